This design comes from an exercise in tuning for small area, a short achievable clock period and few clock cycles on the open sky130 flow, not from production work. The RTL was checked by simulation tests, not by an equivalence proof against the original design. Runs are listed by start time; runs that overlapped did not see each other's results, and the first one shown may already differ from the original design. Not every run is shown, and edits may drop behaviour that the tests do not exercise.

$ cat config.mk
export PLATFORM = sky130hd
export DESIGN_NAME = CHIP
export DESIGN_NICKNAME = CHIP
export VERILOG_FILES = /design/flow/design.v
export SDC_FILE = /design/flow/constraint.sdc
export NUM_CORES = 4
export LEC_CHECK = 0
export CAP_MARGIN = 20
export CORE_MARGIN = 2
export CORE_UTILIZATION = 40
export PLACE_DENSITY = 0.6
export SLEW_MARGIN = 20
$ cat constraint.sdc
create_clock -name core_clock -period 10.0 [get_ports {clk}]
set_input_delay 2.0000 -clock core_clock [delete_from_list [all_inputs] [get_ports {clk}]]
set_output_delay 2.0000 -clock core_clock [all_outputs]
set_load 0.01 [all_outputs]
$ cat design.v
module CHIP (	clk,
				rst_n,
				mem_read_D,
				mem_write_D,
				mem_addr_D,
				mem_wdata_D,
				mem_rdata_D,
				mem_ready_D,
				mem_read_I,
				mem_write_I,
				mem_addr_I,
				mem_wdata_I,
				mem_rdata_I,
				mem_ready_I,
				DCACHE_addr,
				DCACHE_wdata,
				DCACHE_wen
			);
input			clk, rst_n;
output			mem_read_D;
output			mem_write_D;
output	[31:4]	mem_addr_D;
output	[127:0]	mem_wdata_D;
input	[127:0]	mem_rdata_D;
input			mem_ready_D;
output			mem_read_I;
output			mem_write_I;
output	[31:4]	mem_addr_I;
output	[127:0]	mem_wdata_I;
input	[127:0]	mem_rdata_I;
input			mem_ready_I;
output	[29:0]	DCACHE_addr;
output	[31:0]	DCACHE_wdata;
output			DCACHE_wen;
wire [29:0] if_pc;
wire        if_hit;
wire [31:0] if_word;
wire        d_ren;
wire [31:0] d_rdata;
wire        d_stall;
	RISCV_Pipeline i_RISCV(
		.clk        (clk),
		.rst_n      (rst_n),
		.if_pc      (if_pc),
		.if_hit     (if_hit),
		.if_word    (if_word),
		.d_ren      (d_ren),
		.d_wen      (DCACHE_wen),
		.d_addr     (DCACHE_addr),
		.d_wdata    (DCACHE_wdata),
		.d_rdata    (d_rdata),
		.d_stall    (d_stall)
	);
	cache D_cache(
		.clk        (clk),
		.rst_n      (rst_n),
		.proc_read  (d_ren),
		.proc_write (DCACHE_wen),
		.proc_addr  (DCACHE_addr),
		.proc_wdata (DCACHE_wdata),
		.proc_rdata (d_rdata),
		.proc_stall (d_stall),
		.mem_read   (mem_read_D),
		.mem_write  (mem_write_D),
		.mem_addr   (mem_addr_D),
		.mem_wdata  (mem_wdata_D),
		.mem_rdata  (mem_rdata_D),
		.mem_ready  (mem_ready_D)
	);
	cache_read_only I_cache(
		.clk        (clk),
		.rst_n      (rst_n),
		.pc         (if_pc),
		.hit        (if_hit),
		.word       (if_word),
		.mem_read   (mem_read_I),
		.mem_addr   (mem_addr_I),
		.mem_rdata  (mem_rdata_I),
		.mem_ready  (mem_ready_I)
	);
	assign mem_write_I = 1'b0;
	assign mem_wdata_I = 128'd0;
endmodule
module RISCV_Pipeline(
    input              clk,
    input              rst_n,
    output     [29:0]  if_pc,
    input              if_hit,
    input      [31:0]  if_word,
    output             d_ren,
    output             d_wen,
    output     [29:0]  d_addr,
    output     [31:0]  d_wdata,
    input      [31:0]  d_rdata,
    input              d_stall
);
    localparam OP_LUI = 5'b01101;
    wire freeze = d_stall;
    reg  [29:0] pc;
    assign if_pc = pc;
    wire [31:0] if_inst = {if_word[7:0], if_word[15:8], if_word[23:16], if_word[31:24]};
    reg         d_v;
    reg  [31:0] d_inst;
    reg  [29:0] d_pc;
    reg         e_v;
    reg  [29:0] e_pc;
    reg  [31:0] e_a, e_b, e_imm;
    reg  [4:0]  e_rd;
    reg         e_we, e_ld, e_st, e_br, e_jal, e_jalr, e_alusrc, e_pt;
    reg  [2:0]  e_f3;
    reg         e_f7;        
    reg         e_rtype;
    reg         e_fam, e_faw, e_fbm, e_fbw;
    reg         m_we, m_ld, m_st;
    reg  [4:0]  m_rd;
    reg  [31:0] m_res;
    reg  [31:0] m_sd;
    reg         w_we;
    reg  [4:0]  w_rd;
    reg  [31:0] w_res;
    wire [4:0] op  = d_inst[6:2];
    wire [4:0] rs1 = d_inst[19:15];
    wire [4:0] rs2 = d_inst[24:20];
    wire [4:0] rd  = d_inst[11:7];
    wire is_r    = (op == 5'b01100);
    wire is_i    = (op == 5'b00100);
    wire is_ld   = (op == 5'b00000);
    wire is_st   = (op == 5'b01000);
    wire is_br   = (op == 5'b11000);
    wire is_jal  = (op == 5'b11011);
    wire is_jalr = (op == 5'b11001);
    wire we      = (is_r | is_i | is_ld | is_jal | is_jalr) && (rd != 5'd0);
    wire use1    = is_r | is_i | is_ld | is_st | is_br | is_jalr;
    wire use2    = is_r | is_st | is_br;
    reg [31:0] imm;
    always @(*) begin
        if (is_st)       imm = {{21{d_inst[31]}}, d_inst[30:25], d_inst[11:7]};
        else if (is_br)  imm = {{20{d_inst[31]}}, d_inst[7], d_inst[30:25], d_inst[11:8], 1'b0};
        else if (is_jal) imm = {{12{d_inst[31]}}, d_inst[19:12], d_inst[20], d_inst[30:21], 1'b0};
        else             imm = {{21{d_inst[31]}}, d_inst[30:20]};
    end
    wire [31:0] rf_a, rf_b;
    register_file rf(
        .clk(clk), .rst_n(rst_n),
        .we(w_we), .wa(w_rd), .wd(w_res),
        .ra(rs1), .rb(rs2), .da(rf_a), .db(rf_b)
    );
    wire [31:0] id_a = (w_we && w_rd == rs1) ? w_res : rf_a;
    wire [31:0] id_b = (w_we && w_rd == rs2) ? w_res : rf_b;
    wire ld_stall = d_v && e_v && e_ld && e_we &&
                    ((use1 && e_rd == rs1) || (use2 && e_rd == rs2));
    wire pred_t   = is_jal || (is_br && d_inst[31]);
    wire [29:0] id_tgt = d_pc + imm[31:2];
    wire [31:0] fa = e_fam ? m_res : e_faw ? w_res : e_a;
    wire [31:0] fb = e_fbm ? m_res : e_fbw ? w_res : e_b;
    wire [31:0] x  = fa;
    wire [31:0] y  = e_alusrc ? e_imm : fb;
    wire        sub  = e_rtype && e_f7;
    wire [32:0] sum  = {1'b0, x} + {1'b0, sub ? ~y : y} + {32'd0, sub};
    wire [31:0] diff = x - y;
    wire        lt   = (x[31] ^ y[31]) ? x[31] : diff[31];
    wire        shl  = (e_f3 == 3'b001);
    reg  [31:0] xr;
    integer k;
    always @(*) for (k = 0; k < 32; k = k + 1) xr[k] = x[31-k];
    wire [31:0] sin  = shl ? xr : x;
    wire        sfill = e_f7 & x[31] & !shl;
    wire [31:0] sr   = $signed({sfill, sin}) >>> y[4:0];
    reg  [31:0] srr;
    always @(*) for (k = 0; k < 32; k = k + 1) srr[k] = sr[31-k];
    wire [31:0] shv  = shl ? srr : sr;
    reg [31:0] alu;
    always @(*) begin
        case (e_f3)
            3'b000: alu = sum[31:0];
            3'b001: alu = shv;
            3'b010: alu = {31'd0, lt};
            3'b100: alu = x ^ y;
            3'b101: alu = shv;
            3'b110: alu = x | y;
            3'b111: alu = x & y;
            default: alu = sum[31:0];
        endcase
    end
    wire        use_alu = !(e_ld || e_st || e_jalr || e_jal);
    wire [29:0] e_pc4   = e_pc + 30'd1;
    wire [31:0] e_res   = (e_jal || e_jalr) ? {e_pc4, 2'b00} :
                          use_alu ? alu : sum[31:0];
    wire        eq      = (fa == fb);
    wire        taken   = eq ^ e_f3[0];
    wire [29:0] e_btgt  = e_pc + e_imm[31:2];
    wire        br_mis  = e_v && e_br && (taken != e_pt);
    wire        ex_redir = br_mis || (e_v && e_jalr);
    wire [29:0] ex_tgt  = e_jalr ? sum[31:2] : (taken ? e_btgt : e_pc4);
    assign d_ren   = m_ld;
    assign d_wen   = m_st;
    assign d_addr  = m_res[31:2];
    assign d_wdata = m_sd;
    wire [31:0] m_ldv = {d_rdata[7:0], d_rdata[15:8], d_rdata[23:16], d_rdata[31:24]};
    wire id_adv   = !ld_stall;                       
    wire id_redir = d_v && pred_t && id_adv;         
    always @(posedge clk or negedge rst_n) begin
        if (!rst_n) begin
            pc  <= 30'd0;
            d_v <= 1'b0;
            e_v <= 1'b0;
            e_we <= 1'b0; e_ld <= 1'b0; e_st <= 1'b0; e_br <= 1'b0;
            e_jal <= 1'b0; e_jalr <= 1'b0;
            m_we <= 1'b0; m_ld <= 1'b0; m_st <= 1'b0;
            w_we <= 1'b0;
        end else if (!freeze) begin
            if (ex_redir) begin
                pc  <= ex_tgt;
                d_v <= 1'b0;
            end else if (ld_stall) begin
            end else if (id_redir) begin
                pc  <= id_tgt;
                d_v <= 1'b0;
            end else begin
                d_v <= if_hit;
                if (if_hit) pc <= pc + 30'd1;
            end
            if (ex_redir || ld_stall || !d_v) begin
                e_v <= 1'b0;
                e_we <= 1'b0; e_ld <= 1'b0; e_st <= 1'b0; e_br <= 1'b0;
                e_jal <= 1'b0; e_jalr <= 1'b0;
            end else begin
                e_v <= 1'b1;
                e_we <= we; e_ld <= is_ld; e_st <= is_st; e_br <= is_br;
                e_jal <= is_jal; e_jalr <= is_jalr;
            end
            m_we <= e_we; m_ld <= e_ld; m_st <= e_st;
            w_we <= m_we;
        end
    end
    always @(posedge clk) begin
        if (!freeze) begin
            if (!ex_redir && !ld_stall && !id_redir && if_hit) begin
                d_inst <= if_inst;
                d_pc   <= pc;
            end
            if (!ld_stall) begin
                e_pc  <= d_pc;
                e_a   <= id_a;
                e_b   <= id_b;
                e_imm <= imm;
                e_rd  <= rd;
                e_pt  <= pred_t;
                e_f3  <= d_inst[14:12];
                e_f7  <= d_inst[30];
                e_rtype  <= is_r;
                e_alusrc <= !(is_r || is_br);
                e_fam <= e_we && e_v && e_rd == rs1;
                e_faw <= m_we && m_rd == rs1;
                e_fbm <= e_we && e_v && e_rd == rs2;
                e_fbw <= m_we && m_rd == rs2;
            end
            m_rd  <= e_rd;
            m_res <= e_res;
            m_sd  <= {fb[7:0], fb[15:8], fb[23:16], fb[31:24]};
            w_rd  <= m_rd;
            w_res <= m_ld ? m_ldv : m_res;
        end
    end
endmodule
module register_file(
    input         clk,
    input         rst_n,
    input         we,
    input  [4:0]  wa,
    input  [31:0] wd,
    input  [4:0]  ra,
    input  [4:0]  rb,
    output [31:0] da,
    output [31:0] db
);
    reg [31:0] r [1:31];
    reg [31:1] ok;
    wire [31:0] okx = {ok, 1'b0};
    assign da = okx[ra] ? r[ra] : 32'd0;
    assign db = okx[rb] ? r[rb] : 32'd0;
    always @(posedge clk or negedge rst_n) begin
        if (!rst_n) ok <= 31'd0;
        else if (we && wa != 5'd0) ok[wa] <= 1'b1;
    end
    always @(posedge clk) begin
        if (we && wa != 5'd0) r[wa] <= wd;
    end
endmodule
module cache #(
    parameter IW = 3             
)(
    input              clk,
    input              rst_n,
    input              proc_read,
    input              proc_write,
    input      [29:0]  proc_addr,
    input      [31:0]  proc_wdata,
    output     [31:0]  proc_rdata,
    output             proc_stall,
    output             mem_read,
    output             mem_write,
    output     [27:0]  mem_addr,
    output     [127:0] mem_wdata,
    input      [127:0] mem_rdata,
    input              mem_ready
);
    localparam N  = 1 << IW;
    localparam TW = 28 - IW;
    reg [127:0]  data  [0:N-1];
    reg [TW-1:0] tag   [0:N-1];
    reg [N-1:0]  valid, dirty;
    wire [27:0]   line = proc_addr[29:2];
    wire [1:0]    wsel = proc_addr[1:0];
    wire [IW-1:0] idx  = line[IW-1:0];
    wire          hit  = valid[idx] && (tag[idx] == line[27:IW]);
    wire [127:0]  ld   = data[idx];
    assign proc_rdata = ld[wsel*32 +: 32];
    wire          miss = (proc_read || proc_write) && !hit;
    assign proc_stall = miss;
    reg          rd_act, wr_act;
    reg  [27:0]  raddr;
    reg  [127:0] wbuf;
    reg  [27:0]  waddr;
    reg          wbuf_v;
    wire         idle   = !rd_act && !wr_act;
    wire         do_wr  = idle && wbuf_v;
    wire         do_rd  = idle && !wbuf_v && miss;
    assign mem_read  = rd_act || do_rd;
    assign mem_write = wr_act || do_wr;
    assign mem_addr  = wr_act ? waddr : raddr;
    assign mem_wdata = wbuf;
    wire [IW-1:0] fidx = raddr[IW-1:0];
    wire          fill = rd_act && mem_ready;
    always @(posedge clk or negedge rst_n) begin
        if (!rst_n) begin
            rd_act <= 1'b0;
            wr_act <= 1'b0;
            wbuf_v <= 1'b0;
            valid  <= {N{1'b0}};
            dirty  <= {N{1'b0}};
        end else begin
            if (do_rd) rd_act <= 1'b1;
            if (do_wr) wr_act <= 1'b1;
            if (wr_act && mem_ready) begin
                wr_act <= 1'b0;
                wbuf_v <= 1'b0;
            end
            if (fill) begin
                rd_act      <= 1'b0;
                valid[fidx] <= 1'b1;
                dirty[fidx] <= 1'b0;
                if (valid[fidx] && dirty[fidx]) wbuf_v <= 1'b1;
            end
            if (proc_write && hit) dirty[idx] <= 1'b1;
        end
    end
    always @(posedge clk) begin
        if (do_rd) raddr <= line;
        if (fill) begin
            data[fidx] <= mem_rdata;
            tag[fidx]  <= raddr[27:IW];
            wbuf       <= data[fidx];
            waddr      <= {tag[fidx], fidx};
        end
        if (proc_write && hit) data[idx][wsel*32 +: 32] <= proc_wdata;
    end
endmodule
module cache_read_only #(
    parameter IW = 3,            
    parameter PD = 2,            
    parameter PTB = 4            
)(
    input              clk,
    input              rst_n,
    input      [29:0]  pc,
    output             hit,
    output     [31:0]  word,
    output             mem_read,
    output     [27:0]  mem_addr,
    input      [127:0] mem_rdata,
    input              mem_ready
);
    localparam N  = 1 << IW;
    localparam TW = 28 - IW;
    integer i;
    reg [127:0]  data  [0:N-1];
    reg [TW-1:0] tag   [0:N-1];
    reg [N-1:0]  valid;
    wire [27:0]   line = pc[29:2];
    wire [IW-1:0] idx  = line[IW-1:0];
    assign hit  = valid[idx] && (tag[idx] == line[27:IW]);
    wire [127:0] ld = data[idx];
    assign word = ld[pc[1:0]*32 +: 32];
    wire [27:0] l1 = line + 28'd1;
    wire [27:0] l2 = line + 28'd2;
    wire [IW-1:0] i1 = l1[IW-1:0];
    wire [IW-1:0] i2 = l2[IW-1:0];
    wire p1 = valid[i1] && (tag[i1][PTB-1:0] == l1[IW+PTB-1:IW]);
    wire p2 = valid[i2] && (tag[i2][PTB-1:0] == l2[IW+PTB-1:IW]);
    reg          act;
    reg  [27:0]  maddr;
    wire         want = !act && (!hit || !p1 || (PD > 1 && !p2));
    wire [27:0]  nxt  = !hit ? line : !p1 ? l1 : l2;
    assign mem_read = act || want;
    assign mem_addr = maddr;
    always @(posedge clk or negedge rst_n) begin
        if (!rst_n) begin
            act   <= 1'b0;
            valid <= {N{1'b0}};
        end else begin
            if (act) begin
                if (mem_ready) begin
                    act <= 1'b0;
                    valid[maddr[IW-1:0]] <= 1'b1;
                end
            end else if (want) begin
                act <= 1'b1;
            end
        end
    end
    always @(posedge clk) begin
        if (!act && want)
            maddr <= nxt;
        if (act && mem_ready) begin
            data[maddr[IW-1:0]] <= mem_rdata;
            tag[maddr[IW-1:0]]  <= maddr[27:IW];
        end
    end
endmodule
$ cat run.sh
#!/bin/bash
# synth_recipe.tcl (not shown) runs the flow's synth.tcl, then flattens the netlist and writes it again
# the make line also repeats each setting of config.mk as NAME=value (left out here)
make -C /OpenROAD-flow-scripts/flow DESIGN_CONFIG=/design/flow/config.mk WORK_HOME=/design/flow/orfs CLKGATE_MAP_FILE= SYNTH_SCRIPT=/design/flow/synth_recipe.tcl finish
==> results.toml, run 1 <==
[timing]
max_slew_margin = 0.0753
setup_viol = 0
worst_pin_slew_ps = 1350
clock_skew_ps = 115
rsz0062_at_grt = "no"
max_freq_mhz = 116
post-route-period-util = 0.859
finalHoldViolations = 0
post-route-min-period_ps = 8590
maxSlewViolCount = 0
hold_ws_ps = 451

[placed_design]
dpl.hpwl_microns = 389000
dp_cells = 17880
place_congestion = 0.939
io_buffers = 501

[route]
drt_iter0_drc = 15376
totalWireLength_microns = 656000
drt-pass1-iter-count = 8
avgRoutedWirePerCell_microns = 35.0
via_per_inst = 6.36
drc_errors = 0
detail-route-antenna-nets = 0
num_vias = 119094

[critical_path]
critPathKind = "reg2out"
worstPathCellList = "buf_4 > mux4_2 > mux2i_1 > xnor2_1 > nor4_1 > nand3_1 > o22a_1 > inv_6 > or3_1 > nand2b_1 > clkdlybuf4s50_1"
critPathMaxStageDelay_ps = 940
ff2ff_path_depth = 11
cp-endpoint = "mem_read_D"
endpoint_kind = "output pin"
cp_slowest_cell = "clkdlybuf4s50_1"
critPathLaunchType = "flop"
r2r_end = "D_cache.data[1][95]"
critPathRequiredTime_ps = 8000
cp.depth = 11
critPathArrivalTime_ps = 6590
reg2reg_slack_ps = 3170
cp_max_fo = 52
cp_top_family = "buffers and inverters"
crit_buf_inv = 3

[final_layout]
nFillCells = 41455
finalNetCount = 12352
final_common_cell = "edfxtp_1"
drive_above_1_share = 0.300
final_cell_mix = "3,884 x edfxtp_1, 1,377 x mux4_2, 1,172 x mux2_2"
area_delta_synth_final_pct = 13.6
fin_cells = 18730

[synth]
syn_avg_cell_area_sq_um = 16.9
syn_area_sq_um = 195000
ys_ff_latch = 3998
synth_area_leaders = "edfxtp_1 60%, mux4_2 16%, mux2_2 6.8%, a22oi_1 2.4%, mux2i_1 1.9%"
ys.flop_type = "edfxtp_1"
synth_edf_count = 3884
synth_top_area_share = 0.597
ys_seq_area_frac = 0.611
syn_inst = 11559
ys_types = 95
ys_warn_count = 4
ys_async_sr_fraction = 0.0253
yosysTopAreaCell = "edfxtp_1"

[floorplan]
rows = 256
die_x_microns = 703
die-area_sq_um = 494000
ios = 639
core_area_sq_um = 486000
start_util = 0.402
die_h_microns = 703

[clocking]
cts_root_buf = "clkbuf_16"
cts_tree = "built"
path_clk_slew_ps = 60
h-tree-depth = 5
postCtsSetupBuffers = 0
clock_latency_ps = 1070
clk_path_buf_depth = 4
cts-resized-gates = 0
cts_made_buffers = 424
cts_hold_buf = 0
clock-sinks = 3998

[grt]
grt_pass1_vias = 120511
overflow = 0
grt_usage = 0.259
grt_pass1_wl_microns = 915000
antenna_found_initial = 124
grt_max_degree = 126

[hold_path]
hp-class = "reg2reg"

[run_status]
status = "complete, no violations"

[job]
max_cap_violations = 0
-- logic make-up after synthesis --
group | count (synthesis) | synth area share
flops | 3998 | 0.611
fa+ha+maj | 214 | 0.0139
xor+xnor | 316 | 0.0142
other cells | 1 | 0.0000192
simple gates | 1275 | 0.0320
buf+inv | 1247 | 0.0281
compound gates | 1583 | 0.0550
mux | 2925 | 0.246
-- worst min path at each step --
stage | depth (start not counted) | startpoint | end | slack (ps)
2_1_floorplan | 0 | i_RISCV.pc[10] | i_RISCV.d_pc[10] | 420
3_3_place_gp | 0 | i_RISCV.d_pc[0] | i_RISCV.e_pc[0] | 440
3_5_place_dp | 0 | i_RISCV.d_pc[17] | i_RISCV.e_pc[17] | 440
4_1_cts | 0 | i_RISCV.d_pc[17] | i_RISCV.e_pc[17] | 450
5_1_grt | 0 | i_RISCV.d_pc[17] | i_RISCV.e_pc[17] | 470
6_report | 0 | i_RISCV.d_pc[17] | i_RISCV.e_pc[17] | 450
-- cell type report --
class	count	area (sq um)	share of cell area
inverters	184	703	0.00317
diodes	41	103	0.000462
clock buffers	516	11100	0.0499
clock inverters	271	2960	0.0133
repair buffers	828	7910	0.0356
well taps	6450	8070	0.0364
multi-input cells	6442	71600	0.323
flip-flops and latches	3998	119000	0.538
-- per-stage QoR --
step | utilization | instance area, sq um | TNS, ps | worst slack, ps
floorplan | - | 196000 | -1430010 | -2880
global placement | 0.427 | 207000 | 0 | 2700
detailed placement | 0.427 | 207000 | 0 | 2710
CTS | 0.456 | 221000 | 0 | 1570
global route | 0.456 | 222000 | 0 | 1410
finish | 0.456 | 222000 | 0 | 1410
-- cell usage after synthesis, types with 11 or more instances --
cell type / count
o22ai_1: 24
mux2_2: 1172
a211oi_1: 33
nand4_1: 196
a31oi_1: 27
xor2_1: 112
or3_1: 22
a221oi_1: 18
dfrtp_1: 101
buf_4: 175
edfxtp_1: 3884
buf_1: 173
a21oi_1: 293
a211o_1: 13
a22oi_1: 635
nor4_1: 41
dfxtp_1: 13
mux2_1: 14
and3_1: 42
xnor2_1: 204
o21ai_0: 235
buf_2: 118
ha_1: 210
o211ai_1: 37
a311oi_1: 11
o21bai_1: 36
clkbuf_1: 596
nand2b_1: 39
nor2_1: 318
nor3_1: 78
mux4_2: 1377
nor2b_1: 15
a22o_1: 16
inv_1: 179
mux2i_1: 362
o21a_1: 23
nand3_1: 90
nand2_1: 351
a21o_1: 65
and2_1: 15
-- state kept, by name, indices dropped and copies added, names as in the netlist, 30 cells and up, named ones only --
| register | flops |
|---|---|
| D_cache.data | 1024 |
| i_RISCV.w_res | 32 |
| I_cache.data | 960 |
| i_RISCV.pc | 30 |
| i_RISCV.e_b | 32 |
| D_cache.wbuf | 128 |
| I_cache.tag | 200 |
| i_RISCV.rf.r | 992 |
| i_RISCV.m_res | 32 |
| D_cache.tag | 200 |
| i_RISCV.e_a | 32 |
| i_RISCV.m_sd | 32 |
| i_RISCV.rf.ok | 31 |
| i_RISCV.d_inst | 30 |
| i_RISCV.e_pc | 30 |
| i_RISCV.d_pc | 30 |
-- layer usage --
metal	vias up	part of all wire	GRT usage
li1	47934	-	-
met1	62240	0.37	0.327
met2	7120	0.47	0.412
met3	1696	0.11	0.0775
met4	104	0.053	0.115
met5	-	0.0014	0
Testbench counts, summed over its fixed seeds: cycles 17,494.
Power of run 1 is not shown: the default activity estimate is doubtful for this run.
==> run 2: changes to the inputs <==
--- a/design.v
+++ b/design.v
@@ -39,4 +39,7 @@
 wire [31:0] d_rdata;
 wire        d_stall;
+wire [3:0]  d_nset;
+wire        ld_kill, ld_pend, ld_done, ld_busy;
+wire [31:0] ld_ddata;
 	RISCV_Pipeline i_RISCV(
 		.clk        (clk),
@@ -48,7 +51,13 @@
 		.d_wen      (DCACHE_wen),
 		.d_addr     (DCACHE_addr),
+		.d_nset     (d_nset),
 		.d_wdata    (DCACHE_wdata),
 		.d_rdata    (d_rdata),
-		.d_stall    (d_stall)
+		.d_stall    (d_stall),
+		.ld_kill    (ld_kill),
+		.ld_pend    (ld_pend),
+		.ld_done    (ld_done),
+		.ld_ddata   (ld_ddata),
+		.ld_busy    (ld_busy)
 	);
 	cache D_cache(
@@ -58,7 +67,13 @@
 		.proc_write (DCACHE_wen),
 		.proc_addr  (DCACHE_addr),
+		.proc_nset  (d_nset),
 		.proc_wdata (DCACHE_wdata),
 		.proc_rdata (d_rdata),
 		.proc_stall (d_stall),
+		.ld_kill    (ld_kill),
+		.ld_pend    (ld_pend),
+		.ld_done    (ld_done),
+		.ld_ddata   (ld_ddata),
+		.ld_busy    (ld_busy),
 		.mem_read   (mem_read_D),
 		.mem_write  (mem_write_D),
@@ -91,10 +106,17 @@
     output             d_wen,
     output     [29:0]  d_addr,
+    output     [3:0]   d_nset,      
     output     [31:0]  d_wdata,
     input      [31:0]  d_rdata,
-    input              d_stall
+    input              d_stall,
+    input              ld_kill,     
+    input              ld_pend,     
+    input              ld_done,     
+    input      [31:0]  ld_ddata,
+    output             ld_busy      
 );
     localparam OP_LUI = 5'b01101;
     wire freeze = d_stall;
+    integer k;
     reg  [29:0] pc;
     assign if_pc = pc;
@@ -107,9 +129,11 @@
     reg  [31:0] e_a, e_b, e_imm;
     reg  [4:0]  e_rd;
-    reg         e_we, e_ld, e_st, e_br, e_jal, e_jalr, e_alusrc, e_pt;
+    reg         e_we, e_ld, e_st, e_br, e_jal, e_jalr, e_pt;
     reg  [2:0]  e_f3;
     reg         e_f7;        
-    reg         e_rtype;
-    reg         e_fam, e_faw, e_fbm, e_fbw;
+    reg  [3:0]  e_fam, e_fbm;    
+    reg  [3:0]  e_fym;           
+    reg  [31:0] e_y;
+    reg         e_sub;
     reg         m_we, m_ld, m_st;
     reg  [4:0]  m_rd;
@@ -141,26 +165,67 @@
     end
     wire [31:0] rf_a, rf_b;
+    wire        rf_we = w_we || pw_v;
+    wire [4:0]  rf_wa = w_we ? w_rd : pw_rd;
+    wire [31:0] rf_wd = w_we ? w_res : pw_d;
     register_file rf(
         .clk(clk), .rst_n(rst_n),
-        .we(w_we), .wa(w_rd), .wd(w_res),
+        .we(rf_we), .wa(rf_wa), .wd(rf_wd),
         .ra(rs1), .rb(rs2), .da(rf_a), .db(rf_b)
     );
-    wire [31:0] id_a = (w_we && w_rd == rs1) ? w_res : rf_a;
-    wire [31:0] id_b = (w_we && w_rd == rs2) ? w_res : rf_b;
-    wire ld_stall = d_v && e_v && e_ld && e_we &&
-                    ((use1 && e_rd == rs1) || (use2 && e_rd == rs2));
-    wire pred_t   = is_jal || (is_br && d_inst[31]);
+    wire [31:0] m_ldv = {d_rdata[7:0], d_rdata[15:8], d_rdata[23:16], d_rdata[31:24]};
+    wire [31:0] w_nxt = m_ld ? m_ldv : m_res;
+    wire        fm1  = m_we && !m_ld && m_rd == rs1;
+    wire        fm2  = m_we && !m_ld && m_rd == rs2;
+    wire [31:0] id_a = fm1 ? m_res : (w_we && w_rd == rs1) ? w_res : rf_a;
+    wire [31:0] id_b = fm2 ? m_res : (w_we && w_rd == rs2) ? w_res : rf_b;
+    wire sub_d = (is_r && d_inst[30] && d_inst[14:12] == 3'b000) ||
+                 ((is_r || is_i) && d_inst[14:12] == 3'b010);
+    reg         pw_v;
+    reg  [4:0]  pl_rd, pw_rd;
+    reg  [31:0] pw_d;
+    assign ld_busy = pw_v;
+    wire [4:0] sb_rd  = ld_kill ? m_rd : pl_rd;
+    wire       sb_act = (ld_pend || pw_v) && sb_rd != 5'd0;
+    wire sb_stall = sb_act && ((use1 && rs1 == sb_rd) || (use2 && rs2 == sb_rd) ||
+                               (we && rd == sb_rd));
+    wire ld_stall = d_v && ((e_v && e_ld && e_we &&
+                    ((use1 && e_rd == rs1) || (use2 && e_rd == rs2))) ||
+                    (m_ld && m_we && ((use1 && m_rd == rs1) || (use2 && m_rd == rs2))) ||
+                    sb_stall);
+    wire same     = (rs1 == rs2);
+    wire pred_t   = is_jal || (is_br && (same ? !d_inst[12] : (d_inst[31] || d_inst[12])));
     wire [29:0] id_tgt = d_pc + imm[31:2];
-    wire [31:0] fa = e_fam ? m_res : e_faw ? w_res : e_a;
-    wire [31:0] fb = e_fbm ? m_res : e_fbw ? w_res : e_b;
+    reg  [31:0] fa, fb;
+    always @(*) begin
+        for (k = 0; k < 4; k = k + 1) begin
+            fa[8*k +: 8] = e_fam[k] ? m_res[8*k +: 8] : e_a[8*k +: 8];
+            fb[8*k +: 8] = e_fbm[k] ? m_res[8*k +: 8] : e_b[8*k +: 8];
+        end
+    end
     wire [31:0] x  = fa;
-    wire [31:0] y  = e_alusrc ? e_imm : fb;
-    wire        sub  = e_rtype && e_f7;
-    wire [32:0] sum  = {1'b0, x} + {1'b0, sub ? ~y : y} + {32'd0, sub};
-    wire [31:0] diff = x - y;
-    wire        lt   = (x[31] ^ y[31]) ? x[31] : diff[31];
+    reg  [31:0] yy;
+    always @(*) begin
+        for (k = 0; k < 4; k = k + 1)
+            yy[8*k +: 8] = e_fym[k] ? (m_res[8*k +: 8] ^ {8{e_sub}}) : e_y[8*k +: 8];
+    end
+    wire [31:0] y  = yy;     
+    reg  [31:0] pg, pp, sum;
+    integer dd;
+    always @(*) begin
+        pg = x & yy;
+        pp = x ^ yy;
+        pg[0] = pg[0] | (pp[0] & e_sub);
+        for (dd = 1; dd < 32; dd = dd * 2)
+            for (k = 31; k >= dd; k = k - 1) begin
+                pg[k] = pg[k] | (pp[k] & pg[k-dd]);
+                pp[k] = pp[k] & pp[k-dd];
+            end
+        sum = (x ^ yy) ^ {pg[30:0], e_sub};
+    end
+    wire [7:0]  lsum = x[7:0] + e_imm[7:0];          
+    assign d_nset = lsum[7:4];
+    wire        lt   = (x[31] ^ yy[31] ^ e_sub) ? x[31] : sum[31];
     wire        shl  = (e_f3 == 3'b001);
     reg  [31:0] xr;
-    integer k;
     always @(*) for (k = 0; k < 32; k = k + 1) xr[k] = x[31-k];
     wire [31:0] sin  = shl ? xr : x;
@@ -173,5 +238,5 @@
     always @(*) begin
         case (e_f3)
-            3'b000: alu = sum[31:0];
+            3'b000: alu = sum;
             3'b001: alu = shv;
             3'b010: alu = {31'd0, lt};
@@ -180,5 +245,5 @@
             3'b110: alu = x | y;
             3'b111: alu = x & y;
-            default: alu = sum[31:0];
+            default: alu = sum;
         endcase
     end
@@ -186,5 +251,5 @@
     wire [29:0] e_pc4   = e_pc + 30'd1;
     wire [31:0] e_res   = (e_jal || e_jalr) ? {e_pc4, 2'b00} :
-                          use_alu ? alu : sum[31:0];
+                          use_alu ? alu : sum;
     wire        eq      = (fa == fb);
     wire        taken   = eq ^ e_f3[0];
@@ -197,5 +262,4 @@
     assign d_addr  = m_res[31:2];
     assign d_wdata = m_sd;
-    wire [31:0] m_ldv = {d_rdata[7:0], d_rdata[15:8], d_rdata[23:16], d_rdata[31:24]};
     wire id_adv   = !ld_stall;                       
     wire id_redir = d_v && pred_t && id_adv;         
@@ -231,34 +295,51 @@
             end
             m_we <= e_we; m_ld <= e_ld; m_st <= e_st;
-            w_we <= m_we;
+            w_we <= m_we && !ld_kill;
+        end
+    end
+    reg  pl_dead;
+    wire w_pl = w_we && w_rd == pl_rd;
+    always @(posedge clk or negedge rst_n) begin
+        if (!rst_n) begin
+            pw_v    <= 1'b0;
+            pl_dead <= 1'b0;
+        end else begin
+            if (ld_kill) pl_dead <= 1'b0;
+            else if (ld_pend && w_pl) pl_dead <= 1'b1;
+            if (ld_done) pw_v <= ld_kill || !(pl_dead || w_pl);
+            else if (!w_we || w_rd == pw_rd) pw_v <= 1'b0;
+        end
+    end
+    always @(posedge clk) begin
+        if (ld_kill && !freeze) pl_rd <= m_rd;
+        if (ld_done) begin
+            pw_rd <= sb_rd;
+            pw_d  <= {ld_ddata[7:0], ld_ddata[15:8], ld_ddata[23:16], ld_ddata[31:24]};
         end
     end
     always @(posedge clk) begin
         if (!freeze) begin
-            if (!ex_redir && !ld_stall && !id_redir && if_hit) begin
+            if (!ld_stall) begin
                 d_inst <= if_inst;
                 d_pc   <= pc;
             end
-            if (!ld_stall) begin
-                e_pc  <= d_pc;
-                e_a   <= id_a;
-                e_b   <= id_b;
-                e_imm <= imm;
-                e_rd  <= rd;
-                e_pt  <= pred_t;
-                e_f3  <= d_inst[14:12];
-                e_f7  <= d_inst[30];
-                e_rtype  <= is_r;
-                e_alusrc <= !(is_r || is_br);
-                e_fam <= e_we && e_v && e_rd == rs1;
-                e_faw <= m_we && m_rd == rs1;
-                e_fbm <= e_we && e_v && e_rd == rs2;
-                e_fbw <= m_we && m_rd == rs2;
-            end
+            e_pc  <= d_pc;
+            e_a   <= id_a;
+            e_b   <= id_b;
+            e_imm <= imm;
+            e_rd  <= rd;
+            e_pt  <= pred_t;
+            e_f3  <= d_inst[14:12];
+            e_f7  <= d_inst[30];
+            e_fam <= {4{e_we && e_rd == rs1}};
+            e_fbm <= {4{e_we && e_rd == rs2}};
+            e_fym <= {4{e_we && e_rd == rs2 && (is_r || is_br)}};
+            e_y   <= (is_r || is_br ? id_b : imm) ^ {32{sub_d}};
+            e_sub <= sub_d;
             m_rd  <= e_rd;
             m_res <= e_res;
             m_sd  <= {fb[7:0], fb[15:8], fb[23:16], fb[31:24]};
             w_rd  <= m_rd;
-            w_res <= m_ld ? m_ldv : m_res;
+            w_res <= w_nxt;
         end
     end
@@ -289,5 +370,5 @@
 endmodule
 module cache #(
-    parameter IW = 3             
+    parameter IW = 2             
 )(
     input              clk,
@@ -296,7 +377,13 @@
     input              proc_write,
     input      [29:0]  proc_addr,
+    input      [3:0]   proc_nset,    
     input      [31:0]  proc_wdata,
     output     [31:0]  proc_rdata,
     output             proc_stall,
+    output             ld_kill,
+    output             ld_pend,
+    output             ld_done,
+    output     [31:0]  ld_ddata,
+    input              ld_busy,
     output             mem_read,
     output             mem_write,
@@ -306,31 +393,84 @@
     input              mem_ready
 );
-    localparam N  = 1 << IW;
+    localparam S  = 1 << IW;
+    localparam N  = 2 * S;           
     localparam TW = 28 - IW;
-    reg [127:0]  data  [0:N-1];
+    integer i, j;
+    reg [31:0]   data  [0:N-1][0:3];
     reg [TW-1:0] tag   [0:N-1];
     reg [N-1:0]  valid, dirty;
+    reg [3:0]    wv    [0:N-1];
+    reg [S-1:0]  lru;                
     wire [27:0]   line = proc_addr[29:2];
     wire [1:0]    wsel = proc_addr[1:0];
-    wire [IW-1:0] idx  = line[IW-1:0];
-    wire          hit  = valid[idx] && (tag[idx] == line[27:IW]);
-    wire [127:0]  ld   = data[idx];
-    assign proc_rdata = ld[wsel*32 +: 32];
-    wire          miss = (proc_read || proc_write) && !hit;
-    assign proc_stall = miss;
+    wire [IW-1:0] set  = line[IW-1:0];
+    wire [IW:0]   l0   = {1'b0, set};
+    wire [IW:0]   l1   = {1'b1, set};
+    reg  [TW-1:0] mt0, mt1;
+    reg           mv0, mv1;
+    wire          h0   = mv0 && (mt0 == line[27:IW]);
+    wire          h1   = mv1 && (mt1 == line[27:IW]);
+    wire          tmatch = h0 || h1;
+    wire [IW:0]   hl   = {h1, set};                  
+    wire          vw   = lru[set];
+    wire [IW:0]   vl   = {vw, set};                  
+    wire [3:0]    wvi  = h1 ? wv[l1] : wv[l0];
+    wire          acc  = proc_read || proc_write;
+    wire [IW:0]   al   = tmatch ? hl : vl;           
     reg          rd_act, wr_act;
-    reg  [27:0]  raddr;
+    reg          pf_v, pf_iss;       
+    reg  [27:0]  pf_addr;
+    reg  [IW:0]  pf_l;
     reg  [127:0] wbuf;
     reg  [27:0]  waddr;
     reg          wbuf_v;
-    wire         idle   = !rd_act && !wr_act;
-    wire         do_wr  = idle && wbuf_v;
-    wire         do_rd  = idle && !wbuf_v && miss;
-    assign mem_read  = rd_act || do_rd;
-    assign mem_write = wr_act || do_wr;
-    assign mem_addr  = wr_act ? waddr : raddr;
+    reg          vc_v;               
+    reg  [IW:0]  vc_l;
+    reg           sp_v;
+    reg  [IW:0]   sp_l;
+    reg  [1:0]    sp_w;
+    reg  [31:0]   sp_d;
+    wire          sp_hit = sp_v && sp_l == hl && sp_w == wsel;
+    wire [31:0]   rd0 = data[l0][wsel];
+    wire [31:0]   rd1 = data[l1][wsel];
+    wire          fwd_fill = rd_act && mem_ready;
+    wire [31:0]   rdm = mem_rdata[32*wsel +: 32];
+    assign proc_rdata = !wvi[wsel] ? rdm : sp_hit ? sp_d : (h1 ? rd1 : rd0);
+    wire vict_dirty = valid[vl] && dirty[vl];
+    wire alloc      = acc && !tmatch && !pf_v && !(vict_dirty && wbuf_v) &&
+                      !(sp_v && sp_l == vl);
+    wire ld_ok      = tmatch && wvi[wsel];
+    wire alloc_ok   = !pf_v && !(vict_dirty && wbuf_v) && !(sp_v && sp_l == vl);
+    reg          dl_v, dl_cur;
+    reg  [1:0]   dl_w;
+    wire         defer = proc_read && !dl_v && !ld_busy &&
+                         (tmatch ? (!wvi[wsel] && !fwd_fill) : alloc);
+    assign ld_kill  = dl_cur;
+    assign ld_pend  = dl_v;
+    assign ld_done  = dl_v && rd_act && mem_ready;
+    assign ld_ddata = mem_rdata[32*dl_w +: 32];
+    wire          wv0s = wv[l0][wsel];
+    wire          wv1s = wv[l1][wsel];
+    wire          st_h0 = proc_read && !wv0s && !fwd_fill;
+    wire          st_h1 = proc_read && !wv1s && !fwd_fill;
+    wire          st_m  = proc_read || (proc_write && !alloc_ok);
+    assign proc_stall = !dl_cur && ((h0 && st_h0) || (h1 && st_h1) || (!h0 && !h1 && st_m));
+    wire [IW-1:0] sset = proc_stall ? set : proc_nset[IW-1:0];
+    wire [IW:0]   s0 = {1'b0, sset};
+    wire [IW:0]   s1 = {1'b1, sset};
+    wire st_do      = proc_write && (tmatch || alloc);
+    wire rdone   = rd_act && mem_ready;
+    wire wdone   = wr_act && mem_ready;
+    wire free    = !(rd_act || wr_act) || mem_ready;
+    wire [27:0] rd_line = pf_v ? pf_addr : line;
+    wire rd_want = (pf_v && !pf_iss) || alloc;
+    wire rd_ok   = !wbuf_v || wdone || (waddr != rd_line);
+    wire go_rd   = free && rd_want && rd_ok;
+    wire go_wr   = free && !go_rd && wbuf_v && !wdone;
+    assign mem_read  = rd_act;
+    assign mem_write = wr_act;
+    reg  [27:0] maddr;
+    assign mem_addr  = maddr;
     assign mem_wdata = wbuf;
-    wire [IW-1:0] fidx = raddr[IW-1:0];
-    wire          fill = rd_act && mem_ready;
     always @(posedge clk or negedge rst_n) begin
         if (!rst_n) begin
@@ -338,36 +478,83 @@
             wr_act <= 1'b0;
             wbuf_v <= 1'b0;
+            pf_v   <= 1'b0;
+            pf_iss <= 1'b0;
+            sp_v   <= 1'b0;
+            vc_v   <= 1'b0;
             valid  <= {N{1'b0}};
             dirty  <= {N{1'b0}};
+            lru    <= {S{1'b0}};
+            mv0    <= 1'b0;
+            mv1    <= 1'b0;
+            dl_v   <= 1'b0;
+            dl_cur <= 1'b0;
         end else begin
-            if (do_rd) rd_act <= 1'b1;
-            if (do_wr) wr_act <= 1'b1;
-            if (wr_act && mem_ready) begin
-                wr_act <= 1'b0;
-                wbuf_v <= 1'b0;
+            dl_cur <= defer;
+            if (defer) dl_v <= 1'b1;
+            else if (ld_done) dl_v <= 1'b0;
+            mv0 <= (alloc && vl == s0) || valid[s0];
+            mv1 <= (alloc && vl == s1) || valid[s1];
+            if (free) begin
+                rd_act <= go_rd;
+                wr_act <= go_wr;
             end
-            if (fill) begin
-                rd_act      <= 1'b0;
-                valid[fidx] <= 1'b1;
-                dirty[fidx] <= 1'b0;
-                if (valid[fidx] && dirty[fidx]) wbuf_v <= 1'b1;
+            if (go_rd) pf_iss <= 1'b1;
+            if (wdone) wbuf_v <= 1'b0;
+            if (rdone) begin
+                pf_v   <= 1'b0;
+                pf_iss <= 1'b0;
+            end
+            sp_v <= st_do;
+            vc_v <= alloc && vict_dirty;
+            if (acc && (tmatch || alloc)) lru[set] <= !al[IW];
+            if (alloc) begin
+                pf_v <= 1'b1;
+                valid[vl] <= 1'b1;
+                dirty[vl] <= proc_write;
+                if (vict_dirty) wbuf_v <= 1'b1;
+            end else if (st_do) begin
+                dirty[hl] <= 1'b1;
             end
-            if (proc_write && hit) dirty[idx] <= 1'b1;
         end
     end
     always @(posedge clk) begin
-        if (do_rd) raddr <= line;
-        if (fill) begin
-            data[fidx] <= mem_rdata;
-            tag[fidx]  <= raddr[27:IW];
-            wbuf       <= data[fidx];
-            waddr      <= {tag[fidx], fidx};
+        mt0 <= (alloc && vl == s0) ? line[27:IW] : tag[s0];
+        mt1 <= (alloc && vl == s1) ? line[27:IW] : tag[s1];
+        if (defer) dl_w <= wsel;
+        if (go_rd) maddr <= rd_line;
+        else if (go_wr) maddr <= waddr;
+        if (alloc) begin
+            pf_addr  <= line;
+            pf_l     <= vl;
+            tag[vl]  <= line[27:IW];
+            waddr    <= {tag[vl], set};
+            vc_l     <= vl;
+        end
+        if (vc_v)
+            wbuf <= {data[vc_l][3], data[vc_l][2], data[vc_l][1], data[vc_l][0]};
+        if (st_do) begin
+            sp_l <= al;
+            sp_w <= wsel;
+            sp_d <= proc_wdata;
+        end
+        for (i = 0; i < N; i = i + 1) begin
+            for (j = 0; j < 4; j = j + 1) begin
+                if (st_do && al == i && wsel == j)
+                    wv[i][j] <= 1'b1;
+                else if (alloc && vl == i)
+                    wv[i][j] <= 1'b0;
+                else if (rdone && pf_l == i)
+                    wv[i][j] <= 1'b1;
+                if (sp_v && sp_l == i && sp_w == j)
+                    data[i][j] <= sp_d;
+                else if (rdone && pf_l == i && !wv[i][j])
+                    data[i][j] <= mem_rdata[32*j +: 32];
+            end
         end
-        if (proc_write && hit) data[idx][wsel*32 +: 32] <= proc_wdata;
     end
 endmodule
 module cache_read_only #(
     parameter IW = 3,            
-    parameter PD = 2,            
+    parameter PD = 3,            
     parameter PTB = 4            
 )(
@@ -384,5 +571,4 @@
     localparam N  = 1 << IW;
     localparam TW = 28 - IW;
-    integer i;
     reg [127:0]  data  [0:N-1];
     reg [TW-1:0] tag   [0:N-1];
@@ -390,18 +576,33 @@
     wire [27:0]   line = pc[29:2];
     wire [IW-1:0] idx  = line[IW-1:0];
-    assign hit  = valid[idx] && (tag[idx] == line[27:IW]);
-    wire [127:0] ld = data[idx];
+    reg          act;
+    reg  [27:0]  maddr;
+    wire         done = act && mem_ready;
+    wire chit = valid[idx] && (tag[idx] == line[27:IW]);
+    wire byp  = done && maddr == line;
+    assign hit  = chit || byp;
+    wire [127:0] ld = byp ? mem_rdata : data[idx];
     assign word = ld[pc[1:0]*32 +: 32];
-    wire [27:0] l1 = line + 28'd1;
-    wire [27:0] l2 = line + 28'd2;
+    wire         free = !act || mem_ready;
+    reg  [27:0] pline;
+    reg         phit;
+    always @(posedge clk) begin
+        pline <= line;
+        phit  <= hit;
+    end
+    wire [27:0] l1 = pline + 28'd1;
+    wire [27:0] l2 = pline + 28'd2;
+    wire [27:0] l3 = pline + 28'd3;
     wire [IW-1:0] i1 = l1[IW-1:0];
     wire [IW-1:0] i2 = l2[IW-1:0];
-    wire p1 = valid[i1] && (tag[i1][PTB-1:0] == l1[IW+PTB-1:IW]);
-    wire p2 = valid[i2] && (tag[i2][PTB-1:0] == l2[IW+PTB-1:IW]);
-    reg          act;
-    reg  [27:0]  maddr;
-    wire         want = !act && (!hit || !p1 || (PD > 1 && !p2));
-    wire [27:0]  nxt  = !hit ? line : !p1 ? l1 : l2;
-    assign mem_read = act || want;
+    wire [IW-1:0] i3 = l3[IW-1:0];
+    wire [IW+PTB-1:0] mlow = maddr[IW+PTB-1:0];
+    wire p0 = phit || (done && maddr == pline);
+    wire p1 = (valid[i1] && tag[i1][PTB-1:0] == l1[IW+PTB-1:IW]) || (done && mlow == l1[IW+PTB-1:0]);
+    wire p2 = (PD < 2) || (valid[i2] && tag[i2][PTB-1:0] == l2[IW+PTB-1:IW]) || (done && mlow == l2[IW+PTB-1:0]);
+    wire p3 = (PD < 3) || (valid[i3] && tag[i3][PTB-1:0] == l3[IW+PTB-1:IW]) || (done && mlow == l3[IW+PTB-1:0]);
+    wire         want = !p0 || !p1 || !p2 || !p3;
+    wire [27:0]  nxt  = !p0 ? pline : !p1 ? l1 : !p2 ? l2 : l3;
+    assign mem_read = act;
     assign mem_addr = maddr;
     always @(posedge clk or negedge rst_n) begin
@@ -410,18 +611,12 @@
             valid <= {N{1'b0}};
         end else begin
-            if (act) begin
-                if (mem_ready) begin
-                    act <= 1'b0;
-                    valid[maddr[IW-1:0]] <= 1'b1;
-                end
-            end else if (want) begin
-                act <= 1'b1;
-            end
+            if (free) act <= want;
+            if (done) valid[maddr[IW-1:0]] <= 1'b1;
         end
     end
     always @(posedge clk) begin
-        if (!act && want)
+        if (free && want)
             maddr <= nxt;
-        if (act && mem_ready) begin
+        if (done) begin
             data[maddr[IW-1:0]] <= mem_rdata;
             tag[maddr[IW-1:0]]  <= maddr[27:IW];
--- a/config.mk
+++ b/config.mk
@@ -10,3 +10,4 @@
 export CORE_UTILIZATION = 40
 export PLACE_DENSITY = 0.6
+export SETUP_SLACK_MARGIN = 4
 export SLEW_MARGIN = 20
==> results.toml, run 2 <==
[critical_path]
critPathMaxStageDelay_ps = 920
ff2ff_path_depth = 14
cp_slowest_cell = "a21oi_1"
worstPathCellList = "buf_6 > inv_1 > ha_1 > buf_4 > or3_1 > a21oi_4 > buf_4 > a21oi_1 > and4_1 > nand4_1 > o221a_2 > mux2i_1 > a21oi_1 > mux2_2"
critPathKind = "reg2reg"
worstReg2RegStart = "i_RISCV.m_res[5]"
r2r_end = "i_RISCV.w_res[14]"
cp_max_fo = 33
critPathLaunchType = "flop"
endpoint_kind = "flop"
reg2reg_slack_ps = 3870
crit_buf_inv = 4
crit_start = "i_RISCV.m_res[5]"
cp_top_family = "compound AO/OA/AOI/OAI gates"
critPathArrivalTime_ps = 7010
critPathRequiredTime_ps = 10880

[route]
route.met2.wl_microns = 339000
drt_iter0_drc = 20137
maxUsedRoutingLayer = "met5"
num_vias = 138763
via_per_inst = 6.51
avgRoutedWirePerCell_microns = 36.8
wl_met1_microns = 287000
dr_wl_met3_microns = 98300
detail-route-antenna-nets = 0
totalWireLength_microns = 783000
drc_errors = 0
drt-pass1-iter-count = 14

[job]
max_cap_violations = 0

[clocking]
cts_made_buffers = 449
path_clk_slew_ps = 60
clock_latency_ps = 1060
cts_root_buf = "clkbuf_16"
cts_tree = "built"
h-tree-depth = 5
clock-sinks = 4218
clk_path_buf_depth = 4

[synth]
ys_ff_latch = 4218
syn_avg_cell_area_sq_um = 15.2
syn_inst = 13710
synth_top_area_share = 0.580
synth_common_cells = "4,030 x edfxtp_1, 1,211 x mux2_2, 1,073 x mux4_2"
ys.flop_type = "edfxtp_1"
yosysTopAreaCell = "edfxtp_1"
ys_seq_area_frac = 0.600
syn_area_sq_um = 209000
synth_area_leaders = "edfxtp_1 58%, mux4_2 12%, mux2_2 6.5%, mux2i_1 2.7%, a22oi_1 2.1%"
ys_async_sr_fraction = 0.0273
ys_warn_count = 6
synth_edf_count = 4030
post-synth-top-count-cell = "edfxtp_1"
ys_types = 95

[placed_design]
io_buffers = 501
place_congestion = 0.959
dpl.hpwl_microns = 472000
dp_slack_ps = 3520

[floorplan]
rows = 265
core_area_sq_um = 520000
die-area_sq_um = 528000
ios = 639
die_h_microns = 726
start_util = 0.401
die_x_microns = 726

[grt]
grt_max_degree = 133
grt_usage = 0.287
antenna_found_initial = 134
grt_pass1_wl_microns = 1080000
overflow = 0
grt_pass1_vias = 133670

[final_layout]
nFillCells = 45287
top_regs = "D_cache.data x1024, i_RISCV.rf.r x992, I_cache.data x960"
final_common_cell = "edfxtp_1"
final_cell_mix = "4,030 x edfxtp_1, 1,210 x mux2_2, 1,073 x mux4_2"
largest_register_ffs = 1024
drive_above_1_share = 0.253
area_delta_synth_final_pct = 13.5
finalNetCount = 14331
top_register = "D_cache.data"

[hold_path]
hold_end = "i_RISCV.e_pc[13]"
hold_depth = 0
hp-start = "i_RISCV.d_pc[13]"
hp-class = "reg2reg"

[timing]
worst_pin_slew_ps = 1340
max_freq_mhz = 163
post-route-period-util = 0.613
fin_setup_tns_ps = 0
post-route-min-period_ps = 6130
rsz0062_at_grt = "no"
finalHoldViolations = 0
hold_ws_ps = 463
maxSlewViolCount = 0
clock_skew_ps = 161
setup_viol = 0
layout_setup_ws_ps = 3870
max_slew_margin = 0.0982

[run_status]
status = "complete, no violations"
-- run 2: cell count changes in the layout (fill, tap and decap cells not counted), sizes merged, moves of 121 or more --
cell	previous run	this run
a21oi	293	533
a221oi	18	183
a22o	16	175
edfxtp	3884	4030
mux2i	362	577
mux4	1377	1073
nand2	351	472
nor2	320	716
xnor2	204	357
-- run 2: cells by family (layout without fill, tap and decap cells) --
family / Yosys count / count (layout) / share of synthesized area
AND/OR/NAND/NOR: 1989 / 1989 / 0.0447
flip-flops: 4218 / 4218 / 0.600
AO/OA/AOI/OAI: 2463 / 2463 / 0.0829
XOR/XNOR: 558 / 558 / 0.0234
adder cells (fa/ha/maj): 160 / 160 / 0.00973
other: 1 / 200 / 0.0000180
buffers and inverters: 1460 / 1915 / 0.0298
multiplexers: 2861 / 2861 / 0.209
-- run 2: final cells by class --
class	instances	area, sq um	share of cell area
multi-input combinational	8160	78900	0.333
antenna	71	178	0.000750
clock buffer	552	11700	0.0495
clock inverter	281	2850	0.0120
inverter	173	663	0.00280
tap	6942	8690	0.0367
timing repair buffer	909	8540	0.0360
sequential	4218	125000	0.529
-- run 2: worst max-delay path by stage --
stage	cells after the start	endpoint	slack (ps)
6_report	14	i_RISCV.w_res[14]	3870
4_1_cts	16	i_RISCV.d_inst[8]	3950
3_3_place_gp	12	i_RISCV.pc[29]	3550
5_1_grt	18	i_RISCV.pc[24]	4000
2_1_floorplan	4	I_cache.data[2][0]	3380
3_5_place_dp	12	i_RISCV.pc[29]	3520
-- run 2: metrics by stage --
step,cell area [sq um],util,std cells
3_3_place_gp,222000,0.427,20394
2_1_floorplan,209000,-,13838
6_report,237000,0.456,21306
3_5_place_dp,222000,0.427,20396
5_1_grt,237000,0.455,21252
4_1_cts,237000,0.455,21230
-- run 2: what timing repair did --
item / 4_1_cts / 5_1_grt
hold buffers: 0 / 0
gates cloned: 0 / 0
endpoints found under the setup margin: 124 / 111
hold endpoints to repair: 0 / 0
setup buffers: 1 / 0
gates resized for setup: 7 / 6
-- run 2: metal layers --
metal	track usage	up-vias
met5	0.00562	-
met4	0.171	118
met3	0.0929	2574
met2	0.426	9671
met1	0.369	71007
li1	-	55393
Testbench counts for the RTL of run 2, summed over its fixed seeds: cycles 14,694.
Power of run 2 is not shown: the default activity estimate is doubtful for this run.
==> run 3: changes to the inputs <==
--- a/design.v
+++ b/design.v
@@ -36,4 +36,5 @@
 wire        if_hit;
 wire [31:0] if_word;
+wire        if_ptk;
 wire        d_ren;
 wire [31:0] d_rdata;
@@ -48,4 +49,5 @@
 		.if_hit     (if_hit),
 		.if_word    (if_word),
+		.if_ptk     (if_ptk),
 		.d_ren      (d_ren),
 		.d_wen      (DCACHE_wen),
@@ -89,4 +91,5 @@
 		.hit        (if_hit),
 		.word       (if_word),
+		.ptk        (if_ptk),
 		.mem_read   (mem_read_I),
 		.mem_addr   (mem_addr_I),
@@ -103,4 +106,5 @@
     input              if_hit,
     input      [31:0]  if_word,
+    input              if_ptk,
     output             d_ren,
     output             d_wen,
@@ -122,10 +126,21 @@
     assign if_pc = pc;
     wire [31:0] if_inst = {if_word[7:0], if_word[15:8], if_word[23:16], if_word[31:24]};
+    wire        fj    = if_inst[3];                  
+    wire [8:0]  foff  = fj ? if_inst[30:22] : {if_inst[30:25], if_inst[11:9]};
+    wire        ffits = fj ? (&{if_inst[31], if_inst[19:12], if_inst[20], if_inst[30]} ||
+                              !(|{if_inst[31], if_inst[19:12], if_inst[20], if_inst[30]}))
+                           : (&{if_inst[31], if_inst[7], if_inst[30]} ||
+                              !(|{if_inst[31], if_inst[7], if_inst[30]}));
+    wire [9:0]  fsum  = {1'b0, pc[8:0]} + {1'b0, foff};
+    wire        f_pred = if_ptk && ffits && (fsum[9] == if_inst[31]);
+    wire [29:0] f_tgt = {pc[29:9], fsum[8:0]};
     reg         d_v;
+    reg         d_fp;        
     reg  [31:0] d_inst;
     reg  [29:0] d_pc;
     reg         e_v;
     reg  [29:0] e_pc;
-    reg  [31:0] e_a, e_b, e_imm;
+    reg  [31:0] e_a, e_b;
+    reg  [12:0] e_imm;           
     reg  [4:0]  e_rd;
     reg         e_we, e_ld, e_st, e_br, e_jal, e_jalr, e_pt;
@@ -254,5 +269,5 @@
     wire        eq      = (fa == fb);
     wire        taken   = eq ^ e_f3[0];
-    wire [29:0] e_btgt  = e_pc + e_imm[31:2];
+    wire [29:0] e_btgt  = e_pc + {{19{e_imm[12]}}, e_imm[12:2]};
     wire        br_mis  = e_v && e_br && (taken != e_pt);
     wire        ex_redir = br_mis || (e_v && e_jalr);
@@ -263,5 +278,5 @@
     assign d_wdata = m_sd;
     wire id_adv   = !ld_stall;                       
-    wire id_redir = d_v && pred_t && id_adv;         
+    wire id_redir = d_v && pred_t && !d_fp && id_adv;    
     always @(posedge clk or negedge rst_n) begin
         if (!rst_n) begin
@@ -272,5 +287,4 @@
             e_jal <= 1'b0; e_jalr <= 1'b0;
             m_we <= 1'b0; m_ld <= 1'b0; m_st <= 1'b0;
-            w_we <= 1'b0;
         end else if (!freeze) begin
             if (ex_redir) begin
@@ -283,5 +297,5 @@
             end else begin
                 d_v <= if_hit;
-                if (if_hit) pc <= pc + 30'd1;
+                if (if_hit) pc <= f_pred ? f_tgt : pc + 30'd1;
             end
             if (ex_redir || ld_stall || !d_v) begin
@@ -295,7 +309,14 @@
             end
             m_we <= e_we; m_ld <= e_ld; m_st <= e_st;
-            w_we <= m_we && !ld_kill;
         end
     end
+    always @(posedge clk or negedge rst_n) begin
+        if (!rst_n) w_we <= 1'b0;
+        else        w_we <= m_we && !ld_kill && !freeze;
+    end
+    always @(posedge clk) begin
+        w_rd  <= m_rd;
+        w_res <= w_nxt;
+    end
     reg  pl_dead;
     wire w_pl = w_we && w_rd == pl_rd;
@@ -323,9 +344,10 @@
                 d_inst <= if_inst;
                 d_pc   <= pc;
+                d_fp   <= f_pred;
             end
             e_pc  <= d_pc;
             e_a   <= id_a;
             e_b   <= id_b;
-            e_imm <= imm;
+            e_imm <= imm[12:0];
             e_rd  <= rd;
             e_pt  <= pred_t;
@@ -340,6 +362,4 @@
             m_res <= e_res;
             m_sd  <= {fb[7:0], fb[15:8], fb[23:16], fb[31:24]};
-            w_rd  <= m_rd;
-            w_res <= w_nxt;
         end
     end
@@ -397,5 +417,5 @@
     localparam TW = 28 - IW;
     integer i, j;
-    reg [31:0]   data  [0:N-1][0:3];
+    reg [31:0]   data  [0:4*N-1];    
     reg [TW-1:0] tag   [0:N-1];
     reg [N-1:0]  valid, dirty;
@@ -415,5 +435,4 @@
     wire          vw   = lru[set];
     wire [IW:0]   vl   = {vw, set};                  
-    wire [3:0]    wvi  = h1 ? wv[l1] : wv[l0];
     wire          acc  = proc_read || proc_write;
     wire [IW:0]   al   = tmatch ? hl : vl;           
@@ -427,36 +446,36 @@
     reg          vc_v;               
     reg  [IW:0]  vc_l;
+    reg  [3:0]    mwv0, mwv1;        
+    wire          wv0s = mwv0[wsel];
+    wire          wv1s = mwv1[wsel];
     reg           sp_v;
     reg  [IW:0]   sp_l;
     reg  [1:0]    sp_w;
     reg  [31:0]   sp_d;
-    wire          sp_hit = sp_v && sp_l == hl && sp_w == wsel;
-    wire [31:0]   rd0 = data[l0][wsel];
-    wire [31:0]   rd1 = data[l1][wsel];
+    wire          sp0 = sp_v && sp_l == l0 && sp_w == wsel;
+    wire          sp1 = sp_v && sp_l == l1 && sp_w == wsel;
+    wire [31:0]   rd0 = data[{l0, wsel}];
+    wire [31:0]   rd1 = data[{l1, wsel}];
     wire          fwd_fill = rd_act && mem_ready;
     wire [31:0]   rdm = mem_rdata[32*wsel +: 32];
-    assign proc_rdata = !wvi[wsel] ? rdm : sp_hit ? sp_d : (h1 ? rd1 : rd0);
+    wire [31:0]   rw0 = !wv0s ? rdm : sp0 ? sp_d : rd0;
+    wire [31:0]   rw1 = !wv1s ? rdm : sp1 ? sp_d : rd1;
+    assign proc_rdata = h1 ? rw1 : rw0;
     wire vict_dirty = valid[vl] && dirty[vl];
     wire alloc      = acc && !tmatch && !pf_v && !(vict_dirty && wbuf_v) &&
                       !(sp_v && sp_l == vl);
-    wire ld_ok      = tmatch && wvi[wsel];
     wire alloc_ok   = !pf_v && !(vict_dirty && wbuf_v) && !(sp_v && sp_l == vl);
     reg          dl_v, dl_cur;
     reg  [1:0]   dl_w;
     wire         defer = proc_read && !dl_v && !ld_busy &&
-                         (tmatch ? (!wvi[wsel] && !fwd_fill) : alloc);
+                         (tmatch ? (!(h1 ? wv1s : wv0s) && !fwd_fill) : alloc);
     assign ld_kill  = dl_cur;
     assign ld_pend  = dl_v;
     assign ld_done  = dl_v && rd_act && mem_ready;
     assign ld_ddata = mem_rdata[32*dl_w +: 32];
-    wire          wv0s = wv[l0][wsel];
-    wire          wv1s = wv[l1][wsel];
     wire          st_h0 = proc_read && !wv0s && !fwd_fill;
     wire          st_h1 = proc_read && !wv1s && !fwd_fill;
     wire          st_m  = proc_read || (proc_write && !alloc_ok);
     assign proc_stall = !dl_cur && ((h0 && st_h0) || (h1 && st_h1) || (!h0 && !h1 && st_m));
-    wire [IW-1:0] sset = proc_stall ? set : proc_nset[IW-1:0];
-    wire [IW:0]   s0 = {1'b0, sset};
-    wire [IW:0]   s1 = {1'b1, sset};
     wire st_do      = proc_write && (tmatch || alloc);
     wire rdone   = rd_act && mem_ready;
@@ -489,10 +508,12 @@
             dl_v   <= 1'b0;
             dl_cur <= 1'b0;
+            ta_v   <= 1'b0;
         end else begin
+            ta_v   <= alloc;
             dl_cur <= defer;
             if (defer) dl_v <= 1'b1;
             else if (ld_done) dl_v <= 1'b0;
-            mv0 <= (alloc && vl == s0) || valid[s0];
-            mv1 <= (alloc && vl == s1) || valid[s1];
+            mv0 <= proc_stall ? ((alloc && vl == l0) || valid[l0]) : ((alloc && vl == n0) || valid[n0]);
+            mv1 <= proc_stall ? ((alloc && vl == l1) || valid[l1]) : ((alloc && vl == n1) || valid[n1]);
             if (free) begin
                 rd_act <= go_rd;
@@ -518,7 +539,40 @@
         end
     end
+    reg [3:0] wv_n [0:N-1];
+    always @(*) begin
+        for (i = 0; i < N; i = i + 1)
+            for (j = 0; j < 4; j = j + 1) begin
+                if (st_do && al == i && wsel == j)
+                    wv_n[i][j] = 1'b1;
+                else if (alloc && vl == i)
+                    wv_n[i][j] = 1'b0;
+                else if (rdone && pf_l == i)
+                    wv_n[i][j] = 1'b1;
+                else
+                    wv_n[i][j] = wv[i][j];
+            end
+    end
+    reg           ta_v;
+    reg  [IW:0]   ta_l;
+    reg  [TW-1:0] ta_t;
+    wire [IW-1:0] nset = proc_nset[IW-1:0];
+    wire [IW:0]   n0 = {1'b0, nset};
+    wire [IW:0]   n1 = {1'b1, nset};
+    wire [TW-1:0] tvS0 = (ta_v && ta_l == l0) ? ta_t : tag[l0];
+    wire [TW-1:0] tvS1 = (ta_v && ta_l == l1) ? ta_t : tag[l1];
+    wire [TW-1:0] tvN0 = (ta_v && ta_l == n0) ? ta_t : tag[n0];
+    wire [TW-1:0] tvN1 = (ta_v && ta_l == n1) ? ta_t : tag[n1];
+    wire [TW-1:0] mtS0 = (alloc && vl == l0) ? line[27:IW] : tvS0;
+    wire [TW-1:0] mtS1 = (alloc && vl == l1) ? line[27:IW] : tvS1;
+    wire [TW-1:0] mtN0 = (alloc && vl == n0) ? line[27:IW] : tvN0;
+    wire [TW-1:0] mtN1 = (alloc && vl == n1) ? line[27:IW] : tvN1;
     always @(posedge clk) begin
-        mt0 <= (alloc && vl == s0) ? line[27:IW] : tag[s0];
-        mt1 <= (alloc && vl == s1) ? line[27:IW] : tag[s1];
+        mt0  <= proc_stall ? mtS0 : mtN0;
+        mt1  <= proc_stall ? mtS1 : mtN1;
+        mwv0 <= proc_stall ? wv_n[{1'b0, set}] : wv_n[{1'b0, nset}];
+        mwv1 <= proc_stall ? wv_n[{1'b1, set}] : wv_n[{1'b1, nset}];
+        ta_l <= vl;
+        ta_t <= line[27:IW];
+        if (ta_v) tag[ta_l] <= ta_t;
         if (defer) dl_w <= wsel;
         if (go_rd) maddr <= rd_line;
@@ -527,10 +581,9 @@
             pf_addr  <= line;
             pf_l     <= vl;
-            tag[vl]  <= line[27:IW];
             waddr    <= {tag[vl], set};
             vc_l     <= vl;
         end
         if (vc_v)
-            wbuf <= {data[vc_l][3], data[vc_l][2], data[vc_l][1], data[vc_l][0]};
+            wbuf <= {data[{vc_l, 2'd3}], data[{vc_l, 2'd2}], data[{vc_l, 2'd1}], data[{vc_l, 2'd0}]};
         if (st_do) begin
             sp_l <= al;
@@ -540,14 +593,9 @@
         for (i = 0; i < N; i = i + 1) begin
             for (j = 0; j < 4; j = j + 1) begin
-                if (st_do && al == i && wsel == j)
-                    wv[i][j] <= 1'b1;
-                else if (alloc && vl == i)
-                    wv[i][j] <= 1'b0;
-                else if (rdone && pf_l == i)
-                    wv[i][j] <= 1'b1;
+                wv[i][j] <= wv_n[i][j];
                 if (sp_v && sp_l == i && sp_w == j)
-                    data[i][j] <= sp_d;
+                    data[4*i+j] <= sp_d;
                 else if (rdone && pf_l == i && !wv[i][j])
-                    data[i][j] <= mem_rdata[32*j +: 32];
+                    data[4*i+j] <= mem_rdata[32*j +: 32];
             end
         end
@@ -557,5 +605,5 @@
     parameter IW = 3,            
     parameter PD = 3,            
-    parameter PTB = 4            
+    parameter LT = 4             
 )(
     input              clk,
@@ -564,4 +612,5 @@
     output             hit,
     output     [31:0]  word,
+    output             ptk,         
     output             mem_read,
     output     [27:0]  mem_addr,
@@ -570,8 +619,10 @@
 );
     localparam N  = 1 << IW;
-    localparam TW = 28 - IW;
+    localparam RB = 28 - IW - LT;
     reg [127:0]  data  [0:N-1];
-    reg [TW-1:0] tag   [0:N-1];
+    reg [LT-1:0] tag   [0:N-1];
+    reg [RB-1:0] region;
     reg [N-1:0]  valid;
+    reg [3:0]    pt    [0:N-1];   
     wire [27:0]   line = pc[29:2];
     wire [IW-1:0] idx  = line[IW-1:0];
@@ -579,9 +630,21 @@
     reg  [27:0]  maddr;
     wire         done = act && mem_ready;
-    wire chit = valid[idx] && (tag[idx] == line[27:IW]);
+    wire chit = valid[idx] && (tag[idx] == line[IW+LT-1:IW]) && (region == line[27:IW+LT]);
     wire byp  = done && maddr == line;
     assign hit  = chit || byp;
     wire [127:0] ld = byp ? mem_rdata : data[idx];
     assign word = ld[pc[1:0]*32 +: 32];
+    wire [3:0] ptl = pt[idx];
+    assign ptk  = chit && ptl[pc[1:0]];
+    function pred;
+        input [31:0] w;      
+        reg   [31:0] ins;
+        begin
+            ins  = {w[7:0], w[15:8], w[23:16], w[31:24]};
+            pred = (ins[6:2] == 5'b11011) ||
+                   ((ins[6:2] == 5'b11000) &&
+                    ((ins[19:15] == ins[24:20]) ? !ins[12] : (ins[31] || ins[12])));
+        end
+    endfunction
     wire         free = !act || mem_ready;
     reg  [27:0] pline;
@@ -597,9 +660,9 @@
     wire [IW-1:0] i2 = l2[IW-1:0];
     wire [IW-1:0] i3 = l3[IW-1:0];
-    wire [IW+PTB-1:0] mlow = maddr[IW+PTB-1:0];
+    wire [IW+LT-1:0] mlow = maddr[IW+LT-1:0];
     wire p0 = phit || (done && maddr == pline);
-    wire p1 = (valid[i1] && tag[i1][PTB-1:0] == l1[IW+PTB-1:IW]) || (done && mlow == l1[IW+PTB-1:0]);
-    wire p2 = (PD < 2) || (valid[i2] && tag[i2][PTB-1:0] == l2[IW+PTB-1:IW]) || (done && mlow == l2[IW+PTB-1:0]);
-    wire p3 = (PD < 3) || (valid[i3] && tag[i3][PTB-1:0] == l3[IW+PTB-1:IW]) || (done && mlow == l3[IW+PTB-1:0]);
+    wire p1 = (l1[27:IW+LT] != region) || (valid[i1] && tag[i1] == l1[IW+LT-1:IW]) || (done && mlow == l1[IW+LT-1:0]);
+    wire p2 = (PD < 2) || (l2[27:IW+LT] != region) || (valid[i2] && tag[i2] == l2[IW+LT-1:IW]) || (done && mlow == l2[IW+LT-1:0]);
+    wire p3 = (PD < 3) || (l3[27:IW+LT] != region) || (valid[i3] && tag[i3] == l3[IW+LT-1:IW]) || (done && mlow == l3[IW+LT-1:0]);
     wire         want = !p0 || !p1 || !p2 || !p3;
     wire [27:0]  nxt  = !p0 ? pline : !p1 ? l1 : !p2 ? l2 : l3;
@@ -612,5 +675,12 @@
         end else begin
             if (free) act <= want;
-            if (done) valid[maddr[IW-1:0]] <= 1'b1;
+            if (done) begin
+                if (maddr[27:IW+LT] == region) begin
+                    valid[maddr[IW-1:0]] <= 1'b1;
+                end else begin
+                    valid <= {N{1'b0}};
+                    valid[maddr[IW-1:0]] <= 1'b1;
+                end
+            end
         end
     end
@@ -620,5 +690,8 @@
         if (done) begin
             data[maddr[IW-1:0]] <= mem_rdata;
-            tag[maddr[IW-1:0]]  <= maddr[27:IW];
+            tag[maddr[IW-1:0]]  <= maddr[IW+LT-1:IW];
+            pt[maddr[IW-1:0]]   <= {pred(mem_rdata[127:96]), pred(mem_rdata[95:64]),
+                                    pred(mem_rdata[63:32]), pred(mem_rdata[31:0])};
+            region <= maddr[27:IW+LT];
         end
     end
==> results.toml, run 3 <==
[final_layout]
final_cell_mix = "3,871 x edfxtp_1, 1,223 x mux2_2, 1,170 x mux4_2"
multi_input_area_sq_um = 85800
finalNetCount = 15486
nFillCells = 46757
largest_register_ffs = 1024
top_regs = "D_cache.data x1024, i_RISCV.rf.r x992, I_cache.data x960"
regArea_sq_um = 123000
top_register = "D_cache.data"
drive_above_1_share = 0.246
final_common_cell = "edfxtp_1"
area_delta_synth_final_pct = 13.5

[placed_design]
io_buffers = 501
place_congestion = 0.952
dpl.hpwl_microns = 519000

[route]
avgRoutedWirePerCell_microns = 37.9
num_vias = 150697
detail-route-antenna-nets = 0
drt_iter0_drc = 24032
drc_errors = 0
via_per_inst = 6.69
totalWireLength_microns = 853000
drt-pass1-iter-count = 9

[clocking]
cts_made_buffers = 442
cts_root_buf = "clkbuf_16"
clock-sinks = 4186
clock_latency_ps = 1150
path_clk_slew_ps = 60
h-tree-depth = 5
clk_path_buf_depth = 4
cts_tree = "built"

[synth]
ys_types = 112
ys_seq_area_frac = 0.575
synth_top_area_share = 0.543
ys_warn_count = 7
synth_common_cells = "3,871 x edfxtp_1, 1,225 x mux2_2, 1,170 x mux4_2"
syn_area_sq_um = 214000
post-synth-top-count-cell = "edfxtp_1"
yosysTopAreaCell = "edfxtp_1"
ys.flop_type = "edfxtp_1"
syn_inst = 14891
ys_ff_latch = 4186
ys_async_sr_fraction = 0.0277
syn_avg_cell_area_sq_um = 14.4
synth_edf_count = 3871
synth_area_leaders = "edfxtp_1 54%, mux4_2 12%, mux2_2 6.4%, mux2i_1 2.7%, dfxtp_1 1.9%"

[critical_path]
endpoint_kind = "flop"
ff2ff_path_depth = 16
worstPathCellList = "buf_4 > buf_6 > mux2i_1 > inv_2 > xnor2_1 > o32ai_1 > or3_1 > nor4_4 > nand3_1 > o41ai_2 > o41a_2 > buf_4 > nor3_4 > buf_6 > nor2_4 > mux2_1"
critPathRequiredTime_ps = 10970
critPathMaxStageDelay_ps = 640
cp_slowest_cell = "o41a_2"
critPathLaunchType = "flop"
cp_max_fo = 42
critPathArrivalTime_ps = 6950
critPathKind = "reg2reg"

[hold_path]
hp-class = "reg2reg"
hold_depth = 0

[run_status]
status = "complete, no violations"

[grt]
grt_max_degree = 121
grt_usage = 0.304
antenna_found_initial = 135
grt_pass1_wl_microns = 1160000
grt_pass1_vias = 142338
overflow = 0

[job]
max_cap_violations = 0

[floorplan]
die_x_microns = 735
die-area_sq_um = 541000
ios = 639
start_util = 0.402
die_h_microns = 735
core_area_sq_um = 533000
rows = 268

[timing]
hold_ws_ps = 435
worst_pin_slew_ps = 1290
setup_viol = 0
clock_skew_ps = 191
rsz0062_at_grt = "yes"
max_slew_margin = 0.138
max_freq_mhz = 167
post-route-min-period_ps = 5980
fin_setup_tns_ps = 0
maxSlewViolCount = 0
post-route-period-util = 0.598
finalHoldViolations = 0
## run 3: cell types whose count changed after synthesis, moves of 33 or more
cell / previous run / this run
a21oi_1: 532 / 731
a22oi_1: 589 / 466
a31oi_1: 68 / 101
clkbuf_1: 797 / 899
dfxtp_1: 73 / 199
edfxtp_1: 4030 / 3871
inv_1: 166 / 276
mux4_2: 1073 / 1170
nand2_1: 472 / 639
nor2_1: 716 / 941
nor3_1: 92 / 133
o21ai_0: 256 / 357
o22ai_1: 57 / 167
xor2_1: 201 / 280
## run 3: area by class of cell
cell class | instances | area share
inverter | 293 | 0.00460
multi-input combinational | 9152 | 0.353
clock inverter | 238 | 0.00920
clock buffer | 573 | 0.0493
timing repair buffer | 982 | 0.0389
tap | 7020 | 0.0362
antenna | 95 | 0.000979
sequential | 4186 | 0.507
## run 3: final timing paths
path                            slack (ps)        startpoint              end
worst min register to register         440   i_RISCV.d_pc[3]  i_RISCV.e_pc[3]
worst min-delay path                   440   i_RISCV.d_pc[3]  i_RISCV.e_pc[3]
worst max-delay path                  4020  i_RISCV.e_fam[0]   i_RISCV.pc[11]
worst max register to register        4020  i_RISCV.e_fam[0]   i_RISCV.pc[11]
max in group asynchronous             7380             rst_n     D_cache.pf_v
min in group asynchronous              800             rst_n      I_cache.act
## run 3: repair_timing
item | 4_1_cts | 5_1_grt
endpoints found under the setup margin | 147 | 178
gates resized for setup | 33 | 45
hold buffers | 0 | 0
pin swaps | 8 | 8
cloned | 2 | 4
setup buffers | 22 | 18
## run 3: cells by family after synthesis
kind of cell,Yosys count,share of synthesized area
and+or+nand+nor,2477,0.0533
other,1,0.0000175
muxes,2978,0.215
adders and majority gates,169,0.0101
xor gates and xnor gates,638,0.0261
AOI/OAI and AO/OA,2759,0.0870
DFF,4186,0.575
buffers and inverters,1683,0.0331
## run 3: worst max-delay path, delay by kind of cell (launching register included)
family                    cells  cell delay (ps)
buffers and inverters         5             1510
muxes                         2              870
AOI/OAI and AO/OA             3             1230
and+or+nand+nor               5             1460
xor gates and xnor gates      1              400
DFF                           1              350
## run 3: routing by layer
layer | global-route usage | part of all wire
met5 | 0.00397 | 0.00073
met3 | 0.0953 | 0.13
met1 | 0.392 | 0.36
met4 | 0.191 | 0.075
met2 | 0.446 | 0.43
## run 3: metrics by stage
step	util	area (sq um)	setup WS [ps]	instances
3_5_place_dp	0.427	227000	1430	21573
2_1_floorplan	-	215000	2840	15019
4_1_cts	0.454	242000	4010	22408
6_report	0.456	243000	4020	22539
3_3_place_gp	0.426	227000	1370	21571
5_1_grt	0.455	243000	3940	22458
Testbench counts for the RTL of run 3, summed over its fixed seeds: cycles 13,844.
Power of run 3 is not shown: the default activity estimate is doubtful for this run.
==> run 4: changes to the inputs <==
--- a/design.v
+++ b/design.v
@@ -35,5 +35,5 @@
 wire [29:0] if_pc;
 wire        if_hit;
-wire [31:0] if_word;
+wire [31:0] if_word, if_cword;
 wire        if_ptk;
 wire        d_ren;
@@ -49,4 +49,5 @@
 		.if_hit     (if_hit),
 		.if_word    (if_word),
+		.if_cword   (if_cword),
 		.if_ptk     (if_ptk),
 		.d_ren      (d_ren),
@@ -91,4 +92,5 @@
 		.hit        (if_hit),
 		.word       (if_word),
+		.cword      (if_cword),
 		.ptk        (if_ptk),
 		.mem_read   (mem_read_I),
@@ -106,4 +108,5 @@
     input              if_hit,
     input      [31:0]  if_word,
+    input      [31:0]  if_cword,
     input              if_ptk,
     output             d_ren,
@@ -126,12 +129,8 @@
     assign if_pc = pc;
     wire [31:0] if_inst = {if_word[7:0], if_word[15:8], if_word[23:16], if_word[31:24]};
-    wire        fj    = if_inst[3];                  
-    wire [8:0]  foff  = fj ? if_inst[30:22] : {if_inst[30:25], if_inst[11:9]};
-    wire        ffits = fj ? (&{if_inst[31], if_inst[19:12], if_inst[20], if_inst[30]} ||
-                              !(|{if_inst[31], if_inst[19:12], if_inst[20], if_inst[30]}))
-                           : (&{if_inst[31], if_inst[7], if_inst[30]} ||
-                              !(|{if_inst[31], if_inst[7], if_inst[30]}));
-    wire [9:0]  fsum  = {1'b0, pc[8:0]} + {1'b0, foff};
-    wire        f_pred = if_ptk && ffits && (fsum[9] == if_inst[31]);
+    wire [31:0] fi    = {if_cword[7:0], if_cword[15:8], if_cword[23:16], if_cword[31:24]};
+    wire [8:0]  foff  = fi[3] ? fi[30:22] : {fi[30:25], fi[11:9]};
+    wire [8:0]  fsum  = pc[8:0] + foff;
+    wire        f_pred = if_ptk;
     wire [29:0] f_tgt = {pc[29:9], fsum[8:0]};
     reg         d_v;
@@ -151,4 +150,6 @@
     reg  [31:0] e_y;
     reg         e_sub;
+    reg         e_selsum;        
+    reg  [31:0] m_resx;          
     reg         m_we, m_ld, m_st;
     reg  [4:0]  m_rd;
@@ -190,18 +191,19 @@
     wire [31:0] m_ldv = {d_rdata[7:0], d_rdata[15:8], d_rdata[23:16], d_rdata[31:24]};
     wire [31:0] w_nxt = m_ld ? m_ldv : m_res;
+    reg         pw_v;        
+    reg  [4:0]  pl_rd, pw_rd;
+    reg  [31:0] pw_d;
     wire        fm1  = m_we && !m_ld && m_rd == rs1;
     wire        fm2  = m_we && !m_ld && m_rd == rs2;
-    wire [31:0] id_a = fm1 ? m_res : (w_we && w_rd == rs1) ? w_res : rf_a;
-    wire [31:0] id_b = fm2 ? m_res : (w_we && w_rd == rs2) ? w_res : rf_b;
+    wire [31:0] id_a = fm1 ? m_res : (w_we && w_rd == rs1) ? w_res :
+                       (pw_v && pw_rd == rs1) ? pw_d : rf_a;
+    wire [31:0] id_b = fm2 ? m_res : (w_we && w_rd == rs2) ? w_res :
+                       (pw_v && pw_rd == rs2) ? pw_d : rf_b;
     wire sub_d = (is_r && d_inst[30] && d_inst[14:12] == 3'b000) ||
                  ((is_r || is_i) && d_inst[14:12] == 3'b010);
-    reg         pw_v;
-    reg  [4:0]  pl_rd, pw_rd;
-    reg  [31:0] pw_d;
     assign ld_busy = pw_v;
     wire [4:0] sb_rd  = ld_kill ? m_rd : pl_rd;
-    wire       sb_act = (ld_pend || pw_v) && sb_rd != 5'd0;
-    wire sb_stall = sb_act && ((use1 && rs1 == sb_rd) || (use2 && rs2 == sb_rd) ||
-                               (we && rd == sb_rd));
+    wire       sb_act = ld_pend && sb_rd != 5'd0;
+    wire sb_stall = sb_act && ((use1 && rs1 == sb_rd) || (use2 && rs2 == sb_rd));
     wire ld_stall = d_v && ((e_v && e_ld && e_we &&
                     ((use1 && e_rd == rs1) || (use2 && e_rd == rs2))) ||
@@ -222,5 +224,5 @@
     always @(*) begin
         for (k = 0; k < 4; k = k + 1)
-            yy[8*k +: 8] = e_fym[k] ? (m_res[8*k +: 8] ^ {8{e_sub}}) : e_y[8*k +: 8];
+            yy[8*k +: 8] = e_fym[k] ? m_resx[8*k +: 8] : e_y[8*k +: 8];
     end
     wire [31:0] y  = yy;     
@@ -250,8 +252,7 @@
     always @(*) for (k = 0; k < 32; k = k + 1) srr[k] = sr[31-k];
     wire [31:0] shv  = shl ? srr : sr;
-    reg [31:0] alu;
+    reg [31:0] alu;      
     always @(*) begin
         case (e_f3)
-            3'b000: alu = sum;
             3'b001: alu = shv;
             3'b010: alu = {31'd0, lt};
@@ -259,12 +260,10 @@
             3'b101: alu = shv;
             3'b110: alu = x | y;
-            3'b111: alu = x & y;
-            default: alu = sum;
+            default: alu = x & y;
         endcase
     end
-    wire        use_alu = !(e_ld || e_st || e_jalr || e_jal);
     wire [29:0] e_pc4   = e_pc + 30'd1;
-    wire [31:0] e_res   = (e_jal || e_jalr) ? {e_pc4, 2'b00} :
-                          use_alu ? alu : sum;
+    wire [31:0] e_oth   = (e_jal || e_jalr) ? {e_pc4, 2'b00} : alu;
+    wire [31:0] e_res   = e_selsum ? sum : e_oth;
     wire        eq      = (fa == fb);
     wire        taken   = eq ^ e_f3[0];
@@ -328,5 +327,5 @@
             if (ld_kill) pl_dead <= 1'b0;
             else if (ld_pend && w_pl) pl_dead <= 1'b1;
-            if (ld_done) pw_v <= ld_kill || !(pl_dead || w_pl);
+            if (ld_done) pw_v <= (ld_kill || !(pl_dead || w_pl)) && sb_rd != 5'd0;
             else if (!w_we || w_rd == pw_rd) pw_v <= 1'b0;
         end
@@ -359,6 +358,8 @@
             e_y   <= (is_r || is_br ? id_b : imm) ^ {32{sub_d}};
             e_sub <= sub_d;
+            e_selsum <= is_ld || is_st || ((is_r || is_i) && d_inst[14:12] == 3'b000);
             m_rd  <= e_rd;
             m_res <= e_res;
+            m_resx <= e_res ^ {32{sub_d}};
             m_sd  <= {fb[7:0], fb[15:8], fb[23:16], fb[31:24]};
         end
@@ -425,4 +426,5 @@
     wire [1:0]    wsel = proc_addr[1:0];
     wire [IW-1:0] set  = line[IW-1:0];
+    wire [IW-1:0] nset = proc_nset[IW-1:0];
     wire [IW:0]   l0   = {1'b0, set};
     wire [IW:0]   l1   = {1'b1, set};
@@ -433,5 +435,6 @@
     wire          tmatch = h0 || h1;
     wire [IW:0]   hl   = {h1, set};                  
-    wire          vw   = lru[set];
+    reg           m_vw, m_vd;        
+    wire          vw   = m_vw;
     wire [IW:0]   vl   = {vw, set};                  
     wire          acc  = proc_read || proc_write;
@@ -462,7 +465,8 @@
     wire [31:0]   rw1 = !wv1s ? rdm : sp1 ? sp_d : rd1;
     assign proc_rdata = h1 ? rw1 : rw0;
-    wire vict_dirty = valid[vl] && dirty[vl];
+    wire sp_hold    = sp_v && rd_act && mem_ready && (sp_l != pf_l);
+    wire vict_dirty = m_vd;
     wire alloc      = acc && !tmatch && !pf_v && !(vict_dirty && wbuf_v) &&
-                      !(sp_v && sp_l == vl);
+                      !(sp_v && sp_l == vl) && !(proc_write && sp_hold);
     wire alloc_ok   = !pf_v && !(vict_dirty && wbuf_v) && !(sp_v && sp_l == vl);
     reg          dl_v, dl_cur;
@@ -477,6 +481,7 @@
     wire          st_h1 = proc_read && !wv1s && !fwd_fill;
     wire          st_m  = proc_read || (proc_write && !alloc_ok);
-    assign proc_stall = !dl_cur && ((h0 && st_h0) || (h1 && st_h1) || (!h0 && !h1 && st_m));
-    wire st_do      = proc_write && (tmatch || alloc);
+    assign proc_stall = (proc_write && sp_hold) ||
+                        (!dl_cur && ((h0 && st_h0) || (h1 && st_h1) || (!h0 && !h1 && st_m)));
+    wire st_do      = proc_write && (tmatch || alloc) && !sp_hold;
     wire rdone   = rd_act && mem_ready;
     wire wdone   = wr_act && mem_ready;
@@ -506,4 +511,6 @@
             mv0    <= 1'b0;
             mv1    <= 1'b0;
+            m_vw   <= 1'b0;
+            m_vd   <= 1'b0;
             dl_v   <= 1'b0;
             dl_cur <= 1'b0;
@@ -514,4 +521,6 @@
             if (defer) dl_v <= 1'b1;
             else if (ld_done) dl_v <= 1'b0;
+            m_vw <= proc_stall ? vwS : vwN;
+            m_vd <= proc_stall ? vdS : vdN;
             mv0 <= proc_stall ? ((alloc && vl == l0) || valid[l0]) : ((alloc && vl == n0) || valid[n0]);
             mv1 <= proc_stall ? ((alloc && vl == l1) || valid[l1]) : ((alloc && vl == n1) || valid[n1]);
@@ -526,5 +535,5 @@
                 pf_iss <= 1'b0;
             end
-            sp_v <= st_do;
+            sp_v <= st_do || sp_hold;
             vc_v <= alloc && vict_dirty;
             if (acc && (tmatch || alloc)) lru[set] <= !al[IW];
@@ -539,4 +548,24 @@
         end
     end
+    reg [S-1:0] lru_n;
+    reg [N-1:0] vd_n;
+    always @(*) begin
+        lru_n = lru;
+        if (acc && (tmatch || alloc)) lru_n[set] = !al[IW];
+        for (i = 0; i < N; i = i + 1) begin
+            if (alloc && vl == i)          vd_n[i] = proc_write;
+            else if (st_do && hl == i)     vd_n[i] = 1'b1;
+            else                           vd_n[i] = valid[i] && dirty[i];
+        end
+    end
+    wire vwS = lru_n[set];
+    wire vwN = lru_n[nset];
+    wire vdS = vd_n[{vwS, set}];
+    wire vdN = vd_n[{vwN, nset}];
+    reg [31:0] wbus [0:3];
+    always @(*) begin
+        for (j = 0; j < 4; j = j + 1)
+            wbus[j] = (sp_v && !sp_hold && sp_w == j) ? sp_d : mem_rdata[32*j +: 32];
+    end
     reg [3:0] wv_n [0:N-1];
     always @(*) begin
@@ -556,5 +585,4 @@
     reg  [IW:0]   ta_l;
     reg  [TW-1:0] ta_t;
-    wire [IW-1:0] nset = proc_nset[IW-1:0];
     wire [IW:0]   n0 = {1'b0, nset};
     wire [IW:0]   n1 = {1'b1, nset};
@@ -586,5 +614,5 @@
         if (vc_v)
             wbuf <= {data[{vc_l, 2'd3}], data[{vc_l, 2'd2}], data[{vc_l, 2'd1}], data[{vc_l, 2'd0}]};
-        if (st_do) begin
+        if (st_do && !sp_hold) begin
             sp_l <= al;
             sp_w <= wsel;
@@ -594,8 +622,7 @@
             for (j = 0; j < 4; j = j + 1) begin
                 wv[i][j] <= wv_n[i][j];
-                if (sp_v && sp_l == i && sp_w == j)
-                    data[4*i+j] <= sp_d;
-                else if (rdone && pf_l == i && !wv[i][j])
-                    data[4*i+j] <= mem_rdata[32*j +: 32];
+                if ((sp_v && !sp_hold && sp_l == i && sp_w == j) ||
+                    (rdone && pf_l == i && !wv[i][j]))
+                    data[4*i+j] <= wbus[j];
             end
         end
@@ -612,4 +639,5 @@
     output             hit,
     output     [31:0]  word,
+    output     [31:0]  cword,       
     output             ptk,         
     output             mem_read,
@@ -633,16 +661,32 @@
     wire byp  = done && maddr == line;
     assign hit  = chit || byp;
-    wire [127:0] ld = byp ? mem_rdata : data[idx];
-    assign word = ld[pc[1:0]*32 +: 32];
+    wire [127:0] ld = data[idx];
+    assign cword = ld[pc[1:0]*32 +: 32];
+    assign word  = byp ? mem_rdata[pc[1:0]*32 +: 32] : cword;
     wire [3:0] ptl = pt[idx];
     assign ptk  = chit && ptl[pc[1:0]];
     function pred;
         input [31:0] w;      
+        input [6:0]  la;     
+        input [1:0]  k;      
         reg   [31:0] ins;
+        reg   [8:0]  off;
+        reg          fits;
+        reg   [9:0]  s;
         begin
             ins  = {w[7:0], w[15:8], w[23:16], w[31:24]};
-            pred = (ins[6:2] == 5'b11011) ||
-                   ((ins[6:2] == 5'b11000) &&
-                    ((ins[19:15] == ins[24:20]) ? !ins[12] : (ins[31] || ins[12])));
+            if (ins[3]) begin
+                off  = ins[30:22];
+                fits = &{ins[31], ins[19:12], ins[20], ins[30]} ||
+                       !(|{ins[31], ins[19:12], ins[20], ins[30]});
+            end else begin
+                off  = {ins[30:25], ins[11:9]};
+                fits = &{ins[31], ins[7], ins[30]} || !(|{ins[31], ins[7], ins[30]});
+            end
+            s    = {1'b0, la, k} + {1'b0, off};
+            pred = ((ins[6:2] == 5'b11011) ||
+                    ((ins[6:2] == 5'b11000) &&
+                     ((ins[19:15] == ins[24:20]) ? !ins[12] : (ins[31] || ins[12])))) &&
+                   fits && (s[9] == ins[31]);
         end
     endfunction
@@ -691,6 +735,8 @@
             data[maddr[IW-1:0]] <= mem_rdata;
             tag[maddr[IW-1:0]]  <= maddr[IW+LT-1:IW];
-            pt[maddr[IW-1:0]]   <= {pred(mem_rdata[127:96]), pred(mem_rdata[95:64]),
-                                    pred(mem_rdata[63:32]), pred(mem_rdata[31:0])};
+            pt[maddr[IW-1:0]]   <= {pred(mem_rdata[127:96], maddr[6:0], 2'd3),
+                                    pred(mem_rdata[95:64],  maddr[6:0], 2'd2),
+                                    pred(mem_rdata[63:32],  maddr[6:0], 2'd1),
+                                    pred(mem_rdata[31:0],   maddr[6:0], 2'd0)};
             region <= maddr[27:IW+LT];
         end
--- a/config.mk
+++ b/config.mk
@@ -10,4 +10,4 @@
 export CORE_UTILIZATION = 40
 export PLACE_DENSITY = 0.6
-export SETUP_SLACK_MARGIN = 4
+export SETUP_SLACK_MARGIN = 5
 export SLEW_MARGIN = 20
==> results.toml, run 4 <==
[critical_path]
critPathLaunchType = "flop"
crit_start = "D_cache.pf_l[0]"
cp_max_fo = 37
worstPathCellList = "inv_4 > buf_4 > nand2_1 > buf_4 > nor2_4 > buf_4 > a22oi_1 > a31oi_1"
crit_buf_inv = 4
critPathRequiredTime_ps = 10700
worstReg2RegStart = "D_cache.pf_l[0]"
endpoint_kind = "flop"
critPathKind = "reg2reg"
ff2ff_path_depth = 8
cp_common_cell = "buf_4"
r2r_end = "D_cache.wbuf[3]"
critPathMaxStageDelay_ps = 970
reg2reg_slack_ps = 4810
cp_slowest_cell = "nand2_1"
cp_top_family = "buffers and inverters"
critPathArrivalTime_ps = 5890

[floorplan]
die_h_microns = 721
die-area_sq_um = 519000
rows = 263
die_x_microns = 721
core_area_sq_um = 512000
start_util = 0.401
ios = 639

[clocking]
clk_path_buf_depth = 4
clock_latency_ps = 1120
path_clk_slew_ps = 60
clock-sinks = 4221
cts_tree = "built"
cts_hold_buf = 0
h-tree-depth = 5
cts_made_buffers = 445
cts_root_buf = "clkbuf_16"

[final_layout]
top_register = "D_cache.data"
drive_above_1_share = 0.206
area_delta_synth_final_pct = 14.3
multi_input_area_sq_um = 77200
final_cell_mix = "3,904 x edfxtp_1, 1,243 x mux4_2, 731 x nor2_1"
largest_register_ffs = 1024
nFillCells = 44365
regArea_sq_um = 124000
top_regs = "D_cache.data x1024, i_RISCV.rf.r x992, I_cache.data x960"
final_common_cell = "edfxtp_1"
finalNetCount = 14499
postLayoutCellArea_sq_um = 235000

[placed_design]
io_buffers = 501
dpl.hpwl_microns = 468000
dp_slack_ps = 3280
place_area_sq_um = 219000
place_congestion = 0.942

[timing]
post-route-min-period_ps = 5190
hold_ws_ps = 468
max_slew_margin = 0.125
maxSlewViolCount = 0
finalHoldViolations = 0
layout_setup_ws_ps = 4810
fin_setup_tns_ps = 0
max_freq_mhz = 193
post-route-period-util = 0.519
clock_skew_ps = 144
setup_viol = 0
worst_pin_slew_ps = 1310
rsz0062_at_grt = "yes"

[hold_path]
hp-class = "reg2reg"
hp-start = "i_RISCV.d_pc[0]"
hold_depth = 0
hold_end = "i_RISCV.e_pc[0]"

[synth]
syn_area_sq_um = 205000
ys.flop_type = "edfxtp_1"
ys_ff_latch = 4221
ys_async_sr_fraction = 0.0280
synth_common_cells = "3,904 x edfxtp_1, 1,243 x mux4_2, 800 x nor2_1"
synth_edf_count = 3904
ys_types = 107
post-synth-top-count-cell = "edfxtp_1"
synth_area_leaders = "edfxtp_1 57%, mux4_2 14%, mux2i_1 2.7%, dfxtp_1 1.9%, mux2_2 1.8%"
ys_seq_area_frac = 0.604
syn_inst = 13680
syn_avg_cell_area_sq_um = 15.0
yosysTopAreaCell = "edfxtp_1"
synth_top_area_share = 0.571
ys_warn_count = 8

[route]
drt-pass1-iter-count = 7
avgRoutedWirePerCell_microns = 35.7
drc_errors = 0
drt_iter0_drc = 20521
totalWireLength_microns = 758000
via_per_inst = 6.52
num_vias = 138314
detail-route-antenna-nets = 0

[grt]
grt_usage = 0.282
grt_pass1_wl_microns = 1040000
grt_pass1_vias = 132837
overflow = 0
grt_max_degree = 130
antenna_found_initial = 90

[job]
max_cap_violations = 0

[run_status]
status = "complete, no violations"
[run 4: worst max path at each step]
stage                    endpoint  slack (ps)  depth (start not counted)
3_5_place_dp    D_cache.maddr[22]        3280                         14
4_1_cts         I_cache.maddr[18]        5000                         13
3_3_place_gp    D_cache.maddr[22]        3280                         14
6_report          D_cache.wbuf[3]        4810                          8
5_1_grt             i_RISCV.pc[8]        4980                         18
2_1_floorplan  I_cache.data[1][0]        4010                          5
[run 4: cell type report]
cell class | count | share of cell area
timing repair inverter | 1 | 0.0000320
multi-input combinational | 8216 | 0.329
sequential | 4221 | 0.529
timing repair buffer | 932 | 0.0386
clock buffer | 568 | 0.0503
antenna | 51 | 0.000543
tap | 6757 | 0.0360
inverter | 223 | 0.00380
clock inverter | 258 | 0.0127
[run 4: metrics by stage]
| stage | instances | utilization |
|---|---|---|
| global placement | 20300 | 0.427 |
| CTS | 21160 | 0.457 |
| finish | 21227 | 0.458 |
| floorplan | 13808 | - |
| detailed placement | 20302 | 0.427 |
| global route | 21194 | 0.458 |
[run 4: repair_timing]
| action | in CTS | in global routing |
|---|---|---|
| gates resized for setup | 60 | 58 |
| endpoints found under the setup margin | 520 | 337 |
| pin swaps | 7 | 7 |
| setup buffers | 26 | 10 |
| gates cloned | 6 | 5 |
[run 4: cell families (layout without fill, tap and decap cells)]
group | after synthesis | after routing | synth area share
buffers and inverters | 1371 | 1982 | 0.0293
AND/OR/NAND/NOR | 2307 | 2307 | 0.0516
AO/OA/AOI/OAI | 2797 | 2797 | 0.0928
multiplexers | 2126 | 2126 | 0.182
adder cells (fa/ha/maj) | 199 | 199 | 0.0123
flip-flops | 4221 | 4221 | 0.604
other | 1 | 180 | 0.0000183
XOR/XNOR | 658 | 658 | 0.0281
[run 4: metal layers]
metal  part of all wire  vias to the layer above  track usage
li1                   -                    55561            -
met3               0.11                     2263       0.0665
met1               0.37                    70888        0.364
met4              0.068                       32        0.163
met2               0.45                     9570        0.435
met5            0.00034                        -     0.000370
Testbench counts for the RTL of run 4, summed over its fixed seeds: cycles 13,634.
Power of run 4 is not shown: the default activity estimate is doubtful for this run.
==> run 5: changes to the inputs <==
--- a/design.v
+++ b/design.v
@@ -391,5 +391,5 @@
 endmodule
 module cache #(
-    parameter IW = 2             
+    parameter IW = 1             
 )(
     input              clk,
@@ -415,78 +415,103 @@
 );
     localparam S  = 1 << IW;
-    localparam N  = 2 * S;           
+    localparam W  = 4;               
+    localparam N  = W * S;           
     localparam TW = 28 - IW;
-    integer i, j;
+    integer i, j, w;
     reg [31:0]   data  [0:4*N-1];    
     reg [TW-1:0] tag   [0:N-1];
     reg [N-1:0]  valid, dirty;
     reg [3:0]    wv    [0:N-1];
-    reg [S-1:0]  lru;                
+    reg [2:0]    plru  [0:S-1];      
+    function [1:0] plru_victim;
+        input [2:0] b;
+        plru_victim = b[0] ? {1'b1, b[2]} : {1'b0, b[1]};
+    endfunction
+    function [2:0] plru_touch;
+        input [2:0] b;
+        input [1:0] wy;
+        begin
+            plru_touch = b;
+            plru_touch[0] = !wy[1];
+            if (wy[1]) plru_touch[2] = !wy[0];
+            else       plru_touch[1] = !wy[0];
+        end
+    endfunction
     wire [27:0]   line = proc_addr[29:2];
     wire [1:0]    wsel = proc_addr[1:0];
     wire [IW-1:0] set  = line[IW-1:0];
     wire [IW-1:0] nset = proc_nset[IW-1:0];
-    wire [IW:0]   l0   = {1'b0, set};
-    wire [IW:0]   l1   = {1'b1, set};
-    reg  [TW-1:0] mt0, mt1;
-    reg           mv0, mv1;
-    wire          h0   = mv0 && (mt0 == line[27:IW]);
-    wire          h1   = mv1 && (mt1 == line[27:IW]);
-    wire          tmatch = h0 || h1;
-    wire [IW:0]   hl   = {h1, set};                  
-    reg           m_vw, m_vd;        
-    wire          vw   = m_vw;
-    wire [IW:0]   vl   = {vw, set};                  
     wire          acc  = proc_read || proc_write;
-    wire [IW:0]   al   = tmatch ? hl : vl;           
+    reg  [TW-1:0] mt  [0:W-1];
+    reg  [W-1:0]  mv;
+    reg  [3:0]    mwv [0:W-1];
+    reg  [W-1:0]  h, wvs;
+    always @(*) begin
+        for (w = 0; w < W; w = w + 1) begin
+            h[w]   = mv[w] && (mt[w] == line[27:IW]);
+            wvs[w] = mwv[w][wsel];
+        end
+    end
+    wire          tmatch = |h;
+    wire [1:0]    hw   = {h[3] | h[2], h[3] | h[1]};
+    wire [IW+1:0] hl   = {hw, set};                  
+    reg  [1:0]    m_vw;                              
+    reg           m_vd;                              
+    wire [IW+1:0] vl   = {m_vw, set};                
+    wire [IW+1:0] al   = tmatch ? hl : vl;           
     reg          rd_act, wr_act;
     reg          pf_v, pf_iss;       
     reg  [27:0]  pf_addr;
-    reg  [IW:0]  pf_l;
+    reg  [IW+1:0] pf_l;
+    reg          pq_v;               
+    reg  [27:0]  pq_addr;
+    reg  [IW+1:0] pq_l;
     reg  [127:0] wbuf;
     reg  [27:0]  waddr;
     reg          wbuf_v;
     reg          vc_v;               
-    reg  [IW:0]  vc_l;
-    reg  [3:0]    mwv0, mwv1;        
-    wire          wv0s = mwv0[wsel];
-    wire          wv1s = mwv1[wsel];
+    reg  [IW+1:0] vc_l;
     reg           sp_v;
-    reg  [IW:0]   sp_l;
+    reg  [IW+1:0] sp_l;
     reg  [1:0]    sp_w;
     reg  [31:0]   sp_d;
-    wire          sp0 = sp_v && sp_l == l0 && sp_w == wsel;
-    wire          sp1 = sp_v && sp_l == l1 && sp_w == wsel;
-    wire [31:0]   rd0 = data[{l0, wsel}];
-    wire [31:0]   rd1 = data[{l1, wsel}];
-    wire          fwd_fill = rd_act && mem_ready;
+    wire          fwd_fill = rd_act && mem_ready && pf_l == hl;
     wire [31:0]   rdm = mem_rdata[32*wsel +: 32];
-    wire [31:0]   rw0 = !wv0s ? rdm : sp0 ? sp_d : rd0;
-    wire [31:0]   rw1 = !wv1s ? rdm : sp1 ? sp_d : rd1;
-    assign proc_rdata = h1 ? rw1 : rw0;
+    reg  [31:0]   rdata;
+    always @(*) begin
+        rdata = 32'd0;
+        for (w = 0; w < W; w = w + 1)
+            if (h[w])
+                rdata = rdata |
+                    (!wvs[w] ? rdm :
+                     (sp_v && sp_l == {w[1:0], set} && sp_w == wsel) ? sp_d :
+                     data[{w[1:0], set, wsel}]);
+    end
+    assign proc_rdata = rdata;
     wire sp_hold    = sp_v && rd_act && mem_ready && (sp_l != pf_l);
     wire vict_dirty = m_vd;
-    wire alloc      = acc && !tmatch && !pf_v && !(vict_dirty && wbuf_v) &&
-                      !(sp_v && sp_l == vl) && !(proc_write && sp_hold);
-    wire alloc_ok   = !pf_v && !(vict_dirty && wbuf_v) && !(sp_v && sp_l == vl);
+    wire alloc_ok   = !pq_v && !(vict_dirty && wbuf_v) && !(sp_v && sp_l == vl) &&
+                      !(pf_v && pf_l == vl);
+    wire alloc      = acc && !tmatch && alloc_ok && !(proc_write && sp_hold);
     reg          dl_v, dl_cur;
     reg  [1:0]   dl_w;
+    reg  [IW+1:0] dl_l;
     wire         defer = proc_read && !dl_v && !ld_busy &&
-                         (tmatch ? (!(h1 ? wv1s : wv0s) && !fwd_fill) : alloc);
+                         (tmatch ? (!(|(h & wvs)) && !fwd_fill) : alloc);
     assign ld_kill  = dl_cur;
     assign ld_pend  = dl_v;
-    assign ld_done  = dl_v && rd_act && mem_ready;
+    assign ld_done  = dl_v && rd_act && mem_ready && pf_l == dl_l;
     assign ld_ddata = mem_rdata[32*dl_w +: 32];
-    wire          st_h0 = proc_read && !wv0s && !fwd_fill;
-    wire          st_h1 = proc_read && !wv1s && !fwd_fill;
-    wire          st_m  = proc_read || (proc_write && !alloc_ok);
+    wire          st_h = proc_read && !fwd_fill;
+    wire          st_m = proc_read || (proc_write && !alloc_ok);
     assign proc_stall = (proc_write && sp_hold) ||
-                        (!dl_cur && ((h0 && st_h0) || (h1 && st_h1) || (!h0 && !h1 && st_m)));
+                        (!dl_cur && ((|(h & ~wvs) && st_h) || (!tmatch && st_m)));
     wire st_do      = proc_write && (tmatch || alloc) && !sp_hold;
     wire rdone   = rd_act && mem_ready;
     wire wdone   = wr_act && mem_ready;
     wire free    = !(rd_act || wr_act) || mem_ready;
-    wire [27:0] rd_line = pf_v ? pf_addr : line;
-    wire rd_want = (pf_v && !pf_iss) || alloc;
+    wire a_free  = !pf_v || rdone;
+    wire [27:0] rd_line = (pf_v && !pf_iss) ? pf_addr : pq_v ? pq_addr : line;
+    wire rd_want = (pf_v && !pf_iss) || (a_free && (pq_v || alloc));
     wire rd_ok   = !wbuf_v || wdone || (waddr != rd_line);
     wire go_rd   = free && rd_want && rd_ok;
@@ -497,4 +522,19 @@
     assign mem_addr  = maddr;
     assign mem_wdata = wbuf;
+    reg [2:0]   plru_n [0:S-1];
+    reg [N-1:0] vd_n;
+    always @(*) begin
+        for (i = 0; i < S; i = i + 1)
+            plru_n[i] = (acc && (tmatch || alloc) && set == i) ? plru_touch(plru[i], al[IW+1:IW]) : plru[i];
+        for (i = 0; i < N; i = i + 1) begin
+            if (alloc && vl == i)          vd_n[i] = proc_write;
+            else if (st_do && hl == i)     vd_n[i] = 1'b1;
+            else                           vd_n[i] = valid[i] && dirty[i];
+        end
+    end
+    wire [1:0] vwS = plru_victim(plru_n[set]);
+    wire [1:0] vwN = plru_victim(plru_n[nset]);
+    wire vdS = vd_n[{vwS, set}];
+    wire vdN = vd_n[{vwN, nset}];
     always @(posedge clk or negedge rst_n) begin
         if (!rst_n) begin
@@ -504,12 +544,12 @@
             pf_v   <= 1'b0;
             pf_iss <= 1'b0;
+            pq_v   <= 1'b0;
             sp_v   <= 1'b0;
             vc_v   <= 1'b0;
             valid  <= {N{1'b0}};
             dirty  <= {N{1'b0}};
-            lru    <= {S{1'b0}};
-            mv0    <= 1'b0;
-            mv1    <= 1'b0;
-            m_vw   <= 1'b0;
+            for (i = 0; i < S; i = i + 1) plru[i] <= 3'd0;
+            mv     <= {W{1'b0}};
+            m_vw   <= 2'd0;
             m_vd   <= 1'b0;
             dl_v   <= 1'b0;
@@ -523,21 +563,24 @@
             m_vw <= proc_stall ? vwS : vwN;
             m_vd <= proc_stall ? vdS : vdN;
-            mv0 <= proc_stall ? ((alloc && vl == l0) || valid[l0]) : ((alloc && vl == n0) || valid[n0]);
-            mv1 <= proc_stall ? ((alloc && vl == l1) || valid[l1]) : ((alloc && vl == n1) || valid[n1]);
+            for (w = 0; w < W; w = w + 1)
+                mv[w] <= proc_stall ? ((alloc && vl == {w[1:0], set}) || valid[{w[1:0], set}])
+                                    : ((alloc && vl == {w[1:0], nset}) || valid[{w[1:0], nset}]);
             if (free) begin
                 rd_act <= go_rd;
                 wr_act <= go_wr;
             end
-            if (go_rd) pf_iss <= 1'b1;
             if (wdone) wbuf_v <= 1'b0;
-            if (rdone) begin
-                pf_v   <= 1'b0;
-                pf_iss <= 1'b0;
+            if (a_free) begin
+                pf_v   <= pq_v || alloc;
+                pf_iss <= go_rd;
+                pq_v   <= pq_v && alloc;
+            end else begin
+                if (go_rd) pf_iss <= 1'b1;
+                if (alloc) pq_v <= 1'b1;
             end
             sp_v <= st_do || sp_hold;
             vc_v <= alloc && vict_dirty;
-            if (acc && (tmatch || alloc)) lru[set] <= !al[IW];
+            for (i = 0; i < S; i = i + 1) plru[i] <= plru_n[i];
             if (alloc) begin
-                pf_v <= 1'b1;
                 valid[vl] <= 1'b1;
                 dirty[vl] <= proc_write;
@@ -548,19 +591,4 @@
         end
     end
-    reg [S-1:0] lru_n;
-    reg [N-1:0] vd_n;
-    always @(*) begin
-        lru_n = lru;
-        if (acc && (tmatch || alloc)) lru_n[set] = !al[IW];
-        for (i = 0; i < N; i = i + 1) begin
-            if (alloc && vl == i)          vd_n[i] = proc_write;
-            else if (st_do && hl == i)     vd_n[i] = 1'b1;
-            else                           vd_n[i] = valid[i] && dirty[i];
-        end
-    end
-    wire vwS = lru_n[set];
-    wire vwN = lru_n[nset];
-    wire vdS = vd_n[{vwS, set}];
-    wire vdN = vd_n[{vwN, nset}];
     reg [31:0] wbus [0:3];
     always @(*) begin
@@ -583,30 +611,48 @@
     end
     reg           ta_v;
-    reg  [IW:0]   ta_l;
+    reg  [IW+1:0] ta_l;
     reg  [TW-1:0] ta_t;
-    wire [IW:0]   n0 = {1'b0, nset};
-    wire [IW:0]   n1 = {1'b1, nset};
-    wire [TW-1:0] tvS0 = (ta_v && ta_l == l0) ? ta_t : tag[l0];
-    wire [TW-1:0] tvS1 = (ta_v && ta_l == l1) ? ta_t : tag[l1];
-    wire [TW-1:0] tvN0 = (ta_v && ta_l == n0) ? ta_t : tag[n0];
-    wire [TW-1:0] tvN1 = (ta_v && ta_l == n1) ? ta_t : tag[n1];
-    wire [TW-1:0] mtS0 = (alloc && vl == l0) ? line[27:IW] : tvS0;
-    wire [TW-1:0] mtS1 = (alloc && vl == l1) ? line[27:IW] : tvS1;
-    wire [TW-1:0] mtN0 = (alloc && vl == n0) ? line[27:IW] : tvN0;
-    wire [TW-1:0] mtN1 = (alloc && vl == n1) ? line[27:IW] : tvN1;
+    reg  [TW-1:0] mt_n [0:W-1];
+    reg  [3:0]    mwv_n [0:W-1];
+    reg  [IW+1:0] ls, ln;
+    always @(*) begin
+        for (w = 0; w < W; w = w + 1) begin
+            ls = {w[1:0], set};
+            ln = {w[1:0], nset};
+            if (proc_stall)
+                mt_n[w] = (alloc && vl == ls) ? line[27:IW] : (ta_v && ta_l == ls) ? ta_t : tag[ls];
+            else
+                mt_n[w] = (alloc && vl == ln) ? line[27:IW] : (ta_v && ta_l == ln) ? ta_t : tag[ln];
+            mwv_n[w] = proc_stall ? wv_n[ls] : wv_n[ln];
+        end
+    end
     always @(posedge clk) begin
-        mt0  <= proc_stall ? mtS0 : mtN0;
-        mt1  <= proc_stall ? mtS1 : mtN1;
-        mwv0 <= proc_stall ? wv_n[{1'b0, set}] : wv_n[{1'b0, nset}];
-        mwv1 <= proc_stall ? wv_n[{1'b1, set}] : wv_n[{1'b1, nset}];
+        for (w = 0; w < W; w = w + 1) begin
+            mt[w]  <= mt_n[w];
+            mwv[w] <= mwv_n[w];
+        end
         ta_l <= vl;
         ta_t <= line[27:IW];
         if (ta_v) tag[ta_l] <= ta_t;
-        if (defer) dl_w <= wsel;
+        if (defer) begin
+            dl_w <= wsel;
+            dl_l <= al;
+        end
         if (go_rd) maddr <= rd_line;
         else if (go_wr) maddr <= waddr;
+        if (a_free) begin
+            if (pq_v) begin
+                pf_addr <= pq_addr;
+                pf_l    <= pq_l;
+            end else begin
+                pf_addr <= line;
+                pf_l    <= vl;
+            end
+        end
         if (alloc) begin
-            pf_addr  <= line;
-            pf_l     <= vl;
+            pq_addr  <= line;
+            pq_l     <= vl;
+        end
+        if (alloc && vict_dirty) begin
             waddr    <= {tag[vl], set};
             vc_l     <= vl;
--- a/config.mk
+++ b/config.mk
@@ -8,6 +8,6 @@
 export CAP_MARGIN = 20
 export CORE_MARGIN = 2
-export CORE_UTILIZATION = 40
-export PLACE_DENSITY = 0.6
+export CORE_UTILIZATION = 60
+export PLACE_DENSITY = 0.75
 export SETUP_SLACK_MARGIN = 5
 export SLEW_MARGIN = 20
==> results.toml, run 5 <==
[run_status]
status = "complete, no violations"

[critical_path]
critPathMaxStageDelay_ps = 1090
endpoint_kind = "flop"
worstPathCellList = "buf_4 > inv_4 > buf_4 > nor2_4 > buf_4 > a221oi_1 > o21ai_0"
critPathArrivalTime_ps = 6000
cp_max_fo = 40
cp_slowest_cell = "edfxtp_1"
critPathLaunchType = "flop"
critPathKind = "reg2reg"
critPathRequiredTime_ps = 10690
cp_common_cell = "buf_4"

[synth]
post-synth-top-count-cell = "edfxtp_1"
synth_common_cells = "3,950 x edfxtp_1, 1,243 x mux4_2, 1,228 x nand2_1"
syn_area_sq_um = 214000
synth_edf_count = 3950
ys_warn_count = 14
ys_ff_latch = 4337
syn_avg_cell_area_sq_um = 14.3
syn_inst = 14891
ys_types = 109
ys_async_sr_fraction = 0.0286
ys_seq_area_frac = 0.595
synth_top_area_share = 0.555
synth_area_leaders = "edfxtp_1 56%, mux4_2 13%, mux2i_1 3.3%, dfxtp_1 2.5%, nand2_1 2.2%"
ys.flop_type = "edfxtp_1"
yosysTopAreaCell = "edfxtp_1"

[grt]
grt_pass1_vias = 143220
antenna_found_initial = 100
grt_max_degree = 134
grt_pass1_wl_microns = 1070000
overflow = 0
grt_usage = 0.414

[timing]
fin_setup_tns_ps = 0
clock_skew_ps = 126
rsz0062_at_grt = "yes"
max_freq_mhz = 188
max_slew_margin = 0.0353
post-route-min-period_ps = 5310
maxSlewViolCount = 0
finalHoldViolations = 0
setup_viol = 0
worst_pin_slew_ps = 1430
post-route-period-util = 0.531

[final_layout]
fin_util = 0.677
largest_register_ffs = 1024
multi_input_area_sq_um = 82600
top_regs = "D_cache.data x1024, i_RISCV.rf.r x992, I_cache.data x960"
final_common_cell = "edfxtp_1"
top_register = "D_cache.data"
fin_cells = 20356
area_delta_synth_final_pct = 12.7
drive_above_1_share = 0.199
nFillCells = 23748
regArea_sq_um = 127000
finalNetCount = 15623
final_cell_mix = "3,950 x edfxtp_1, 1,242 x mux4_2, 1,206 x nand2_1"

[job]
max_cap_violations = 0

[floorplan]
start_util = 0.601
die_x_microns = 601
ios = 639
die_h_microns = 601
core_area_sq_um = 355000
die-area_sq_um = 361000
rows = 219

[placed_design]
place_congestion = 1.02
io_buffers = 501
dpl.hpwl_microns = 455000
dp_cells = 19388

[clocking]
cts_made_buffers = 438
cts_tree = "built"
clock_latency_ps = 1100
clock-sinks = 4337
cts_root_buf = "clkbuf_16"
path_clk_slew_ps = 60
h-tree-depth = 5
cts_hold_buf = 0
clk_path_buf_depth = 4

[route]
via_per_inst = 7.39
num_vias = 150357
avgRoutedWirePerCell_microns = 37.6
drc_errors = 0
drt_iter0_drc = 26659
drt-pass1-iter-count = 12
detail-route-antenna-nets = 0
totalWireLength_microns = 765000

[hold_path]
hp-class = "reg2reg"
[run 5: changes by cell type after synthesis, sizes merged, moves of 72 or more]
cell,before,now
a22oi,371,78
nor2,800,939
a22o,155,38
nand2,669,1230
a21oi,589,676
mux2i,557,710
clkbuf,684,756
o21ai,492,701
[run 5: path summary, 6_finish.rpt]
check / cells past startpoint / slack, ps / to / from
worst min register to register: 0 / 450 / i_RISCV.e_pc[9] / i_RISCV.d_pc[9]
worst max-delay path: 7 / 4690 / D_cache.wbuf[60] / D_cache.vc_l[0]
max in group asynchronous: 2 / 7910 / D_cache.vc_v / rst_n
worst max register to register: 7 / 4690 / D_cache.wbuf[60] / D_cache.vc_l[0]
min in group asynchronous: 1 / 800 / i_RISCV.pc[6] / rst_n
worst min-delay path: 0 / 450 / i_RISCV.e_pc[9] / i_RISCV.d_pc[9]
[run 5: worst max-delay path, delay by kind of cell, from the launching register on]
family | cells | cell delay, ps
flops | 1 | 1090
buf+inv | 4 | 1740
compound gates | 2 | 1340
simple gates | 1 | 570
[run 5: cells by family after synthesis]
group | after synthesis | share of synthesized area
buffers and inverters | 1446 | 0.0292
muxes | 2331 | 0.185
AOI/OAI and AO/OA | 2874 | 0.0884
xor gates and xnor gates | 714 | 0.0294
DFF | 4337 | 0.595
adders and majority gates | 199 | 0.0118
other | 1 | 0.0000176
and+or+nand+nor | 2989 | 0.0616
[run 5: per-layer routing]
| metal | global-route usage | vias to the layer above | share of wire |
|---|---|---|---|
| met1 | 0.521 | 73776 | 0.32 |
| li1 | - | 59205 | - |
| met3 | 0.162 | 3519 | 0.16 |
| met2 | 0.595 | 13759 | 0.43 |
| met5 | 0.0157 | - | 0.0015 |
| met4 | 0.279 | 98 | 0.087 |
[run 5: per-stage QoR]
step | cell area [sq um] | worst slack, ps | hold slack [ps]
CTS | 240000 | 5000 | 459
detailed placement | 224000 | 3200 | 443
global route | 240000 | 4960 | 461
global placement | 224000 | 3250 | 436
finish | 241000 | 4690 | 452
floorplan | 214000 | 3990 | 361
[run 5: timing repair]
item,4_1_cts,5_1_grt
setup endpoints to repair,612,280
gates cloned,14,6
setup buffers,34,30
pin swaps,7,6
resized for setup,88,83
[run 5: area by class of cell]
| type | count | area share |
|---|---|---|
| antenna | 60 | 0.000624 |
| sequential | 4337 | 0.528 |
| inverter | 197 | 0.00327 |
| clock inverter | 283 | 0.0128 |
| tap | 4751 | 0.0247 |
| timing repair buffer | 951 | 0.0390 |
| multi-input combinational | 9239 | 0.343 |
| clock buffer | 538 | 0.0483 |
Testbench counts for the RTL of run 5, summed over its fixed seeds: cycles 12,789.
Power of run 5 is not shown: the default activity estimate is doubtful for this run.
==> run 6: changes to the inputs <==
--- a/design.v
+++ b/design.v
@@ -35,5 +35,6 @@
 wire [29:0] if_pc;
 wire        if_hit;
-wire [31:0] if_word, if_cword;
+wire [31:0] if_word;
+wire [8:0]  if_coff;
 wire        if_ptk;
 wire        d_ren;
@@ -49,5 +50,5 @@
 		.if_hit     (if_hit),
 		.if_word    (if_word),
-		.if_cword   (if_cword),
+		.if_coff    (if_coff),
 		.if_ptk     (if_ptk),
 		.d_ren      (d_ren),
@@ -92,5 +93,5 @@
 		.hit        (if_hit),
 		.word       (if_word),
-		.cword      (if_cword),
+		.coff       (if_coff),
 		.ptk        (if_ptk),
 		.mem_read   (mem_read_I),
@@ -108,5 +109,5 @@
     input              if_hit,
     input      [31:0]  if_word,
-    input      [31:0]  if_cword,
+    input      [8:0]   if_coff,
     input              if_ptk,
     output             d_ren,
@@ -128,7 +129,6 @@
     reg  [29:0] pc;
     assign if_pc = pc;
-    wire [31:0] if_inst = {if_word[7:0], if_word[15:8], if_word[23:16], if_word[31:24]};
-    wire [31:0] fi    = {if_cword[7:0], if_cword[15:8], if_cword[23:16], if_cword[31:24]};
-    wire [8:0]  foff  = fi[3] ? fi[30:22] : {fi[30:25], fi[11:9]};
+    wire [31:0] if_inst = if_word;       
+    wire [8:0]  foff  = if_coff;
     wire [8:0]  fsum  = pc[8:0] + foff;
     wire        f_pred = if_ptk;
@@ -194,15 +194,19 @@
     reg  [4:0]  pl_rd, pw_rd;
     reg  [31:0] pw_d;
+    reg         pl_dead;
+    wire [31:0] ld_word = {ld_ddata[7:0], ld_ddata[15:8], ld_ddata[23:16], ld_ddata[31:24]};
+    wire        ldb1 = ld_done && !pl_dead && pl_rd == rs1 && rs1 != 5'd0;
+    wire        ldb2 = ld_done && !pl_dead && pl_rd == rs2 && rs2 != 5'd0;
     wire        fm1  = m_we && !m_ld && m_rd == rs1;
     wire        fm2  = m_we && !m_ld && m_rd == rs2;
     wire [31:0] id_a = fm1 ? m_res : (w_we && w_rd == rs1) ? w_res :
-                       (pw_v && pw_rd == rs1) ? pw_d : rf_a;
+                       (pw_v && pw_rd == rs1) ? pw_d : ldb1 ? ld_word : rf_a;
     wire [31:0] id_b = fm2 ? m_res : (w_we && w_rd == rs2) ? w_res :
-                       (pw_v && pw_rd == rs2) ? pw_d : rf_b;
+                       (pw_v && pw_rd == rs2) ? pw_d : ldb2 ? ld_word : rf_b;
     wire sub_d = (is_r && d_inst[30] && d_inst[14:12] == 3'b000) ||
                  ((is_r || is_i) && d_inst[14:12] == 3'b010);
     assign ld_busy = pw_v;
-    wire [4:0] sb_rd  = ld_kill ? m_rd : pl_rd;
-    wire       sb_act = ld_pend && sb_rd != 5'd0;
+    wire [4:0] sb_rd  = pl_rd;
+    wire       sb_act = ld_pend && !ld_done && sb_rd != 5'd0;
     wire sb_stall = sb_act && ((use1 && rs1 == sb_rd) || (use2 && rs2 == sb_rd));
     wire ld_stall = d_v && ((e_v && e_ld && e_we &&
@@ -318,5 +322,4 @@
         w_res <= w_nxt;
     end
-    reg  pl_dead;
     wire w_pl = w_we && w_rd == pl_rd;
     always @(posedge clk or negedge rst_n) begin
@@ -327,5 +330,5 @@
             if (ld_kill) pl_dead <= 1'b0;
             else if (ld_pend && w_pl) pl_dead <= 1'b1;
-            if (ld_done) pw_v <= (ld_kill || !(pl_dead || w_pl)) && sb_rd != 5'd0;
+            if (ld_done) pw_v <= !(pl_dead || w_pl) && sb_rd != 5'd0;
             else if (!w_we || w_rd == pw_rd) pw_v <= 1'b0;
         end
@@ -417,5 +420,7 @@
     localparam W  = 4;               
     localparam N  = W * S;           
-    localparam TW = 28 - IW;
+    localparam LT = 6;               
+    localparam TW = LT;
+    localparam RB = 28 - IW - LT;    
     integer i, j, w;
     reg [31:0]   data  [0:4*N-1];    
@@ -443,4 +448,7 @@
     wire [IW-1:0] nset = proc_nset[IW-1:0];
     wire          acc  = proc_read || proc_write;
+    reg  [RB-1:0] dreg;              
+    wire          inreg = line[27:IW+LT] == dreg;
+    wire [TW-1:0] ltag  = line[IW+LT-1:IW];
     reg  [TW-1:0] mt  [0:W-1];
     reg  [W-1:0]  mv;
@@ -449,5 +457,5 @@
     always @(*) begin
         for (w = 0; w < W; w = w + 1) begin
-            h[w]   = mv[w] && (mt[w] == line[27:IW]);
+            h[w]   = mv[w] && (mt[w] == ltag) && inreg;
             wvs[w] = mwv[w][wsel];
         end
@@ -462,8 +470,8 @@
     reg          rd_act, wr_act;
     reg          pf_v, pf_iss;       
-    reg  [27:0]  pf_addr;
+    reg  [IW+LT-1:0] pf_addr;      
     reg  [IW+1:0] pf_l;
     reg          pq_v;               
-    reg  [27:0]  pq_addr;
+    reg  [IW+LT-1:0] pq_addr;
     reg  [IW+1:0] pq_l;
     reg  [127:0] wbuf;
@@ -493,18 +501,31 @@
     wire alloc_ok   = !pq_v && !(vict_dirty && wbuf_v) && !(sp_v && sp_l == vl) &&
                       !(pf_v && pf_l == vl);
-    wire alloc      = acc && !tmatch && alloc_ok && !(proc_write && sp_hold);
-    reg          dl_v, dl_cur;
+    wire alloc      = acc && !tmatch && inreg && alloc_ok && !(proc_write && sp_hold);
+    wire          oreg  = acc && !inreg;
+    wire          quiet = !pf_v && !pq_v && !dl_v && !sp_v && !vc_v;
+    wire [N-1:0]  dl_lines = valid & dirty;
+    wire          any_d = |dl_lines;
+    reg  [IW+1:0] ev_l;
+    always @(*) begin
+        ev_l = {(IW+2){1'b0}};
+        for (i = N - 1; i >= 0; i = i - 1)
+            if (dl_lines[i]) ev_l = i;
+    end
+    wire          rmove = oreg && quiet && !any_d;
+    wire          evict = oreg && quiet && any_d && !wbuf_v;
+    reg          dl_v;
     reg  [1:0]   dl_w;
     reg  [IW+1:0] dl_l;
     wire         defer = proc_read && !dl_v && !ld_busy &&
                          (tmatch ? (!(|(h & wvs)) && !fwd_fill) : alloc);
-    assign ld_kill  = dl_cur;
+    assign ld_kill  = defer;
     assign ld_pend  = dl_v;
     assign ld_done  = dl_v && rd_act && mem_ready && pf_l == dl_l;
     assign ld_ddata = mem_rdata[32*dl_w +: 32];
-    wire          st_h = proc_read && !fwd_fill;
-    wire          st_m = proc_read || (proc_write && !alloc_ok);
+    wire          dl_ok = !dl_v && !ld_busy;
+    wire          st_h = proc_read && !fwd_fill && !dl_ok;
+    wire          st_m = proc_read ? !(alloc_ok && dl_ok) : (proc_write && !alloc_ok);
     assign proc_stall = (proc_write && sp_hold) ||
-                        (!dl_cur && ((|(h & ~wvs) && st_h) || (!tmatch && st_m)));
+                        (|(h & ~wvs) && st_h) || (!tmatch && (inreg ? st_m : acc));
     wire st_do      = proc_write && (tmatch || alloc) && !sp_hold;
     wire rdone   = rd_act && mem_ready;
@@ -512,5 +533,5 @@
     wire free    = !(rd_act || wr_act) || mem_ready;
     wire a_free  = !pf_v || rdone;
-    wire [27:0] rd_line = (pf_v && !pf_iss) ? pf_addr : pq_v ? pq_addr : line;
+    wire [27:0] rd_line = {dreg, (pf_v && !pf_iss) ? pf_addr : pq_v ? pq_addr : line[IW+LT-1:0]};
     wire rd_want = (pf_v && !pf_iss) || (a_free && (pq_v || alloc));
     wire rd_ok   = !wbuf_v || wdone || (waddr != rd_line);
@@ -522,4 +543,11 @@
     assign mem_addr  = maddr;
     assign mem_wdata = wbuf;
+    reg [N-1:0] valid_n;
+    always @(*) begin
+        valid_n = valid;
+        if (rmove) valid_n = {N{1'b0}};
+        if (evict) valid_n[ev_l] = 1'b0;
+        if (alloc) valid_n[vl] = 1'b1;
+    end
     reg [2:0]   plru_n [0:S-1];
     reg [N-1:0] vd_n;
@@ -528,11 +556,12 @@
             plru_n[i] = (acc && (tmatch || alloc) && set == i) ? plru_touch(plru[i], al[IW+1:IW]) : plru[i];
         for (i = 0; i < N; i = i + 1) begin
-            if (alloc && vl == i)          vd_n[i] = proc_write;
+            if (rmove || (evict && ev_l == i)) vd_n[i] = 1'b0;
+            else if (alloc && vl == i)     vd_n[i] = proc_write;
             else if (st_do && hl == i)     vd_n[i] = 1'b1;
             else                           vd_n[i] = valid[i] && dirty[i];
         end
     end
-    wire [1:0] vwS = plru_victim(plru_n[set]);
-    wire [1:0] vwN = plru_victim(plru_n[nset]);
+    wire [1:0] vwS = plru_victim(plru[set]);
+    wire [1:0] vwN = plru_victim(plru[nset]);
     wire vdS = vd_n[{vwS, set}];
     wire vdN = vd_n[{vwN, nset}];
@@ -554,9 +583,7 @@
             m_vd   <= 1'b0;
             dl_v   <= 1'b0;
-            dl_cur <= 1'b0;
             ta_v   <= 1'b0;
         end else begin
             ta_v   <= alloc;
-            dl_cur <= defer;
             if (defer) dl_v <= 1'b1;
             else if (ld_done) dl_v <= 1'b0;
@@ -564,6 +591,10 @@
             m_vd <= proc_stall ? vdS : vdN;
             for (w = 0; w < W; w = w + 1)
-                mv[w] <= proc_stall ? ((alloc && vl == {w[1:0], set}) || valid[{w[1:0], set}])
-                                    : ((alloc && vl == {w[1:0], nset}) || valid[{w[1:0], nset}]);
+                mv[w] <= proc_stall ? valid_n[{w[1:0], set}] : valid_n[{w[1:0], nset}];
+            valid <= valid_n;
+            if (evict) begin
+                dirty[ev_l] <= 1'b0;
+                wbuf_v      <= 1'b1;
+            end
             if (free) begin
                 rd_act <= go_rd;
@@ -580,8 +611,7 @@
             end
             sp_v <= st_do || sp_hold;
-            vc_v <= alloc && vict_dirty;
+            vc_v <= (alloc && vict_dirty) || evict;
             for (i = 0; i < S; i = i + 1) plru[i] <= plru_n[i];
             if (alloc) begin
-                valid[vl] <= 1'b1;
                 dirty[vl] <= proc_write;
                 if (vict_dirty) wbuf_v <= 1'b1;
@@ -621,7 +651,7 @@
             ln = {w[1:0], nset};
             if (proc_stall)
-                mt_n[w] = (alloc && vl == ls) ? line[27:IW] : (ta_v && ta_l == ls) ? ta_t : tag[ls];
+                mt_n[w] = (alloc && vl == ls) ? ltag : (ta_v && ta_l == ls) ? ta_t : tag[ls];
             else
-                mt_n[w] = (alloc && vl == ln) ? line[27:IW] : (ta_v && ta_l == ln) ? ta_t : tag[ln];
+                mt_n[w] = (alloc && vl == ln) ? ltag : (ta_v && ta_l == ln) ? ta_t : tag[ln];
             mwv_n[w] = proc_stall ? wv_n[ls] : wv_n[ln];
         end
@@ -633,5 +663,6 @@
         end
         ta_l <= vl;
-        ta_t <= line[27:IW];
+        ta_t <= ltag;
+        if (rmove) dreg <= line[27:IW+LT];
         if (ta_v) tag[ta_l] <= ta_t;
         if (defer) begin
@@ -646,15 +677,18 @@
                 pf_l    <= pq_l;
             end else begin
-                pf_addr <= line;
+                pf_addr <= line[IW+LT-1:0];
                 pf_l    <= vl;
             end
         end
         if (alloc) begin
-            pq_addr  <= line;
+            pq_addr  <= line[IW+LT-1:0];
             pq_l     <= vl;
         end
         if (alloc && vict_dirty) begin
-            waddr    <= {tag[vl], set};
+            waddr    <= {dreg, tag[vl], set};
             vc_l     <= vl;
+        end else if (evict) begin
+            waddr    <= {dreg, tag[ev_l], ev_l[IW-1:0]};
+            vc_l     <= ev_l;
         end
         if (vc_v)
@@ -685,5 +719,5 @@
     output             hit,
     output     [31:0]  word,
-    output     [31:0]  cword,       
+    output     [8:0]   coff,        
     output             ptk,         
     output             mem_read,
@@ -694,5 +728,5 @@
     localparam N  = 1 << IW;
     localparam RB = 28 - IW - LT;
-    reg [127:0]  data  [0:N-1];
+    reg [111:0]  data  [0:N-1];
     reg [LT-1:0] tag   [0:N-1];
     reg [RB-1:0] region;
@@ -707,7 +741,52 @@
     wire byp  = done && maddr == line;
     assign hit  = chit || byp;
-    wire [127:0] ld = data[idx];
-    assign cword = ld[pc[1:0]*32 +: 32];
-    assign word  = byp ? mem_rdata[pc[1:0]*32 +: 32] : cword;
+    wire [111:0] ld = data[idx];
+    wire [27:0] cw = ld[pc[1:0]*28 +: 28];
+    wire [31:0] cword = decomp(cw);
+    assign coff  = {cw[26:21], cw[7:5]};
+    wire [31:0] bw = mem_rdata[pc[1:0]*32 +: 32];
+    assign word  = byp ? {bw[7:0], bw[15:8], bw[23:16], bw[31:24]} : cword;
+    function [27:0] comp;
+        input [31:0] w;      
+        reg   [31:0] ins;
+        reg   [2:0]  c;
+        begin
+            ins = {w[7:0], w[15:8], w[23:16], w[31:24]};
+            case (ins[6:2])
+                5'b01100: c = 3'd1;      
+                5'b00100: c = 3'd2;      
+                5'b00000: c = 3'd3;      
+                5'b01000: c = 3'd4;      
+                5'b11000: c = 3'd5;      
+                5'b11011: c = 3'd6;      
+                5'b11001: c = 3'd7;      
+                default:  c = 3'd0;      
+            endcase
+            if (c == 3'd6)
+                comp = {ins[31:25], ins[11:9], ins[21:12], ins[24:22], ins[8:7], c};
+            else
+                comp = {ins[31:7], c};
+        end
+    endfunction
+    function [31:0] decomp;
+        input [27:0] c;
+        reg   [4:0]  op;
+        begin
+            case (c[2:0])
+                3'd1: op = 5'b01100;
+                3'd2: op = 5'b00100;
+                3'd3: op = 5'b00000;
+                3'd4: op = 5'b01000;
+                3'd5: op = 5'b11000;
+                3'd6: op = 5'b11011;
+                3'd7: op = 5'b11001;
+                default: op = 5'b11111;
+            endcase
+            if (c[2:0] == 3'd6)
+                decomp = {c[27:21], c[7:5], c[17:8], c[20:18], c[4:3], op, 2'b11};
+            else
+                decomp = {c[27:3], op, 2'b11};
+        end
+    endfunction
     wire [3:0] ptl = pt[idx];
     assign ptk  = chit && ptl[pc[1:0]];
@@ -744,7 +823,8 @@
         phit  <= hit;
     end
-    wire [27:0] l1 = pline + 28'd1;
-    wire [27:0] l2 = pline + 28'd2;
-    wire [27:0] l3 = pline + 28'd3;
+    wire          pout = pline[27:IW+LT] != region;
+    wire [IW+LT:0] l1 = {1'b0, pline[IW+LT-1:0]} + 1'd1;
+    wire [IW+LT:0] l2 = {1'b0, pline[IW+LT-1:0]} + 2'd2;
+    wire [IW+LT:0] l3 = {1'b0, pline[IW+LT-1:0]} + 2'd3;
     wire [IW-1:0] i1 = l1[IW-1:0];
     wire [IW-1:0] i2 = l2[IW-1:0];
@@ -752,9 +832,10 @@
     wire [IW+LT-1:0] mlow = maddr[IW+LT-1:0];
     wire p0 = phit || (done && maddr == pline);
-    wire p1 = (l1[27:IW+LT] != region) || (valid[i1] && tag[i1] == l1[IW+LT-1:IW]) || (done && mlow == l1[IW+LT-1:0]);
-    wire p2 = (PD < 2) || (l2[27:IW+LT] != region) || (valid[i2] && tag[i2] == l2[IW+LT-1:IW]) || (done && mlow == l2[IW+LT-1:0]);
-    wire p3 = (PD < 3) || (l3[27:IW+LT] != region) || (valid[i3] && tag[i3] == l3[IW+LT-1:IW]) || (done && mlow == l3[IW+LT-1:0]);
+    wire p1 = pout || l1[IW+LT] || (valid[i1] && tag[i1] == l1[IW+LT-1:IW]) || (done && mlow == l1[IW+LT-1:0]);
+    wire p2 = (PD < 2) || pout || l2[IW+LT] || (valid[i2] && tag[i2] == l2[IW+LT-1:IW]) || (done && mlow == l2[IW+LT-1:0]);
+    wire p3 = (PD < 3) || pout || l3[IW+LT] || (valid[i3] && tag[i3] == l3[IW+LT-1:IW]) || (done && mlow == l3[IW+LT-1:0]);
     wire         want = !p0 || !p1 || !p2 || !p3;
-    wire [27:0]  nxt  = !p0 ? pline : !p1 ? l1 : !p2 ? l2 : l3;
+    wire [IW+LT-1:0] nlow = !p1 ? l1[IW+LT-1:0] : !p2 ? l2[IW+LT-1:0] : l3[IW+LT-1:0];
+    wire [27:0]  nxt  = !p0 ? pline : {region, nlow};
     assign mem_read = act;
     assign mem_addr = maddr;
@@ -779,5 +860,6 @@
             maddr <= nxt;
         if (done) begin
-            data[maddr[IW-1:0]] <= mem_rdata;
+            data[maddr[IW-1:0]] <= {comp(mem_rdata[127:96]), comp(mem_rdata[95:64]),
+                                    comp(mem_rdata[63:32]), comp(mem_rdata[31:0])};
             tag[maddr[IW-1:0]]  <= maddr[IW+LT-1:IW];
             pt[maddr[IW-1:0]]   <= {pred(mem_rdata[127:96], maddr[6:0], 2'd3),
==> results.toml, run 6 <==
[timing]
layout_setup_ws_ps = 4600
fin_setup_tns_ps = 0
clock_skew_ps = 105
post-route-min-period_ps = 5400
max_freq_mhz = 185
worst_pin_slew_ps = 1320
finalHoldViolations = 0
setup_viol = 0
rsz0062_at_grt = "no"
max_slew_margin = 0.118
post-route-period-util = 0.540
maxSlewViolCount = 0

[job]
max_cap_violations = 0

[clocking]
clock_latency_ps = 1040
cts_made_buffers = 408
path_clk_slew_ps = 70
clk_path_buf_depth = 4
h-tree-depth = 5
cts_root_buf = "clkbuf_16"
cts_hold_buf = 0
clock-sinks = 3978
cts_tree = "built"

[synth]
ys_types = 97
yosysTopAreaCell = "edfxtp_1"
synth_common_cells = "3,697 x edfxtp_1, 1,147 x mux4_2, 938 x nor2_1"
synth_area_leaders = "edfxtp_1 57%, mux4_2 13%, mux2i_1 3.3%, mux2_2 2.7%, nor2_1 1.8%"
syn_inst = 13392
syn_area_sq_um = 196000
ys_warn_count = 14
ys_ff_latch = 3978
ys_async_sr_fraction = 0.0309
synth_edf_count = 3697
post-synth-top-count-cell = "edfxtp_1"
ys.flop_type = "edfxtp_1"
ys_seq_area_frac = 0.597
syn_avg_cell_area_sq_um = 14.7
synth_top_area_share = 0.565

[critical_path]
critPathArrivalTime_ps = 6200
cp_max_fo = 29
critPathRequiredTime_ps = 10800
worstPathCellList = "buf_6 > buf_16 > inv_2 > buf_4 > nor2_4 > buf_6 > a221oi_1 > o21ai_0 > o211ai_1 > a21oi_1 > a2111oi_1 > a21oi_1"
r2r_end = "i_RISCV.w_res[2]"
reg2reg_slack_ps = 4600
cp_top_family = "buffers and inverters"
worstReg2RegStart = "i_RISCV.m_res[2]"
critPathKind = "reg2reg"
ff2ff_path_depth = 12
cp_slowest_cell = "a21oi_1"
critPathLaunchType = "flop"
crit_buf_inv = 5
endpoint_kind = "flop"
critPathMaxStageDelay_ps = 790

[floorplan]
rows = 210
ios = 639
die-area_sq_um = 332000
core_area_sq_um = 327000
die_h_microns = 576
die_x_microns = 576
start_util = 0.601

[final_layout]
area_delta_synth_final_pct = 12.8
final_cell_mix = "3,697 x edfxtp_1, 1,147 x mux4_2, 873 x nor2_1"
finalNetCount = 14211
largest_register_ffs = 1024
top_regs = "D_cache.data x1024, i_RISCV.rf.r x992, I_cache.data x896"
final_common_cell = "edfxtp_1"
drive_above_1_share = 0.207
top_register = "D_cache.data"

[route]
totalWireLength_microns = 714000
drt_iter0_drc = 24393
avgRoutedWirePerCell_microns = 38.7
drc_errors = 0
detail-route-antenna-nets = 0
drt-pass1-iter-count = 14
num_vias = 137688
via_per_inst = 7.45

[grt]
antenna_found_initial = 78
overflow = 0
grt_max_degree = 126
grt_pass1_vias = 132744
grt_pass1_wl_microns = 995000
grt_usage = 0.424

[placed_design]
io_buffers = 501
place_congestion = 1.02
dpl.hpwl_microns = 436000
dp_slack_ps = 2450

[run_status]
status = "complete, no violations"

[hold_path]
hold_depth = 0
hp-start = "i_RISCV.d_pc[9]"
hold_end = "i_RISCV.e_pc[9]"
hp-class = "reg2reg"
## run 6: cell count changes after synthesis, sizes merged, moves of 71 or more
cell / previous run / this run
mux4: 1243 / 1147
o21ai: 701 / 465
xnor2: 424 / 303
edfxtp: 3950 / 3697
nand2: 1230 / 785
mux2: 378 / 477
o221ai: 105 / 34
clkbuf: 756 / 658
dfxtp: 263 / 158
## run 6: cell type report
class | count | area [sq um]
clock buffer | 508 | 10800
fill | 21798 | 105000
tap | 4346 | 5440
inverter | 183 | 738
multi-input combinational | 8269 | 75800
clock inverter | 244 | 2600
antenna | 48 | 120
timing repair inverter | 1 | 5.00
timing repair buffer | 905 | 8750
sequential | 3978 | 117000
## run 6: logic make-up after synthesis
family          count (synthesis)  share of synthesized area
simple gates                 2518                     0.0566
mux                          2270                      0.192
buf+inv                      1275                     0.0283
compound gates               2548                     0.0860
xor+xnor                      597                     0.0269
fa+ha+maj                     205                     0.0133
other cells                     1                  0.0000191
flops                        3978                      0.597
## run 6: stage by stage
step                area [sq um]  hold slack [ps]   util  instances
finish                    222000              446  0.678      18482
detailed placement        207000              443  0.633      17627
global route              221000              435  0.678      18446
floorplan                 197000              361      -      13520
global placement          207000              442  0.633      17624
CTS                       221000              450  0.677      18411
## run 6: worst max path at each step
stage	endpoint	cells after the start	from	slack [ps]
finish	i_RISCV.w_res[2]	12	i_RISCV.m_res[2]	4600
global placement	i_RISCV.e_y[14]	13	mem_ready_D	2460
global route	i_RISCV.m_resx[30]	17	i_RISCV.e_fym[0]	4920
detailed placement	i_RISCV.e_y[14]	13	mem_ready_D	2450
floorplan	I_cache.data[1][0]	5	mem_ready_I	4190
CTS	i_RISCV.w_res[7]	12	i_RISCV.m_res[4]	4960
## run 6: metal layers
| metal | global-route usage | wire, microns |
|---|---|---|
| met1 | 0.553 | 242000 |
| met2 | 0.617 | 308000 |
| met3 | 0.160 | 114000 |
| met4 | 0.232 | 50800 |
| met5 | 0.00502 | 551 |
## run 6: what timing repair did
action,in CTS,in global routing
gates resized for setup,67,51
buffers inserted,25,20
endpoints found under the setup margin,1088,514
pin swaps,7,12
cloned,7,3
Testbench counts for the RTL of run 6, summed over its fixed seeds: cycles 12,711.
Power of run 6 is not shown: the default activity estimate is doubtful for this run.
==> run 7: changes to the inputs <==
--- a/config.mk
+++ b/config.mk
@@ -8,6 +8,6 @@
 export CAP_MARGIN = 20
 export CORE_MARGIN = 2
-export CORE_UTILIZATION = 60
-export PLACE_DENSITY = 0.75
+export CORE_UTILIZATION = 40
+export PLACE_DENSITY = 0.6
 export SETUP_SLACK_MARGIN = 5
 export SLEW_MARGIN = 20
==> results.toml, run 7 <==
[final_layout]
finalNetCount = 14241
final_common_cell = "edfxtp_1"
top_register = "D_cache.data"
drive_above_1_share = 0.208
top_regs = "D_cache.data x1024, i_RISCV.rf.r x992, I_cache.data x896"
area_delta_synth_final_pct = 14.4
largest_register_ffs = 1024
final_cell_mix = "3,697 x edfxtp_1, 1,147 x mux4_2, 879 x nor2_1"

[floorplan]
die_h_microns = 705
core_area_sq_um = 489000
start_util = 0.401
die_x_microns = 705
die-area_sq_um = 497000
ios = 639
rows = 257

[critical_path]
cp_slowest_cell = "nand2_1"
critPathLaunchType = "flop"
critPathMaxStageDelay_ps = 800
crit_buf_inv = 5
critPathKind = "reg2reg"
cp_top_family = "buffers and inverters"
critPathRequiredTime_ps = 10910
critPathArrivalTime_ps = 6010
cp_max_fo = 21
worstPathCellList = "buf_4 > nand2_1 > buf_4 > nor2_4 > buf_4 > buf_4 > a22o_1 > a221oi_1 > o211ai_1 > o21ai_0 > nor2_1 > a21oi_1 > o22ai_1 > a2111oi_2 > buf_4 > a21oi_1"
endpoint_kind = "flop"
cp_common_cell = "buf_4"
reg2reg_slack_ps = 4900

[clocking]
h-tree-depth = 5
clock-sinks = 3978
cts_hold_buf = 0
cts_tree = "built"
cts_root_buf = "clkbuf_16"
clock_latency_ps = 1070
path_clk_slew_ps = 60
cts_made_buffers = 427
clk_path_buf_depth = 4

[hold_path]
hp-class = "reg2reg"

[synth]
syn_area_sq_um = 196000
synth_edf_count = 3697
post-synth-top-count-cell = "edfxtp_1"
synth_top_area_share = 0.565
synth_common_cells = "3,697 x edfxtp_1, 1,147 x mux4_2, 938 x nor2_1"
ys_async_sr_fraction = 0.0309
ys.flop_type = "edfxtp_1"
ys_seq_area_frac = 0.597
syn_inst = 13392
syn_avg_cell_area_sq_um = 14.7
ys_ff_latch = 3978
synth_area_leaders = "edfxtp_1 57%, mux4_2 13%, mux2i_1 3.3%, mux2_2 2.7%, nor2_1 1.8%"
yosysTopAreaCell = "edfxtp_1"
ys_warn_count = 14
ys_types = 97

[timing]
rsz0062_at_grt = "yes"
clock_skew_ps = 148
setup_viol = 0
finalHoldViolations = 0
hold_ws_ps = 457
worst_pin_slew_ps = 1320
fin_setup_tns_ps = 0
max_freq_mhz = 196
post-route-min-period_ps = 5100
max_slew_margin = 0.118
maxSlewViolCount = 0
post-route-period-util = 0.510

[grt]
grt_usage = 0.282
grt_pass1_vias = 127177
overflow = 0
antenna_found_initial = 63
grt_max_degree = 127
grt_pass1_wl_microns = 1000000

[placed_design]
place_congestion = 0.971
dpl.hpwl_microns = 453000
io_buffers = 501

[route]
drt-pass1-iter-count = 9
num_vias = 132489
drt_iter0_drc = 18428
avgRoutedWirePerCell_microns = 35.2
drc_errors = 0
detail-route-antenna-nets = 0
totalWireLength_microns = 726000
via_per_inst = 6.42

[job]
max_cap_violations = 0

[run_status]
status = "complete, no violations"
## run 7: cell counts after synthesis
Identical to the previous run, type by type.
## run 7: final timing paths
kind	from	end	cells after the start
worst min-delay path	i_RISCV.d_pc[11]	i_RISCV.e_pc[11]	0
worst min register to register	i_RISCV.d_pc[11]	i_RISCV.e_pc[11]	0
worst max register to register	i_RISCV.m_res[3]	i_RISCV.w_res[21]	16
max in group asynchronous	rst_n	D_cache.vc_v	2
worst max-delay path	i_RISCV.m_res[3]	i_RISCV.w_res[21]	16
min in group asynchronous	rst_n	I_cache.valid[5]	1
## run 7: repair_timing
action                                  4_1_cts  5_1_grt
pin swaps                                     3        5
gates resized for setup                      65       63
cloned                                        7        1
buffers inserted                             13       18
endpoints found under the setup margin      622      267
## run 7: routing by layer
| metal | up-vias | GRT usage | share of wire |
|---|---|---|---|
| met1 | 67752 | 0.363 | 0.37 |
| li1 | 53883 | - | - |
| met4 | 38 | 0.157 | 0.068 |
| met5 | - | 0 | 0.00032 |
| met2 | 8747 | 0.434 | 0.45 |
| met3 | 2069 | 0.0762 | 0.12 |
## run 7: per-stage QoR
step	cells	setup WS (ps)	area [sq um]	util
floorplan	13520	4190	197000	-
global placement	19783	2350	210000	0.428
detailed placement	19783	2340	210000	0.428
CTS	20597	4940	224000	0.458
global route	20623	4970	225000	0.459
finish	20643	4900	225000	0.459
## run 7: final cells by class
type	instances	area (sq um)
well taps	6475	8100
repair inverters	2	12.5
inverters	183	751
fillers	42640	265000
multi-input cells	8269	75700
flip-flops and latches	3978	117000
clock buffers	559	11500
diodes	27	67.6
clock inverters	235	2530
repair buffers	915	8710
## run 7: worst reg2reg max path, cell delays in order, from the launching register on
cell and delay (ps):
edfxtp_1 340, buf_4 380, nand2_1 840, buf_4 500
nor2_4 530, buf_4 380, buf_4 490, a22o_1 230
a221oi_1 50, o211ai_1 130, o21ai_0 130, nor2_1 110
a21oi_1 50, o22ai_1 220, a2111oi_2 100, buf_4 250
a21oi_1 200
## run 7: cell families (layout without fill, tap and decap cells)
| group | after synthesis | in the layout | share of synthesized area |
|---|---|---|---|
| xor+xnor | 597 | 597 | 0.0269 |
| other cells | 1 | 156 | 0.0000191 |
| compound gates | 2548 | 2550 | 0.0860 |
| buf+inv | 1275 | 1894 | 0.0283 |
| flops | 3978 | 3978 | 0.597 |
| mux | 2270 | 2270 | 0.192 |
| fa+ha+maj | 205 | 205 | 0.0133 |
| simple gates | 2518 | 2518 | 0.0566 |
Power of run 7 is not shown: the default activity estimate is doubtful for this run.
==> run 8: changes to the inputs <==
--- a/config.mk
+++ b/config.mk
@@ -8,6 +8,6 @@
 export CAP_MARGIN = 20
 export CORE_MARGIN = 2
-export CORE_UTILIZATION = 40
-export PLACE_DENSITY = 0.6
+export CORE_UTILIZATION = 30
+export PLACE_DENSITY = 0.5
 export SETUP_SLACK_MARGIN = 5
 export SLEW_MARGIN = 20
==> results.toml, run 8 <==
[synth]
ys_async_sr_fraction = 0.0309
ys_ff_latch = 3978
synth_top_area_share = 0.565
ys_types = 97
ys_seq_area_frac = 0.597
yosysTopAreaCell = "edfxtp_1"
synth_common_cells = "3,697 x edfxtp_1, 1,147 x mux4_2, 938 x nor2_1"
post-synth-top-count-cell = "edfxtp_1"
syn_area_sq_um = 196000
syn_avg_cell_area_sq_um = 14.7
ys.flop_type = "edfxtp_1"
ys_warn_count = 14
syn_inst = 13392
synth_edf_count = 3697
synth_area_leaders = "edfxtp_1 57%, mux4_2 13%, mux2i_1 3.3%, mux2_2 2.7%, nor2_1 1.8%"

[timing]
fin_setup_tns_ps = 0
max_slew_margin = 0.118
post-route-period-util = 0.507
max_freq_mhz = 197
finalHoldViolations = 0
post-route-min-period_ps = 5070
maxSlewViolCount = 0
clock_skew_ps = 105
rsz0062_at_grt = "yes"
worst_pin_slew_ps = 1320
setup_viol = 0

[grt]
overflow = 0
grt_pass1_vias = 128451
grt_pass1_wl_microns = 1080000
antenna_found_initial = 75
grt_max_degree = 119
grt_usage = 0.231

[route]
totalWireLength_microns = 792000
num_vias = 132754
detail-route-antenna-nets = 0
avgRoutedWirePerCell_microns = 34.5
drt_iter0_drc = 17666
via_per_inst = 5.79
drc_errors = 0
drt-pass1-iter-count = 7

[hold_path]
hold_depth = 0
hold_end = "i_RISCV.e_pc[0]"
hp-class = "reg2reg"
hp-start = "i_RISCV.d_pc[0]"

[run_status]
status = "complete, no violations"

[critical_path]
r2r_end = "i_RISCV.w_res[7]"
worstPathCellList = "clkdlybuf4s50_1 > buf_4 > nand2_2 > nor4_4 > nand2_2 > nor4_4 > buf_6 > nand2_1 > o211ai_1 > o211ai_1 > a31oi_1 > nor2_1 > nor2_1 > xor2_1"
reg2reg_slack_ps = 5010
cp_slowest_cell = "a31oi_1"
critPathKind = "in2reg"
cp_top_family = "simple AND/OR/NAND/NOR gates"
critPathRequiredTime_ps = 10750
crit_buf_inv = 3
worstReg2RegStart = "i_RISCV.m_res[4]"
critPathMaxStageDelay_ps = 670
critPathArrivalTime_ps = 5820
cp_max_fo = 32
endpoint_kind = "flop"
ff2ff_path_depth = 12
critPathLaunchType = "input pin"

[clocking]
clock-sinks = 3978
cts_made_buffers = 448
clock_latency_ps = 1090
cts_root_buf = "clkbuf_16"
cts_hold_buf = 0
path_clk_slew_ps = 60
h-tree-depth = 5
cts_tree = "built"
clk_path_buf_depth = 4

[placed_design]
dpl.hpwl_microns = 501000
io_buffers = 501
place_congestion = 0.925
dp_cells = 22006

[job]
max_cap_violations = 0

[floorplan]
rows = 297
die_x_microns = 813
ios = 639
core_area_sq_um = 653000
die_h_microns = 813
die-area_sq_um = 661000
start_util = 0.301

[final_layout]
final_common_cell = "edfxtp_1"
finalNetCount = 14311
area_delta_synth_final_pct = 16.4
largest_register_ffs = 1024
final_cell_mix = "3,697 x edfxtp_1, 1,147 x mux4_2, 874 x nor2_1"
top_regs = "D_cache.data x1024, i_RISCV.rf.r x992, I_cache.data x896"
drive_above_1_share = 0.212
fin_cells = 22942
top_register = "D_cache.data"
run 8: cell count changes in the layout (fill, tap and decap cells not counted), moves of 5 or more:
cell / change
clkinv_1: +11
diode_2: +14
nor2_1: -5
mux2i_1: +5
buf_4: +46
clkbuf_8: -10
inv_6: +6
clkinvlp_4: +6
clkbuf_16: +18
clkbuf_1: +6
run 8: per-stage QoR:
stage / util / cell area [sq um] / hold slack [ps] / setup WS, ps
floorplan: - / 197000 / 361 / 4190
global placement: 0.326 / 213000 / 445 / 2990
detailed placement: 0.326 / 213000 / 443 / 2890
CTS: 0.349 / 228000 / 457 / 4970
global route: 0.350 / 229000 / 477 / 4960
finish: 0.350 / 229000 / 458 / 4930
run 8: layer usage:
| layer | share of wire | track usage | vias up | wire [microns] |
|---|---|---|---|---|
| met4 | 0.058 | 0.111 | 26 | 46300 |
| met1 | 0.39 | 0.302 | 69290 | 309000 |
| li1 | - | - | 54059 | - |
| met5 | 0.00024 | 0 | - | 191 |
| met2 | 0.45 | 0.358 | 7619 | 355000 |
| met3 | 0.10 | 0.0594 | 1760 | 81700 |
run 8: final cells by class:
cell class                 count  area, sq um
fill                       62796       425000
sequential                  3978       117000
multi-input combinational   8267        75800
clock buffer                 573        11900
tap                         8671        10800
timing repair buffer         966         9110
clock inverter               261         2800
inverter                     183          751
antenna                       41          103
timing repair inverter         2         12.5
run 8: kinds of logic after synthesis:
group | count (synthesis) | share of synthesized area
AO/OA/AOI/OAI | 2548 | 0.0860
XOR/XNOR | 597 | 0.0269
adder cells (fa/ha/maj) | 205 | 0.0133
buffers and inverters | 1275 | 0.0283
flip-flops | 3978 | 0.597
multiplexers | 2270 | 0.192
other | 1 | 0.0000191
AND/OR/NAND/NOR | 2518 | 0.0566
run 8: timing repair:
item / in CTS / in global routing
gates resized for setup: 60 / 59
buffers inserted: 29 / 26
endpoints found under the hold margin: 0 / 0
setup endpoints to repair: 581 / 465
pin swaps: 7 / 7
cloned: 4 / 1
run 8: worst register-to-register path, delay by kind of cell (launching register included):
family          cells  cell delay [ps]
simple gates        3             1180
compound gates      5             1700
flops               1              390
buf+inv             3             1400
xor+xnor            1              170
run 8: worst max path at each step:
stage                                 start                  to  slack, ps  cells past startpoint
after global routing      i_RISCV.d_inst[5]      i_RISCV.pc[28]       4960                     20
after floorplan                 mem_ready_I  I_cache.data[1][0]       4190                      5
after CTS                 i_RISCV.m_res[12]    D_cache.mt[1][1]       4970                     12
final                           mem_ready_D      i_RISCV.e_y[3]       4930                     14
after global placement          mem_ready_D      i_RISCV.e_y[0]       2990                     14
after detailed placement        mem_ready_D      i_RISCV.e_y[2]       2890                     14
Power of run 8 is not shown: the default activity estimate is doubtful for this run.
==> run 9: changes to the inputs <==
--- a/config.mk
+++ b/config.mk
@@ -6,8 +6,8 @@
 export NUM_CORES = 4
 export LEC_CHECK = 0
-export CAP_MARGIN = 20
+export CAP_MARGIN = 10
 export CORE_MARGIN = 2
-export CORE_UTILIZATION = 30
-export PLACE_DENSITY = 0.5
+export CORE_UTILIZATION = 40
+export PLACE_DENSITY = 0.6
 export SETUP_SLACK_MARGIN = 5
-export SLEW_MARGIN = 20
+export SLEW_MARGIN = 10
==> results.toml, run 9 <==
[route]
detail-route-antenna-nets = 0
avgRoutedWirePerCell_microns = 35.2
via_per_inst = 6.43
drt_iter0_drc = 18566
drt-pass1-iter-count = 9
drc_errors = 0
totalWireLength_microns = 727000
num_vias = 132708

[placed_design]
io_buffers = 501
dpl.hpwl_microns = 453000
place_congestion = 0.971
dp_cells = 19783

[hold_path]
hp-class = "reg2reg"
hold_end = "i_RISCV.e_pc[23]"
hold_depth = 0
hp-start = "i_RISCV.d_pc[23]"

[synth]
ys_warn_count = 14
syn_avg_cell_area_sq_um = 14.7
syn_inst = 13392
synth_top_area_share = 0.565
yosysTopAreaCell = "edfxtp_1"
ys.flop_type = "edfxtp_1"
synth_edf_count = 3697
post-synth-top-count-cell = "edfxtp_1"
ys_seq_area_frac = 0.597
synth_common_cells = "3,697 x edfxtp_1, 1,147 x mux4_2, 938 x nor2_1"
synth_area_leaders = "edfxtp_1 57%, mux4_2 13%, mux2i_1 3.3%, mux2_2 2.7%, nor2_1 1.8%"
ys_types = 97
syn_area_sq_um = 196000
ys_async_sr_fraction = 0.0309
ys_ff_latch = 3978

[critical_path]
critPathMaxStageDelay_ps = 770
r2r_end = "i_RISCV.w_res[21]"
critPathKind = "reg2reg"
critPathLaunchType = "flop"
critPathRequiredTime_ps = 10880
cp_max_fo = 21
critPathArrivalTime_ps = 5950
worstPathCellList = "buf_4 > nand2_1 > buf_4 > nor2_4 > buf_4 > buf_4 > a22o_1 > a221oi_1 > o211ai_1 > o21ai_0 > nor2_1 > a21oi_1 > o22ai_1 > a2111oi_2 > buf_4 > a21oi_1"
cp_slowest_cell = "nand2_1"
crit_start = "i_RISCV.m_res[3]"
worstReg2RegStart = "i_RISCV.m_res[3]"
cp_common_cell = "buf_4"
ff2ff_path_depth = 16
endpoint_kind = "flop"
reg2reg_slack_ps = 4930

[floorplan]
core_area_sq_um = 489000
die_h_microns = 705
ios = 639
die_x_microns = 705
rows = 257
start_util = 0.401
die-area_sq_um = 497000

[grt]
grt_pass1_wl_microns = 1000000
overflow = 0
grt_usage = 0.282
grt_max_degree = 127
antenna_found_initial = 62
grt_pass1_vias = 127059

[clocking]
cts_hold_buf = 0
cts_root_buf = "clkbuf_16"
path_clk_slew_ps = 70
cts_tree = "built"
cts_made_buffers = 426
clock-sinks = 3978
clock_latency_ps = 1070
clk_path_buf_depth = 4
h-tree-depth = 5

[final_layout]
area_delta_synth_final_pct = 14.6
fin_cells = 20647
final_common_cell = "edfxtp_1"
final_cell_mix = "3,697 x edfxtp_1, 1,147 x mux4_2, 878 x nor2_1"
top_register = "D_cache.data"
top_regs = "D_cache.data x1024, i_RISCV.rf.r x992, I_cache.data x896"
finalNetCount = 14250
largest_register_ffs = 1024
drive_above_1_share = 0.209
nFillCells = 42628

[timing]
worst_pin_slew_ps = 1240
clock_skew_ps = 143
max_slew_margin = 0.165
finalHoldViolations = 0
post-route-min-period_ps = 5070
maxSlewViolCount = 0
setup_viol = 0
max_freq_mhz = 197
fin_setup_tns_ps = 0
post-route-period-util = 0.507
hold_ws_ps = 461
rsz0062_at_grt = "yes"

[run_status]
status = "complete, no violations"

[job]
max_cap_violations = 0
## run 9: cell counts after synthesis
Identical to the previous run, type by type.
## run 9: stage by stage
step / util / cell area, sq um / worst slack, ps
after floorplan: - / 197000 / 4190
after global placement: 0.428 / 210000 / 2350
after detailed placement: 0.428 / 210000 / 2350
after CTS: 0.459 / 224000 / 4920
after global routing: 0.460 / 225000 / 4920
final: 0.460 / 225000 / 4930
## run 9: cell type report
cell class | count | area (sq um) | share of cell area
Clock inverter | 242 | 2730 | 0.0121
Timing Repair Buffer | 924 | 8790 | 0.0391
Antenna cell | 26 | 65.1 | 0.000289
Timing Repair inverter | 2 | 12.5 | 0.0000556
Sequential cell | 3978 | 117000 | 0.521
Tap cell | 6475 | 8100 | 0.0360
Multi-Input combinational cell | 8270 | 75800 | 0.337
Inverter | 183 | 751 | 0.00334
Clock buffer | 547 | 11500 | 0.0512
## run 9: how the worst max path moves through the flow
stage | cells past startpoint | slack (ps) | end
2_1_floorplan | 5 | 4190 | I_cache.data[1][0]
3_3_place_gp | 13 | 2350 | i_RISCV.e_y[6]
3_5_place_dp | 13 | 2350 | i_RISCV.e_y[6]
4_1_cts | 13 | 4920 | i_RISCV.e_y[6]
5_1_grt | 16 | 4920 | i_RISCV.pc[29]
6_report | 16 | 4930 | i_RISCV.w_res[21]
## run 9: critical path: cells and delay by family (launching register included)
kind,cells,cell delay (ps)
AOI/OAI and AO/OA,8,1070
DFF,1,340
and+or+nand+nor,3,1390
buffers and inverters,5,2020
## run 9: logic make-up (layout without fill, tap and decap cells)
family	count (synthesis)	after routing	synth area share
DFF	3978	3978	0.597
AOI/OAI and AO/OA	2548	2550	0.0860
and+or+nand+nor	2518	2518	0.0566
muxes	2270	2271	0.192
buffers and inverters	1275	1898	0.0283
xor gates and xnor gates	597	597	0.0269
adders and majority gates	205	205	0.0133
other	1	155	0.0000191
## run 9: repair_timing
item	4_1_cts	5_1_grt
hold endpoints to repair	0	0
cloned	7	2
setup endpoints to repair	621	363
gates resized for setup	69	63
pin swaps	3	5
setup buffers	17	23
## run 9: metal layers
metal / vias to the layer above / routed length [microns] / GRT usage
met1: 67973 / 268000 / 0.364
li1: 53922 / - / -
met2: 8651 / 326000 / 0.434
met3: 2122 / 82000 / 0.0728
met5: - / 269 / 0
met4: 40 / 50400 / 0.159
Power of run 9 is not shown: the default activity estimate is doubtful for this run.
==> run 10: changes to the inputs <==
--- a/design.v
+++ b/design.v
@@ -41,5 +41,5 @@
 wire [31:0] d_rdata;
 wire        d_stall;
-wire [3:0]  d_nset;
+wire [5:0]  d_nset;
 wire        ld_kill, ld_pend, ld_done, ld_busy;
 wire [31:0] ld_ddata;
@@ -114,5 +114,5 @@
     output             d_wen,
     output     [29:0]  d_addr,
-    output     [3:0]   d_nset,      
+    output     [5:0]   d_nset,      
     output     [31:0]  d_wdata,
     input      [31:0]  d_rdata,
@@ -245,5 +245,5 @@
     end
     wire [7:0]  lsum = x[7:0] + e_imm[7:0];          
-    assign d_nset = lsum[7:4];
+    assign d_nset = lsum[7:2];
     wire        lt   = (x[31] ^ yy[31] ^ e_sub) ? x[31] : sum[31];
     wire        shl  = (e_f3 == 3'b001);
@@ -401,5 +401,5 @@
     input              proc_write,
     input      [29:0]  proc_addr,
-    input      [3:0]   proc_nset,    
+    input      [5:0]   proc_nset,    
     input      [31:0]  proc_wdata,
     output     [31:0]  proc_rdata,
@@ -446,5 +446,5 @@
     wire [1:0]    wsel = proc_addr[1:0];
     wire [IW-1:0] set  = line[IW-1:0];
-    wire [IW-1:0] nset = proc_nset[IW-1:0];
+    wire [IW-1:0] nset = proc_nset[IW+1:2];
     wire          acc  = proc_read || proc_write;
     reg  [RB-1:0] dreg;              
@@ -485,5 +485,20 @@
     reg  [31:0]   sp_d;
     wire          fwd_fill = rd_act && mem_ready && pf_l == hl;
-    wire [31:0]   rdm = mem_rdata[32*wsel +: 32];
+    reg  [3:0]    r_ws;
+    reg  [S-1:0]  r_so;
+    reg  [31:0]   rdm;
+    reg  [31:0]   rdw [0:W-1];
+    integer       s2;
+    always @(*) begin
+        rdm = 32'd0;
+        for (j = 0; j < 4; j = j + 1)
+            if (r_ws[j]) rdm = rdm | mem_rdata[32*j +: 32];
+        for (w = 0; w < W; w = w + 1) begin
+            rdw[w] = 32'd0;
+            for (s2 = 0; s2 < S; s2 = s2 + 1)
+                for (j = 0; j < 4; j = j + 1)
+                    if (r_so[s2] && r_ws[j]) rdw[w] = rdw[w] | data[4*(S*w+s2)+j];
+        end
+    end
     reg  [31:0]   rdata;
     always @(*) begin
@@ -494,5 +509,5 @@
                     (!wvs[w] ? rdm :
                      (sp_v && sp_l == {w[1:0], set} && sp_w == wsel) ? sp_d :
-                     data[{w[1:0], set, wsel}]);
+                     rdw[w]);
     end
     assign proc_rdata = rdata;
@@ -658,4 +673,8 @@
     end
     always @(posedge clk) begin
+        if (!proc_stall) begin
+            r_ws <= 4'b0001 << proc_nset[1:0];
+            r_so <= {{(S-1){1'b0}}, 1'b1} << nset;
+        end
         for (w = 0; w < W; w = w + 1) begin
             mt[w]  <= mt_n[w];
--- a/config.mk
+++ b/config.mk
@@ -6,8 +6,8 @@
 export NUM_CORES = 4
 export LEC_CHECK = 0
-export CAP_MARGIN = 10
+export CAP_MARGIN = 20
 export CORE_MARGIN = 2
 export CORE_UTILIZATION = 40
 export PLACE_DENSITY = 0.6
 export SETUP_SLACK_MARGIN = 5
-export SLEW_MARGIN = 10
+export SLEW_MARGIN = 20
==> results.toml, run 10 <==
[synth]
synth_edf_count = 3703
synth_area_leaders = "edfxtp_1 57%, mux4_2 12%, mux2i_1 2.6%, mux2_2 2.4%, dfxtp_1 1.6%"
syn_inst = 13130
ys.flop_type = "edfxtp_1"
post-synth-top-count-cell = "edfxtp_1"
syn_avg_cell_area_sq_um = 14.8
ys_warn_count = 15
yosysTopAreaCell = "edfxtp_1"
ys_types = 110
ys_async_sr_fraction = 0.0309
syn_area_sq_um = 194000
synth_top_area_share = 0.572
synth_common_cells = "3,703 x edfxtp_1, 1,068 x mux4_2, 816 x nor2_1"
ys_ff_latch = 3984
ys_seq_area_frac = 0.605

[clocking]
clock-sinks = 3984
clock_latency_ps = 1050
h-tree-depth = 5
cts_tree = "built"
cts_made_buffers = 424
clk_path_buf_depth = 4
path_clk_slew_ps = 60
cts_root_buf = "clkbuf_16"

[floorplan]
die_x_microns = 701
core_area_sq_um = 483000
die-area_sq_um = 491000
die_h_microns = 701
rows = 255
ios = 639
start_util = 0.402

[critical_path]
critPathKind = "reg2reg"
critPathMaxStageDelay_ps = 810
r2r_end = "i_RISCV.w_res[30]"
critPathArrivalTime_ps = 6010
cp_slowest_cell = "buf_4"
ff2ff_path_depth = 13
worstPathCellList = "buf_4 > buf_4 > and2_4 > buf_4 > buf_4 > a22o_1 > a221oi_1 > nand4_1 > o21ai_0 > o22ai_1 > nor3_1 > buf_4 > a21oi_1"
crit_start = "D_cache.r_ws[3]"
cp_top_family = "buffers and inverters"
critPathRequiredTime_ps = 10980
cp_max_fo = 50
cp-endpoint = "i_RISCV.w_res[30]"
crit_buf_inv = 5
cp.depth = 13
cp_common_cell = "buf_4"
reg2reg_slack_ps = 4970
critPathLaunchType = "flop"
endpoint_kind = "flop"
worstReg2RegStart = "D_cache.r_ws[3]"

[route]
totalWireLength_microns = 713000
drc_errors = 0
avgRoutedWirePerCell_microns = 35.1
drt-pass1-iter-count = 8
via_per_inst = 6.41
drt_iter0_drc = 18036
detail-route-antenna-nets = 0
num_vias = 130223

[timing]
post-route-period-util = 0.503
maxSlewViolCount = 0
post-route-min-period_ps = 5030
worst_pin_slew_ps = 1290
setup_viol = 0
rsz0062_at_grt = "yes"
clock_skew_ps = 113
finalHoldViolations = 0
max_freq_mhz = 199
max_slew_margin = 0.140
fin_setup_tns_ps = 0

[final_layout]
largest_register_ffs = 1024
area_delta_synth_final_pct = 14.4
drive_above_1_share = 0.202
finalNetCount = 13957
final_common_cell = "edfxtp_1"
top_regs = "D_cache.data x1024, i_RISCV.rf.r x992, I_cache.data x896"
final_cell_mix = "3,703 x edfxtp_1, 1,068 x mux4_2, 763 x nor2_1"
nFillCells = 42169
top_register = "D_cache.data"

[grt]
grt_max_degree = 142
grt_usage = 0.281
grt_pass1_vias = 125761
overflow = 0
grt_pass1_wl_microns = 984000
antenna_found_initial = 61

[placed_design]
dpl.hpwl_microns = 447000
io_buffers = 501
place_congestion = 0.954

[job]
max_cap_violations = 0

[run_status]
status = "complete, no violations"

[hold_path]
hp-class = "reg2reg"
[run 10: cell count changes after synthesis, moves of 43 or more]
cell      delta
nand4_1    +115
a22oi_1    +277
nand3_1     -43
mux2i_1    -144
xnor2_1     -49
nor2_1     -122
mux2_2      -61
o22ai_1     -58
a221oi_1    +57
a22o_1      +97
xor2_1      +65
nand2_1    -108
mux4_2      -79
a31oi_1     -62
[run 10: final cells by class]
| type | count | area (sq um) | share of cell area |
|---|---|---|---|
| diodes | 24 | 60.1 | 0.000270 |
| clock buffers | 524 | 11200 | 0.0504 |
| clock inverters | 270 | 2980 | 0.0134 |
| inverters | 201 | 796 | 0.00358 |
| multi-input cells | 7996 | 73100 | 0.329 |
| flip-flops and latches | 3984 | 118000 | 0.529 |
| well taps | 6425 | 8040 | 0.0362 |
| repair buffers | 882 | 8440 | 0.0380 |
| repair inverters | 2 | 12.5 | 0.0000563 |
[run 10: logic make-up after synthesis]
family,count (synthesis),synth area share
flip-flops,3984,0.605
AO/OA/AOI/OAI,2732,0.0958
AND/OR/NAND/NOR,2308,0.0541
other,1,0.0000193
adder cells (fa/ha/maj),206,0.0135
multiplexers,2008,0.175
buffers and inverters,1281,0.0291
XOR/XNOR,610,0.0276
[run 10: through the flow]
step	std cells	worst slack, ps	area, sq um	util	hold WS (ps)
2_1_floorplan	13258	4240	195000	-	361
3_3_place_gp	19440	2690	207000	0.428	442
3_5_place_dp	19441	2620	207000	0.428	450
4_1_cts	20258	4930	222000	0.459	445
5_1_grt	20291	4970	222000	0.460	460
6_report	20308	4970	222000	0.460	447
[run 10: metal layers]
metal	global-route usage	share of wire
met5	0	0.00030
met4	0.153	0.065
met3	0.0819	0.12
met2	0.433	0.45
met1	0.358	0.37
[run 10: what timing repair did]
item	CTS	global route
pin swaps	7	6
resized for setup	58	50
hold buffers	0	0
setup endpoints to repair	440	233
gates cloned	5	4
buffers inserted	18	21
hold endpoints to repair	0	0
[run 10: worst min-delay path by stage]
stage          slack (ps)                 to              from  cells past startpoint
4_1_cts               450   i_RISCV.e_pc[11]  i_RISCV.d_pc[11]                      0
5_1_grt               460   i_RISCV.e_pc[11]  i_RISCV.d_pc[11]                      0
3_3_place_gp          440   i_RISCV.e_pc[12]  i_RISCV.d_pc[12]                      0
6_report              450   i_RISCV.e_pc[11]  i_RISCV.d_pc[11]                      0
2_1_floorplan         360  I_cache.pline[10]    i_RISCV.pc[12]                      0
3_5_place_dp          450    i_RISCV.e_pc[3]   i_RISCV.d_pc[3]                      0
Testbench counts for the RTL of run 10, summed over its fixed seeds: cycles 12,711.
Power of run 10 is not shown: the default activity estimate is doubtful for this run.
==> run 11: changes to the inputs <==
--- a/config.mk
+++ b/config.mk
@@ -6,8 +6,8 @@
 export NUM_CORES = 4
 export LEC_CHECK = 0
-export CAP_MARGIN = 20
+export CAP_MARGIN = 10
 export CORE_MARGIN = 2
-export CORE_UTILIZATION = 40
-export PLACE_DENSITY = 0.6
+export CORE_UTILIZATION = 30
+export PLACE_DENSITY = 0.5
 export SETUP_SLACK_MARGIN = 5
-export SLEW_MARGIN = 20
+export SLEW_MARGIN = 10
==> results.toml, run 11 <==
[grt]
overflow = 0
antenna_found_initial = 57
grt_usage = 0.225
grt_pass1_wl_microns = 1040000
grt_pass1_vias = 125862
grt_max_degree = 131

[floorplan]
core_area_sq_um = 645000
ios = 639
die_h_microns = 809
die-area_sq_um = 654000
rows = 295
start_util = 0.301
die_x_microns = 809

[route]
via_per_inst = 5.77
drc_errors = 0
totalWireLength_microns = 768000
drt_iter0_drc = 16181
num_vias = 130052
drt-pass1-iter-count = 6
avgRoutedWirePerCell_microns = 34.1
detail-route-antenna-nets = 0

[synth]
ys_ff_latch = 3984
synth_top_area_share = 0.572
synth_edf_count = 3703
yosysTopAreaCell = "edfxtp_1"
syn_inst = 13130
syn_avg_cell_area_sq_um = 14.8
synth_common_cells = "3,703 x edfxtp_1, 1,068 x mux4_2, 816 x nor2_1"
ys_seq_area_frac = 0.605
synth_area_leaders = "edfxtp_1 57%, mux4_2 12%, mux2i_1 2.6%, mux2_2 2.4%, dfxtp_1 1.6%"
ys.flop_type = "edfxtp_1"
syn_area_sq_um = 194000
ys_warn_count = 15
ys_async_sr_fraction = 0.0309
ys_types = 110
post-synth-top-count-cell = "edfxtp_1"

[final_layout]
top_register = "D_cache.data"
largest_register_ffs = 1024
final_common_cell = "edfxtp_1"
area_delta_synth_final_pct = 16.1
drive_above_1_share = 0.203
final_cell_mix = "3,703 x edfxtp_1, 1,068 x mux4_2, 762 x nor2_1"
finalNetCount = 13982
nFillCells = 62032
top_regs = "D_cache.data x1024, i_RISCV.rf.r x992, I_cache.data x896"

[critical_path]
reg2reg_slack_ps = 4990
critPathKind = "reg2reg"
cp_max_fo = 92
endpoint_kind = "flop"
critPathLaunchType = "flop"
critPathArrivalTime_ps = 5960
critPathRequiredTime_ps = 10950

[timing]
rsz0062_at_grt = "yes"
clock_skew_ps = 135
worst_pin_slew_ps = 1340
max_slew_margin = 0.101
setup_viol = 0
max_freq_mhz = 199
finalHoldViolations = 0
post-route-period-util = 0.501
fin_setup_tns_ps = 0
post-route-min-period_ps = 5010
maxSlewViolCount = 0

[clocking]
path_clk_slew_ps = 60
cts_made_buffers = 431
cts_hold_buf = 0
clock_latency_ps = 1110
clock-sinks = 3984
cts_tree = "built"
clk_path_buf_depth = 4
cts_root_buf = "clkbuf_16"
h-tree-depth = 5

[hold_path]
hp-class = "reg2reg"

[placed_design]
place_congestion = 0.941
dpl.hpwl_microns = 480000
io_buffers = 501

[run_status]
status = "complete, no violations"

[job]
max_cap_violations = 0
[run 11: cell type report]
type                       instances  area [sq um]  share of cell area
antenna                           43           108            0.000477
clock buffer                     537         11400              0.0506
clock inverter                   262          2990              0.0132
inverter                         201           818             0.00363
multi-input combinational       7996         73300               0.325
sequential                      3984        118000               0.521
tap                             8613         10800              0.0478
timing repair buffer             902          8680              0.0385
[run 11: worst max-delay path, cell delays in order (launching register included)]
cell	delay, ps
edfxtp_1	650
xor2_1	270
nor4_2	690
nor2_1	180
nor2_2	210
inv_1	130
xor2_1	200
a311o_2	380
nand2_8	190
clkinv_16	230
nand2_2	460
a211oi_1	750
a221o_1	220
[run 11: metal layers]
metal	wire length, microns	vias to the layer above	GRT usage
met5	77	-	0
met3	79900	1638	0.0576
met4	39300	14	0.0996
li1	-	53181	-
met1	301000	67628	0.296
met2	347000	7591	0.350
[run 11: final timing paths]
path                                        from          endpoint  cells after the start
worst max-delay path            i_RISCV.m_res[7]     i_RISCV.pc[0]                     12
worst min register to register  i_RISCV.d_pc[14]  i_RISCV.e_pc[14]                      0
worst min-delay path            i_RISCV.d_pc[14]  i_RISCV.e_pc[14]                      0
max in group asynchronous                  rst_n     i_RISCV.pc[3]                      2
worst max register to register  i_RISCV.m_res[7]     i_RISCV.pc[0]                     12
min in group asynchronous                  rst_n       I_cache.act                      1
[run 11: stage by stage]
stage,utilization,area [sq um],std cells,hold WS (ps),setup WS [ps]
2_1_floorplan,-,195000,13258,361,4240
3_3_place_gp,0.325,210000,21650,443,2860
5_1_grt,0.349,225000,22505,470,5000
4_1_cts,0.349,225000,22473,457,4970
6_report,0.350,226000,22538,456,4990
3_5_place_dp,0.325,210000,21650,445,2830
[run 11: logic make-up after synthesis]
| family | after synthesis | synth area share |
|---|---|---|
| flip-flops | 3984 | 0.605 |
| AO/OA/AOI/OAI | 2732 | 0.0958 |
| AND/OR/NAND/NOR | 2308 | 0.0541 |
| multiplexers | 2008 | 0.175 |
| buffers and inverters | 1281 | 0.0291 |
| XOR/XNOR | 610 | 0.0276 |
| adder cells (fa/ha/maj) | 206 | 0.0135 |
| other | 1 | 0.0000193 |
[run 11: timing repair]
action,in CTS,in global routing
cloned,2,4
setup endpoints to repair,705,615
pin swaps,8,6
setup buffers,22,18
endpoints found under the hold margin,0,0
gates resized for setup,64,70
Power of run 11 is not shown: the default activity estimate is doubtful for this run.
==> run 12: changes to the inputs <==
--- a/config.mk
+++ b/config.mk
@@ -8,6 +8,6 @@
 export CAP_MARGIN = 10
 export CORE_MARGIN = 2
-export CORE_UTILIZATION = 30
-export PLACE_DENSITY = 0.5
+export CORE_UTILIZATION = 22
+export PLACE_DENSITY = 0.4
 export SETUP_SLACK_MARGIN = 5
 export SLEW_MARGIN = 10
==> results.toml, run 12 <==
[timing]
setup_viol = 0
max_freq_mhz = 200
post-route-period-util = 0.501
fin_setup_tns_ps = 0
finalHoldViolations = 0
maxSlewViolCount = 0
max_slew_margin = 0.148
post-route-min-period_ps = 5010
clock_skew_ps = 145
worst_pin_slew_ps = 1270
rsz0062_at_grt = "no"
layout_setup_ws_ps = 4990

[floorplan]
rows = 345
core_area_sq_um = 881000
die-area_sq_um = 890000
die_x_microns = 944
start_util = 0.220
die_h_microns = 944
ios = 639

[grt]
grt_use_met1 = 0.245
grt_pass1_vias = 126383
grt_usage = 0.183
grt_pass1_wl_microns = 1140000
overflow = 0
gr-max-usage-layer = "met2"
grt_max_degree = 112
antenna_found_initial = 91
met3_usage = 0.0399
grtUsageMet2 = 0.294

[critical_path]
critPathLaunchType = "flop"
critPathKind = "reg2reg"
endpoint_kind = "flop"
critPathRequiredTime_ps = 10800
critPathArrivalTime_ps = 5800
cp_max_fo = 59

[synth]
ys.flop_type = "edfxtp_1"
ys_seq_area_frac = 0.605
synth_top_area_share = 0.572
post-synth-top-count-cell = "edfxtp_1"
ys_async_sr_fraction = 0.0309
ys_ff_latch = 3984
synth_edf_count = 3703
synth_common_cells = "3,703 x edfxtp_1, 1,068 x mux4_2, 816 x nor2_1"
syn_avg_cell_area_sq_um = 14.8
syn_area_sq_um = 194000
ys_types = 110
ys_warn_count = 15
yosysTopAreaCell = "edfxtp_1"
synth_area_leaders = "edfxtp_1 57%, mux4_2 12%, mux2i_1 2.6%, mux2_2 2.4%, dfxtp_1 1.6%"
syn_inst = 13130

[clocking]
path_clk_slew_ps = 60
cts_made_buffers = 441
cts_hold_buf = 0
clock-sinks = 3984
cts_root_buf = "clkbuf_16"
h-tree-depth = 5
clock_latency_ps = 1110
clk_path_buf_depth = 4
cts_tree = "built"

[route]
num_vias = 129329
via_per_inst = 5.02
detail-route-antenna-nets = 0
drt-pass1-iter-count = 9
totalWireLength_microns = 853000
drt_iter0_drc = 16369
drc_errors = 0
avgRoutedWirePerCell_microns = 33.1

[final_layout]
drive_above_1_share = 0.208
multi_input_area_sq_um = 73400
nFillCells = 90342
final_cell_mix = "3,703 x edfxtp_1, 1,068 x mux4_2, 760 x nor2_1"
final_common_cell = "edfxtp_1"
largest_register_ffs = 1024
area_delta_synth_final_pct = 18.4
top_register = "D_cache.data"
top_regs = "D_cache.data x1024, i_RISCV.rf.r x992, I_cache.data x896"
finalNetCount = 14034
regArea_sq_um = 118000

[job]
max_cap_violations = 0

[placed_design]
place_congestion = 0.875
dpl.hpwl_microns = 552000
io_buffers = 501
dp_slack_ps = 2750

[run_status]
status = "complete, no violations"

[hold_path]
hp-class = "reg2reg"
-- run 12: cell counts after synthesis --
No cell type changed its count.
-- run 12: path summary, 6_finish.rpt --
path,cells after the start,to,start,slack (ps)
max,7,D_cache.wbuf[15],D_cache.vc_l[2],4990
min,0,i_RISCV.e_pc[6],i_RISCV.d_pc[6],450
max reg2reg,7,D_cache.wbuf[15],D_cache.vc_l[2],4990
min reg2reg,0,i_RISCV.e_pc[6],i_RISCV.d_pc[6],450
max in group asynchronous,2,i_RISCV.rf.ok[11],rst_n,7790
min in group asynchronous,1,I_cache.act,rst_n,840
-- run 12: logic make-up after synthesis --
kind of cell               count (synthesis)  synth area share
xor gates and xnor gates                 610            0.0276
and+or+nand+nor                         2308            0.0541
muxes                                   2008             0.175
buffers and inverters                   1281            0.0291
DFF                                     3984             0.605
AOI/OAI and AO/OA                       2732            0.0958
adders and majority gates                206            0.0135
other                                      1         0.0000193
-- run 12: layout make-up --
class	count	share of cell area
multi-input combinational	7997	0.319
timing repair inverter	3	0.000114
timing repair buffer	940	0.0394
antenna	34	0.000370
clock buffer	543	0.0504
sequential	3984	0.511
tap	11798	0.0642
inverter	201	0.00354
clock inverter	273	0.0115
-- run 12: repair_timing --
item	in CTS	in global routing
setup buffers	27	13
cloned	9	4
pin swaps	11	9
endpoints found under the setup margin	1588	195
resized for setup	89	67
-- run 12: critical path: stages (launching register included) --
cell and delay [ps]:
edfxtp_1 850, buf_4 660, buf_4 760, buf_4 810
nor2_2 440, a22o_1 350, a221oi_1 530, nor2_1 130
-- run 12: layer usage --
layer	vias up	wire length (microns)
met4	34	33700
met5	-	598
met1	68510	358000
met3	1370	69100
met2	6061	392000
li1	53354	-
-- run 12: through the flow --
step | cells | hold WS [ps] | utilization | area (sq um)
final | 25773 | 454 | 0.261 | 230000
after global routing | 25746 | 465 | 0.261 | 230000
after CTS | 25720 | 453 | 0.260 | 229000
after detailed placement | 24868 | 446 | 0.243 | 214000
after global placement | 24867 | 447 | 0.243 | 214000
after floorplan | 13258 | 361 | - | 195000
Power of run 12 is not shown: the default activity estimate is doubtful for this run.
==> run 13: changes to the inputs <==
--- a/design.v
+++ b/design.v
@@ -486,5 +486,5 @@
     wire          fwd_fill = rd_act && mem_ready && pf_l == hl;
     reg  [3:0]    r_ws;
-    reg  [S-1:0]  r_so;
+    reg  [4*S-1:0] r_sk;             
     reg  [31:0]   rdm;
     reg  [31:0]   rdw [0:W-1];
@@ -498,5 +498,5 @@
             for (s2 = 0; s2 < S; s2 = s2 + 1)
                 for (j = 0; j < 4; j = j + 1)
-                    if (r_so[s2] && r_ws[j]) rdw[w] = rdw[w] | data[4*(S*w+s2)+j];
+                    if (r_sk[4*s2+j]) rdw[w] = rdw[w] | data[4*(S*w+s2)+j];
         end
     end
@@ -675,5 +675,5 @@
         if (!proc_stall) begin
             r_ws <= 4'b0001 << proc_nset[1:0];
-            r_so <= {{(S-1){1'b0}}, 1'b1} << nset;
+            r_sk <= {{(4*S-1){1'b0}}, 1'b1} << {nset, proc_nset[1:0]};
         end
         for (w = 0; w < W; w = w + 1) begin
--- a/config.mk
+++ b/config.mk
@@ -8,6 +8,6 @@
 export CAP_MARGIN = 10
 export CORE_MARGIN = 2
-export CORE_UTILIZATION = 22
-export PLACE_DENSITY = 0.4
+export CORE_UTILIZATION = 30
+export PLACE_DENSITY = 0.5
 export SETUP_SLACK_MARGIN = 5
 export SLEW_MARGIN = 10
==> results.toml, run 13 <==
[final_layout]
drive_above_1_share = 0.201
finalNetCount = 14079
fin_util = 0.349
top_regs = "D_cache.data x1024, i_RISCV.rf.r x992, I_cache.data x896"
fin_cells = 22651
final_common_cell = "edfxtp_1"
area_delta_synth_final_pct = 15.9
final_cell_mix = "3,709 x edfxtp_1, 1,047 x mux4_2, 712 x nand2_1"
top_register = "D_cache.data"
largest_register_ffs = 1024

[floorplan]
ios = 639
start_util = 0.301
die_x_microns = 811
die_h_microns = 811
rows = 296
core_area_sq_um = 649000
die-area_sq_um = 658000

[critical_path]
worstReg2RegStart = "i_RISCV.e_fam[0]"
r2r_end = "i_RISCV.m_resx[19]"
critPathRequiredTime_ps = 10660
reg2reg_slack_ps = 4970
cp_max_fo = 23
critPathLaunchType = "flop"
endpoint_kind = "flop"
critPathKind = "reg2reg"
critPathArrivalTime_ps = 5690
ff2ff_path_depth = 15

[hold_path]
hp-class = "reg2reg"
hold_end = "i_RISCV.e_rd[4]"
hold_depth = 0
hp-start = "i_RISCV.d_inst[11]"

[clocking]
cts_root_buf = "clkbuf_16"
cts_made_buffers = 441
path_clk_slew_ps = 60
clk_path_buf_depth = 4
h-tree-depth = 5
clock_latency_ps = 1110
cts_tree = "built"
cts_hold_buf = 0
clock-sinks = 3990

[synth]
post-synth-top-count-cell = "edfxtp_1"
syn_area_sq_um = 195000
ys_ff_latch = 3990
synth_common_cells = "3,709 x edfxtp_1, 1,047 x mux4_2, 719 x nand2_1"
syn_inst = 13202
ys_warn_count = 15
ys_seq_area_frac = 0.602
syn_avg_cell_area_sq_um = 14.8
synth_edf_count = 3709
yosysTopAreaCell = "edfxtp_1"
synth_area_leaders = "edfxtp_1 57%, mux4_2 12%, mux2i_1 2.6%, mux2_2 2.5%, a22oi_1 1.7%"
ys.flop_type = "edfxtp_1"
synth_top_area_share = 0.570
ys_async_sr_fraction = 0.0308
ys_types = 117

[run_status]
status = "complete, no violations"

[timing]
post-route-min-period_ps = 5030
setup_viol = 0
max_freq_mhz = 199
layout_setup_ws_ps = 4970
rsz0062_at_grt = "no"
finalHoldViolations = 0
worst_pin_slew_ps = 1310
fin_setup_tns_ps = 0
clock_skew_ps = 173
post-route-period-util = 0.503
max_slew_margin = 0.121
maxSlewViolCount = 0

[placed_design]
dp_cells = 21762
io_buffers = 501
place_congestion = 0.941
dp_slack_ps = 2940
dpl.hpwl_microns = 489000

[grt]
grt_usage = 0.227
antenna_found_initial = 86
grt_pass1_vias = 126936
overflow = 0
grt_max_degree = 158
grt_pass1_wl_microns = 1060000

[route]
drt_iter0_drc = 17355
via_per_inst = 5.82
totalWireLength_microns = 778000
drc_errors = 0
detail-route-antenna-nets = 0
avgRoutedWirePerCell_microns = 34.4
drt-pass1-iter-count = 8
num_vias = 131726

[job]
max_cap_violations = 0
[run 13: changes by cell type in the layout (fill, tap and decap cells not counted), moves of 31 or more]
cell and delta:
a21o_1 -33, o21ai_0 +121, nand2_1 +50, a21oi_1 -136, xnor2_1 +55, o211ai_1 +31, nor2_1 -192, o21a_1 +35
xor2_1 -71, o22a_1 +40, a22oi_1 +40, nand3_1 +36
[run 13: worst max-delay path by stage]
stage	startpoint	endpoint	slack [ps]
after floorplan	mem_ready_D	flop	2620
after global placement	mem_ready_D	i_RISCV.e_y[12]	2920
after detailed placement	mem_ready_D	i_RISCV.e_y[12]	2940
after CTS	flop	i_RISCV.e_y[6]	5020
after global routing	i_RISCV.d_inst[4]	i_RISCV.pc[29]	5000
final	i_RISCV.e_fam[0]	i_RISCV.m_resx[19]	4970
[run 13: metrics by stage]
step / hold WS (ps) / cell area [sq um]
floorplan: 361 / 196000
global placement: 441 / 211000
detailed placement: 444 / 211000
CTS: 453 / 226000
global route: 466 / 226000
finish: 441 / 226000
[run 13: metal layers]
| layer | GRT usage | up-vias | wire [microns] |
|---|---|---|---|
| met5 | 0 | - | 305 |
| met4 | 0.0986 | 50 | 40000 |
| met3 | 0.0567 | 1718 | 78200 |
| met2 | 0.351 | 7493 | 348000 |
| met1 | 0.304 | 68574 | 312000 |
| li1 | - | 53891 | - |
[run 13: timing repair]
action,4_1_cts,5_1_grt
hold endpoints to repair,0,0
setup endpoints to repair,575,323
cloned,8,1
buffers inserted,22,18
gates resized for setup,65,36
pin swaps,3,4
[run 13: final cells by class]
class                           instances  area, sq um
Antenna cell                           33         82.6
Clock buffer                          572        11900
Clock inverter                        235         2280
Fill cell                           62077       423000
Inverter                              211          816
Multi-Input combinational cell       8048        74000
Sequential cell                      3990       118000
Tap cell                             8642        10800
Timing Repair Buffer                  916         8760
Timing Repair inverter                  4         22.5
[run 13: critical path: stages, from the launching register on]
cell and delay [ps]:
edfxtp_1 360, buf_4 360, mux2i_1 1020, inv_1 120, ha_1 290, a21o_1 210
a21oi_1 220, o2111a_1 270, o31a_1 330, buf_4 190, o21bai_1 70, xor2_1 370
nor2_1 80, a21oi_1 340, o31a_1 310, xor2_1 90
[run 13: kinds of logic after synthesis]
group,share of synthesized area
other,0.0000192
adder cells (fa/ha/maj),0.0135
AO/OA/AOI/OAI,0.104
AND/OR/NAND/NOR,0.0523
flip-flops,0.602
multiplexers,0.173
XOR/XNOR,0.0266
buffers and inverters,0.0291
Testbench counts for the RTL of run 13, summed over its fixed seeds: cycles 12,711.
Power of run 13 is not shown: the default activity estimate is doubtful for this run.
==> run 14: changes to the inputs <==
--- a/design.v
+++ b/design.v
@@ -475,9 +475,15 @@
     reg  [IW+LT-1:0] pq_addr;
     reg  [IW+1:0] pq_l;
-    reg  [127:0] wbuf;
-    reg  [27:0]  waddr;
-    reg          wbuf_v;
+    reg  [127:0] wbuf  [0:1];
+    reg  [27:0]  waddr [0:1];
+    reg  [1:0]   wb_v;
+    reg          wb_h;               
     reg          vc_v;               
     reg  [IW+1:0] vc_l;
+    reg          vc_s;               
+    wire         wb_full = &wb_v;
+    wire         wb_any  = |wb_v;
+    wire         wb_t    = wb_any ? !wb_h : wb_h;     
+    wire         wbuf_v  = wb_any;
     reg           sp_v;
     reg  [IW+1:0] sp_l;
@@ -486,5 +492,5 @@
     wire          fwd_fill = rd_act && mem_ready && pf_l == hl;
     reg  [3:0]    r_ws;
-    reg  [4*S-1:0] r_sk;             
+    reg  [S-1:0]  r_so;
     reg  [31:0]   rdm;
     reg  [31:0]   rdw [0:W-1];
@@ -498,5 +504,5 @@
             for (s2 = 0; s2 < S; s2 = s2 + 1)
                 for (j = 0; j < 4; j = j + 1)
-                    if (r_sk[4*s2+j]) rdw[w] = rdw[w] | data[4*(S*w+s2)+j];
+                    if (r_so[s2] && r_ws[j]) rdw[w] = rdw[w] | data[4*(S*w+s2)+j];
         end
     end
@@ -514,5 +520,5 @@
     wire sp_hold    = sp_v && rd_act && mem_ready && (sp_l != pf_l);
     wire vict_dirty = m_vd;
-    wire alloc_ok   = !pq_v && !(vict_dirty && wbuf_v) && !(sp_v && sp_l == vl) &&
+    wire alloc_ok   = !pq_v && !(vict_dirty && wb_full) && !(sp_v && sp_l == vl) &&
                       !(pf_v && pf_l == vl);
     wire alloc      = acc && !tmatch && inreg && alloc_ok && !(proc_write && sp_hold);
@@ -528,5 +534,5 @@
     end
     wire          rmove = oreg && quiet && !any_d;
-    wire          evict = oreg && quiet && any_d && !wbuf_v;
+    wire          evict = oreg && quiet && any_d && !wb_full;
     reg          dl_v;
     reg  [1:0]   dl_w;
@@ -550,12 +556,14 @@
     wire [27:0] rd_line = {dreg, (pf_v && !pf_iss) ? pf_addr : pq_v ? pq_addr : line[IW+LT-1:0]};
     wire rd_want = (pf_v && !pf_iss) || (a_free && (pq_v || alloc));
-    wire rd_ok   = !wbuf_v || wdone || (waddr != rd_line);
+    wire rd_ok   = !((wb_v[0] && !(wdone && !wb_h) && waddr[0] == rd_line) ||
+                     (wb_v[1] && !(wdone &&  wb_h) && waddr[1] == rd_line));
     wire go_rd   = free && rd_want && rd_ok;
-    wire go_wr   = free && !go_rd && wbuf_v && !wdone;
+    wire wb_next = wdone ? wb_v[!wb_h] : wb_v[wb_h];   
+    wire go_wr   = free && !go_rd && wb_next;
     assign mem_read  = rd_act;
     assign mem_write = wr_act;
     reg  [27:0] maddr;
     assign mem_addr  = maddr;
-    assign mem_wdata = wbuf;
+    assign mem_wdata = wbuf[wb_h];
     reg [N-1:0] valid_n;
     always @(*) begin
@@ -585,5 +593,6 @@
             rd_act <= 1'b0;
             wr_act <= 1'b0;
-            wbuf_v <= 1'b0;
+            wb_v   <= 2'b00;
+            wb_h   <= 1'b0;
             pf_v   <= 1'b0;
             pf_iss <= 1'b0;
@@ -610,5 +619,5 @@
             if (evict) begin
                 dirty[ev_l] <= 1'b0;
-                wbuf_v      <= 1'b1;
+                wb_v[wb_t]  <= 1'b1;
             end
             if (free) begin
@@ -616,5 +625,8 @@
                 wr_act <= go_wr;
             end
-            if (wdone) wbuf_v <= 1'b0;
+            if (wdone) begin
+                wb_v[wb_h] <= 1'b0;
+                wb_h       <= !wb_h;
+            end
             if (a_free) begin
                 pf_v   <= pq_v || alloc;
@@ -630,5 +642,5 @@
             if (alloc) begin
                 dirty[vl] <= proc_write;
-                if (vict_dirty) wbuf_v <= 1'b1;
+                if (vict_dirty) wb_v[wb_t] <= 1'b1;
             end else if (st_do) begin
                 dirty[hl] <= 1'b1;
@@ -675,5 +687,5 @@
         if (!proc_stall) begin
             r_ws <= 4'b0001 << proc_nset[1:0];
-            r_sk <= {{(4*S-1){1'b0}}, 1'b1} << {nset, proc_nset[1:0]};
+            r_so <= {{(S-1){1'b0}}, 1'b1} << nset;
         end
         for (w = 0; w < W; w = w + 1) begin
@@ -690,5 +702,5 @@
         end
         if (go_rd) maddr <= rd_line;
-        else if (go_wr) maddr <= waddr;
+        else if (go_wr) maddr <= wdone ? waddr[!wb_h] : waddr[wb_h];
         if (a_free) begin
             if (pq_v) begin
@@ -705,12 +717,14 @@
         end
         if (alloc && vict_dirty) begin
-            waddr    <= {dreg, tag[vl], set};
+            waddr[wb_t] <= {dreg, tag[vl], set};
             vc_l     <= vl;
+            vc_s     <= wb_t;
         end else if (evict) begin
-            waddr    <= {dreg, tag[ev_l], ev_l[IW-1:0]};
+            waddr[wb_t] <= {dreg, tag[ev_l], ev_l[IW-1:0]};
             vc_l     <= ev_l;
+            vc_s     <= wb_t;
         end
         if (vc_v)
-            wbuf <= {data[{vc_l, 2'd3}], data[{vc_l, 2'd2}], data[{vc_l, 2'd1}], data[{vc_l, 2'd0}]};
+            wbuf[vc_s] <= {data[{vc_l, 2'd3}], data[{vc_l, 2'd2}], data[{vc_l, 2'd1}], data[{vc_l, 2'd0}]};
         if (st_do && !sp_hold) begin
             sp_l <= al;
--- a/config.mk
+++ b/config.mk
@@ -6,8 +6,8 @@
 export NUM_CORES = 4
 export LEC_CHECK = 0
-export CAP_MARGIN = 10
+export CAP_MARGIN = 20
 export CORE_MARGIN = 2
-export CORE_UTILIZATION = 30
-export PLACE_DENSITY = 0.5
+export CORE_UTILIZATION = 40
+export PLACE_DENSITY = 0.6
 export SETUP_SLACK_MARGIN = 5
-export SLEW_MARGIN = 10
+export SLEW_MARGIN = 20
==> results.toml, run 14 <==
[run_status]
status = "complete, no violations"

[route]
drt_iter0_drc = 17714
totalWireLength_microns = 727000
avgRoutedWirePerCell_microns = 34.5
detail-route-antenna-nets = 0
drt-pass1-iter-count = 8
via_per_inst = 6.35
num_vias = 133784
drc_errors = 0

[clocking]
path_clk_slew_ps = 60
cts_made_buffers = 436
cts_tree = "built"
clk_path_buf_depth = 4
clock-sinks = 4144
clock_latency_ps = 1060
cts_root_buf = "clkbuf_16"
h-tree-depth = 5

[grt]
overflow = 0
grt_usage = 0.276
grt_max_degree = 164
antenna_found_initial = 91
grt_pass1_wl_microns = 1010000
grt_pass1_vias = 128623

[placed_design]
io_buffers = 501
dpl.hpwl_microns = 462000
dp_slack_ps = 3580
place_congestion = 0.994

[critical_path]
critPathLaunchType = "flop"
endpoint_kind = "flop"
critPathRequiredTime_ps = 10680
cp_max_fo = 41
critPathArrivalTime_ps = 5660
critPathKind = "reg2reg"

[timing]
maxSlewViolCount = 0
post-route-min-period_ps = 4980
max_slew_margin = 0.0518
finalHoldViolations = 0
rsz0062_at_grt = "no"
setup_viol = 0
worst_pin_slew_ps = 1420
clock_skew_ps = 148
layout_setup_ws_ps = 5020
post-route-period-util = 0.498
fin_setup_tns_ps = 0
max_freq_mhz = 201

[floorplan]
core_area_sq_um = 502000
rows = 260
die_h_microns = 715
ios = 639
die-area_sq_um = 511000
start_util = 0.402
die_x_microns = 715

[synth]
ys_types = 101
ys_ff_latch = 4144
synth_edf_count = 3861
synth_area_leaders = "edfxtp_1 57%, mux4_2 12%, mux2_2 2.7%, mux2i_1 2.7%, xnor2_1 1.6%"
ys.flop_type = "edfxtp_1"
post-synth-top-count-cell = "edfxtp_1"
ys_warn_count = 15
syn_area_sq_um = 202000
synth_common_cells = "3,861 x edfxtp_1, 1,093 x mux4_2, 806 x nor2_1"
yosysTopAreaCell = "edfxtp_1"
synth_top_area_share = 0.574
ys_async_sr_fraction = 0.0302
ys_seq_area_frac = 0.605
syn_avg_cell_area_sq_um = 14.8
syn_inst = 13605

[final_layout]
largest_register_ffs = 1024
finalNetCount = 14400
top_register = "D_cache.data"
area_delta_synth_final_pct = 13.9
drive_above_1_share = 0.199
top_regs = "D_cache.data x1024, i_RISCV.rf.r x992, I_cache.data x896"
final_cell_mix = "3,861 x edfxtp_1, 1,093 x mux4_2, 759 x nor2_1"
final_common_cell = "edfxtp_1"
fin_util = 0.458

[hold_path]
hp-class = "reg2reg"

[job]
max_cap_violations = 0
[run 14: path summary, 6_finish.rpt]
check / depth (start not counted) / from / end / slack [ps]
max: 11 / i_RISCV.e_f3[0] / i_RISCV.m_resx[12] / 5020
min reg2reg: 0 / i_RISCV.d_pc[10] / i_RISCV.e_pc[10] / 450
max in group asynchronous: 2 / rst_n / i_RISCV.m_ld / 7840
min in group asynchronous: 1 / rst_n / I_cache.act / 840
min: 0 / i_RISCV.d_pc[10] / i_RISCV.e_pc[10] / 450
max reg2reg: 11 / i_RISCV.e_f3[0] / i_RISCV.m_resx[12] / 5020
[run 14: repair_timing]
item                                   4_1_cts  5_1_grt
resized for setup                           59       39
setup buffers                               16       12
pin swaps                                    7        1
endpoints found under the hold margin        0        0
setup endpoints to repair                  688      570
cloned                                       5        0
hold buffers                                 0        0
[run 14: kinds of logic (layout without fill, tap and decap cells)]
kind of cell / Yosys count / in the layout / synth area share
xor+xnor: 645 / 645 / 0.0281
simple gates: 2246 / 2246 / 0.0500
other cells: 1 / 195 / 0.0000186
compound gates: 2865 / 2867 / 0.0977
mux: 2137 / 2137 / 0.177
fa+ha+maj: 206 / 206 / 0.0129
flops: 4144 / 4144 / 0.605
buf+inv: 1361 / 1932 / 0.0291
[run 14: metal layers]
layer	share of wire	GRT usage
met5	0.00046	0
met3	0.11	0.0725
met1	0.37	0.350
met4	0.071	0.166
met2	0.45	0.427
[run 14: metrics by stage]
step / hold slack [ps] / area, sq um / cells
after floorplan: 361 / 203000 / 13733
after global placement: 437 / 215000 / 20141
after detailed placement: 439 / 215000 / 20142
after CTS: 453 / 230000 / 20973
after global routing: 472 / 230000 / 21016
final: 452 / 230000 / 21053
[run 14: cell type report]
cell class / instances / area (sq um)
fillers: 43839 / 272000
multi-input cells: 8230 / 75800
well taps: 6681 / 8360
clock buffers: 567 / 11600
inverters: 245 / 961
diodes: 66 / 165
clock inverters: 243 / 2590
flip-flops and latches: 4144 / 122000
repair buffers: 877 / 8340
[run 14: worst max-delay path, stage by stage, from the launching register on]
cell and delay (ps):
edfxtp_1 350, buf_6 370, or3b_2 720, buf_4 330
mux4_2 510, mux2i_1 290, mux2_2 300, mux2i_1 90
o311ai_0 1010, a31oi_1 190, a21oi_1 390, xor2_1 130
Testbench counts for the RTL of run 14, summed over its fixed seeds: cycles 12,235.
Power of run 14 is not shown: the default activity estimate is doubtful for this run.

[static timing again, ports no longer ideal]
Ports are ideal in the flow. The routed layouts listed here were re-timed in OpenROAD.
Step 1: set_driving_cell puts a clkbuf_16 on clk and a buf_2 on each other input, an assumption about the parent block.
Step 2 also shifts input and output timing later by t, the mid clock arrival at the registers, as if the neighbouring blocks saw the same clock.
Slacks: ideal / step 1 / step 2; pairs: ideal / step 1.
run | shift t [ns] | setup WS [ns] | cell pins on the clock port's net
run 1 | 1.135 | 1.407 / 1.285 / 2.420 | 1
run 2 | 1.131 | 3.873 / 3.873 / 3.873 | 1
run 3 | 1.151 | 4.022 / 4.022 / 3.147 | 1
run 4 | 1.159 | 4.811 / 4.811 / 3.816 | 1
run 5 | 1.134 | 4.689 / 4.689 / 4.028 | 1
run 6 | 1.092 | 4.598 / 4.598 / 4.017 | 1
run 7 | 1.123 | 4.895 / 4.895 / 4.141 | 1
run 8 | 1.157 | 4.933 / 4.978 / 3.876 | 1
run 9 | 1.127 | 4.929 / 4.929 / 4.091 | 1
run 10 | 1.126 | 4.968 / 4.968 / 4.017 | 1
run 11 | 1.167 | 4.987 / 4.965 / 4.032 | 1
run 12 | 1.192 | 4.992 / 4.992 / 3.955 | 1
run 13 | 1.127 | 4.973 / 4.973 / 4.002 | 1
run 14 | 1.110 | 5.021 / 4.954 / 4.029 | 1
After both steps every run listed still meets setup and hold. The setup slack of run 8, which loses most, moves by +0.045 ns with the drivers and by -1.057 ns with both steps.
